This is an optimization exercise on Yosys and OpenROAD, whose aim is small area, not a production implementation.
RTL that was checked went through simulation tests only; none was proved equivalent to the original.
The runs stand in the order in which they began. Some may have run side by side, so a run need not build on the results above it, and the first need not be the original design.
The series may have gaps, and a smaller design here may also do less where the tests do not look.
Only the layout flow was run in runs 3 and 15 to 18; the RTL was not checked for function there.
The clock cells of runs 12 to 21 come from the design's own scripts or RTL, not from TritonCTS.
The flow treats the clock pin as an ideal source. Dropping or thinning the clock tree relies on that and would not hold on a real chip.

## design/flow/config.mk

```make
export PLATFORM = sky130hd
export DESIGN_NAME = led_controller
export DESIGN_NICKNAME = led_controller
export VERILOG_FILES = /design/flow/design.v
export SDC_FILE = /design/flow/constraint.sdc
export NUM_CORES = 4
export LEC_CHECK = 0
export CAP_MARGIN = 20
export CORE_MARGIN = 2
export CORE_UTILIZATION = 40
export SLEW_MARGIN = 20
```

## design/flow/constraint.sdc

```tcl
create_clock -name core_clock -period 10.0 [get_ports {clk}]
set_input_delay 2.0000 -clock core_clock [delete_from_list [all_inputs] [get_ports {clk}]]
set_output_delay 2.0000 -clock core_clock [all_outputs]
set_load 0.01 [all_outputs]
```

## design/flow/design.v

```verilog
`timescale 1ns / 1ps
module transmitter #(
    parameter T0H = 30,
    parameter T1H = 60,
    parameter T0L = 90,
    parameter T1L = 60,
    parameter TRST = 8000,
    parameter pixel_width = 24
) (
    input wire clk,
    input wire aresetn,
    input wire reset,
    input wire ready_in,
    input wire [pixel_width -1 : 0] pixelData,
    output reg ready_out,
    output reg data_out
);
    localparam Ready = 0; 
    localparam WaitingForHandShake = 1;
    localparam PixelHigh = 2;
    localparam PixelLow = 3;
    localparam Reset = 4;
    reg[2:0] state;
    integer index;
    integer counter;
    integer threshold;
    reg [pixel_width -1 : 0] currentPixelData;
    always @ (posedge clk) begin
        if (aresetn == 1'b0) begin
            state <= Ready;
            index <= 0;
            counter <= 0;
            currentPixelData <= 0;
            ready_out <= 0;
        end else
        case (state)
            Ready: begin
                state <= WaitingForHandShake;
                ready_out <= 1;
            end
            WaitingForHandShake: begin
                if (ready_in == 1) begin
                    if (reset == 1) begin
                        state <= Reset;
                        ready_out <= 0;
                        index <= 0;
                        counter <= 0;
                        currentPixelData <= 0;
                    end else begin
                        state <= PixelHigh;
                        currentPixelData <= pixelData;
                        ready_out <= 0;
                        index <= 0;
                        counter <= 0;
                    end
                end else begin
                    state <= WaitingForHandShake;
                end
            end
            PixelHigh: begin 
                if (counter >= threshold) begin
                    state <= PixelLow;
                    counter <= 0;
                end else begin
                    state <= PixelHigh;
                    counter <= counter + 1;
                end
            end
            PixelLow: begin 
                if (counter >= threshold) begin
                    index <= index + 1;
                    if (index >= (pixel_width - 1)) begin
                        state <= Ready;
                        counter <= 0;
                    end else begin
                        state <= PixelHigh;
                        counter <= 0;
                        currentPixelData <= currentPixelData << 1;
                    end
                end else begin
                    state <= PixelLow;
                    counter <= counter + 1;
                end
            end
            Reset: begin 
                if (counter == threshold) begin
                    state <= Ready;
                    counter <= 0;
                end else begin
                    state <= Reset;
                    counter <= counter + 1;
                end
            end
        endcase
    end
    always @ (posedge clk) begin
        if (aresetn == 1'b0) begin
            threshold <= TRST;
            data_out <= 0;
        end else
        case (state)
            PixelHigh: begin
                threshold <= currentPixelData[(pixel_width - 1)] == 1'b0 ? T0H : T1H;
                data_out <= 1;
            end
            PixelLow: begin
                threshold <= currentPixelData[(pixel_width - 1)] == 1'b0 ? T0L : T1L;
                data_out <= 0;
            end
            Reset: begin
                threshold <= TRST;
                data_out <= 0;
            end
            default: begin
                threshold <= threshold;
                data_out <= data_out;
            end
        endcase
    end
endmodule
module led_controller # (
    parameter T0H = 30,
    parameter T1H = 60,
    parameter T0L = 90,
    parameter T1L = 60,
    parameter TRST = 8000,
    parameter ADDR_WIDTH = 32,
    parameter PIXEL_WIDTH = 24,
    parameter PIXEL_OFFSET = 4
)(
        input wire clk,
        input wire aresetn,
        input wire [ADDR_WIDTH - 1:0] dout,
        output reg [ADDR_WIDTH - 1:0] addr,
        output reg en,
        output wire led_data,
        output reg [3:0]web,
        output reg rst
    );
    localparam Idle = 0;
    localparam RequestPixelCount = 1;
    localparam WaitForPixelCount = 2;
    localparam SetPixelCount = 3;
    localparam IsValidToContinue = 4;
    localparam WaitForPixelValue = 5;
    localparam GetPixelValue = 6;
    localparam WaitForHandShake = 7;
    localparam ShakeHand = 8;
    localparam AdvanceState = 9;
    reg [3:0] state;
    reg [PIXEL_WIDTH -1 : 0] nextPixelData;
    reg [ADDR_WIDTH -1 : 0] pixelCount;
    reg [ADDR_WIDTH -1 : 0] pixelIndex;
    reg handshake;
    reg set_reset;
    wire handshake_in;
    transmitter #(.T0H(T0H), .T1H(T1H), .T0L(T0L), .T1L(T1L), .TRST(TRST), .pixel_width(PIXEL_WIDTH)) transmitter_int(
        .clk(clk),
        .aresetn(aresetn),
        .reset(set_reset),
        .ready_in(handshake),
        .pixelData(nextPixelData),
        .ready_out(handshake_in),
        .data_out(led_data)
    );
    always @ (posedge clk) begin
        rst <= 0;
        web <= 0;
    end
    always @ (posedge clk) begin
        if (aresetn == 1'b0) begin
            state <= Idle;
            addr <= 0;
            en <= 0;
            pixelCount <= 0;
            nextPixelData <= 0;
            set_reset <= 0;
            handshake <= 0;
            pixelIndex <= 0;
        end else begin
            case (state)
                Idle: begin
                    state <= RequestPixelCount;
                end
                RequestPixelCount: begin
                    addr <= 0;
                    en <= 1;
                    state <= WaitForPixelCount;
                end
                WaitForPixelCount: begin
                    en <= 0;
                    state <= SetPixelCount;
                end
                SetPixelCount: begin
                    pixelCount <= dout;
                    state <= IsValidToContinue;
                end
                IsValidToContinue: begin
                    if (pixelCount == 0) begin
                        state <= RequestPixelCount;
                    end else if (pixelIndex >= pixelCount) begin
                        state <= WaitForHandShake;
                        set_reset <= 1;
                    end else begin
                        addr <= addr + PIXEL_OFFSET;
                        en <= 1;
                        state <= WaitForPixelValue;
                    end
                end
                WaitForPixelValue: begin
                    state <= GetPixelValue;
                    en <= 0;
                end
                GetPixelValue: begin
                    state <= WaitForHandShake;
                    nextPixelData <= dout[PIXEL_WIDTH -1 : 0];
                end
                WaitForHandShake: begin
                    if (handshake_in == 1) begin
                        state <= ShakeHand;
                        handshake <= 1;
                    end else begin
                        state <= WaitForHandShake;
                        handshake <= 0;
                    end
                end
                ShakeHand: begin
                    if (handshake_in == 0) begin
                        state <= AdvanceState;
                        handshake <= 0;
                    end else begin
                        state <= ShakeHand;
                        handshake <= 1;
                    end
                end
                AdvanceState: begin
                    if (set_reset == 1) begin
                        state <= RequestPixelCount;
                        pixelIndex <= 0;
                        set_reset <= 0;
                    end else begin
                        state <= IsValidToContinue;
                        pixelIndex <= pixelIndex + 1;
                    end
                end
            endcase
        end
    end
endmodule
```

## design/flow/run.sh

```bash
#!/bin/bash
# synth_recipe.tcl (not shown) runs the flow's synth.tcl, then flattens the netlist and writes it again
# the make line also repeats each setting of config.mk as NAME=value (left out here)
make -C /OpenROAD-flow-scripts/flow DESIGN_CONFIG=/design/flow/config.mk WORK_HOME=/design/flow/orfs CLKGATE_MAP_FILE= SYNTH_SCRIPT=/design/flow/synth_recipe.tcl finish
```

==> results of run 1 <==
[cells in the mapped netlist, types with 12 or more instances]
master,n
o21ai_0,41
o21ai_1,27
nand3_1,65
inv_1,61
xnor2_1,27
ha_1,47
buf_2,12
clkbuf_1,60
xor2_1,45
and2_1,16
and3_1,52
nor2_1,113
a21oi_2,22
nand4_1,47
or3_1,14
nand2_1,218
a21oi_1,137
dfxtp_1,224
nor4_1,23
nor3_1,16
o31ai_1,29
[logic make-up (layout without fill, tap and decap cells)]
logic type	Yosys count	after routing	synth area share [%]
other	1	7	0.0331
multiplexers	3	3	0.265
XOR/XNOR	72	72	5.57
AND/OR/NAND/NOR	608	608	26.0
flip-flops	224	224	39.6
adder cells (fa/ha/maj)	47	47	5.20
AO/OA/AOI/OAI	325	325	17.9
buffers and inverters	147	175	5.44
[routing by layer]
layer,part of all wire [%],vias up
met5,0,-
met4,1.6,0
met3,3.5,32
met2,48,160
met1,47,4675
li1,-,5041
[layout make-up]
cell class	instances	area share, %
Sequential cell	224	34.5
Timing Repair Buffer	73	5.59
Tap cell	378	3.64
Multi-Input combinational cell	1062	48.3
Inverter	62	1.79
Clock inverter	4	0.568
Clock buffer	36	5.60
[worst max-delay path, stage by stage]
cell             delay, ps
clkdlybuf4s50_1        460
buf_4                  400
nand2_1                670
or4_1                  690
nand2_1                 80
[flip-flops by register name (all words and copies together), names as in the netlist, 3 cells and up]
register	flops
addr	30
nextPixelData	24
pixelCount	32
pixelIndex	32
state	4
transmitter_int.counter	32
transmitter_int.currentPixelData	24
transmitter_int.index	32
transmitter_int.state	3
transmitter_int.threshold	6
[worst max-delay path by stage]
stage / endpoint
after floorplan: transmitter_int.counter[29]
after global placement: transmitter_int.counter[29]
after detailed placement: transmitter_int.counter[29]
after CTS: transmitter_int.counter[29]
after global routing: transmitter_int.index[14]
final: transmitter_int.index[14]
[metrics by stage]
step / instances / worst slack [ps] / area, um^2
global route: 1839 / 5940 / 13000
finish: 1839 / 6140 / 13000
floorplan: 1433 / 7050 / 11300
global placement: 1797 / 5480 / 12100
detailed placement: 1797 / 5400 / 12100
CTS: 1837 / 5930 / 12900
[cells in the final DEF, fill, tap and decap left out, types with 15 or more instances in the layout]
cell type,count
a21oi_1,137
a21oi_2,22
and2_1,16
and3_1,51
clkbuf_16,25
clkdlybuf4s50_1,65
dfxtp_1,224
ha_1,47
inv_1,60
nand2_1,218
nand3_1,63
nand4_1,47
nor2_1,112
nor3_1,15
nor4_1,23
o21ai_0,41
o21ai_1,27
o31ai_1,28
xnor2_1,27
xor2_1,45
==> results_dict.tcl, run 1 <==
set metrics [dict create \
    status "timing/DRC/antenna clean" \
    period_share_pct 38.6 \
    rows 61 \
    ys_warn_count 2 \
    reg2reg_from "transmitter_int.counter[16]" \
    hp-class "flip-flop to flip-flop" \
    holdPathStages 2 \
    root_buffer "clkbuf_16" \
    area_growth_pct 14.8 \
    layout_min_cycle_time_ps 3860 \
    synth_area_leader_cell "dfxtp_1" \
    port_buffers 65 \
    grt_max_degree 78 \
    critical_path_required_ps 10470 \
    post_cts_resize_count 0 \
    route.detailed.drc 0 \
    fin_nets 1529 \
    pin_count 73 \
    rsz0062_at_grt "no" \
    tns_ps 0 \
    use_met3_pct 2.59 \
    grtUsageTotal_pct 19.0 \
    synth_edf_count 0 \
    rrSetupSlack_ps 6600 \
    timing.critical_path.from "aresetn" \
    r2r_cells 8 \
    ctsHoldBuffers 0 \
    yosysUniqueCellTypes 64 \
    avgViaCountPerCell 5.39 \
    grt_pass1_vias 9388 \
    start_util_pct 40.6 \
    drtIter0Drc 506 \
    syn_area_um2 11300 \
    hpwl_um 19300 \
    cts.clk_slew.worst_paths_ps 60 \
    wl_per_cell_um 15.0 \
    insertion_delay_ps 530 \
    first_pass_iters 5 \
    crit_fanout 41 \
    hold_viol 0 \
    synth_area_leaders "dfxtp_1 40%, nand2_1 7.2%, a21oi_1 6.1%" \
    holdPathEnd "nextPixelData[14]" \
    htreeDepth 1 \
    multiInputGateArea_um2 6270 \
    vias 9908 \
    endpoint_kind "flip-flop" \
    hp-start "nextPixelData[14]" \
    postCtsSetupRepairBufs 0 \
    grt-busiest-layer "met2" \
    postSynthAreaPerCell_um2 7.93 \
    grt.met1_usage_pct 25.8 \
    met2_usage_pct 31.8 \
    setup_viol 0 \
    antenna_cells 0 \
    grt_pass1_wl_um 46800 \
    cts_buffer_depth 3 \
    worst_clock_skew_ps 14.3 \
    ant_nets 0 \
    core_area_um2 27900 \
    syn_inst 1427 \
    yosysTopAreaCellShare_pct 39.6 \
    synth_top_flop_cell "dfxtp_1" \
    finalMaxSlewViolations 0 \
    path_class "primary input to flip-flop" \
    gp_congestion 0.785 \
    overflow 0 \
    die_x_um 172 \
    routed_wl_um 27600 \
    antenna_found_initial 0 \
    cts_tree "done" \
    ys_ff_latch 224 \
    drive_gt1_share_pct 5.95 \
    max_freq_mhz 259 \
    numCtsBuffers 25 \
    relSlewSlack_pct 31.6 \
    r2r-end "transmitter_int.currentPixelData[23]" \
    start_kind "primary input" \
    cts.sinks 224 \
    holdWs_ps 449 \
    num-fill-cells 2793 \
    ff_latch_area_um2 4480 \
    drv_cap 0 \
    dieArea_um2 29700 \
    seq_area_frac_synth_pct 39.6 \
    final_core_util_pct 46.6 \
    die_h_um 172 \
    critPathArrivalTime_ps 4330 \
    async_flop_share_pct 0 \
    worst-slew-pin-transition_ps 1030 \
]
Power of run 1 is not shown: the default activity estimate is doubtful for this run.
==> inputs of run 2 (changes only) <==
==> design/flow/design.v (replaced) <==
`timescale 1ns / 1ps
module led_controller # (
    parameter T0H = 30,
    parameter T1H = 60,
    parameter T0L = 90,
    parameter T1L = 60,
    parameter TRST = 8000,
    parameter ADDR_WIDTH = 32,
    parameter PIXEL_WIDTH = 24,
    parameter PIXEL_OFFSET = 4
)(
        input wire clk,
        input wire aresetn,
        input wire [ADDR_WIDTH - 1:0] dout,
        output wire [ADDR_WIDTH - 1:0] addr,
        output reg en,
        output reg led_data,
        output wire [3:0] web,
        output wire rst
    );
    localparam Advance = 3'd0;
    localparam RequestPixelCount = 3'd1;
    localparam WaitForPixelCount = 3'd2;
    localparam SetPixelCount = 3'd3;
    localparam IsValidToContinue = 3'd4;
    localparam WaitForPixelValue = 3'd5;
    localparam GetPixelValue = 3'd6;
    localparam Sending = 3'd7;
    localparam [6:0] TSTART = 7'd3;                  
    localparam [6:0] TBIT = 7'd128 - (T0H + T0L + 2);  
    localparam [12:0] LSTART = 13'd8191 - TRST;      
    reg [2:0] cst;
    reg [31:0] pixelCount;
    reg [31:0] pixelIndex;
    reg [23:0] pixel;
    reg latch;       
    reg last;        
    reg tx;
    reg [4:0] tb;
    reg [6:0] tt;
    assign addr = {pixelIndex[29:0], 2'b00};
    assign web = 4'b0000;
    assign rst = 1'b0;
    wire tpre = !latch && tt < TBIT;                
    wire twait = !latch && tt == TSTART + 7'd1;
    wire tgo = !latch && tt == TSTART + 7'd2;
    wire tbitend = !latch && tt == 7'd127;
    wire hold = twait && cst != Sending;
    wire eq = pixelIndex == pixelCount;
    wire pcheck = !latch && tb == 5'd8 && tt == TBIT + 7'd2;
    wire check = cst == IsValidToContinue || pcheck;
    always @(posedge clk) begin
        if (!aresetn) begin
            latch <= 1'b0;
            tb <= 5'd8;
            tt <= TSTART;
        end else if (hold) begin
        end else if (tgo && last) begin
            latch <= 1'b1;
            {tx, tb, tt} <= LSTART;
        end else if (tbitend) begin
            if (tb == 5'd31) begin
                tb <= 5'd8;
                tt <= TSTART;
            end else begin
                tb <= tb + 5'd1;
                tt <= TBIT;
            end
        end else if (latch && {tx, tb, tt} == 13'h1fff) begin
            latch <= 1'b0;
            tb <= 5'd8;
            tt <= TSTART;
        end else begin
            {tx, tb, tt} <= {tx, tb, tt} + 13'd1;
        end
    end
    always @(posedge clk) begin
        if (tpre)
            pixel <= dout[23:0];
        else if (tbitend)
            pixel <= {pixel[22:0], 1'b0};
    end
    always @(posedge clk) begin
        if (!aresetn)
            led_data <= 1'b0;
        else
            led_data <= !latch && !tpre
                && tt <= (pixel[23] ? TBIT + T1H : TBIT + T0H);
    end
    always @(posedge clk) begin
        if (!aresetn)
            cst <= Advance;
        else case (cst)
            IsValidToContinue: cst <= eq ? RequestPixelCount : WaitForPixelValue;
            Sending: if (latch && last) cst <= Advance;
            default: cst <= cst + 3'd1;
        endcase
    end
    always @(posedge clk) begin
        if (!aresetn)
            last <= 1'b0;
        else if (pcheck && eq)
            last <= 1'b1;
        else if (cst == Advance)
            last <= 1'b0;
    end
    always @(posedge clk) begin
        if (!aresetn)
            en <= 1'b0;
        else
            en <= cst == RequestPixelCount || (check && !eq);
    end
    always @(posedge clk) begin
        if (cst == RequestPixelCount)
            pixelIndex <= 32'd0;
        else if (check && !eq)
            pixelIndex <= pixelIndex + 32'd1;
    end
    always @(posedge clk) begin
        if (cst == SetPixelCount)
            pixelCount <= dout;
    end
endmodule
==> run 2 against run 1 <==
Still clean. Sequential cell count is 116 lower. Cell count is 59% lower. Global-route usage is 0.78 points lower. Synthesized area is 49% lower. Core utilization is 0.20 points higher. Clock skew is 5.9 ps lower. Setup slack better by 360 ps. Register-to-register slack better by 380 ps. Sequential share of layout area is 7.2 points higher. Critical path type is now flip-flop to output pin. Largest cell class is now registers.
==> results_dict.tcl, run 2 <==
set metrics [dict create \
    rrSetupSlack_ps 6980 \
    layout_min_cycle_time_ps 3500 \
    reg2reg_from "tt[4]" \
    wl_per_cell_um 17.4 \
    port_buffers 65 \
    crit_buf_inv 1 \
    timing.critical_path.from "pixelIndex[17]" \
    cts.sinks 108 \
    crit_fanout 8 \
    grtUsageTotal_pct 18.2 \
    grt_max_degree 31 \
    critical_path_required_ps 8000 \
    r2r_cells 3 \
    cts_buffer_depth 2 \
    antenna_found_initial 0 \
    die_x_um 124 \
    ctsHoldBuffers 0 \
    hp-class "flip-flop to flip-flop" \
    insertion_delay_ps 360 \
    grt_pass1_vias 3955 \
    antenna_cells 0 \
    synth_top_flop_cell "edfxtp_1" \
    drive_gt1_share_pct 13.3 \
    start_util_pct 41.1 \
    slowest_stage "clkdlybuf4s50_1" \
    setup_viol 0 \
    synth_area_leader_cell "edfxtp_1" \
    grt_pass1_wl_um 21200 \
    pin_count 73 \
    cts.clk_slew.worst_paths_ps 80 \
    route.detailed.drc 0 \
    period_share_pct 35.0 \
    layout_commonest_cell "clkdlybuf4s50_1" \
    post_cts_resize_count 0 \
    path_delay_family "buffers and inverters" \
    avgViaCountPerCell 5.37 \
    synthTopCellsByCount "57 x edfxtp_1, 51 x dfxtp_1, 43 x nor2_1, 41 x nand2_1, 38 x buf_4" \
    worstPathCellList "clkdlybuf4s50_1" \
    first_pass_iters 4 \
    seq_area_frac_synth_pct 47.5 \
    drv_cap 0 \
    critPathArrivalTime_ps 1500 \
    overflow 0 \
    drtIter0Drc 341 \
    synth_area_leaders "edfxtp_1 30%, dfxtp_1 18%, xor2_1 5.5%" \
    numCtsBuffers 9 \
    top_regs "pixelCount (32), pixelIndex (32), pixel (24)" \
    yosysUniqueCellTypes 69 \
    fin_nets 623 \
    start_kind "flip-flop" \
    rows 43 \
    postSynthAreaPerCell_um2 10.5 \
    cts_tree "done" \
    area_growth_pct 13.9 \
    synth_most_common_cell "edfxtp_1" \
    ant_nets 0 \
    gp_congestion 0.860 \
    endpoint "addr[19]" \
    syn_inst 547 \
    ys_warn_count 2 \
    postCtsSetupRepairBufs 0 \
    max_freq_mhz 286 \
    core_area_um2 14000 \
    htreeDepth 3 \
    final_cell_mix "65 x clkdlybuf4s50_1, 57 x edfxtp_1, 51 x dfxtp_1" \
    routed_wl_um 13200 \
    holdPathStages 2 \
    relSlewSlack_pct 33.5 \
    yosysTopAreaCellShare_pct 29.8 \
    synth_edf_count 57 \
    cp.depth 1 \
    syn_area_um2 5750 \
    max_stage_delay_ps 630 \
    status "timing/DRC/antenna clean" \
    path_class "flip-flop to output pin" \
    die_h_um 124 \
    rsz0062_at_grt "no" \
    worst_clock_skew_ps 8.42 \
    async_flop_share_pct 0 \
    root_buffer "clkbuf_16" \
    vias 4073 \
    ys_ff_latch 108 \
    endpoint_kind "output pin" \
    worst-slew-pin-transition_ps 996 \
    r2r-end "pixel[10]" \
    hpwl_um 9620 \
    finalMaxSlewViolations 0 \
    dieArea_um2 15400 \
    tns_ps 0 \
    hold_viol 0 \
]
-- run 2: cell types whose count changed after synthesis, sizes merged, moves of 23 or more --
cell,before,now
edfxtp,0,57
o21ai,68,18
clkbuf,60,8
and3,52,12
dfxtp,224,51
nand4,47,10
o31ai,30,3
a21oi,159,28
nand2,218,41
ha,47,16
mux2,0,23
nor2,113,43
nand3,65,17
inv,62,12
-- run 2: how the worst min path moves through the flow --
stage,start,end
floorplan,pixelIndex[16],pixelIndex[16]
global placement,tb[1],tb[1]
detailed placement,pixelIndex[16],pixelIndex[16]
CTS,pixelIndex[16],pixelIndex[16]
global route,tb[1],tb[1]
finish,pixelIndex[16],pixelIndex[16]
-- run 2: cell families after synthesis --
kind of cell	after synthesis	synth area share (%)
AND/OR/NAND/NOR	178	15.7
buffers and inverters	70	8.29
other	1	0.0652
flip-flops	108	47.5
adder cells (fa/ha/maj)	16	3.48
multiplexers	25	4.85
AO/OA/AOI/OAI	105	13.4
XOR/XNOR	44	6.70
-- run 2: metal layers --
| metal | GRT usage, % | vias to the layer above | part of all wire, % |
|---|---|---|---|
| li1 | - | 1998 | - |
| met1 | 25.1 | 1937 | 48 |
| met2 | 28.1 | 117 | 44 |
| met3 | 4.76 | 21 | 5.4 |
| met4 | 5.62 | 0 | 2.1 |
| met5 | 0 | - | 0 |
-- run 2: through the flow --
stage,cell area [um^2],setup slack (ps),hold WS (ps),std cells,utilization (%)
after detailed placement,6240,6400,527,742,44.6
after global routing,6550,6430,567,758,46.8
after floorplan,5780,7230,479,553,-
after global placement,6240,6430,514,742,44.6
final,6550,6500,543,758,46.8
after CTS,6550,6500,538,758,46.8
-- run 2: tightest hold or removal path: stages (launching register included) --
cell	delay [ps]
dfxtp_1	370
nand2_1	80
mux2i_1	60
-- run 2: layout make-up --
| cell class | instances | area [um^2] |
|---|---|---|
| fillers | 1299 | 7440 |
| flip-flops and latches | 108 | 2730 |
| multi-input cells | 375 | 2570 |
| repair buffers | 67 | 666 |
| clock buffers | 9 | 225 |
| well taps | 180 | 225 |
| clock inverters | 7 | 87.6 |
| inverters | 12 | 45.0 |
Power of run 2 is not shown: the default activity estimate is doubtful for this run.
==> inputs of run 3 (changes only) <==
--- a/design/flow/design.v
+++ b/design/flow/design.v
@@ -77,15 +77,13 @@
     always @(posedge clk) begin
         if (tpre)
             pixel <= dout[23:0];
-        else if (tbitend)
-            pixel <= {pixel[22:0], 1'b0};
     end
     always @(posedge clk) begin
         if (!aresetn)
             led_data <= 1'b0;
         else
             led_data <= !latch && !tpre
-                && tt <= (pixel[23] ? TBIT + T1H : TBIT + T0H);
+                && tt <= (pixel[~tb] ? TBIT + T1H : TBIT + T0H);
     end
     always @(posedge clk) begin
         if (!aresetn)
==> design/flow/flow/run.sh (new file) <==
#!/bin/bash
# Layout flow: the standard ORFS flow (standard.sh), with the input and
# output ports buffered by the smallest buffer and a clock tree of small
# clock buffers without dummy loads.
set -euo pipefail
export BUFFER_PORTS_ARGS="-buffer_cell sky130_fd_sc_hd__buf_1"
export CTS_ARGS="-sink_clustering_enable -repair_clock_nets -dont_use_dummy_load -buf_list sky130_fd_sc_hd__clkbuf_8 -sink_clustering_size 20 -sink_clustering_max_diameter 60"
bash standard.sh > flow_make.log 2>&1
==> design/flow/standard.sh (new file) <==
#!/bin/bash
# synth_recipe.tcl (not shown) runs the flow's synth.tcl, then flattens the netlist and writes it again
# the make line also repeats each setting of config.mk as NAME=value (left out here)
make -C /OpenROAD-flow-scripts/flow DESIGN_CONFIG=/design/flow/config.mk WORK_HOME=/design/flow/orfs CLKGATE_MAP_FILE= SYNTH_SCRIPT=/design/flow/synth_recipe.tcl "${@:-finish}"
removed: design/flow/run.sh
==> run 3 against run 2 <==
First-iteration DRC count fell by 34%. Global-route usage barely moved. Register-to-register slack got worse by 350 ps. Die area fell by 4.2%. Hold slack got worse by 52 ps. Critical path depth rose by 11. Critical path type is now flip-flop to flip-flop. Synthesized area fell by 4.4%. Clock-buffer cell count did not move. Synthesized cell count fell by 3.7%. Highest routed layer unchanged. Wire length fell by 1.2%.
==> results_dict.tcl, run 3 <==
set metrics [dict create \
    holdPathEnd "pixelIndex[31]" \
    ys_warn_count 2 \
    async_flop_share_pct 0 \
    start_kind "flip-flop" \
    period_share_pct 33.7 \
    layout_min_cycle_time_ps 3370 \
    cts.clk_slew.worst_paths_ps 90 \
    port_buffers 65 \
    root_buffer "clkbuf_8" \
    cts.sinks 108 \
    grt_pass1_vias 3885 \
    endpoint_kind "flip-flop" \
    core_area_um2 13300 \
    hp-class "flip-flop to flip-flop" \
    hold_viol 0 \
    synth_top_flop_cell "edfxtp_1" \
    grt_max_degree 33 \
    vias 4062 \
    wl_per_cell_um 17.9 \
    status "timing/DRC/antenna clean" \
    htreeDepth 3 \
    synthAdderAreaFrac_pct 3.64 \
    gp_congestion 0.846 \
    antenna_found_initial 0 \
    rrSetupSlack_ps 6630 \
    antenna_cells 0 \
    syn_inst 527 \
    worst-slew-pin-transition_ps 877 \
    post_cts_resize_count 0 \
    die_h_um 121 \
    cts_tree "done" \
    overflow 0 \
    drive_gt1_share_pct 5.65 \
    final_cell_mix "65 x buf_1, 57 x edfxtp_1, 51 x dfxtp_1" \
    path_delay_family "compound AO/OA/AOI/OAI gates" \
    final_core_util_pct 43.3 \
    rsz0062_at_grt "no" \
    synthMuxAreaShare_pct 3.03 \
    area_growth_pct 5.12 \
    ant_nets 0 \
    seq_area_frac_synth_pct 49.7 \
    r2r-end "led_data" \
    max_freq_mhz 297 \
    r2r_cells 12 \
    num-fill-cells 1334 \
    slowest_stage "dfxtp_1" \
    multiInputGateArea_um2 2400 \
    holdPathStages 2 \
    crit_fanout 11 \
    postSynthAreaPerCell_um2 10.4 \
    relSlewSlack_pct 40.7 \
    route.detailed.drc 0 \
    synth_top_family_by_area "simple AND/OR/NAND/NOR gates" \
    pin_count 73 \
    synthTopCellsByCount "57 x edfxtp_1, 51 x dfxtp_1, 37 x a21oi_1, 37 x buf_4, 37 x xor2_1" \
    max_stage_delay_ps 680 \
    worst_clock_skew_ps 28.2 \
    holdWs_ps 492 \
    hp-start "pixelIndex[31]" \
    yosysTopAreaCellShare_pct 31.1 \
    fin_nets 601 \
    drtIter0Drc 226 \
    hpwl_um 9600 \
    dp.cells 716 \
    tns_ps 0 \
    yosysUniqueCellTypes 60 \
    critical_path_required_ps 10270 \
    yosys.area_share.simple_pct 17.0 \
    rows 42 \
    ys_ff_latch 108 \
    ctsHoldBuffers 0 \
    worstPathCellList "mux4_2, mux2_2, a22o_1, a22oi_1, inv_1, ha_1, nor2b_1, o41ai_1, nand2b_1, a21oi_1, a41oi_1, nor4_1" \
    top_regs "pixelCount (32), pixelIndex (32), pixel (24)" \
    synth_edf_count 57 \
    path_class "flip-flop to flip-flop" \
    start_util_pct 41.2 \
    cts_buffer_depth 2 \
    dieArea_um2 14700 \
    first_pass_iters 5 \
    synth_area_leader_cell "edfxtp_1" \
    syn_area_um2 5500 \
    crit_buf_inv 1 \
    critPathArrivalTime_ps 3640 \
    insertion_delay_ps 370 \
    routed_wl_um 13000 \
    synth_most_common_cell "edfxtp_1" \
    avgViaCountPerCell 5.60 \
    setup_viol 0 \
    finalMaxSlewViolations 0 \
    layout_commonest_cell "buf_1" \
    ff_latch_area_um2 2730 \
    postCtsSetupRepairBufs 0 \
    grtUsageTotal_pct 18.2 \
    synthXorXnorAreaFrac_pct 7.01 \
    grt_pass1_wl_um 20600 \
    synth_compound_area_share_pct 12.0 \
    synth_area_leaders "edfxtp_1 31%, dfxtp_1 19%, xor2_1 5.9%" \
    instances_no_fill 725 \
    reg2reg_from "tb[0]" \
    drv_cap 0 \
    die_x_um 121 \
    numCtsBuffers 9 \
]
run 3: cell types whose count changed after synthesis, moves of 5 or more:
cell / delta
mux4_2: +6
or4_1: +9
or3_1: +6
nand4_1: +5
clkbuf_1: +13
o31ai_1: +7
nor3_1: -7
nand2_1: -7
mux2_2: -22
nor2_1: -7
a21oi_1: +9
a31o_2: -8
run 3: logic make-up after synthesis:
family          count (synthesis)
compound gates                102
xor+xnor                       44
fa+ha+maj                      16
buf+inv                        72
flops                         108
mux                             9
other cells                     1
simple gates                  175
run 3: metrics by stage:
step           instance area (um^2)  setup slack [ps]
6_report                       5780              6630
5_1_grt                        5780              6340
4_1_cts                        5770              6540
3_5_place_dp                   5650              6560
3_3_place_gp                   5640              6680
2_1_floorplan                  5520              6700
run 3: final cells by class:
type | instances | share of cell area (%)
inverters | 12 | 0.779
repair buffers | 67 | 4.54
flip-flops and latches | 108 | 47.3
well taps | 176 | 3.81
clock buffers | 9 | 2.14
multi-input cells | 353 | 41.5
run 3: worst max-delay path by stage:
stage               startpoint             end  depth (start not counted)
floorplan                tt[4]        pixel[0]                          3
global placement         tb[0]  pixelIndex[21]                          7
detailed placement       tb[0]  pixelIndex[13]                          7
CTS                      tb[0]  pixelIndex[13]                          7
global route             tb[0]        led_data                         12
finish                   tb[0]        led_data                         12
run 3: per-layer routing:
metal	vias to the layer above	track usage [%]	share of wire (%)
li1	1935	-	-
met1	1986	25.2	45
met2	132	29.5	48
met3	9	3.24	5.8
met4	0	4.81	1.4
met5	-	0	0
run 3: worst reg2reg max path, stage by stage (launching register included):
cell	delay, ps
dfxtp_1	680
mux4_2	560
mux2_2	280
a22o_1	180
a22oi_1	250
inv_1	140
ha_1	310
nor2b_1	140
o41ai_1	250
nand2b_1	100
a21oi_1	150
a41oi_1	60
nor4_1	180
Power of run 3 is not shown: the default activity estimate is doubtful for this run.
==> inputs of run 4 (changes only) <==
--- a/design/flow/design.v
+++ b/design/flow/design.v
@@ -49,6 +49,8 @@
     wire eq = pixelIndex == pixelCount;
     wire pcheck = !latch && tb == 5'd8 && tt == TBIT + 7'd2;
     wire check = cst == IsValidToContinue || pcheck;
+    wire [12:0] tnext = {tx, tb, tt} + 13'd1;
+    wire tpend = tb == 5'd31 && tt == 7'd127 && (tx || !latch);
     always @(posedge clk) begin
         if (!aresetn) begin
             latch <= 1'b0;
@@ -58,20 +60,12 @@
         end else if (tgo && last) begin
             latch <= 1'b1;
             {tx, tb, tt} <= LSTART;
-        end else if (tbitend) begin
-            if (tb == 5'd31) begin
-                tb <= 5'd8;
-                tt <= TSTART;
-            end else begin
-                tb <= tb + 5'd1;
-                tt <= TBIT;
-            end
-        end else if (latch && {tx, tb, tt} == 13'h1fff) begin
-            latch <= 1'b0;
-            tb <= 5'd8;
-            tt <= TSTART;
         end else begin
-            {tx, tb, tt} <= {tx, tb, tt} + 13'd1;
+            if (tpend)
+                latch <= 1'b0;
+            tx <= tnext[12];
+            tb <= tnext[11:7] | (tpend ? 5'd8 : 5'd0);
+            tt <= tnext[6:0] | (tpend ? TSTART : tbitend ? TBIT : 7'd0);
         end
     end
     always @(posedge clk) begin
==> design/flow/flow/run.sh (replaced) <==
#!/bin/bash
# Layout flow: the standard ORFS flow (standard.sh) with three changes:
# * synthesis maps the logic with an area-recovering ABC script (flow/area.abc)
#   instead of ORFS's delay script; everything else in synthesis, including
#   the registers, is the standard synthesis (synth_recipe.tcl);
# * the input and output ports are buffered with the smallest buffer;
# * the clock tree is built from clkbuf_8 cells, without dummy loads.
# Each tool's output goes to ORFS's logs (orfs/logs/...); make's output to
# flow_make.log here.
set -euo pipefail
W=$PWD
sed 's#^\( *\)log_cmd abc {\*}\$abc_args#\1set abc_args [lreplace $abc_args 1 1 '"$W"'/flow/area.abc]\n\1log_cmd abc {*}$abc_args#' \
    "$FLOW_HOME/scripts/synth.tcl" > my_synth.tcl
grep -q "flow/area.abc" my_synth.tcl
sed "s#source \$::env(SCRIPTS_DIR)/synth.tcl#source $W/my_synth.tcl#" synth_recipe.tcl > my_synth_recipe.tcl
grep -q "my_synth.tcl" my_synth_recipe.tcl
sed "s#SYNTH_SCRIPT=[^ ]*#SYNTH_SCRIPT=$W/my_synth_recipe.tcl#" standard.sh > my_standard.sh
grep -q "my_synth_recipe.tcl" my_standard.sh
export BUFFER_PORTS_ARGS="-buffer_cell sky130_fd_sc_hd__buf_1"
export CTS_ARGS="${CTS_ARGS_OVERRIDE:--sink_clustering_enable -repair_clock_nets -dont_use_dummy_load -buf_list {sky130_fd_sc_hd__clkbuf_2 sky130_fd_sc_hd__clkbuf_4 sky130_fd_sc_hd__clkbuf_8}}"
bash my_standard.sh > flow_make.log 2>&1
==> design/flow/flow/area.abc (new file) <==
&get -n
&st
&dch
&nf -R 1000
&st
&syn2
&if -g -K 6
&synch2
&nf -R 1000
&st
&syn2
&if -g -K 6
&synch2
&nf -R 1000
&put
topo
==> run 4 against run 3 <==
Die area down 8.2%. Fmax up 1.2%. First-iteration DRC count up 4.4%. Sequential share of layout area up 3.6 points. Core utilization up 0.87 points. Setup slack better by 41 ps. Highest routed layer unchanged. Global-route usage down 1.9 points.
==> results_dict.tcl, run 4 <==
set metrics [dict create \
    status "timing/DRC/antenna clean" \
    tns_ps 0 \
    drive_gt1_share_pct 4.06 \
    start_kind "flip-flop" \
    cts.sinks 108 \
    synthTopCellsByCount "57 x edfxtp_1, 51 x dfxtp_1, 51 x nor2_1, 49 x xnor2_1, 37 x buf_4" \
    crit_buf_inv 2 \
    rrSetupSlack_ps 6680 \
    synth_compound_area_share_pct 5.20 \
    cts_tree "done" \
    avgViaCountPerCell 4.97 \
    critPathArrivalTime_ps 3590 \
    drtIter0Drc 236 \
    synthXorXnorAreaFrac_pct 11.7 \
    synth_top_family_by_area "simple AND/OR/NAND/NOR gates" \
    ant_nets 0 \
    slowest_stage "dfxtp_1" \
    synth_area_leaders "edfxtp_1 34%, dfxtp_1 20%, xnor2_1 8.5%" \
    period_share_pct 33.2 \
    path_class "flip-flop to flip-flop" \
    grtUsageTotal_pct 16.3 \
    antenna_cells 0 \
    routed_wl_um 10200 \
    synth_most_common_cell "edfxtp_1" \
    fin_nets 542 \
    max_freq_mhz 301 \
    drv_cap 0 \
    start_util_pct 41.4 \
    worstPathCellList "mux4_2, mux4_2, nand2_1, o21a_1, clkinv_1, ha_1, clkinv_1, o21ai_0, o21ai_0, nand2b_1, a21oi_1, a41oi_1, nor4b_1" \
    worst-slew-pin-transition_ps 688 \
    yosysTopAreaCellShare_pct 34.0 \
    synthAdderAreaFrac_pct 3.23 \
    postCtsSetupRepairBufs 0 \
    max_stage_delay_ps 690 \
    route.detailed.drc 0 \
    worst_clock_skew_ps 15.9 \
    final_cell_mix "65 x buf_1, 57 x edfxtp_1, 51 x nor2_1, 51 x dfxtp_1, 49 x xnor2_1" \
    grt_pass1_vias 3177 \
    die_x_um 116 \
    vias 3282 \
    instances_no_fill 661 \
    root_buffer "clkbuf_8" \
    hp-class "flip-flop to flip-flop" \
    finalMaxSlewViolations 0 \
    layout_commonest_cell "buf_1" \
    synth_edf_count 57 \
    ys_warn_count 2 \
    post_cts_resize_count 0 \
    rows 40 \
    grt_max_degree 34 \
    dp.cells 652 \
    gp_congestion 0.825 \
    setup_viol 0 \
    seq_area_frac_synth_pct 54.3 \
    wl_per_cell_um 15.5 \
    syn_area_um2 5030 \
    numCtsBuffers 9 \
    synthMuxAreaShare_pct 3.75 \
    postSynthAreaPerCell_um2 11.2 \
    cts_buffer_depth 2 \
    grt_pass1_wl_um 16400 \
    syn_inst 448 \
    rsz0062_at_grt "no" \
    relSlewSlack_pct 54.1 \
    antenna_found_initial 0 \
    yosys.area_share.simple_pct 15.1 \
    synth_top_flop_cell "edfxtp_1" \
    die_h_um 116 \
    yosysUniqueCellTypes 40 \
    first_pass_iters 4 \
    core_area_um2 12200 \
    pin_count 73 \
    async_flop_share_pct 0 \
    ctsHoldBuffers 0 \
    ys_ff_latch 108 \
    crit_fanout 12 \
    htreeDepth 3 \
    hold_viol 0 \
    overflow 0 \
    port_buffers 65 \
    critical_path_required_ps 10270 \
    top_regs "pixelCount (32), pixelIndex (32), pixel (24)" \
    endpoint_kind "flip-flop" \
    dieArea_um2 13500 \
    area_growth_pct 6.79 \
    insertion_delay_ps 370 \
    cts.clk_slew.worst_paths_ps 90 \
    layout_min_cycle_time_ps 3320 \
    path_delay_family "multiplexers" \
    synth_area_leader_cell "edfxtp_1" \
    hpwl_um 7620 \
]
==> run 4: cell types whose count changed after synthesis, sizes merged, moves of 7 or more <==
cell	change
a21oi	-30
clkbuf	-20
clkinv	+15
inv	-12
nand3	-8
nor2	+15
nor4	-7
o31ai	-10
or4	-11
xnor2	+42
xor2	-19
==> run 4: logic make-up (layout without fill, tap and decap cells) <==
logic type,Yosys count,in the layout
other cells,1,7
fa+ha+maj,13,13
simple gates,156,156
buf+inv,52,91
flops,108,108
xor+xnor,67,67
mux,10,10
compound gates,41,41
==> run 4: per-stage QoR <==
| step | setup WS (ps) | utilization [%] | hold WS, ps | cell area (um^2) |
|---|---|---|---|---|
| 3_3_place_gp | 6820 | 43.2 | 517 | 5250 |
| 2_1_floorplan | 7020 | - | 491 | 5050 |
| 5_1_grt | 6320 | 44.2 | 565 | 5370 |
| 6_report | 6680 | 44.2 | 535 | 5370 |
| 4_1_cts | 6640 | 44.2 | 540 | 5370 |
| 3_5_place_dp | 6700 | 43.2 | 528 | 5250 |
==> run 4: path summary, 6_finish.rpt <==
kind	startpoint	endpoint	cells past startpoint
worst min register to register	pixelIndex[22]	pixelIndex[22]	2
worst min-delay path	pixelIndex[22]	pixelIndex[22]	2
worst max-delay path	tb[0]	led_data	13
worst max register to register	tb[0]	led_data	13
==> run 4: area by class of cell <==
type                            count  area (um^2)
Clock buffer                        9          124
Fill cell                        1176         6790
Inverter                           15         56.3
Multi-Input combinational cell    294         1990
Sequential cell                   108         2730
Tap cell                          168          210
Timing Repair Buffer               67          259
==> run 4: worst reg2reg max path: stages (launching register included) <==
cell and delay (ps):
dfxtp_1 690, mux4_2 580, mux4_2 460, nand2_1 80
o21a_1 160, clkinv_1 130, ha_1 310, clkinv_1 50
o21ai_0 80, o21ai_0 170, nand2b_1 70, a21oi_1 150
a41oi_1 60, nor4b_1 240
==> run 4: per-layer routing <==
layer  GRT usage, %  up-vias  share of wire (%)
met5              0        -                  0
met4           4.76        0                1.7
met1           22.3     1554                 47
met3           4.72       11                5.5
li1               -     1626                  -
met2           25.3       91                 46
Power of run 4 is not shown: the default activity estimate is doubtful for this run.
==> inputs of run 5 (changes only) <==
--- a/design/flow/flow/run.sh
+++ b/design/flow/flow/run.sh
@@ -17,5 +17,5 @@
 sed "s#SYNTH_SCRIPT=[^ ]*#SYNTH_SCRIPT=$W/my_synth_recipe.tcl#" standard.sh > my_standard.sh
 grep -q "my_synth_recipe.tcl" my_standard.sh
 export BUFFER_PORTS_ARGS="-buffer_cell sky130_fd_sc_hd__buf_1"
-export CTS_ARGS="${CTS_ARGS_OVERRIDE:--sink_clustering_enable -repair_clock_nets -dont_use_dummy_load -buf_list {sky130_fd_sc_hd__clkbuf_2 sky130_fd_sc_hd__clkbuf_4 sky130_fd_sc_hd__clkbuf_8}}"
+export CTS_ARGS="${CTS_ARGS_OVERRIDE:--sink_clustering_enable -repair_clock_nets -dont_use_dummy_load -buf_list sky130_fd_sc_hd__clkbuf_8}"
 bash my_standard.sh > flow_make.log 2>&1
==> run 5 against run 4 <==
Hold slack did not move. Synthesized area unchanged. Critical endpoint unchanged. Setup slack did not move. Non-clock buffer count is the same. Clock skew did not move. Design area did not move. Wire length stayed put. Critical path depth is the same. Clock-buffer cell count did not move.
==> results_dict.tcl, run 5 <==
set metrics [dict create \
    use_met3_pct 4.72 \
    vias 3282 \
    reg2reg_from "tb[0]" \
    grt-busiest-layer "met2" \
    relSlewSlack_pct 54.1 \
    rsz0062_at_grt "no" \
    cts.sinks 108 \
    layout_min_cycle_time_ps 3320 \
    start_kind "flip-flop" \
    antenna_found_initial 0 \
    synth_edf_count 57 \
    core_area_um2 12200 \
    drv_cap 0 \
    grt_max_degree 34 \
    holdWs_ps 535 \
    worstPathCellList "mux4_2, mux4_2, nand2_1, o21a_1, clkinv_1, ha_1, clkinv_1, o21ai_0, o21ai_0, nand2b_1, a21oi_1, a41oi_1, nor4b_1" \
    synth_top_flop_cell "edfxtp_1" \
    yosys.area_share.simple_pct 15.1 \
    die_x_um 116 \
    endpoint_kind "flip-flop" \
    placedInstanceArea_um2 5250 \
    port_buffers 65 \
    die_h_um 116 \
    numCtsBuffers 9 \
    grtUsageTotal_pct 16.3 \
    ant_nets 0 \
    async_flop_share_pct 0 \
    post-route-cell-area_um2 5370 \
    drtIter0Drc 236 \
    critPathArrivalTime_ps 3590 \
    insertion_delay_ps 370 \
    tns_ps 0 \
    grt_pass1_vias 3177 \
    period_share_pct 33.2 \
    cts.clk_slew.worst_paths_ps 90 \
    synth_top_family_by_area "simple AND/OR/NAND/NOR gates" \
    grt.met1_usage_pct 22.3 \
    root_buffer "clkbuf_8" \
    timing.critical_path.from "tb[0]" \
    postCtsSetupRepairBufs 0 \
    layout_commonest_cell "buf_1" \
    syn_inst 448 \
    final_cell_mix "65 x buf_1, 57 x edfxtp_1, 51 x nor2_1, 51 x dfxtp_1, 49 x xnor2_1" \
    crit_fanout 12 \
    setup_ws_ps 6680 \
    hp-start "pixelIndex[22]" \
    antenna_cells 0 \
    holdPathStages 2 \
    ctsHoldBuffers 0 \
    top_regs "pixelCount (32), pixelIndex (32), pixel (24)" \
    synth_area_leader_cell "edfxtp_1" \
    max_stage_delay_ps 690 \
    synth_compound_area_share_pct 5.20 \
    area_growth_pct 6.79 \
    pin_count 73 \
    setup_viol 0 \
    first_pass_iters 4 \
    hpwl_um 7620 \
    critical_path_required_ps 10270 \
    hold_viol 0 \
    pre_cts_ws_ps 6700 \
    avgViaCountPerCell 4.97 \
    rows 40 \
    synthAdderAreaFrac_pct 3.23 \
    dieArea_um2 13500 \
    wl_per_cell_um 15.5 \
    cts_buffer_depth 2 \
    status "timing/DRC/antenna clean" \
    path_class "flip-flop to flip-flop" \
    synthXorXnorAreaFrac_pct 11.7 \
    routed_wl_um 10200 \
    overflow 0 \
    post_cts_resize_count 0 \
    met2_usage_pct 25.3 \
    ys_ff_latch 108 \
    grt_pass1_wl_um 16400 \
    yosysUniqueCellTypes 40 \
    hp-class "flip-flop to flip-flop" \
    route.detailed.drc 0 \
    seq_area_frac_synth_pct 54.3 \
    finalMaxSlewViolations 0 \
    cts_tree "done" \
    start_util_pct 41.4 \
    htreeDepth 3 \
    slowest_stage "dfxtp_1" \
    r2r_cells 13 \
    synthMuxAreaShare_pct 3.75 \
    synth_area_leaders "edfxtp_1 34%, dfxtp_1 20%, xnor2_1 8.5%" \
    fin_nets 542 \
    ys_warn_count 2 \
    syn_area_um2 5030 \
    synth_most_common_cell "edfxtp_1" \
    worst_clock_skew_ps 15.9 \
    max_freq_mhz 301 \
    postSynthAreaPerCell_um2 11.2 \
    synthTopCellsByCount "57 x edfxtp_1, 51 x dfxtp_1, 51 x nor2_1, 49 x xnor2_1, 37 x buf_4" \
    worst-slew-pin-transition_ps 688 \
    yosysTopAreaCellShare_pct 34.0 \
    gp_congestion 0.825 \
    drive_gt1_share_pct 4.06 \
]
## run 5: cell counts in the layout (fill, tap and decap cells not counted)
No cell type changed its count.
## run 5: logic make-up (layout without fill, tap and decap cells)
kind of cell,after synthesis,after routing
adders and majority gates,13,13
xor gates and xnor gates,67,67
muxes,10,10
AOI/OAI and AO/OA,41,41
other,1,7
buffers and inverters,52,91
and+or+nand+nor,156,156
DFF,108,108
## run 5: final timing paths
check	endpoint	slack (ps)
worst max-delay path	led_data	6680
worst min register to register	pixelIndex[22]	540
worst max register to register	led_data	6680
worst min-delay path	pixelIndex[22]	540
## run 5: routing by layer
layer	part of all wire, %	vias to the layer above
met5	0	-
met4	1.7	0
met3	5.5	11
met2	46	91
met1	47	1554
li1	-	1626
## run 5: worst max-delay path: cells and delay by family (launching register included)
family	cells	cell delay (ps)
AO/OA/AOI/OAI	5	620
buffers and inverters	2	180
flip-flops	1	690
adder cells (fa/ha/maj)	1	310
AND/OR/NAND/NOR	3	390
multiplexers	2	1040
## run 5: cell type report
cell class | count | area, um^2
flip-flops and latches | 108 | 2730
fillers | 1176 | 6790
inverters | 15 | 56.3
multi-input cells | 294 | 1990
clock buffers | 9 | 124
well taps | 168 | 210
repair buffers | 67 | 259
## run 5: per-stage QoR
stage          std cells  utilization (%)
3_3_place_gp         652             43.2
3_5_place_dp         652             43.2
2_1_floorplan        454                -
6_report             661             44.2
5_1_grt              661             44.2
4_1_cts              661             44.2
Power of run 5 is not shown: the default activity estimate is doubtful for this run.
==> inputs of run 6 (changes only) <==
--- a/design/flow/flow/run.sh
+++ b/design/flow/flow/run.sh
@@ -17,5 +17,5 @@
 sed "s#SYNTH_SCRIPT=[^ ]*#SYNTH_SCRIPT=$W/my_synth_recipe.tcl#" standard.sh > my_standard.sh
 grep -q "my_synth_recipe.tcl" my_standard.sh
 export BUFFER_PORTS_ARGS="-buffer_cell sky130_fd_sc_hd__buf_1"
-export CTS_ARGS="${CTS_ARGS_OVERRIDE:--sink_clustering_enable -repair_clock_nets -dont_use_dummy_load -buf_list sky130_fd_sc_hd__clkbuf_8}"
+export CTS_ARGS="${CTS_ARGS_OVERRIDE:--sink_clustering_enable -repair_clock_nets -dont_use_dummy_load -buf_list sky130_fd_sc_hd__clkbuf_16 -sink_clustering_size 40 -sink_clustering_max_diameter 200}"
 bash my_standard.sh > flow_make.log 2>&1
==> run 6 against run 5 <==
Wire length increased by 0.41%. Synthesized area unchanged. Still clean. Critical endpoint unchanged. Design area increased by 1.9%. Die area unchanged. Global-route usage increased by 0.089 points. Critical path type unchanged.
==> results_dict.tcl, run 6 <==
set metrics [dict create \
    status "timing/DRC/antenna clean" \
    core_area_um2 12200 \
    route.met3.wl_um 559 \
    cts.clk_slew.worst_paths_ps 60 \
    finalMaxSlewViolations 0 \
    seq_area_frac_synth_pct 54.3 \
    layout_min_cycle_time_ps 3320 \
    gp_congestion 0.825 \
    overflow 0 \
    path_class "flip-flop to flip-flop" \
    root_buffer "clkbuf_16" \
    synth_edf_count 57 \
    die_h_um 116 \
    ant_nets 0 \
    drv_cap 0 \
    holdWs_ps 530 \
    yosysUniqueCellTypes 40 \
    worst-slew-pin-transition_ps 665 \
    numCtsBuffers 9 \
    relSlewSlack_pct 55.7 \
    crit_fanout 12 \
    yosysTopAreaCellShare_pct 34.0 \
    postCtsSetupRepairBufs 0 \
    hold_viol 0 \
    fin_nets 542 \
    rows 40 \
    syn_inst 448 \
    wl_per_cell_um 15.6 \
    num-fill-cells 1160 \
    ctsHoldBuffers 0 \
    dp.cells 652 \
    die_x_um 116 \
    top_regs "pixelCount (32), pixelIndex (32), pixel (24)" \
    ff_latch_area_um2 2730 \
    cts_buffer_depth 2 \
    synth_area_leaders "edfxtp_1 34%, dfxtp_1 20%, xnor2_1 8.5%" \
    insertion_delay_ps 350 \
    ys_ff_latch 108 \
    critPathArrivalTime_ps 3570 \
    synthTopCellsByCount "57 x edfxtp_1, 51 x dfxtp_1, 51 x nor2_1, 49 x xnor2_1, 37 x buf_4" \
    dieArea_um2 13500 \
    route.detailed.drc 0 \
    synth_area_leader_cell "edfxtp_1" \
    hpwl_um 7620 \
    vias 3283 \
    setup_viol 0 \
    postSynthAreaPerCell_um2 11.2 \
    endpoint_kind "flip-flop" \
    worst_clock_skew_ps 10.5 \
    max_freq_mhz 301 \
    grtUsageTotal_pct 16.3 \
    post_cts_resize_count 0 \
    synth_most_common_cell "edfxtp_1" \
    placedInstanceArea_um2 5250 \
    routed_wl_um 10300 \
    grt_max_degree 34 \
    instances_no_fill 661 \
    rsz0062_at_grt "no" \
    start_util_pct 41.4 \
    port_buffers 65 \
    ys_warn_count 2 \
    period_share_pct 33.2 \
    multiInputGateArea_um2 1990 \
    final_cell_mix "65 x buf_1, 57 x edfxtp_1, 51 x nor2_1, 51 x dfxtp_1, 49 x xnor2_1" \
    pin_count 73 \
    cts_tree "done" \
    highest_layer "met4" \
    post-route-cell-area_um2 5480 \
    wl_met1_um 4720 \
    htreeDepth 3 \
    hp-class "flip-flop to flip-flop" \
    met2_length_um 4870 \
    tns_ps 0 \
    antenna_found_initial 0 \
    cts.sinks 108 \
    antenna_cells 0 \
    critical_path_required_ps 10250 \
    grt_pass1_vias 3192 \
    syn_area_um2 5030 \
    grt_pass1_wl_um 16500 \
    drtIter0Drc 272 \
    area_growth_pct 8.80 \
    synth_top_flop_cell "edfxtp_1" \
    first_pass_iters 4 \
    drive_gt1_share_pct 4.06 \
    layout_commonest_cell "buf_1" \
    start_kind "flip-flop" \
    async_flop_share_pct 0 \
    avgViaCountPerCell 4.97 \
]
run 6: cell counts after synthesis:
Identical to the previous run, type by type.
run 6: cells by family after synthesis:
group | share of synthesized area, %
other cells | 0.0745
flops | 54.3
buf+inv | 6.64
mux | 3.75
simple gates | 15.1
fa+ha+maj | 3.23
xor+xnor | 11.7
compound gates | 5.20
run 6: final timing paths:
check	from	to	slack, ps	cells past startpoint
worst max register to register	tb[0]	led_data	6680	13
worst min-delay path	pixelIndex[22]	pixelIndex[22]	530	2
worst max-delay path	tb[0]	led_data	6680	13
worst min register to register	pixelIndex[22]	pixelIndex[22]	530	2
run 6: final cells by class:
class | count | share of cell area, %
sequential | 108 | 49.9
tap | 168 | 3.84
clock buffer | 9 | 4.11
timing repair buffer | 67 | 4.73
multi-input combinational | 294 | 36.4
inverter | 15 | 1.03
run 6: critical path: stages, from the launching register on:
cell	delay (ps)
dfxtp_1	690
mux4_2	580
mux4_2	460
nand2_1	80
o21a_1	160
clkinv_1	130
ha_1	310
clkinv_1	50
o21ai_0	80
o21ai_0	170
nand2b_1	70
a21oi_1	150
a41oi_1	60
nor4b_1	240
run 6: metal layers:
metal | track usage [%] | vias up
li1 | - | 1631
met1 | 22.5 | 1558
met2 | 25.4 | 88
met3 | 4.57 | 6
met4 | 4.92 | 0
met5 | 0 | -
run 6: through the flow:
step	setup slack [ps]	utilization, %
after floorplan	7020	-
after global placement	6820	43.2
after detailed placement	6700	43.2
after CTS	6650	45.0
after global routing	6330	45.0
final	6680	45.0
Power of run 6 is not shown: the default activity estimate is doubtful for this run.
==> inputs of run 7 (changes only) <==
--- a/design/flow/flow/run.sh
+++ b/design/flow/flow/run.sh
@@ -17,5 +17,5 @@
 sed "s#SYNTH_SCRIPT=[^ ]*#SYNTH_SCRIPT=$W/my_synth_recipe.tcl#" standard.sh > my_standard.sh
 grep -q "my_synth_recipe.tcl" my_standard.sh
 export BUFFER_PORTS_ARGS="-buffer_cell sky130_fd_sc_hd__buf_1"
-export CTS_ARGS="${CTS_ARGS_OVERRIDE:--sink_clustering_enable -repair_clock_nets -dont_use_dummy_load -buf_list sky130_fd_sc_hd__clkbuf_16 -sink_clustering_size 40 -sink_clustering_max_diameter 200}"
+export CTS_ARGS="${CTS_ARGS_OVERRIDE:--sink_clustering_enable -repair_clock_nets -dont_use_dummy_load -buf_list sky130_fd_sc_hd__clkbuf_8 -sink_buffer_max_cap_derate 1.0 -sink_clustering_size 40 -sink_clustering_max_diameter 200}"
 bash my_standard.sh > flow_make.log 2>&1
==> run 7 against run 6 <==
Critical path depth did not move. Core utilization fell by 0.83 points. Sequential cell count did not move. Non-clock buffer count did not move. Global-route usage fell by 0.089 points. Hold slack improved by 4.9 ps. Highest routed layer unchanged. Design area fell by 1.9%. Die area did not move. Wire length fell by 0.41%. Synthesized cell count did not move. Clock skew rose by 5.4 ps. Sequential share of layout area rose by 0.94 points.
==> results_dict.tcl, run 7 <==
set metrics [dict create \
    status "timing/DRC/antenna clean" \
    critical_path_required_ps 10270 \
    dieArea_um2 13500 \
    pin_count 73 \
    vias 3282 \
    async_flop_share_pct 0 \
    hold_viol 0 \
    core_area_um2 12200 \
    hp-class "flip-flop to flip-flop" \
    synth_most_common_cell "edfxtp_1" \
    antenna_found_initial 0 \
    finalMaxSlewViolations 0 \
    area_growth_pct 6.79 \
    endpoint "led_data" \
    ys_warn_count 2 \
    fin_nets 542 \
    multiInputGateArea_um2 1990 \
    worstPathCellList "mux4_2, mux4_2, nand2_1, o21a_1, clkinv_1, ha_1, clkinv_1, o21ai_0, o21ai_0, nand2b_1, a21oi_1, a41oi_1, nor4b_1" \
    relSlewSlack_pct 54.1 \
    synth_area_leaders "edfxtp_1 34%, dfxtp_1 20%, xnor2_1 8.5%" \
    max_stage_delay_ps 690 \
    port_buffers 65 \
    postSynthAreaPerCell_um2 11.2 \
    numCtsBuffers 9 \
    path_class "flip-flop to flip-flop" \
    cts.clk_slew.worst_paths_ps 90 \
    period_share_pct 33.2 \
    start_kind "flip-flop" \
    syn_inst 448 \
    critPathArrivalTime_ps 3590 \
    worst_clock_skew_ps 15.9 \
    ctsHoldBuffers 0 \
    antenna_cells 0 \
    rows 40 \
    ys_ff_latch 108 \
    rsz0062_at_grt "no" \
    synth_top_flop_cell "edfxtp_1" \
    r2r_cells 13 \
    routed_wl_um 10200 \
    syn_area_um2 5030 \
    overflow 0 \
    yosysTopAreaCellShare_pct 34.0 \
    cts_tree "done" \
    layout_commonest_cell "buf_1" \
    drive_gt1_share_pct 4.06 \
    die_h_um 116 \
    ff_latch_area_um2 2730 \
    root_buffer "clkbuf_8" \
    seq_area_frac_synth_pct 54.3 \
    route.detailed.drc 0 \
    cts.sinks 108 \
    timing.critical_path.from "tb[0]" \
    die_x_um 116 \
    slowest_stage "dfxtp_1" \
    post_cts_resize_count 0 \
    start_util_pct 41.4 \
    drv_cap 0 \
    ant_nets 0 \
    drtIter0Drc 236 \
    avgViaCountPerCell 4.97 \
    setup_viol 0 \
    wl_per_cell_um 15.5 \
    grtUsageTotal_pct 16.3 \
    cts_buffer_depth 2 \
    num-fill-cells 1176 \
    first_pass_iters 4 \
    synthTopCellsByCount "57 x edfxtp_1, 51 x dfxtp_1, 51 x nor2_1, 49 x xnor2_1, 37 x buf_4" \
    r2r-end "led_data" \
    top_regs "pixelCount (32), pixelIndex (32), pixel (24)" \
    final_cell_mix "65 x buf_1, 57 x edfxtp_1, 51 x nor2_1, 51 x dfxtp_1, 49 x xnor2_1" \
    yosysUniqueCellTypes 40 \
    grt_pass1_wl_um 16400 \
    max_freq_mhz 301 \
    rrSetupSlack_ps 6680 \
    gp_congestion 0.825 \
    grt_pass1_vias 3177 \
    crit_fanout 12 \
    worst-slew-pin-transition_ps 688 \
    grt_max_degree 34 \
    layout_min_cycle_time_ps 3320 \
    hpwl_um 7620 \
    htreeDepth 3 \
    insertion_delay_ps 370 \
    postCtsSetupRepairBufs 0 \
    synth_area_leader_cell "edfxtp_1" \
    endpoint_kind "flip-flop" \
    tns_ps 0 \
    reg2reg_from "tb[0]" \
    synth_edf_count 57 \
]
-- run 7: metal layers --
metal	routed length [um]	vias to the layer above	global-route usage (%)	part of all wire, %
li1	-	1626	-	-
met3	567	11	4.72	5.5
met4	169	0	4.76	1.7
met2	4700	91	25.3	46
met1	4800	1554	22.3	47
met5	0	-	0	0
-- run 7: worst max-delay path: cells and delay by family, from the launching register on --
family | cells | cell delay [ps]
AO/OA/AOI/OAI | 5 | 620
adder cells (fa/ha/maj) | 1 | 310
buffers and inverters | 2 | 180
flip-flops | 1 | 690
multiplexers | 2 | 1040
AND/OR/NAND/NOR | 3 | 390
-- run 7: worst min-delay path by stage --
stage | startpoint | to | slack, ps | cells after the start
final | pixelIndex[22] | pixelIndex[22] | 540 | 2
after global routing | pixelIndex[22] | pixelIndex[22] | 560 | 2
after CTS | pixelIndex[22] | pixelIndex[22] | 540 | 2
after detailed placement | pixelIndex[22] | pixelIndex[22] | 530 | 2
after global placement | pixelIndex[22] | pixelIndex[22] | 520 | 2
after floorplan | latch | led_data | 490 | 1
-- run 7: kinds of logic after synthesis --
logic type	Yosys count	synth area share (%)
other cells	1	0.0745
xor+xnor	67	11.7
compound gates	41	5.20
fa+ha+maj	13	3.23
flops	108	54.3
mux	10	3.75
buf+inv	52	6.64
simple gates	156	15.1
-- run 7: final cells by class --
cell class	instances	area share [%]
Clock buffer	9	2.31
Inverter	15	1.05
Multi-Input combinational cell	294	37.1
Sequential cell	108	50.8
Tap cell	168	3.91
Timing Repair Buffer	67	4.82
-- run 7: through the flow --
stage	setup WS [ps]	instances	hold WS, ps	util (%)	cell area, um^2
2_1_floorplan	7020	454	491	-	5050
3_3_place_gp	6820	652	517	43.2	5250
3_5_place_dp	6700	652	528	43.2	5250
4_1_cts	6640	661	540	44.2	5370
5_1_grt	6320	661	565	44.2	5370
6_report	6680	661	535	44.2	5370
Power of run 7 is not shown: the default activity estimate is doubtful for this run.
==> inputs of run 8 (changes only) <==
--- a/design/flow/design.v
+++ b/design/flow/design.v
@@ -13,8 +13,8 @@
         input wire aresetn,
         input wire [ADDR_WIDTH - 1:0] dout,
         output wire [ADDR_WIDTH - 1:0] addr,
-        output reg en,
-        output reg led_data,
+        output wire en,
+        output wire led_data,
         output wire [3:0] web,
         output wire rst
     );
@@ -72,13 +72,8 @@
         if (tpre)
             pixel <= dout[23:0];
     end
-    always @(posedge clk) begin
-        if (!aresetn)
-            led_data <= 1'b0;
-        else
-            led_data <= !latch && !tpre
-                && tt <= (pixel[~tb] ? TBIT + T1H : TBIT + T0H);
-    end
+    assign led_data = !latch && tt > TBIT
+        && tt <= (pixel[~tb] ? TBIT + T1H + 7'd1 : TBIT + T0H + 7'd1);
     always @(posedge clk) begin
         if (!aresetn)
             cst <= Advance;
@@ -96,12 +91,8 @@
         else if (cst == Advance)
             last <= 1'b0;
     end
-    always @(posedge clk) begin
-        if (!aresetn)
-            en <= 1'b0;
-        else
-            en <= cst == RequestPixelCount || (check && !eq);
-    end
+    assign en = cst == WaitForPixelCount || cst == WaitForPixelValue
+        || (!latch && tb == 5'd8 && tt == TBIT + 7'd3 && !last);
     always @(posedge clk) begin
         if (cst == RequestPixelCount)
             pixelIndex <= 32'd0;
--- a/design/flow/flow/run.sh
+++ b/design/flow/flow/run.sh
@@ -17,5 +17,5 @@
 sed "s#SYNTH_SCRIPT=[^ ]*#SYNTH_SCRIPT=$W/my_synth_recipe.tcl#" standard.sh > my_standard.sh
 grep -q "my_synth_recipe.tcl" my_standard.sh
 export BUFFER_PORTS_ARGS="-buffer_cell sky130_fd_sc_hd__buf_1"
-export CTS_ARGS="${CTS_ARGS_OVERRIDE:--sink_clustering_enable -repair_clock_nets -dont_use_dummy_load -buf_list sky130_fd_sc_hd__clkbuf_8 -sink_buffer_max_cap_derate 1.0 -sink_clustering_size 40 -sink_clustering_max_diameter 200}"
+export CTS_ARGS="${CTS_ARGS_OVERRIDE:--sink_clustering_enable -repair_clock_nets -dont_use_dummy_load -buf_list sky130_fd_sc_hd__clkbuf_8}"
 bash my_standard.sh > flow_make.log 2>&1
==> design/flow/flow/area.abc (replaced) <==
&get -n
&st
&deepsyn -T 30
&dch -f
&nf -R 1000 -p
&put
topo
==> run 8 against run 7 <==
Critical path depth is 2 higher. Clock-buffer cell count unchanged. Global-route usage up 0.89 points. Largest cell class unchanged.
==> results_dict.tcl, run 8 <==
set metrics [dict create \
    final_core_util_pct 43.3 \
    seq_area_frac_synth_pct 56.0 \
    route.detailed.drc 0 \
    yosysTopAreaCellShare_pct 35.6 \
    avgViaCountPerCell 5.46 \
    antenna_found_initial 0 \
    postCtsSetupRepairBufs 0 \
    grt_pass1_wl_um 17000 \
    setup_ws_ps 4420 \
    synth_edf_count 57 \
    r2r_cells 24 \
    critPathArrivalTime_ps 3580 \
    htreeDepth 3 \
    relSlewSlack_pct 61.0 \
    cts.clk_slew.worst_paths_ps 70 \
    status "timing/DRC/antenna clean" \
    ys_warn_count 2 \
    synthTopCellsByCount "57 x edfxtp_1, 49 x dfxtp_1, 38 x a21oi_1, 37 x buf_4, 33 x nor3_1" \
    die_x_um 114 \
    worst-slew-pin-transition_ps 580 \
    die_h_um 114 \
    endpoint_kind "output pin" \
    holdPathStages 2 \
    setup_viol 0 \
    ctsHoldBuffers 0 \
    pin_count 73 \
    grt_max_degree 33 \
    area_growth_pct 6.68 \
    worst_clock_skew_ps 29.1 \
    first_pass_iters 6 \
    post_cts_resize_count 0 \
    root_buffer "clkbuf_8" \
    async_flop_share_pct 0 \
    ant_nets 0 \
    numCtsBuffers 9 \
    ff_latch_area_um2 2690 \
    drv_cap 0 \
    cts.sinks 106 \
    start_kind "flip-flop" \
    final_cell_mix "65 x buf_1, 57 x edfxtp_1, 49 x dfxtp_1" \
    met2_usage_pct 25.3 \
    rows 40 \
    synth_area_leaders "edfxtp_1 36%, dfxtp_1 20%, buf_4 5.8%" \
    yosysUniqueCellTypes 43 \
    max_freq_mhz 179 \
    crit_fanout 10 \
    syn_area_um2 4810 \
    num-fill-cells 1137 \
    synth_top_flop_cell "edfxtp_1" \
    drtIter0Drc 326 \
    layout_commonest_cell "buf_1" \
    grt.met1_usage_pct 25.0 \
    layout_min_cycle_time_ps 5580 \
    multiInputGateArea_um2 1760 \
    synth_most_common_cell "edfxtp_1" \
    cts_buffer_depth 2 \
    insertion_delay_ps 380 \
    top_regs "pixelCount (32), pixelIndex (32), pixel (24)" \
    critical_path_required_ps 8000 \
    ys_ff_latch 106 \
    antenna_cells 0 \
    dieArea_um2 12900 \
    cts_tree "done" \
    routed_wl_um 10800 \
    finalMaxSlewViolations 0 \
    grt_pass1_vias 3227 \
    slowest_stage "dfxtp_1" \
    period_share_pct 55.8 \
    grt-busiest-layer "met2" \
    hp-class "flip-flop to flip-flop" \
    syn_inst 446 \
    synth_area_leader_cell "edfxtp_1" \
    core_area_um2 11900 \
    cpMostUsedCell "nor2_1" \
    use_met3_pct 3.72 \
    fin_nets 543 \
    hpwl_um 8120 \
    worstPathCellList "nand2_1, o22ai_1, nor2_1, o211ai_1, o21ai_0, mux2_1, a32oi_1, clkinv_1, ha_1, a211o_1, a21o_1, a21oi_1, nor2_1, nor3_1, buf_1" \
    pre_cts_ws_ps 4680 \
    tns_ps 0 \
    vias 3488 \
    path_class "flip-flop to output pin" \
    port_buffers 65 \
    max_stage_delay_ps 490 \
    overflow 0 \
    hold_viol 0 \
    grtUsageTotal_pct 17.1 \
    postSynthAreaPerCell_um2 10.8 \
    wl_per_cell_um 16.9 \
    drive_gt1_share_pct 2.64 \
    start_util_pct 40.6 \
    gp_congestion 0.877 \
    rsz0062_at_grt "no" \
]
[run 8: cell count changes in the layout (fill, tap and decap cells not counted), moves of 10 or more]
cell / before / now
nand2_1: 31 / 12
clkinv_1: 15 / 29
nand4_1: 15 / 5
a21oi_1: 7 / 38
o22ai_1: 0 / 12
xnor2_1: 49 / 5
and3_1: 8 / 27
nor3_1: 8 / 33
nor2_1: 51 / 26
[run 8: final timing paths]
check | from | end | slack (ps)
max | tb[0] | led_data | 4420
min | cst[1] | cst[1] | 510
max reg2reg | pixelIndex[11] | pixelIndex[31] | 4610
min reg2reg | cst[1] | cst[1] | 510
[run 8: worst max-delay path, delay by kind of cell (launching register included)]
| family | cells | cell delay (ps) |
|---|---|---|
| mux | 1 | 300 |
| buf+inv | 2 | 340 |
| fa+ha+maj | 1 | 320 |
| compound gates | 7 | 1260 |
| simple gates | 4 | 530 |
| flops | 1 | 490 |
[run 8: cell families (layout without fill, tap and decap cells)]
family | Yosys count | after routing | share of synthesized area, %
xor gates and xnor gates | 20 | 20 | 3.64
adders and majority gates | 15 | 15 | 3.90
muxes | 3 | 3 | 0.650
other | 1 | 7 | 0.0779
DFF | 106 | 106 | 56.0
and+or+nand+nor | 141 | 141 | 15.4
AOI/OAI and AO/OA | 94 | 94 | 12.3
buffers and inverters | 66 | 106 | 8.03
[run 8: through the flow]
| stage | cells | hold WS (ps) | area, um^2 |
|---|---|---|---|
| 3_5_place_dp | 630 | 498 | 5010 |
| 4_1_cts | 639 | 508 | 5130 |
| 3_3_place_gp | 630 | 486 | 5010 |
| 5_1_grt | 639 | 526 | 5130 |
| 2_1_floorplan | 452 | 470 | 4830 |
| 6_report | 639 | 507 | 5130 |
[run 8: cell type report]
| cell class | instances | area share, % |
|---|---|---|
| timing repair buffer | 68 | 5.19 |
| multi-input combinational | 280 | 34.2 |
| tap | 147 | 3.58 |
| inverter | 29 | 2.12 |
| sequential | 106 | 52.4 |
| clock buffer | 9 | 2.41 |
[run 8: per-layer routing]
| layer | share of wire (%) | wire, um | vias up |
|---|---|---|---|
| li1 | - | - | 1693 |
| met1 | 49 | 5260 | 1658 |
| met2 | 44 | 4720 | 125 |
| met3 | 6.3 | 685 | 12 |
| met4 | 1.4 | 156 | 0 |
| met5 | 0 | 0 | - |
Power of run 8 is not shown: the default activity estimate is doubtful for this run.
==> inputs of run 9 (changes only) <==
--- a/design/flow/flow/run.sh
+++ b/design/flow/flow/run.sh
@@ -4,7 +4,8 @@
 #   instead of ORFS's delay script; everything else in synthesis, including
 #   the registers, is the standard synthesis (synth_recipe.tcl);
 # * the input and output ports are buffered with the smallest buffer;
-# * the clock tree is built from clkbuf_8 cells, without dummy loads.
+# * the clock tree is built from clkbuf_8 cells, without dummy loads;
+# * the constant outputs share one tie cell.
 # Each tool's output goes to ORFS's logs (orfs/logs/...); make's output to
 # flow_make.log here.
 set -euo pipefail
@@ -17,5 +18,6 @@
 sed "s#SYNTH_SCRIPT=[^ ]*#SYNTH_SCRIPT=$W/my_synth_recipe.tcl#" standard.sh > my_standard.sh
 grep -q "my_synth_recipe.tcl" my_standard.sh
 export BUFFER_PORTS_ARGS="-buffer_cell sky130_fd_sc_hd__buf_1"
+export SKIP_REPAIR_TIE_FANOUT=1
 export CTS_ARGS="${CTS_ARGS_OVERRIDE:--sink_clustering_enable -repair_clock_nets -dont_use_dummy_load -buf_list sky130_fd_sc_hd__clkbuf_8}"
 bash my_standard.sh > flow_make.log 2>&1
--- a/design/flow/config.mk
+++ b/design/flow/config.mk
@@ -5,7 +5,8 @@
 export SDC_FILE = /design/flow/constraint.sdc
 export NUM_CORES = 4
 export LEC_CHECK = 0
-export CAP_MARGIN = 20
+export CAP_MARGIN = 5
 export CORE_MARGIN = 2
 export CORE_UTILIZATION = 40
-export SLEW_MARGIN = 20
+export GPL_TIMING_DRIVEN = 0
+export SLEW_MARGIN = 5
==> run 9 against run 8 <==
Largest cell class unchanged. Critical endpoint unchanged. Clock skew fell by 13 ps. Setup slack worse by 110 ps. Via count increased by 3.5%. Still clean. Wire length fell by 1.0%.
==> results_dict.tcl, run 9 <==
set metrics [dict create \
    layout_min_cycle_time_ps 5690 \
    drtIter0Drc 231 \
    seq_area_frac_synth_pct 56.0 \
    hold_viol 0 \
    die_h_um 114 \
    rsz0062_at_grt "no" \
    tns_ps 0 \
    slowest_stage "dfxtp_1" \
    num-fill-cells 1134 \
    grtUsageTotal_pct 16.8 \
    hp-start "cst[1]" \
    start_util_pct 40.6 \
    worst-slew-pin-transition_ps 806 \
    rows 40 \
    ant_nets 0 \
    synth_edf_count 57 \
    cts_buffer_depth 2 \
    reg2reg_from "pixelIndex[11]" \
    root_buffer "clkbuf_8" \
    ctsHoldBuffers 0 \
    status "timing/DRC/antenna clean" \
    antenna_found_initial 0 \
    r2r-end "pixelIndex[31]" \
    pin_count 73 \
    path_delay_family "compound AO/OA/AOI/OAI gates" \
    postCtsSetupRepairBufs 0 \
    core_area_um2 11900 \
    antenna_cells 0 \
    synth_area_leader_cell "edfxtp_1" \
    layout_commonest_cell "buf_1" \
    synth_area_leaders "edfxtp_1 36%, dfxtp_1 20%, buf_4 5.8%" \
    drive_gt1_share_pct 9.58 \
    dieArea_um2 12900 \
    yosysUniqueCellTypes 43 \
    holdPathStages 2 \
    yosysTopAreaCellShare_pct 35.6 \
    wl_per_cell_um 16.0 \
    max_stage_delay_ps 500 \
    grt_pass1_wl_um 17000 \
    syn_inst 446 \
    first_pass_iters 4 \
    syn_area_um2 4810 \
    top_regs "pixelCount (32), pixelIndex (32), pixel (24)" \
    overflow 0 \
    ys_warn_count 2 \
    vias 3610 \
    cts.clk_slew.worst_paths_ps 80 \
    worstPathCellList "nand2_1, o22ai_1, nor2_1, o211ai_1, o21ai_0, mux2_1, a32oi_1, clkinv_1, ha_1, a211o_1, a21o_1, a21oi_1, nor2_1, nor3_1, buf_1" \
    crit_buf_inv 2 \
    die_x_um 114 \
    setup_viol 0 \
    synthTopCellsByCount "57 x edfxtp_1, 49 x dfxtp_1, 38 x a21oi_1, 37 x buf_4, 33 x nor3_1" \
    hpwl_um 8250 \
    route.detailed.drc 0 \
    insertion_delay_ps 370 \
    placedInstanceArea_um2 5290 \
    crit_fanout 10 \
    htreeDepth 3 \
    async_flop_share_pct 0 \
    holdPathEnd "cst[1]" \
    grt_max_degree 33 \
    start_kind "flip-flop" \
    post_cts_resize_count 0 \
    period_share_pct 56.9 \
    fin_nets 573 \
    synth_most_common_cell "edfxtp_1" \
    cts.sinks 106 \
    rrSetupSlack_ps 4440 \
    critical_path_required_ps 8000 \
    routed_wl_um 10700 \
    cts_tree "done" \
    finalMaxSlewViolations 0 \
    synth_top_flop_cell "edfxtp_1" \
    cpMostUsedCell "nor2_1" \
    grt_pass1_vias 3349 \
    endpoint_kind "output pin" \
    ys_ff_latch 106 \
    post-route-cell-area_um2 5410 \
    gp_congestion 0.881 \
    drv_cap 0 \
    final_cell_mix "65 x buf_1, 57 x edfxtp_1, 49 x dfxtp_1" \
    critPathArrivalTime_ps 3690 \
    path_class "flip-flop to output pin" \
    max_freq_mhz 176 \
    r2r_cells 24 \
    worst_clock_skew_ps 16.5 \
    relSlewSlack_pct 46.2 \
    area_growth_pct 12.5 \
    hp-class "flip-flop to flip-flop" \
    port_buffers 65 \
    numCtsBuffers 9 \
    avgViaCountPerCell 5.40 \
    postSynthAreaPerCell_um2 10.8 \
]
## run 9: cell count changes in the layout (fill, tap and decap cells not counted)
cell,change
and2_1,+1
and2_0,-1
buf_16,+1
ha_1,-1
buf_4,+34
conb_1,-6
buf_8,+1
ha_2,+1
## run 9: logic make-up (layout without fill, tap and decap cells)
kind of cell | count (synthesis) | count (layout) | synth area share (%)
other | 1 | 1 | 0.0779
muxes | 3 | 3 | 0.650
buffers and inverters | 66 | 142 | 8.03
AOI/OAI and AO/OA | 94 | 94 | 12.3
xor gates and xnor gates | 20 | 20 | 3.64
DFF | 106 | 106 | 56.0
adders and majority gates | 15 | 15 | 3.90
and+or+nand+nor | 141 | 141 | 15.4
## run 9: routing by layer
layer / vias to the layer above / track usage [%] / share of wire [%]
li1: 1769 / - / -
met1: 1721 / 23.5 / 48
met2: 101 / 26.5 / 45
met3: 19 / 2.39 / 5.0
met4: 0 / 6.91 / 2.0
met5: - / 0 / 0
## run 9: how the worst max path moves through the flow
| stage | startpoint | slack (ps) | cells after the start | to |
|---|---|---|---|---|
| after detailed placement | pixelIndex[11] | 4500 | 24 | pixelIndex[31] |
| after global routing | tb[0] | 4020 | 15 | led_data |
| final | tb[0] | 4310 | 15 | led_data |
| after global placement | pixelIndex[11] | 4540 | 24 | pixelIndex[31] |
| after CTS | tb[0] | 4310 | 15 | led_data |
| after floorplan | pixelIndex[11] | 5140 | 24 | pixelIndex[31] |
## run 9: layout make-up
type	instances	area [um^2]	area share, %
timing repair buffer	67	287	5.29
tap	147	184	3.40
clock buffer	9	124	2.29
multi-input combinational	274	1740	32.1
buffer	37	278	5.13
inverter	29	109	2.01
sequential	106	2690	49.8
## run 9: worst reg2reg max path: stages, from the launching register on
cell,delay (ps)
dfxtp_1,430
clkinv_1,140
a22o_1,220
nor4_1,340
nand4_1,120
or4_1,490
a21boi_0,260
and2_0,290
nand3_1,100
nor2_1,60
and3_1,200
and3_1,200
and3_1,200
and3_1,210
and3_1,210
and3_1,210
and3_1,210
and3_1,210
and3_1,210
and3_1,210
and3_1,210
and3_1,210
and3_1,210
and3_1,180
nor3_1,150
## run 9: through the flow
step / utilization, % / worst slack [ps] / hold slack [ps] / instances
CTS: 45.6 / 4310 / 511 / 669
detailed placement: 44.6 / 4500 / 500 / 660
global route: 45.6 / 4020 / 530 / 669
global placement: 44.2 / 4540 / 488 / 658
finish: 45.6 / 4310 / 505 / 669
floorplan: - / 5140 / 470 / 446
Power of run 9 is not shown: the default activity estimate is doubtful for this run.
==> inputs of run 10 (changes only) <==
==> design/flow/config.mk (replaced) <==
export PLATFORM = sky130hd
export DESIGN_NAME = led_controller
export DESIGN_NICKNAME = led_controller
export VERILOG_FILES = /design/flow/design.v
export SDC_FILE = /design/flow/constraint.sdc
export NUM_CORES = 4
export LEC_CHECK = 0
export CAP_MARGIN = 10
export CORE_MARGIN = 2
export CORE_UTILIZATION = 40
export SLEW_MARGIN = 10
==> run 10 against run 9 <==
Critical path type unchanged. Critical path depth did not move. Still clean. Die area did not move. Fmax rose by 3.0%.
==> results_dict.tcl, run 10 <==
set metrics [dict create \
    status "timing/DRC/antenna clean" \
    highest_layer "met4" \
    synth_edf_count 57 \
    setup_viol 0 \
    critical_path_required_ps 8000 \
    holdWs_ps 517 \
    layout_commonest_cell "buf_1" \
    cts.sinks 106 \
    cts.clk_slew.worst_paths_ps 90 \
    grtUsageTotal_pct 17.2 \
    synthTopCellsByCount "57 x edfxtp_1, 49 x dfxtp_1, 38 x a21oi_1, 37 x buf_4, 33 x nor3_1" \
    hpwl_um 8200 \
    max_freq_mhz 181 \
    tns_ps 0 \
    num-fill-cells 1133 \
    fin_nets 537 \
    wl_met1_um 5210 \
    ff_latch_area_um2 2690 \
    antenna_found_initial 0 \
    endpoint_kind "output pin" \
    crit_fanout 10 \
    vias 3476 \
    htreeDepth 3 \
    hp-class "flip-flop to flip-flop" \
    dieArea_um2 12900 \
    cpMostUsedCell "nor2_1" \
    grt_max_degree 33 \
    first_pass_iters 5 \
    start_util_pct 40.6 \
    syn_area_um2 4810 \
    routed_wl_um 10800 \
    cts_tree "done" \
    grt_pass1_vias 3324 \
    ctsHoldBuffers 0 \
    worstPathCellList "nand2_1, o22ai_1, nor2_1, o211ai_1, o21ai_0, mux2_1, a32oi_1, clkinv_1, ha_1, a211o_1, a21o_1, a21oi_1, nor2_1, nor3_1, buf_1" \
    multiInputGateArea_um2 1740 \
    ys_ff_latch 106 \
    route.met3.wl_um 561 \
    yosysUniqueCellTypes 43 \
    synth_area_leaders "edfxtp_1 36%, dfxtp_1 20%, buf_4 5.8%" \
    gp_congestion 0.864 \
    synth_top_flop_cell "edfxtp_1" \
    antenna_cells 0 \
    seq_area_frac_synth_pct 56.0 \
    slowest_stage "dfxtp_1" \
    start_kind "flip-flop" \
    period_share_pct 55.2 \
    synth_most_common_cell "edfxtp_1" \
    path_class "flip-flop to output pin" \
    drive_gt1_share_pct 2.67 \
    yosysTopAreaCellShare_pct 35.6 \
    postCtsSetupRepairBufs 0 \
    synth_area_leader_cell "edfxtp_1" \
    max_stage_delay_ps 490 \
    ys_warn_count 2 \
    worst_clock_skew_ps 36.9 \
    rsz0062_at_grt "no" \
    rows 40 \
    hold_viol 0 \
    syn_inst 446 \
    ant_nets 0 \
    insertion_delay_ps 380 \
    dp.cells 624 \
    overflow 0 \
    drv_cap 0 \
    port_buffers 65 \
    postSynthAreaPerCell_um2 10.8 \
    drtIter0Drc 195 \
    wl_per_cell_um 17.1 \
    relSlewSlack_pct 46.2 \
    core_area_um2 11900 \
    grt_pass1_wl_um 17100 \
    post_cts_resize_count 0 \
    die_x_um 114 \
    instances_no_fill 633 \
    die_h_um 114 \
    numCtsBuffers 9 \
    area_growth_pct 6.21 \
    avgViaCountPerCell 5.49 \
    async_flop_share_pct 0 \
    pre_cts_ws_ps 4690 \
    root_buffer "clkbuf_8" \
    met2_length_um 4890 \
    final_cell_mix "65 x buf_1, 57 x edfxtp_1, 49 x dfxtp_1" \
    top_regs "pixelCount (32), pixelIndex (32), pixel (24)" \
    critPathArrivalTime_ps 3520 \
    setup_ws_ps 4480 \
    worst-slew-pin-transition_ps 807 \
    layout_min_cycle_time_ps 5520 \
    route.detailed.drc 0 \
    pin_count 73 \
    cts_buffer_depth 2 \
    finalMaxSlewViolations 0 \
]
run 10: cell counts after synthesis:
Identical to the previous run, type by type.
run 10: cell families (layout without fill, tap and decap cells):
family / count (synthesis) / in the layout / share of synthesized area [%]
buf+inv: 66 / 106 / 8.03
flops: 106 / 106 / 56.0
compound gates: 94 / 94 / 12.3
xor+xnor: 20 / 20 / 3.64
simple gates: 141 / 141 / 15.4
mux: 3 / 3 / 0.650
other cells: 1 / 1 / 0.0779
fa+ha+maj: 15 / 15 / 3.90
run 10: metal layers:
layer	global-route usage (%)	vias to the layer above
li1	-	1692
met1	24.0	1669
met2	26.5	101
met3	3.67	14
met4	6.26	0
met5	0	-
run 10: path summary, 6_finish.rpt:
kind	start	end	slack, ps	cells after the start
worst max-delay path	tb[0]	led_data	4480	15
worst min-delay path	cst[1]	cst[1]	520	2
worst max register to register	pixelIndex[11]	pixelIndex[31]	4620	24
worst min register to register	cst[1]	cst[1]	520	2
run 10: critical path: cells and delay by family, from the launching register on:
kind | cells | cell delay, ps
multiplexers | 1 | 300
flip-flops | 1 | 490
adder cells (fa/ha/maj) | 1 | 310
AND/OR/NAND/NOR | 4 | 490
buffers and inverters | 2 | 330
AO/OA/AOI/OAI | 7 | 1240
run 10: per-stage QoR:
| step | util, % | cell area (um^2) |
|---|---|---|
| floorplan | - | 4810 |
| global placement | 42.0 | 4990 |
| detailed placement | 42.0 | 4990 |
| CTS | 43.1 | 5110 |
| global route | 43.1 | 5110 |
| finish | 43.1 | 5110 |
run 10: layout make-up:
class / count / area share [%]
flip-flops and latches: 106 / 52.7
multi-input cells: 274 / 34.0
well taps: 147 / 3.60
repair buffers: 68 / 5.21
inverters: 29 / 2.13
clock buffers: 9 / 2.42
Power of run 10 is not shown: the default activity estimate is doubtful for this run.
==> inputs of run 11 (changes only) <==
--- a/design/flow/config.mk
+++ b/design/flow/config.mk
@@ -5,7 +5,7 @@
 export SDC_FILE = /design/flow/constraint.sdc
 export NUM_CORES = 4
 export LEC_CHECK = 0
-export CAP_MARGIN = 10
+export CAP_MARGIN = 20
 export CORE_MARGIN = 2
 export CORE_UTILIZATION = 40
-export SLEW_MARGIN = 10
+export SLEW_MARGIN = 20
==> run 11 against run 10 <==
Still clean on timing, DRC and antenna. First-iteration DRC count is the same. Global-route usage unchanged. Clock skew stayed put. Register-to-register slack hardly changed. Core utilization unchanged. Critical path depth unchanged. Non-clock buffer count unchanged. Synthesized area unchanged. Sequential cell count did not move. Hold slack did not move. Cell count unchanged. Critical endpoint unchanged.
==> results_dict.tcl, run 11 <==
set metrics [dict create \
    layout_commonest_cell "buf_1" \
    wl_per_cell_um 17.1 \
    drive_gt1_share_pct 2.67 \
    synth_most_common_cell "edfxtp_1" \
    antenna_cells 0 \
    area_growth_pct 6.21 \
    grt_pass1_vias 3324 \
    final_cell_mix "65 x buf_1, 57 x edfxtp_1, 49 x dfxtp_1" \
    gp_congestion 0.864 \
    grtUsageTotal_pct 17.2 \
    period_share_pct 55.2 \
    die_h_um 114 \
    synth_top_flop_cell "edfxtp_1" \
    route.detailed.drc 0 \
    multiInputGateArea_um2 1740 \
    core_area_um2 11900 \
    setup_viol 0 \
    ctsHoldBuffers 0 \
    postSynthAreaPerCell_um2 10.8 \
    cts.clk_slew.worst_paths_ps 90 \
    path_class "flip-flop to output pin" \
    syn_inst 446 \
    die_x_um 114 \
    pin_count 73 \
    async_flop_share_pct 0 \
    hold_viol 0 \
    root_buffer "clkbuf_8" \
    hpwl_um 8200 \
    ys_ff_latch 106 \
    critical_path_required_ps 8000 \
    dieArea_um2 12900 \
    ant_nets 0 \
    yosysTopAreaCellShare_pct 35.6 \
    grt_max_degree 33 \
    status "timing/DRC/antenna clean" \
    seq_area_frac_synth_pct 56.0 \
    port_buffers 65 \
    fin_nets 537 \
    syn_area_um2 4810 \
    cts_buffer_depth 2 \
    max_freq_mhz 181 \
    layout_min_cycle_time_ps 5520 \
    hp-class "flip-flop to flip-flop" \
    synthTopCellsByCount "57 x edfxtp_1, 49 x dfxtp_1, 38 x a21oi_1, 37 x buf_4, 33 x nor3_1" \
    top_regs "pixelCount (32), pixelIndex (32), pixel (24)" \
    drtIter0Drc 195 \
    start_kind "flip-flop" \
    post_cts_resize_count 0 \
    synth_area_leaders "edfxtp_1 36%, dfxtp_1 20%, buf_4 5.8%" \
    critPathArrivalTime_ps 3520 \
    insertion_delay_ps 380 \
    routed_wl_um 10800 \
    synth_area_leader_cell "edfxtp_1" \
    rrSetupSlack_ps 4620 \
    rsz0062_at_grt "no" \
    tns_ps 0 \
    first_pass_iters 5 \
    relSlewSlack_pct 46.2 \
    drv_cap 0 \
    crit_fanout 10 \
    htreeDepth 3 \
    worst_clock_skew_ps 36.9 \
    overflow 0 \
    worst-slew-pin-transition_ps 807 \
    finalMaxSlewViolations 0 \
    numCtsBuffers 9 \
    ys_warn_count 2 \
    cts_tree "done" \
    endpoint_kind "output pin" \
    antenna_found_initial 0 \
    rows 40 \
    cts.sinks 106 \
    avgViaCountPerCell 5.49 \
    synth_edf_count 57 \
    ff_latch_area_um2 2690 \
    num-fill-cells 1133 \
    grt_pass1_wl_um 17100 \
    start_util_pct 40.6 \
    vias 3476 \
    yosysUniqueCellTypes 43 \
    postCtsSetupRepairBufs 0 \
]
==> run 11: cell counts after synthesis <==
No cell type changed its count.
==> run 11: stage by stage <==
stage / instances / area (um^2) / setup WS (ps) / util (%) / hold slack [ps]
after global routing: 633 / 5110 / 4120 / 43.1 / 556
after global placement: 624 / 4990 / 4770 / 42.0 / 492
after detailed placement: 624 / 4990 / 4690 / 42.0 / 497
final: 633 / 5110 / 4480 / 43.1 / 517
after floorplan: 446 / 4810 / 5140 / - / 470
after CTS: 633 / 5110 / 4450 / 43.1 / 511
==> run 11: layer usage <==
metal  track usage [%]  wire (um)
met5                 0          0
met4              6.26        182
met3              3.67        561
met2              26.5       4890
met1              24.0       5210
==> run 11: worst paths after layout <==
path / from / to / cells after the start
hold / removal: cst[1] / cst[1] / 2
setup / recovery: tb[0] / led_data / 15
setup reg to reg: pixelIndex[11] / pixelIndex[31] / 24
hold reg to reg: cst[1] / cst[1] / 2
==> run 11: cell families (layout without fill, tap and decap cells) <==
| family | Yosys count | in the layout | share of synthesized area [%] |
|---|---|---|---|
| muxes | 3 | 3 | 0.650 |
| and+or+nand+nor | 141 | 141 | 15.4 |
| other | 1 | 1 | 0.0779 |
| AOI/OAI and AO/OA | 94 | 94 | 12.3 |
| buffers and inverters | 66 | 106 | 8.03 |
| xor gates and xnor gates | 20 | 20 | 3.64 |
| adders and majority gates | 15 | 15 | 3.90 |
| DFF | 106 | 106 | 56.0 |
==> run 11: layout make-up <==
class	count	area share [%]
timing repair buffer	68	5.21
clock buffer	9	2.42
multi-input combinational	274	34.0
tap	147	3.60
sequential	106	52.7
inverter	29	2.13
==> run 11: worst max-delay path, cell delays in order, from the launching register on <==
cell      delay, ps
dfxtp_1         490
nand2_1         210
o22ai_1         190
nor2_1           60
o211ai_1         90
o21ai_0         100
mux2_1          300
a32oi_1         300
clkinv_1        160
ha_1            310
a211o_1         260
a21o_1          170
a21oi_1         130
nor2_1           60
nor3_1          160
buf_1           170
Power of run 11 is not shown: the default activity estimate is doubtful for this run.
==> inputs of run 12 (changes only) <==
==> design/flow/flow/run.sh (replaced) <==
#!/bin/bash
# Layout flow: the standard ORFS flow (standard.sh) with these changes:
# * synthesis maps the logic with an area-recovering ABC script (flow/area.abc)
#   instead of ORFS's delay script; everything else in synthesis, including
#   the registers, is the standard synthesis (synth_recipe.tcl);
# * the input and output ports are buffered with the smallest buffer;
# * the constant outputs share one tie cell;
# * after ORFS's clock tree synthesis, flow/clocktree.tcl rebuilds the clock
#   tree as one level of four buffers fed by the clock port, each driving the
#   flip-flops of one quarter of the layout; routing and the rest then run as
#   usual (with their timing repair).
# make's output goes to flow_make.log, the clock tree step's to clocktree.log;
# each ORFS step's own log is under orfs/logs/.
set -euo pipefail
W=$PWD
sed 's#^\( *\)log_cmd abc {\*}\$abc_args#\1set abc_args [lreplace $abc_args 1 1 '"$W"'/flow/area.abc]\n\1log_cmd abc {*}$abc_args#' \
    "$FLOW_HOME/scripts/synth.tcl" > my_synth.tcl
grep -q "flow/area.abc" my_synth.tcl
sed "s#source \$::env(SCRIPTS_DIR)/synth.tcl#source $W/my_synth.tcl#" synth_recipe.tcl > my_synth_recipe.tcl
grep -q "my_synth.tcl" my_synth_recipe.tcl
sed "s#SYNTH_SCRIPT=[^ ]*#SYNTH_SCRIPT=$W/my_synth_recipe.tcl#" standard.sh > my_standard.sh
grep -q "my_synth_recipe.tcl" my_standard.sh
export BUFFER_PORTS_ARGS="-buffer_cell sky130_fd_sc_hd__buf_1"
export SKIP_REPAIR_TIE_FANOUT=1
export CTS_ARGS="-sink_clustering_enable -repair_clock_nets -dont_use_dummy_load -buf_list sky130_fd_sc_hd__clkbuf_8"
bash my_standard.sh synth floorplan place cts > flow_make.log 2>&1
R=orfs/results/$FLOW_PLATFORM/led_controller/base
LIB_FILE=$FLOW_HOME/platforms/$FLOW_PLATFORM/lib/sky130_fd_sc_hd__tt_025C_1v80.lib \
PLATFORM_DIR=$FLOW_HOME/platforms/$FLOW_PLATFORM \
IN_ODB=$R/4_cts.odb IN_SDC=$R/4_cts.sdc OUT_ODB=$R/4_cts.odb \
NLEAF=4 LEAF_BUF=sky130_fd_sc_hd__buf_12 CLK_PORT=clk \
    openroad -no_init -exit flow/clocktree.tcl > clocktree.log 2>&1
bash my_standard.sh finish >> flow_make.log 2>&1
==> design/flow/flow/clocktree.tcl (new file) <==
read_liberty $::env(LIB_FILE)
read_db $::env(IN_ODB)
read_sdc $::env(IN_SDC)
set block [ord::get_db_block]
set nleaf $::env(NLEAF)
set bufname $::env(LEAF_BUF)
set clknet [$block findNet $::env(CLK_PORT)]
set sinks {}
set bufs {}
set nets {}
proc walk {net} {
  global sinks bufs nets
  foreach it [$net getITerms] {
    if {[$it isOutputSignal]} { continue }
    set inst [$it getInst]
    set m [[$inst getMaster] getName]
    if {[string match "*clkbuf*" $m] || [string match "*clkinv*" $m] || [string match "*_buf_*" $m]} {
      lappend bufs $inst
      foreach o [$inst getITerms] {
        if {[$o isOutputSignal] && [$o getNet] ne "NULL"} { set n [$o getNet]; lappend nets $n; walk $n }
      }
    } else {
      lappend sinks $it
    }
  }
}
walk $clknet
puts "clocktree: [llength $bufs] buffers, [llength $sinks] sinks"
foreach inst $bufs { odb::dbInst_destroy $inst }
foreach n $nets { odb::dbNet_destroy $n }
# sink positions
set pts {}
foreach it $sinks {
  set b [[$it getInst] getBBox]
  lappend pts [list [expr {([$b xMin]+[$b xMax])/2}] [expr {([$b yMin]+[$b yMax])/2}] $it]
}
proc split_groups {pts n axis} {
  if {$n <= 1} { return [list $pts] }
  set s [lsort -integer -index $axis $pts]
  set h [expr {[llength $s] * ($n/2) / $n}]
  set a [lrange $s 0 [expr {$h-1}]]
  set b [lrange $s $h end]
  set na [expr {$n/2}]
  return [concat [split_groups $a $na [expr {1-$axis}]] [split_groups $b [expr {$n-$na}] [expr {1-$axis}]]]
}
set groups [split_groups $pts $nleaf 0]
set master [[ord::get_db] findMaster $bufname]
set k 0
foreach g $groups {
  set sx 0; set sy 0
  foreach p $g { incr sx [lindex $p 0]; incr sy [lindex $p 1] }
  set cx [expr {$sx / [llength $g]}]; set cy [expr {$sy / [llength $g]}]
  set inst [odb::dbInst_create $block $master "clkbuf_leaf_${k}_clk"]
  $inst setLocation [expr {$cx - [$master getWidth]/2}] [expr {$cy - [$master getHeight]/2}]
  $inst setPlacementStatus PLACED
  set net [odb::dbNet_create $block "clknet_leaf_${k}_clk"]
  $net setSigType CLOCK
  [$inst findITerm A] connect $clknet
  [$inst findITerm X] connect $net
  foreach p $g { [lindex $p 2] connect $net }
  puts "clocktree: leaf $k drives [llength $g] sinks"
  incr k
}
detailed_placement
check_placement -verbose
write_db $::env(OUT_ODB)
==> run 12 against run 11 <==
Critical endpoint is now pixelIndex[31]. Global-route usage fell by 0.49 points. Synthesized cell count did not move. Sequential cell count did not move. Clock skew fell by 29 ps. Register-to-register slack barely moved. Highest routed layer unchanged. Hold slack got worse by 2.3 ps. Synthesized area did not move. Via count fell by 1.8%. Die area did not move. Critical path type is now flip-flop to flip-flop. Fmax rose by 2.5%. Core utilization fell by 0.37 points. Wire length fell by 1.9%.
==> results_dict.tcl, run 12 <==
set metrics [dict create \
    worstPathCellList "clkinv_1, a22o_1, nor4_1, nand4_1, or4_1, a21boi_0, and2_0, nand3_1, nor2_1, and3_1, and3_1, and3_1, and3_1, and3_1, and3_1, and3_1, and3_1, and3_1, and3_1, and3_1, and3_1, and3_1, and3_1, nor3_1" \
    rrSetupSlack_ps 4610 \
    hp-class "flip-flop to flip-flop" \
    route.detailed.drc 0 \
    overflow 0 \
    synth_area_leaders "edfxtp_1 36%, dfxtp_1 20%, buf_4 5.8%" \
    endpoint_kind "flip-flop" \
    wl_met1_um 5060 \
    start_util_pct 40.6 \
    antenna_found_initial 0 \
    num-fill-cells 1138 \
    route.met3.wl_um 560 \
    ys_ff_latch 106 \
    crit_fanout 6 \
    worst-slew-pin-transition_ps 808 \
    worst_clock_skew_ps 7.83 \
    antenna_cells 0 \
    vias 3413 \
    grt_pass1_wl_um 17000 \
    die_h_um 114 \
    grt_max_degree 33 \
    tns_ps 0 \
    ctsHoldBuffers 0 \
    cts.clk_slew.worst_paths_ps 100 \
    hp-start "cst[1]" \
    die_x_um 114 \
    pin_count 73 \
    rows 40 \
    highest_layer "met4" \
    met2_length_um 4900 \
    holdPathEnd "cst[1]" \
    r2r_cells 24 \
    final_cell_mix "65 x buf_1, 57 x edfxtp_1, 49 x dfxtp_1" \
    setup_viol 0 \
    insertion_delay_ps 140 \
    synth_edf_count 57 \
    yosysTopAreaCellShare_pct 35.6 \
    hold_viol 0 \
    rsz0062_at_grt "no" \
    routed_wl_um 10600 \
    layout_min_cycle_time_ps 5390 \
    async_flop_share_pct 0 \
    reg2reg_from "pixelIndex[11]" \
    max_stage_delay_ps 470 \
    max_freq_mhz 186 \
    drtIter0Drc 226 \
    relSlewSlack_pct 46.1 \
    seq_area_frac_synth_pct 56.0 \
    slowest_stage "or4_1" \
    postCtsSetupRepairBufs 0 \
    yosysUniqueCellTypes 43 \
    synthTopCellsByCount "57 x edfxtp_1, 49 x dfxtp_1, 38 x a21oi_1, 37 x buf_4, 33 x nor3_1" \
    critical_path_required_ps 10060 \
    cpMostUsedCell "and3_1" \
    ant_nets 0 \
    syn_inst 446 \
    fin_nets 532 \
    grt_pass1_vias 3281 \
    postSynthAreaPerCell_um2 10.8 \
    ys_warn_count 2 \
    dieArea_um2 12900 \
    hpwl_um 8200 \
    first_pass_iters 4 \
    critPathArrivalTime_ps 5450 \
    synth_top_flop_cell "edfxtp_1" \
    gp_congestion 0.864 \
    start_kind "flip-flop" \
    status "timing/DRC/antenna clean" \
    r2r-end "pixelIndex[31]" \
    layout_commonest_cell "buf_1" \
    syn_area_um2 4810 \
    core_area_um2 11900 \
    wl_per_cell_um 16.9 \
    avgViaCountPerCell 5.43 \
    drv_cap 0 \
    drive_gt1_share_pct 1.66 \
    port_buffers 65 \
    cts.sinks 106 \
    area_growth_pct 5.30 \
    path_class "flip-flop to flip-flop" \
    finalMaxSlewViolations 0 \
    synth_most_common_cell "edfxtp_1" \
    synth_area_leader_cell "edfxtp_1" \
    post_cts_resize_count 0 \
    top_regs "pixelCount (32), pixelIndex (32), pixel (24)" \
    grtUsageTotal_pct 16.7 \
    period_share_pct 53.9 \
    holdPathStages 2 \
]
## run 12: cell types whose count changed in the layout (fill, tap and decap cells not counted), sizes merged
cell / before / now
clkbuf: 9 / 0
buf: 68 / 72
## run 12: kinds of logic after synthesis
logic type               after synthesis  share of synthesized area, %
AO/OA/AOI/OAI                         94                          12.3
flip-flops                           106                          56.0
multiplexers                           3                         0.650
adder cells (fa/ha/maj)               15                          3.90
AND/OR/NAND/NOR                      141                          15.4
other                                  1                        0.0779
buffers and inverters                 66                          8.03
XOR/XNOR                              20                          3.64
## run 12: metrics by stage
| step | hold WS [ps] | utilization (%) | instance area (um^2) | std cells | setup slack, ps |
|---|---|---|---|---|---|
| detailed placement | 497 | 42.0 | 4990 | 624 | 4690 |
| floorplan | 470 | - | 4810 | 446 | 5140 |
| global route | 557 | 42.7 | 5070 | 628 | 4220 |
| global placement | 492 | 42.0 | 4990 | 624 | 4770 |
| finish | 514 | 42.7 | 5070 | 628 | 4610 |
| CTS | 511 | 43.1 | 5110 | 633 | 4450 |
## run 12: worst max-delay path by stage
stage              startpoint              to  depth (start not counted)
3_5_place_dp   pixelIndex[11]  pixelIndex[31]                         24
5_1_grt        pixelIndex[11]  pixelIndex[31]                         24
4_1_cts                 tb[0]        led_data                         15
3_3_place_gp   pixelIndex[11]  pixelIndex[31]                         24
2_1_floorplan  pixelIndex[11]  pixelIndex[31]                         24
6_report       pixelIndex[11]  pixelIndex[31]                         24
## run 12: layout make-up
| cell class | instances | area (um^2) | share of cell area [%] |
|---|---|---|---|
| flip-flops and latches | 106 | 2690 | 53.1 |
| multi-input cells | 274 | 1740 | 34.2 |
| repair buffers | 68 | 267 | 5.26 |
| well taps | 147 | 184 | 3.63 |
| inverters | 29 | 109 | 2.15 |
| plain buffers | 4 | 80.1 | 1.58 |
## run 12: metal layers
layer  track usage, %  vias up
met5                0        -
met4             4.07        0
met3             2.76        8
met2             26.7       91
met1             23.9     1629
li1                 -     1685
## run 12: critical path, delay by kind of cell (launching register included)
family / cells / cell delay (ps)
simple gates: 21 / 4290
compound gates: 2 / 450
flops: 1 / 430
buf+inv: 1 / 120
Power of run 12 is not shown: the default activity estimate is doubtful for this run.
==> inputs of run 13 (changes only) <==
--- a/design/flow/flow/run.sh
+++ b/design/flow/flow/run.sh
@@ -2,7 +2,8 @@
 # Layout flow: the standard ORFS flow (standard.sh) with these changes:
 # * synthesis maps the logic with an area-recovering ABC script (flow/area.abc)
 #   instead of ORFS's delay script; everything else in synthesis, including
-#   the registers, is the standard synthesis (synth_recipe.tcl);
+#   the registers, is the standard synthesis (synth_recipe.tcl), except
+#   that adders are left to ABC rather than premapped to half-adder cells;
 # * the input and output ports are buffered with the smallest buffer;
 # * the constant outputs share one tie cell;
 # * after ORFS's clock tree synthesis, flow/clocktree.tcl rebuilds the clock
@@ -22,6 +23,7 @@
 grep -q "my_synth_recipe.tcl" my_standard.sh
 export BUFFER_PORTS_ARGS="-buffer_cell sky130_fd_sc_hd__buf_1"
 export SKIP_REPAIR_TIE_FANOUT=1
+export ADDER_MAP_FILE=
 export CTS_ARGS="-sink_clustering_enable -repair_clock_nets -dont_use_dummy_load -buf_list sky130_fd_sc_hd__clkbuf_8"
 bash my_standard.sh synth floorplan place cts > flow_make.log 2>&1
 R=orfs/results/$FLOW_PLATFORM/led_controller/base
==> design/flow/flow/area.abc (replaced) <==
&get -n
&st
&deepsyn -T 20
&dch -f
&nf -R 1000 -p
&st
&deepsyn -T 20
&dch -f
&nf -R 1000 -p
&put
topo
==> run 13 against run 12 <==
Still clean on timing, DRC and antenna. Critical endpoint unchanged. Register-to-register slack lost 1000 ps. Core utilization grew 0.48 points. First-iteration DRC count shrank 23%. Fmax shrank 16%. Sequential share of layout area grew 4.4 points. Cell count shrank 9.1%.
==> results_dict.tcl, run 13 <==
set metrics [dict create \
    cts.clk_slew.worst_paths_ps 110 \
    port_buffers 65 \
    endpoint_kind "flip-flop" \
    crit_fanout 6 \
    cpMostUsedCell "and3_1" \
    synthTopCellsByCount "57 x edfxtp_1, 49 x dfxtp_1, 37 x buf_4, 31 x o21ai_0, 28 x a21oi_1" \
    max_freq_mhz 155 \
    synthXorXnorAreaFrac_pct 4.93 \
    post_cts_resize_count 0 \
    antenna_cells 0 \
    path_class "flip-flop to flip-flop" \
    grt_pass1_wl_um 14700 \
    synth_compound_area_share_pct 12.8 \
    yosys.area_share.simple_pct 14.0 \
    cts.sinks 106 \
    grt_max_degree 35 \
    ctsHoldBuffers 0 \
    async_flop_share_pct 0 \
    route.detailed.drc 0 \
    worst-slew-pin-transition_ps 683 \
    instances_no_fill 571 \
    worst_clock_skew_ps 14.0 \
    hp-class "flip-flop to flip-flop" \
    num-fill-cells 1065 \
    top_regs "pixelCount (32), pixelIndex (32), pixel (24)" \
    start_util_pct 41.0 \
    ys_warn_count 2 \
    layout_commonest_cell "buf_1" \
    syn_inst 397 \
    critPathArrivalTime_ps 6490 \
    drive_gt1_share_pct 1.62 \
    final_cell_mix "65 x buf_1, 57 x edfxtp_1, 49 x dfxtp_1" \
    drtIter0Drc 173 \
    final_core_util_pct 43.2 \
    synthMuxAreaShare_pct 0 \
    avgViaCountPerCell 5.28 \
    grt_pass1_vias 2742 \
    gp_congestion 0.873 \
    rsz0062_at_grt "no" \
    placedInstanceArea_um2 4600 \
    synthAdderAreaFrac_pct 0 \
    period_share_pct 64.3 \
    overflow 0 \
    dieArea_um2 12000 \
    insertion_delay_ps 140 \
    dp.cells 567 \
    setup_viol 0 \
    layout_min_cycle_time_ps 6430 \
    post-route-cell-area_um2 4680 \
    status "timing/DRC/antenna clean" \
    hpwl_um 7250 \
    ys_ff_latch 106 \
    fin_nets 467 \
    synth_top_family_by_area "simple AND/OR/NAND/NOR gates" \
    finalMaxSlewViolations 0 \
    seq_area_frac_synth_pct 60.6 \
    critical_path_required_ps 10060 \
    antenna_found_initial 0 \
    core_area_um2 10800 \
    synth_area_leader_cell "edfxtp_1" \
    ant_nets 0 \
    synth_area_leaders "edfxtp_1 39%, dfxtp_1 22%, buf_4 6.3%" \
    postSynthAreaPerCell_um2 11.2 \
    tns_ps 0 \
    yosysUniqueCellTypes 40 \
    pin_count 73 \
    grtUsageTotal_pct 16.4 \
    vias 3015 \
    wl_per_cell_um 17.0 \
    max_stage_delay_ps 440 \
    die_h_um 109 \
    routed_wl_um 9710 \
    syn_area_um2 4440 \
    synth_edf_count 57 \
    rrSetupSlack_ps 3570 \
    synth_most_common_cell "edfxtp_1" \
    start_kind "flip-flop" \
    relSlewSlack_pct 54.4 \
    postCtsSetupRepairBufs 0 \
    synth_top_flop_cell "edfxtp_1" \
    first_pass_iters 4 \
    die_x_um 109 \
    drv_cap 0 \
    area_growth_pct 5.47 \
    slowest_stage "or3_1" \
    yosysTopAreaCellShare_pct 38.5 \
    rows 38 \
    hold_viol 0 \
]
-- run 13: cell count changes after synthesis, moves of 5 or more --
cell	before	now
ha_1	15	0
and2_0	5	15
o2bb2ai_1	6	1
o21ai_0	9	31
nor2_1	26	21
clkinv_1	29	15
a21oi_1	38	28
xnor2_1	5	10
nor3_1	33	26
o22ai_1	12	6
and3_1	27	14
-- run 13: metal layers --
layer | GRT usage [%] | share of wire [%] | vias up
met4 | 3.71 | 1.3 | 0
met3 | 3.26 | 4.8 | 10
li1 | - | - | 1496
met1 | 22.7 | 46 | 1439
met5 | 0 | 0 | -
met2 | 26.7 | 48 | 70
-- run 13: worst max-delay path: cells and delay by family, from the launching register on --
kind,cells,cell delay (ps)
flops,1,380
simple gates,26,5720
xor+xnor,1,250
-- run 13: cell families after synthesis --
logic type                count (synthesis)
xor gates and xnor gates                 25
AOI/OAI and AO/OA                        94
buffers and inverters                    52
and+or+nand+nor                         119
other                                     1
DFF                                     106
-- run 13: final timing paths --
check | startpoint | to | cells past startpoint
setup / recovery | pixelIndex[25] | pixelIndex[31] | 27
hold / removal | pixelIndex[30] | pixelIndex[30] | 1
setup reg to reg | pixelIndex[25] | pixelIndex[31] | 27
hold reg to reg | pixelIndex[30] | pixelIndex[30] | 1
-- run 13: area by class of cell --
type	instances	area [um^2]	share of cell area, %
plain buffers	4	80.1	1.71
repair buffers	67	259	5.53
flip-flops and latches	106	2690	57.5
inverters	15	56.3	1.20
well taps	140	175	3.74
multi-input cells	239	1420	30.3
-- run 13: through the flow --
| step | setup slack, ps | hold WS [ps] |
|---|---|---|
| 2_1_floorplan | 4290 | 462 |
| 3_3_place_gp | 3860 | 492 |
| 3_5_place_dp | 3670 | 498 |
| 4_1_cts | 3600 | 516 |
| 5_1_grt | 3060 | 554 |
| 6_report | 3570 | 524 |
Power of run 13 is not shown: the default activity estimate is doubtful for this run.
==> inputs of run 14 (changes only) <==
--- a/design/flow/config.mk
+++ b/design/flow/config.mk
@@ -7,5 +7,5 @@
 export LEC_CHECK = 0
 export CAP_MARGIN = 20
 export CORE_MARGIN = 2
-export CORE_UTILIZATION = 40
+export CORE_UTILIZATION = 70
 export SLEW_MARGIN = 20
==> run 14 against run 13 <==
Register-to-register slack worse by 20 ps. Critical path depth is the same. Die area fell by 41%. Clock skew barely moved. Via count grew 1.6%. Fmax shrank 0.30%. Synthesized area unchanged. Critical endpoint unchanged.
==> results_dict.tcl, run 14 <==
set metrics [dict create \
    final_cell_mix "65 x buf_1, 57 x edfxtp_1, 49 x dfxtp_1" \
    routed_wl_um 8930 \
    antenna_cells 0 \
    yosysUniqueCellTypes 40 \
    grtUsageTotal_pct 26.8 \
    rows 29 \
    status "timing/DRC/antenna clean" \
    cts.clk_slew.worst_paths_ps 100 \
    path_class "flip-flop to flip-flop" \
    critical_path_required_ps 10050 \
    first_pass_iters 5 \
    worst_clock_skew_ps 14.0 \
    synthTopCellsByCount "57 x edfxtp_1, 49 x dfxtp_1, 37 x buf_4, 31 x o21ai_0, 28 x a21oi_1" \
    max_freq_mhz 155 \
    seq_area_frac_synth_pct 60.6 \
    crit_fanout 6 \
    grt_pass1_vias 2985 \
    ant_nets 0 \
    avgViaCountPerCell 6.03 \
    synth_edf_count 57 \
    die_x_um 83.6 \
    top_regs "pixelCount (32), pixelIndex (32), pixel (24)" \
    hold_viol 0 \
    layout_commonest_cell "buf_1" \
    gp_congestion 0.892 \
    grt_max_degree 35 \
    core_area_um2 6240 \
    critPathArrivalTime_ps 6510 \
    rsz0062_at_grt "no" \
    synth_most_common_cell "edfxtp_1" \
    start_util_pct 71.2 \
    holdWs_ps 528 \
    postSynthAreaPerCell_um2 11.2 \
    relSlewSlack_pct 45.2 \
    endpoint_kind "flip-flop" \
    cts.sinks 106 \
    drtIter0Drc 204 \
    setup_viol 0 \
    syn_inst 397 \
    ys_warn_count 2 \
    async_flop_share_pct 0 \
    r2r-end "pixelIndex[31]" \
    yosysTopAreaCellShare_pct 38.5 \
    wl_per_cell_um 17.6 \
    syn_area_um2 4440 \
    ys_ff_latch 106 \
    route.met3.wl_um 461 \
    drive_gt1_share_pct 1.62 \
    wl_met1_um 3910 \
    worst-slew-pin-transition_ps 821 \
    met2_length_um 4360 \
    hp-class "flip-flop to flip-flop" \
    port_buffers 65 \
    post_cts_resize_count 0 \
    reg2reg_from "pixelIndex[22]" \
    highest_layer "met4" \
    pin_count 73 \
    finalMaxSlewViolations 0 \
    synth_area_leaders "edfxtp_1 39%, dfxtp_1 22%, buf_4 6.3%" \
    ctsHoldBuffers 0 \
    layout_min_cycle_time_ps 6450 \
    overflow 0 \
    rrSetupSlack_ps 3550 \
    vias 3064 \
    insertion_delay_ps 140 \
    hp-start "pixelIndex[30]" \
    drv_cap 0 \
    postCtsSetupRepairBufs 0 \
    synth_area_leader_cell "edfxtp_1" \
    start_kind "flip-flop" \
    die_h_um 83.6 \
    holdPathEnd "pixelIndex[30]" \
    route.detailed.drc 0 \
    grt_pass1_wl_um 14600 \
    synth_top_flop_cell "edfxtp_1" \
    area_growth_pct 3.69 \
    tns_ps 0 \
    fin_nets 467 \
    holdPathStages 1 \
    r2r_cells 27 \
    antenna_found_initial 0 \
    period_share_pct 64.5 \
    dieArea_um2 7000 \
    hpwl_um 6620 \
]
run 14: cell counts in the layout (fill, tap and decap cells not counted):
Identical to the previous run, type by type.
run 14: how the worst max path moves through the flow:
stage	start	endpoint	slack, ps	cells after the start
after floorplan	pixelCount[14]	pixelIndex[31]	4290	27
after global placement	pixelCount[14]	pixelIndex[31]	3890	27
after detailed placement	pixelCount[27]	pixelIndex[31]	3630	27
after CTS	pixelCount[27]	pixelIndex[31]	3580	27
after global routing	tt[5]	pixelIndex[31]	2980	26
final	pixelIndex[22]	pixelIndex[31]	3550	27
run 14: layer usage:
layer,vias up,global-route usage (%)
li1,1496,-
met1,1442,37.1
met2,106,43.4
met3,20,3.66
met4,0,10.3
met5,-,0
run 14: per-stage QoR:
step / std cells / utilization, % / instance area, um^2 / worst slack [ps]
CTS: 513 / 74.5 / 4650 / 3580
floorplan: 397 / - / 4440 / 4290
global route: 508 / 73.8 / 4600 / 2980
global placement: 504 / 72.5 / 4520 / 3890
detailed placement: 504 / 72.5 / 4520 / 3630
finish: 508 / 73.8 / 4600 / 3550
run 14: worst max-delay path: stages, from the launching register on:
cell      delay [ps]
dfxtp_1          460
clkinv_1         140
a22o_1           220
a211oi_1         180
nand4_1          110
or3_1            440
and3_1           240
and3_1           200
and2_0           220
and3_1           230
and2_0           220
and3_1           230
and2_0           220
and3_1           230
and2_0           220
and3_1           230
and2_0           220
and3_1           230
and2_0           210
and3_1           230
and2_0           210
and3_1           220
and2_0           210
and3_1           220
and2_0           220
and3_1           260
and3_1           190
nor3_1           140
run 14: layout make-up:
type	count	area, um^2
fillers	463	1640
well taps	77	96.3
flip-flops and latches	106	2690
inverters	15	56.3
repair buffers	67	259
multi-input cells	239	1420
plain buffers	4	80.1
run 14: logic make-up after synthesis:
group,synth area share [%]
xor+xnor,4.93
compound gates,12.8
flops,60.6
buf+inv,7.52
other cells,0.0844
simple gates,14.0
Power of run 14 is not shown: the default activity estimate is doubtful for this run.
==> inputs of run 15 (changes only) <==
--- a/design/flow/design.v
+++ b/design/flow/design.v
@@ -49,14 +49,13 @@
     wire eq = pixelIndex == pixelCount;
     wire pcheck = !latch && tb == 5'd8 && tt == TBIT + 7'd2;
     wire check = cst == IsValidToContinue || pcheck;
-    wire [12:0] tnext = {tx, tb, tt} + 13'd1;
+    wire [12:0] tnext = {tx, tb, tt} + {12'd0, !hold};
     wire tpend = tb == 5'd31 && tt == 7'd127 && (tx || !latch);
     always @(posedge clk) begin
         if (!aresetn) begin
             latch <= 1'b0;
             tb <= 5'd8;
             tt <= TSTART;
-        end else if (hold) begin
         end else if (tgo && last) begin
             latch <= 1'b1;
             {tx, tb, tt} <= LSTART;
==> design/flow/config.mk (replaced) <==
export PLATFORM = sky130hd
export DESIGN_NAME = led_controller
export DESIGN_NICKNAME = led_controller
export VERILOG_FILES = /design/flow/design.v
export SDC_FILE = /design/flow/constraint.sdc
export NUM_CORES = 4
export LEC_CHECK = 0
export CAP_MARGIN = 0
export CORE_MARGIN = 2
export CORE_UTILIZATION = 40
export SLEW_MARGIN = 0
==> run 15 against run 14 <==
Clock skew down 2.2 ps. Sequential cell count unchanged. Die area up 71%. Via count down 4.2%. Setup slack better by 50 ps. Wire length up 3.4%. Critical path depth unchanged. Register-to-register slack better by 50 ps. Core utilization down 30 points. Critical endpoint unchanged.
==> results_dict.tcl, run 15 <==
set metrics [dict create \
    start_util_pct 41.0 \
    postSynthAreaPerCell_um2 11.2 \
    first_pass_iters 4 \
    hp-class "flip-flop to flip-flop" \
    overflow 0 \
    final_cell_mix "65 x buf_1, 57 x edfxtp_1, 49 x dfxtp_1" \
    max_freq_mhz 156 \
    worst_clock_skew_ps 11.8 \
    dieArea_um2 12000 \
    layout_commonest_cell "buf_1" \
    ctsHoldBuffers 0 \
    synth_top_flop_cell "edfxtp_1" \
    async_flop_share_pct 0 \
    ys_warn_count 2 \
    hold_viol 0 \
    cts.clk_slew.worst_paths_ps 110 \
    hpwl_um 6930 \
    syn_area_um2 4440 \
    rsz0062_at_grt "no" \
    die_x_um 109 \
    ys_ff_latch 106 \
    critPathArrivalTime_ps 6470 \
    syn_inst 396 \
    layout_min_cycle_time_ps 6400 \
    critical_path_required_ps 10070 \
    crit_fanout 4 \
    drtIter0Drc 120 \
    synth_area_leader_cell "edfxtp_1" \
    core_area_um2 10800 \
    cts.sinks 106 \
    timing.critical_path.from "pixelCount[22]" \
    grtUsageTotal_pct 15.9 \
    antenna_cells 0 \
    port_buffers 65 \
    top_regs "pixelCount (32), pixelIndex (32), pixel (24)" \
    yosysTopAreaCellShare_pct 38.5 \
    drive_gt1_share_pct 2.32 \
    status "timing/DRC/antenna clean" \
    period_share_pct 64.0 \
    pin_count 73 \
    endpoint "pixelIndex[31]" \
    die_h_um 109 \
    path_class "flip-flop to flip-flop" \
    grt_pass1_wl_um 14300 \
    drv_cap 0 \
    insertion_delay_ps 140 \
    fin_nets 467 \
    rrSetupSlack_ps 3600 \
    route.detailed.drc 0 \
    yosysUniqueCellTypes 35 \
    synth_area_leaders "edfxtp_1 39%, dfxtp_1 22%, buf_4 6.3%" \
    wl_per_cell_um 16.2 \
    routed_wl_um 9240 \
    grt_max_degree 33 \
    r2r-end "pixelIndex[31]" \
    endpoint_kind "flip-flop" \
    tns_ps 0 \
    start_kind "flip-flop" \
    antenna_found_initial 0 \
    ant_nets 0 \
    final_core_util_pct 43.3 \
    setup_viol 0 \
    reg2reg_from "pixelCount[22]" \
    rows 38 \
    vias 2935 \
    grt_pass1_vias 2645 \
    synth_edf_count 57 \
    relSlewSlack_pct 62.7 \
    finalMaxSlewViolations 0 \
    post_cts_resize_count 0 \
    synth_most_common_cell "edfxtp_1" \
    worst-slew-pin-transition_ps 552 \
    seq_area_frac_synth_pct 60.6 \
    r2r_cells 27 \
    synthTopCellsByCount "57 x edfxtp_1, 49 x dfxtp_1, 37 x buf_4, 37 x nor3_1, 32 x nor2_1" \
    num-fill-cells 1062 \
    postCtsSetupRepairBufs 0 \
    avgViaCountPerCell 5.14 \
    gp_congestion 0.865 \
    area_growth_pct 5.72 \
]
## run 15: changes by cell type after synthesis, moves of 3 or more
cell and change:
a21oi_1 -3, o221ai_1 -3, o21ai_0 -25, o22ai_1 +4, xnor2_1 +7, xor2_1 +4
a21boi_0 -4, nor2_1 +11, and2_0 -4, nor3_1 +11
## run 15: per-layer routing
metal	global-route usage (%)	vias to the layer above	routed length [um]
li1	-	1462	-
met1	23.2	1401	4600
met2	25.0	62	4170
met3	1.78	10	333
met4	4.79	0	139
met5	0	-	0
## run 15: worst min-delay path by stage
| stage | from | to | slack (ps) | depth (start not counted) |
|---|---|---|---|---|
| after floorplan | tx | latch | 480 | 1 |
| after global placement | tx | latch | 500 | 1 |
| after detailed placement | tx | latch | 520 | 1 |
| after CTS | tx | latch | 530 | 1 |
| after global routing | tx | latch | 550 | 1 |
| final | tx | latch | 530 | 1 |
## run 15: through the flow
stage	cells	setup slack [ps]	instance area [um^2]	hold WS [ps]
2_1_floorplan	396	4260	4440	476
3_3_place_gp	567	3800	4610	503
3_5_place_dp	567	3630	4610	516
4_1_cts	576	3570	4740	530
5_1_grt	571	2980	4690	551
6_report	571	3600	4690	534
## run 15: cell type report
type | instances | area [um^2] | share of cell area (%)
tap | 140 | 175 | 3.73
multi-input combinational | 239 | 1430 | 30.4
timing repair buffer | 68 | 267 | 5.68
sequential | 106 | 2690 | 57.4
buffer | 4 | 80.1 | 1.71
inverter | 14 | 52.6 | 1.12
## run 15: worst max-delay path: stages, from the launching register on
cell and delay (ps):
edfxtp_1 420, xor2_1 180, nor4_1 370, nand4_1 140, or3_1 450, and3_1 250
nand2_1 90, nor2_1 60, and2_0 210, and3_1 250, and3_1 220, and2_0 220
and3_1 230, and2_0 220, and3_1 240, and2_0 220, and3_1 230, and2_0 210
and3_1 230, and2_0 210, and3_1 230, and2_0 210, and3_1 230, and2_0 210
and3_1 230, and2_0 210, and3_1 200, nor3_1 160
## run 15: cell families (layout without fill, tap and decap cells)
family,after synthesis,after routing,share of synthesized area [%]
simple gates,144,144,16.7
other cells,1,1,0.0844
buf+inv,51,86,7.44
xor+xnor,36,36,7.10
compound gates,58,58,8.06
flops,106,106,60.6
Power of run 15 is not shown: the default activity estimate is doubtful for this run.
==> inputs of run 16 (changes only) <==
--- a/design/flow/config.mk
+++ b/design/flow/config.mk
@@ -5,7 +5,7 @@
 export SDC_FILE = /design/flow/constraint.sdc
 export NUM_CORES = 4
 export LEC_CHECK = 0
-export CAP_MARGIN = 0
+export CAP_MARGIN = 20
 export CORE_MARGIN = 2
 export CORE_UTILIZATION = 40
-export SLEW_MARGIN = 0
+export SLEW_MARGIN = 20
==> run 16 against run 15 <==
Setup slack stayed put. Synthesized cell count stayed put. Die area stayed put. Critical path depth stayed put. Design area stayed put. Core utilization stayed put. Hold slack stayed put. Sequential cell count stayed put. Via count stayed put. Fmax stayed put.
==> results_dict.tcl, run 16 <==
set metrics [dict create \
    synth_top_flop_cell "edfxtp_1" \
    hpwl_um 6930 \
    crit_fanout 4 \
    hold_viol 0 \
    dieArea_um2 12000 \
    antenna_cells 0 \
    synth_area_leader_cell "edfxtp_1" \
    postSynthAreaPerCell_um2 11.2 \
    cts.clk_slew.worst_paths_ps 110 \
    core_area_um2 10800 \
    first_pass_iters 4 \
    seq_area_frac_synth_pct 60.6 \
    rsz0062_at_grt "no" \
    layout_min_cycle_time_ps 6400 \
    post_cts_resize_count 0 \
    critPathArrivalTime_ps 6470 \
    setup_ws_ps 3600 \
    critical_path_required_ps 10070 \
    period_share_pct 64.0 \
    layout_commonest_cell "buf_1" \
    synth_area_leaders "edfxtp_1 39%, dfxtp_1 22%, buf_4 6.3%" \
    gp_congestion 0.865 \
    hp-class "flip-flop to flip-flop" \
    port_buffers 65 \
    drtIter0Drc 120 \
    drive_gt1_share_pct 2.32 \
    die_h_um 109 \
    vias 2935 \
    avgViaCountPerCell 5.14 \
    ys_ff_latch 106 \
    worst_clock_skew_ps 11.8 \
    synth_most_common_cell "edfxtp_1" \
    worst-slew-pin-transition_ps 552 \
    start_kind "flip-flop" \
    routed_wl_um 9240 \
    async_flop_share_pct 0 \
    yosysUniqueCellTypes 35 \
    rows 38 \
    fin_nets 467 \
    start_util_pct 41.0 \
    tns_ps 0 \
    status "timing/DRC/antenna clean" \
    finalMaxSlewViolations 0 \
    syn_inst 396 \
    path_class "flip-flop to flip-flop" \
    overflow 0 \
    cts.sinks 106 \
    max_freq_mhz 156 \
    ys_warn_count 2 \
    drv_cap 0 \
    final_cell_mix "65 x buf_1, 57 x edfxtp_1, 49 x dfxtp_1" \
    antenna_found_initial 0 \
    grtUsageTotal_pct 15.9 \
    postCtsSetupRepairBufs 0 \
    grt_pass1_wl_um 14300 \
    wl_per_cell_um 16.2 \
    ctsHoldBuffers 0 \
    relSlewSlack_pct 62.7 \
    route.detailed.drc 0 \
    endpoint_kind "flip-flop" \
    setup_viol 0 \
    final_core_util_pct 43.3 \
    area_growth_pct 5.72 \
    top_regs "pixelCount (32), pixelIndex (32), pixel (24)" \
    die_x_um 109 \
    ant_nets 0 \
    insertion_delay_ps 140 \
    pin_count 73 \
    grt_max_degree 33 \
    synth_edf_count 57 \
    yosysTopAreaCellShare_pct 38.5 \
    syn_area_um2 4440 \
    pre_cts_ws_ps 3630 \
    grt_pass1_vias 2645 \
    synthTopCellsByCount "57 x edfxtp_1, 49 x dfxtp_1, 37 x buf_4, 37 x nor3_1, 32 x nor2_1" \
]
## run 16: final timing paths
kind	to	slack (ps)	cells past startpoint	from
worst min-delay path	latch	530	1	tx
worst max register to register	pixelIndex[31]	3600	27	pixelCount[22]
worst min register to register	latch	530	1	tx
worst max-delay path	pixelIndex[31]	3600	27	pixelCount[22]
## run 16: layout make-up
class | instances | area [um^2]
plain buffers | 4 | 80.1
fillers | 1062 | 6150
inverters | 14 | 52.6
multi-input cells | 239 | 1430
flip-flops and latches | 106 | 2690
well taps | 140 | 175
repair buffers | 68 | 267
## run 16: routing by layer
metal	vias up	part of all wire [%]	GRT usage (%)
li1	1462	-	-
met1	1401	50	23.2
met2	62	45	25.0
met3	10	3.6	1.78
met4	0	1.5	4.79
met5	-	0	0
## run 16: cells by family (layout without fill, tap and decap cells)
family	Yosys count	after routing	share of synthesized area, %
other	1	1	0.0844
flip-flops	106	106	60.6
AND/OR/NAND/NOR	144	144	16.7
buffers and inverters	51	86	7.44
AO/OA/AOI/OAI	58	58	8.06
XOR/XNOR	36	36	7.10
## run 16: through the flow
stage	std cells	hold WS, ps	instance area, um^2
after floorplan	396	476	4440
after global placement	567	503	4610
after detailed placement	567	516	4610
after CTS	576	530	4740
after global routing	571	551	4690
final	571	534	4690
## run 16: critical path, cell delays in order (launching register included)
cell and delay, ps:
edfxtp_1 420, xor2_1 180, nor4_1 370, nand4_1 140, or3_1 450, and3_1 250
nand2_1 90, nor2_1 60, and2_0 210, and3_1 250, and3_1 220, and2_0 220
and3_1 230, and2_0 220, and3_1 240, and2_0 220, and3_1 230, and2_0 210
and3_1 230, and2_0 210, and3_1 230, and2_0 210, and3_1 230, and2_0 210
and3_1 230, and2_0 210, and3_1 200, nor3_1 160
Power of run 16 is not shown: the default activity estimate is doubtful for this run.
==> inputs of run 17 (changes only) <==
--- a/design/flow/design.v
+++ b/design/flow/design.v
@@ -95,8 +95,8 @@
     always @(posedge clk) begin
         if (cst == RequestPixelCount)
             pixelIndex <= 32'd0;
-        else if (check && !eq)
-            pixelIndex <= pixelIndex + 32'd1;
+        else
+            pixelIndex <= pixelIndex + {31'd0, check && !eq};
     end
     always @(posedge clk) begin
         if (cst == SetPixelCount)
==> design/flow/flow/area.abc (replaced) <==
&get -n
&st
&deepsyn -J 100 -T 120
&dch -f
&nf -R 1000 -p
&put
topo
==> run 17 against run 16 <==
Fmax fell by 2.8%. Hold slack got worse by 46 ps. Critical path type unchanged. Clock skew fell by 2.0 ps. Via count rose by 6.1%. Critical endpoint is now pixelIndex[31]. Cell count rose by 2.6%. Highest routed layer unchanged. Die area rose by 1.2%. Synthesized cell count rose by 3.8%. Sequential share of layout area fell by 0.66 points.
==> results_dict.tcl, run 17 <==
set metrics [dict create \
    synth_top_flop_cell "edfxtp_1" \
    final_cell_mix "65 x buf_1, 57 x edfxtp_1, 49 x dfxtp_1" \
    drive_gt1_share_pct 2.24 \
    setup_ws_ps 3420 \
    setup_viol 0 \
    ctsHoldBuffers 0 \
    synth_top_family_by_area "simple AND/OR/NAND/NOR gates" \
    cts.sinks 106 \
    synth_most_common_cell "edfxtp_1" \
    worst-slew-pin-transition_ps 520 \
    routed_wl_um 9530 \
    antenna_cells 0 \
    start_kind "flip-flop" \
    timing.critical_path.from "tb[0]" \
    fin_nets 482 \
    grt_pass1_vias 2832 \
    gp_congestion 0.867 \
    synth_area_leader_cell "edfxtp_1" \
    reg2reg_from "tb[0]" \
    core_area_um2 10900 \
    seq_area_frac_synth_pct 59.9 \
    critPathArrivalTime_ps 6660 \
    endpoint_kind "flip-flop" \
    holdWs_ps 488 \
    rows 38 \
    tns_ps 0 \
    hold_viol 0 \
    pre_cts_ws_ps 3460 \
    yosys.area_share.simple_pct 16.9 \
    crit_fanout 12 \
    dp.cells 582 \
    async_flop_share_pct 0 \
    grt_max_degree 34 \
    start_util_pct 41.3 \
    syn_inst 411 \
    drv_cap 0 \
    path_class "flip-flop to flip-flop" \
    max_freq_mhz 152 \
    route.detailed.drc 0 \
    postSynthAreaPerCell_um2 10.9 \
    insertion_delay_ps 140 \
    synthMuxAreaShare_pct 0 \
    synth_compound_area_share_pct 10.0 \
    ys_warn_count 2 \
    grt_pass1_wl_um 14700 \
    synthXorXnorAreaFrac_pct 5.07 \
    syn_area_um2 4500 \
    status "timing/DRC/antenna clean" \
    drtIter0Drc 211 \
    postCtsSetupRepairBufs 0 \
    yosysTopAreaCellShare_pct 38.1 \
    cts.clk_slew.worst_paths_ps 100 \
    grtUsageTotal_pct 16.1 \
    hp-class "flip-flop to flip-flop" \
    die_x_um 110 \
    yosysUniqueCellTypes 38 \
    critical_path_required_ps 10080 \
    synth_edf_count 57 \
    port_buffers 65 \
    synthTopCellsByCount "57 x edfxtp_1, 49 x dfxtp_1, 37 x buf_4, 36 x nor2_1, 29 x nor3_1" \
    post_cts_resize_count 0 \
    area_growth_pct 5.65 \
    layout_commonest_cell "buf_1" \
    ant_nets 0 \
    pin_count 73 \
    ys_ff_latch 106 \
    die_h_um 110 \
    dieArea_um2 12100 \
    top_regs "pixelCount (32), pixelIndex (32), pixel (24)" \
    relSlewSlack_pct 65.4 \
    hpwl_um 7250 \
    instances_no_fill 586 \
    antenna_found_initial 0 \
    hp-start "pixelIndex[31]" \
    layout_min_cycle_time_ps 6580 \
    wl_per_cell_um 16.3 \
    synth_area_leaders "edfxtp_1 38%, dfxtp_1 22%, buf_4 6.2%" \
    first_pass_iters 5 \
    vias 3115 \
    overflow 0 \
    avgViaCountPerCell 5.32 \
    worst_clock_skew_ps 9.80 \
    period_share_pct 65.8 \
    rsz0062_at_grt "no" \
    synthAdderAreaFrac_pct 0 \
    finalMaxSlewViolations 0 \
    num-fill-cells 1043 \
]
run 17: cell count changes after synthesis, moves of 4 or more:
cell / before / now
nor3_1: 37 / 29
a21boi_0: 0 / 4
a221oi_1: 4 / 8
xor2_1: 19 / 13
clkinv_1: 14 / 22
nand2_1: 12 / 21
xnor2_1: 17 / 13
nor2_1: 32 / 36
run 17: kinds of logic after synthesis:
| logic type | count (synthesis) |
|---|---|
| xor gates and xnor gates | 26 |
| other | 1 |
| buffers and inverters | 59 |
| AOI/OAI and AO/OA | 68 |
| and+or+nand+nor | 151 |
| DFF | 106 |
run 17: area by class of cell:
type / count / area [um^2] / area share (%)
well taps: 140 / 175 / 3.69
inverters: 22 / 82.6 / 1.74
flip-flops and latches: 106 / 2690 / 56.7
plain buffers: 4 / 80.1 / 1.69
repair buffers: 68 / 267 / 5.61
multi-input cells: 246 / 1450 / 30.6
run 17: through the flow:
step	utilization, %	instance area (um^2)
5_1_grt	43.6	4750
3_3_place_gp	42.9	4670
6_report	43.6	4750
4_1_cts	44.0	4790
3_5_place_dp	42.9	4670
2_1_floorplan	-	4500
run 17: final timing paths:
kind	to	slack, ps	depth (start not counted)
min reg2reg	pixelIndex[31]	490	1
max reg2reg	pixelIndex[31]	3420	27
min	pixelIndex[31]	490	1
max	pixelIndex[31]	3420	27
run 17: critical path: stages (launching register included):
cell and delay [ps]:
dfxtp_1 430, nor2_1 420, nand4_1 140, or2_0 240, or3_1 330, nand2_1 90
and3_1 230, and3_1 210, and2_0 230, and3_1 250, and3_1 210, and2_0 240
and3_1 220, and2_0 300, and3_1 250, and2_0 240, and3_1 220, and2_0 240
and3_1 220, and2_0 230, and3_1 220, and2_0 250, and3_1 220, and2_0 230
and3_1 230, and3_1 210, o21bai_1 70, a21oi_1 110
run 17: metal layers:
metal	part of all wire, %	vias up	wire [um]	global-route usage, %
met3	5.1	10	491	2.94
met4	1.5	0	146	4.79
li1	-	1513	-	-
met5	0	-	0	0
met2	44	87	4230	24.8
met1	49	1505	4670	23.2
Power of run 17 is not shown: the default activity estimate is doubtful for this run.
==> inputs of run 18 (changes only) <==
==> design/flow/flow/area.abc (replaced) <==
&get -n
&st
&deepsyn -I 4 -J 100 -T 300
&dch -f
&nf -R 1000 -p -C 32 -F 10 -A 10
&put
topo
==> run 18 against run 17 <==
Still clean on timing, DRC and antenna. Via count fell by 2.7%. Global-route usage rose by 0.43 points. Cell count fell by 1.9%. Design area fell by 1.1%. Synthesized area fell by 0.78%. Setup slack got worse by 71 ps. Die area fell by 0.75%. Hold slack improved by 41 ps. Critical path depth did not move. Clock skew rose by 3.9 ps. Wire length fell by 0.87%. Fmax fell by 1.1%. Critical path type unchanged.
==> results_dict.tcl, run 18 <==
set metrics [dict create \
    drv_cap 0 \
    r2r_cells 27 \
    yosysTopAreaCellShare_pct 38.4 \
    ys_warn_count 2 \
    postCtsSetupRepairBufs 0 \
    post_cts_resize_count 0 \
    num-fill-cells 1058 \
    seq_area_frac_synth_pct 60.4 \
    start_util_pct 41.1 \
    rsz0062_at_grt "no" \
    port_buffers 65 \
    pre_cts_ws_ps 3400 \
    overflow 0 \
    grt_max_degree 35 \
    avgViaCountPerCell 5.27 \
    postSynthAreaPerCell_um2 11.1 \
    relSlewSlack_pct 49.0 \
    grt_pass1_vias 2775 \
    syn_area_um2 4460 \
    die_x_um 110 \
    vias 3030 \
    tns_ps 0 \
    fin_nets 471 \
    reg2reg_from "pixelIndex[25]" \
    dieArea_um2 12000 \
    drive_gt1_share_pct 2.07 \
    period_share_pct 66.5 \
    rrSetupSlack_ps 3350 \
    ctsHoldBuffers 0 \
    holdPathStages 2 \
    path_class "flip-flop to flip-flop" \
    synth_area_leader_cell "edfxtp_1" \
    grtUsageTotal_pct 16.5 \
    finalMaxSlewViolations 0 \
    ant_nets 0 \
    hp-class "flip-flop to flip-flop" \
    wl_per_cell_um 16.4 \
    cts.clk_slew.worst_paths_ps 100 \
    die_h_um 110 \
    multiInputGateArea_um2 1410 \
    core_area_um2 10800 \
    drtIter0Drc 151 \
    gp_congestion 0.897 \
    hpwl_um 7240 \
    syn_inst 401 \
    layout_min_cycle_time_ps 6650 \
    antenna_found_initial 0 \
    synth_most_common_cell "edfxtp_1" \
    max_freq_mhz 150 \
    async_flop_share_pct 0 \
    synthTopCellsByCount "57 x edfxtp_1, 49 x dfxtp_1, 37 x buf_4, 28 x a21oi_1" \
    endpoint_kind "flip-flop" \
    setup_ws_ps 3350 \
    start_kind "flip-flop" \
    grt_pass1_wl_um 14900 \
    r2r-end "pixelIndex[31]" \
    setup_viol 0 \
    worst_clock_skew_ps 13.7 \
    worst-slew-pin-transition_ps 765 \
    antenna_cells 0 \
    layout_commonest_cell "buf_1" \
    synth_area_leaders "edfxtp_1 38%, dfxtp_1 22%, buf_4 6.2%" \
    critical_path_required_ps 10060 \
    rows 38 \
    ff_latch_area_um2 2690 \
    pin_count 73 \
    routed_wl_um 9450 \
    synth_edf_count 57 \
    first_pass_iters 4 \
    critPathArrivalTime_ps 6710 \
    status "timing/DRC/antenna clean" \
    ys_ff_latch 106 \
    crit_fanout 6 \
    insertion_delay_ps 140 \
    hold_viol 0 \
    hp-start "last" \
    holdPathEnd "last" \
    area_growth_pct 5.36 \
    yosysUniqueCellTypes 39 \
    route.detailed.drc 0 \
    synth_top_flop_cell "edfxtp_1" \
    cts.sinks 106 \
    top_regs "pixelCount (32), pixelIndex (32), pixel (24)" \
    final_cell_mix "65 x buf_1, 57 x edfxtp_1, 49 x dfxtp_1" \
]
run 18: kinds of logic (layout without fill, tap and decap cells):
group                  count (synthesis)  in the layout  synth area share, %
other                                  1              1               0.0841
AO/OA/AOI/OAI                         98             98                 13.5
multiplexers                           2              2                 1.01
AND/OR/NAND/NOR                      117            117                 13.5
buffers and inverters                 60             94                 8.16
XOR/XNOR                              17             17                 3.34
flip-flops                           106            106                 60.4
run 18: how the worst max path moves through the flow:
stage / cells after the start / slack (ps) / endpoint / from
finish: 27 / 3350 / pixelIndex[31] / pixelIndex[25]
global route: 27 / 2690 / pixelIndex[31] / pixelIndex[25]
CTS: 27 / 3380 / pixelIndex[31] / pixelIndex[25]
detailed placement: 27 / 3400 / pixelIndex[31] / pixelIndex[25]
global placement: 27 / 3700 / pixelIndex[31] / pixelIndex[25]
floorplan: 28 / 4200 / pixelIndex[31] / pixelIndex[13]
run 18: routing by layer:
layer,wire (um),vias to the layer above,track usage (%)
met3,493,8,3.14
met1,4470,1432,23.7
met5,0,-,0
met4,133,0,4.25
met2,4350,90,25.8
li1,-,1500,-
run 18: cell type report:
class / instances / share of cell area, %
sequential: 106 / 57.3
multi-input combinational: 235 / 29.9
timing repair buffer: 67 / 5.51
tap: 140 / 3.73
inverter: 23 / 1.84
buffer: 4 / 1.70
run 18: worst max-delay path: stages (launching register included):
cell	delay, ps
dfxtp_1	440
clkinv_1	130
a221oi_1	250
nor3b_1	230
nand4_1	110
nor4_1	680
nor3_1	180
and3_1	250
and2_0	210
and3_1	230
and2_0	210
and3_1	220
and2_0	210
and3_1	220
and2_0	220
and3_1	230
and2_0	230
and3_1	230
and2_0	210
and3_1	220
and2_0	210
and3_1	230
and2_0	210
and3_1	220
and2_0	210
and3_1	250
and3_1	190
nor3_1	140
run 18: through the flow:
stage                     cell area [um^2]  util [%]  hold slack, ps  cells
after floorplan                       4460         -             463    401
after global placement                4620      42.6             495    571
after detailed placement              4620      42.6             499    571
after CTS                             4740      43.8             522    580
after global routing                  4700      43.4             550    575
final                                 4700      43.4             530    575
Power of run 18 is not shown: the default activity estimate is doubtful for this run.
==> inputs of run 19 (changes only) <==
--- a/design/flow/design.v
+++ b/design/flow/design.v
@@ -28,14 +28,13 @@
     localparam Sending = 3'd7;
     localparam [6:0] TSTART = 7'd3;                  
     localparam [6:0] TBIT = 7'd128 - (T0H + T0L + 2);  
-    localparam [12:0] LSTART = 13'd8191 - TRST;      
+    localparam [12:0] LSTART = 13'd8192 - TRST;      
     reg [2:0] cst;
     reg [31:0] pixelCount;
     reg [31:0] pixelIndex;
     reg [23:0] pixel;
     reg latch;       
-    reg last;        
-    reg tx;
+    reg tx;          
     reg [4:0] tb;
     reg [6:0] tt;
     assign addr = {pixelIndex[29:0], 2'b00};
@@ -43,26 +42,27 @@
     assign rst = 1'b0;
     wire tpre = !latch && tt < TBIT;                
     wire twait = !latch && tt == TSTART + 7'd1;
-    wire tgo = !latch && tt == TSTART + 7'd2;
     wire tbitend = !latch && tt == 7'd127;
     wire hold = twait && cst != Sending;
     wire eq = pixelIndex == pixelCount;
     wire pcheck = !latch && tb == 5'd8 && tt == TBIT + 7'd2;
+    wire tlatch = !latch && tb == 5'd8 && tt == TBIT && tx;
     wire check = cst == IsValidToContinue || pcheck;
     wire [12:0] tnext = {tx, tb, tt} + {12'd0, !hold};
     wire tpend = tb == 5'd31 && tt == 7'd127 && (tx || !latch);
     always @(posedge clk) begin
         if (!aresetn) begin
             latch <= 1'b0;
+            tx <= 1'b0;
             tb <= 5'd8;
             tt <= TSTART;
-        end else if (tgo && last) begin
+        end else if (tlatch) begin
             latch <= 1'b1;
             {tx, tb, tt} <= LSTART;
         end else begin
             if (tpend)
                 latch <= 1'b0;
-            tx <= tnext[12];
+            tx <= latch ? tnext[12] : tx || (pcheck && eq);
             tb <= tnext[11:7] | (tpend ? 5'd8 : 5'd0);
             tt <= tnext[6:0] | (tpend ? TSTART : tbitend ? TBIT : 7'd0);
         end
@@ -78,20 +78,12 @@
             cst <= Advance;
         else case (cst)
             IsValidToContinue: cst <= eq ? RequestPixelCount : WaitForPixelValue;
-            Sending: if (latch && last) cst <= Advance;
+            Sending: if (tlatch) cst <= Advance;
             default: cst <= cst + 3'd1;
         endcase
     end
-    always @(posedge clk) begin
-        if (!aresetn)
-            last <= 1'b0;
-        else if (pcheck && eq)
-            last <= 1'b1;
-        else if (cst == Advance)
-            last <= 1'b0;
-    end
     assign en = cst == WaitForPixelCount || cst == WaitForPixelValue
-        || (!latch && tb == 5'd8 && tt == TBIT + 7'd3 && !last);
+        || (!latch && tb == 5'd8 && tt == TBIT + 7'd3 && !tx);
     always @(posedge clk) begin
         if (cst == RequestPixelCount)
             pixelIndex <= 32'd0;
--- a/design/flow/flow/run.sh
+++ b/design/flow/flow/run.sh
@@ -24,6 +24,7 @@
 export BUFFER_PORTS_ARGS="-buffer_cell sky130_fd_sc_hd__buf_1"
 export SKIP_REPAIR_TIE_FANOUT=1
 export ADDER_MAP_FILE=
+export SYNTH_INSBUF=0
 export CTS_ARGS="-sink_clustering_enable -repair_clock_nets -dont_use_dummy_load -buf_list sky130_fd_sc_hd__clkbuf_8"
 bash my_standard.sh synth floorplan place cts > flow_make.log 2>&1
 R=orfs/results/$FLOW_PLATFORM/led_controller/base
--- a/design/flow/config.mk
+++ b/design/flow/config.mk
@@ -8,4 +8,5 @@
 export CAP_MARGIN = 20
 export CORE_MARGIN = 2
 export CORE_UTILIZATION = 40
+export GPL_TIMING_DRIVEN = 0
 export SLEW_MARGIN = 20
==> run 19 against run 18 <==
First-iteration DRC count grew 29%. Sequential cell count fell by 1. Largest cell class unchanged. Die area is 6.6% lower. Critical endpoint unchanged. Critical path depth grew 2. Wire length fell by 2.5%. Global-route usage about the same. Cell count shrank 0.52%. Design area fell by 0.13%. Clock skew is 1.4 ps higher. Hold slack lost 48 ps.
==> results_dict.tcl, run 19 <==
set metrics [dict create \
    grt_max_degree 33 \
    start_kind "flip-flop" \
    grtUsageTotal_pct 16.6 \
    layout_commonest_cell "buf_1" \
    pin_count 73 \
    synthTopCellsByCount "56 x edfxtp_1, 49 x dfxtp_1, 43 x nor2_1, 32 x nor3_1, 24 x a21oi_1" \
    slowest_stage "dfxtp_1" \
    critPathArrivalTime_ps 7470 \
    route.met3.wl_um 435 \
    synth_area_leader_cell "edfxtp_1" \
    grt_pass1_vias 2798 \
    rows 37 \
    antenna_cells 0 \
    path_class "flip-flop to flip-flop" \
    seq_area_frac_synth_pct 64.1 \
    ctsHoldBuffers 0 \
    die_h_um 106 \
    endpoint_kind "flip-flop" \
    async_flop_share_pct 0 \
    finalMaxSlewViolations 0 \
    hold_viol 0 \
    final_cell_mix "65 x buf_1, 56 x edfxtp_1, 49 x dfxtp_1" \
    worst-slew-pin-transition_ps 752 \
    die_x_um 106 \
    antenna_found_initial 0 \
    drv_cap 0 \
    fin_nets 472 \
    ys_ff_latch 105 \
    route.detailed.drc 0 \
    max_freq_mhz 135 \
    cts.clk_slew.worst_paths_ps 110 \
    top_regs "pixelCount (32), pixelIndex (32), pixel (24)" \
    layout_min_cycle_time_ps 7390 \
    period_share_pct 73.9 \
    crit_buf_inv 0 \
    ys_warn_count 3 \
    synth_area_leaders "edfxtp_1 40%, dfxtp_1 24%, nor2_1 3.9%" \
    insertion_delay_ps 140 \
    ant_nets 0 \
    avgViaCountPerCell 5.19 \
    dieArea_um2 11200 \
    drive_gt1_share_pct 1.83 \
    status "timing/DRC/antenna clean" \
    relSlewSlack_pct 49.8 \
    drtIter0Drc 195 \
    port_buffers 65 \
    hpwl_um 6810 \
    highest_layer "met4" \
    synth_top_flop_cell "edfxtp_1" \
    yosysTopAreaCellShare_pct 40.5 \
    wl_met1_um 4350 \
    routed_wl_um 9220 \
    worst_clock_skew_ps 15.1 \
    met2_length_um 4330 \
    crit_fanout 14 \
    core_area_um2 10200 \
    cts.sinks 105 \
    hp-class "flip-flop to flip-flop" \
    ff_latch_area_um2 2660 \
    num-fill-cells 985 \
    syn_area_um2 4160 \
    overflow 0 \
    postCtsSetupRepairBufs 0 \
    tns_ps 0 \
    area_growth_pct 12.9 \
    first_pass_iters 4 \
    rsz0062_at_grt "no" \
    post_cts_resize_count 0 \
    wl_per_cell_um 16.1 \
    gp_congestion 0.807 \
    max_stage_delay_ps 470 \
    synth_edf_count 56 \
    path_delay_family "simple AND/OR/NAND/NOR gates" \
    yosysUniqueCellTypes 35 \
    grt_pass1_wl_um 14400 \
    multiInputGateArea_um2 1440 \
    critical_path_required_ps 10080 \
    synth_most_common_cell "edfxtp_1" \
    vias 2969 \
    start_util_pct 40.8 \
    postSynthAreaPerCell_um2 11.4 \
    syn_inst 366 \
    setup_viol 0 \
]
==> run 19: changes by cell type in the layout (fill, tap and decap cells not counted), moves of 3 or more <==
cell,before,now
and2_0,14,11
xnor2_1,7,18
o2bb2ai_1,5,2
a22oi_1,2,5
a21oi_1,28,24
nand3b_1,0,3
o21a_1,4,1
nand2_1,15,11
nor2_1,27,41
o21ai_0,27,5
nor3_1,19,32
==> run 19: layer usage <==
metal  vias to the layer above  track usage [%]
li1                       1485                -
met1                      1422             22.5
met2                        56             27.6
met3                         6             3.56
met4                         0             3.20
met5                         -                0
==> run 19: worst paths after layout <==
check                         to  slack (ps)  cells after the start            from
hold reg to reg   pixelIndex[31]         480                      1  pixelIndex[31]
setup reg to reg  pixelIndex[31]        2610                     29           tb[0]
setup / recovery  pixelIndex[31]        2610                     29           tb[0]
hold / removal    pixelIndex[31]         480                      1  pixelIndex[31]
==> run 19: cell type report <==
| cell class | instances | area share [%] |
|---|---|---|
| flip-flops and latches | 105 | 56.7 |
| multi-input cells | 240 | 30.6 |
| repair buffers | 66 | 5.63 |
| well taps | 136 | 3.63 |
| plain buffers | 4 | 1.71 |
| inverters | 21 | 1.68 |
==> run 19: metrics by stage <==
stage / hold WS, ps / cells / cell area (um^2) / utilization (%) / setup WS (ps)
final: 481 / 572 / 4690 / 46.1 / 2610
after global routing: 525 / 572 / 4690 / 46.1 / 1800
after CTS: 478 / 577 / 4740 / 46.5 / 2540
after detailed placement: 464 / 568 / 4610 / 45.3 / 2610
after global placement: 456 / 567 / 4570 / 44.9 / 2780
after floorplan: 445 / 366 / 4160 / - / 4010
==> run 19: kinds of logic after synthesis <==
group / count (synthesis) / synth area share (%)
AND/OR/NAND/NOR: 140 / 16.9
flip-flops: 105 / 64.1
AO/OA/AOI/OAI: 69 / 10.7
XOR/XNOR: 30 / 6.32
buffers and inverters: 21 / 1.90
other: 1 / 0.0902
==> run 19: worst reg2reg max path, delay by kind of cell, from the launching register on <==
| family | cells | cell delay, ps |
|---|---|---|
| compound gates | 3 | 330 |
| flops | 1 | 470 |
| simple gates | 26 | 6550 |
Power of run 19 is not shown: the default activity estimate is doubtful for this run.
==> inputs of run 20 (changes only) <==
--- a/design/flow/flow/run.sh
+++ b/design/flow/flow/run.sh
@@ -24,7 +24,6 @@
 export BUFFER_PORTS_ARGS="-buffer_cell sky130_fd_sc_hd__buf_1"
 export SKIP_REPAIR_TIE_FANOUT=1
 export ADDER_MAP_FILE=
-export SYNTH_INSBUF=0
 export CTS_ARGS="-sink_clustering_enable -repair_clock_nets -dont_use_dummy_load -buf_list sky130_fd_sc_hd__clkbuf_8"
 bash my_standard.sh synth floorplan place cts > flow_make.log 2>&1
 R=orfs/results/$FLOW_PLATFORM/led_controller/base
--- a/design/flow/config.mk
+++ b/design/flow/config.mk
@@ -8,5 +8,4 @@
 export CAP_MARGIN = 20
 export CORE_MARGIN = 2
 export CORE_UTILIZATION = 40
-export GPL_TIMING_DRIVEN = 0
 export SLEW_MARGIN = 20
==> run 20 against run 19 <==
Core utilization decreased by 2.9 points. Critical path depth unchanged. Synthesized cell count grew 10%. Cell count is 1.0% higher. Setup slack improved by 450 ps. Critical endpoint unchanged. Largest cell class unchanged. Highest routed layer unchanged.
==> results_dict.tcl, run 20 <==
set metrics [dict create \
    hpwl_um 6930 \
    pin_count 73 \
    layout_min_cycle_time_ps 6940 \
    synth_most_common_cell "edfxtp_1" \
    max_freq_mhz 144 \
    core_area_um2 10800 \
    worst_clock_skew_ps 11.3 \
    antenna_found_initial 0 \
    slowest_stage "dfxtp_1" \
    synth_top_flop_cell "edfxtp_1" \
    ys_warn_count 3 \
    crit_buf_inv 0 \
    grt_pass1_wl_um 14400 \
    ant_nets 0 \
    path_class "flip-flop to flip-flop" \
    avgViaCountPerCell 5.11 \
    critPathArrivalTime_ps 7010 \
    routed_wl_um 9230 \
    post-route-cell-area_um2 4690 \
    route.detailed.drc 0 \
    yosysTopAreaCellShare_pct 37.9 \
    cts.clk_slew.worst_paths_ps 100 \
    antenna_cells 0 \
    dieArea_um2 11900 \
    drive_gt1_share_pct 2.28 \
    synthTopCellsByCount "56 x edfxtp_1, 49 x dfxtp_1, 43 x nor2_1, 37 x buf_4, 32 x nor3_1" \
    status "timing/DRC/antenna clean" \
    layout_commonest_cell "buf_1" \
    endpoint_kind "flip-flop" \
    gp_congestion 0.878 \
    top_regs "pixelCount (32), pixelIndex (32), pixel (24)" \
    start_util_pct 40.9 \
    wl_per_cell_um 16.0 \
    grtUsageTotal_pct 15.9 \
    grt_pass1_vias 2760 \
    die_h_um 109 \
    cts.sinks 105 \
    postCtsSetupRepairBufs 0 \
    synth_edf_count 56 \
    overflow 0 \
    syn_area_um2 4430 \
    fin_nets 474 \
    crit_fanout 14 \
    die_x_um 109 \
    path_delay_family "simple AND/OR/NAND/NOR gates" \
    final_cell_mix "65 x buf_1, 56 x edfxtp_1, 49 x dfxtp_1" \
    relSlewSlack_pct 56.9 \
    rsz0062_at_grt "no" \
    period_share_pct 69.4 \
    dp.cells 574 \
    insertion_delay_ps 140 \
    port_buffers 65 \
    critical_path_required_ps 10070 \
    num-fill-cells 1039 \
    setup_viol 0 \
    start_kind "flip-flop" \
    yosysUniqueCellTypes 36 \
    synth_area_leaders "edfxtp_1 38%, dfxtp_1 22%, buf_4 6.3%" \
    instances_no_fill 578 \
    finalMaxSlewViolations 0 \
    hp-class "flip-flop to flip-flop" \
    seq_area_frac_synth_pct 60.0 \
    drv_cap 0 \
    max_stage_delay_ps 450 \
    postSynthAreaPerCell_um2 11.0 \
    drtIter0Drc 127 \
    syn_inst 403 \
    synth_area_leader_cell "edfxtp_1" \
    ctsHoldBuffers 0 \
    grt_max_degree 33 \
    worst-slew-pin-transition_ps 645 \
    tns_ps 0 \
    post_cts_resize_count 0 \
    first_pass_iters 5 \
    ys_ff_latch 105 \
    async_flop_share_pct 0 \
    hold_viol 0 \
    holdWs_ps 482 \
    rows 38 \
    vias 2953 \
    placedInstanceArea_um2 4610 \
    area_growth_pct 5.67 \
]
-- run 20: layout make-up --
type | count | area [um^2] | area share, %
Tap cell | 140 | 175 | 3.74
Sequential cell | 105 | 2660 | 56.8
Timing Repair Buffer | 68 | 267 | 5.69
Inverter | 21 | 78.8 | 1.68
Buffer | 4 | 80.1 | 1.71
Multi-Input combinational cell | 240 | 1420 | 30.4
-- run 20: metal layers --
layer	up-vias	routed length (um)	track usage, %
li1	1484	-	-
met1	1386	4300	22.3
met2	77	4280	26.1
met3	6	572	3.02
met4	0	79	2.98
met5	-	0	0
-- run 20: path summary, 6_finish.rpt --
kind / slack [ps] / endpoint / cells after the start / startpoint
worst max-delay path: 3060 / pixelIndex[31] / 29 / tb[0]
worst min register to register: 480 / pixelIndex[31] / 1 / pixelIndex[31]
worst max register to register: 3060 / pixelIndex[31] / 29 / tb[0]
worst min-delay path: 480 / pixelIndex[31] / 1 / pixelIndex[31]
-- run 20: stage by stage --
stage	worst slack, ps	utilization [%]
floorplan	4010	-
global placement	3400	42.5
detailed placement	3140	42.5
CTS	3120	43.6
global route	2340	43.2
finish	3060	43.2
-- run 20: logic make-up after synthesis --
| logic type | synth area share (%) |
|---|---|
| xor+xnor | 5.93 |
| compound gates | 10.1 |
| other cells | 0.0846 |
| simple gates | 15.8 |
| flops | 60.0 |
| buf+inv | 8.04 |
Power of run 20 is not shown: the default activity estimate is doubtful for this run.
==> inputs of run 21 (changes only) <==
--- a/design/flow/flow/run.sh
+++ b/design/flow/flow/run.sh
@@ -24,6 +24,7 @@
 export BUFFER_PORTS_ARGS="-buffer_cell sky130_fd_sc_hd__buf_1"
 export SKIP_REPAIR_TIE_FANOUT=1
 export ADDER_MAP_FILE=
+export GPL_KEEP_OVERFLOW=0
 export CTS_ARGS="-sink_clustering_enable -repair_clock_nets -dont_use_dummy_load -buf_list sky130_fd_sc_hd__clkbuf_8"
 bash my_standard.sh synth floorplan place cts > flow_make.log 2>&1
 R=orfs/results/$FLOW_PLATFORM/led_controller/base
==> run 21 against run 20 <==
Core utilization increased by 0.12 points. Sequential share of layout area is 0.15 points lower. Via count grew 0.14%. Die area stayed put. Still clean. Wire length grew 1.1%. Setup slack gained 36 ps. Highest routed layer unchanged. Synthesized cell count unchanged. Cell count fell by 0.35%. First-iteration DRC count rose by 12%.
==> results_dict.tcl, run 21 <==
set metrics [dict create \
    area_growth_pct 5.95 \
    ys_ff_latch 105 \
    max_stage_delay_ps 450 \
    antenna_cells 0 \
    synth_area_leader_cell "edfxtp_1" \
    grt_pass1_wl_um 14400 \
    yosysUniqueCellTypes 36 \
    hpwl_um 7040 \
    grt_pass1_vias 2766 \
    fin_nets 472 \
    cts.sinks 105 \
    path_delay_family "simple AND/OR/NAND/NOR gates" \
    ctsHoldBuffers 0 \
    worst-slew-pin-transition_ps 733 \
    dieArea_um2 11900 \
    num-fill-cells 1055 \
    core_area_um2 10800 \
    seq_area_frac_synth_pct 60.0 \
    max_freq_mhz 145 \
    setup_viol 0 \
    hold_viol 0 \
    antenna_found_initial 0 \
    status "timing/DRC/antenna clean" \
    critical_path_required_ps 10080 \
    start_kind "flip-flop" \
    endpoint_kind "flip-flop" \
    layout_min_cycle_time_ps 6900 \
    drive_gt1_share_pct 1.83 \
    pin_count 73 \
    async_flop_share_pct 0 \
    synth_area_leaders "edfxtp_1 38%, dfxtp_1 22%, buf_4 6.3%" \
    slowest_stage "dfxtp_1" \
    synth_edf_count 56 \
    yosysTopAreaCellShare_pct 37.9 \
    path_class "flip-flop to flip-flop" \
    port_buffers 65 \
    die_h_um 109 \
    cts.clk_slew.worst_paths_ps 100 \
    route.detailed.drc 0 \
    gp_congestion 0.865 \
    period_share_pct 69.0 \
    wl_per_cell_um 16.2 \
    tns_ps 0 \
    first_pass_iters 4 \
    synth_most_common_cell "edfxtp_1" \
    final_cell_mix "65 x buf_1, 56 x edfxtp_1, 49 x dfxtp_1" \
    vias 2957 \
    worst_clock_skew_ps 9.96 \
    relSlewSlack_pct 51.0 \
    rows 38 \
    drv_cap 0 \
    postCtsSetupRepairBufs 0 \
    critPathArrivalTime_ps 6980 \
    syn_inst 403 \
    die_x_um 109 \
    synth_top_flop_cell "edfxtp_1" \
    grt_max_degree 33 \
    synthTopCellsByCount "56 x edfxtp_1, 49 x dfxtp_1, 43 x nor2_1, 37 x buf_4, 32 x nor3_1" \
    layout_commonest_cell "buf_1" \
    insertion_delay_ps 140 \
    avgViaCountPerCell 5.13 \
    hp-class "flip-flop to flip-flop" \
    ys_warn_count 3 \
    ant_nets 0 \
    crit_fanout 14 \
    finalMaxSlewViolations 0 \
    overflow 0 \
    post_cts_resize_count 0 \
    grtUsageTotal_pct 16.2 \
    syn_area_um2 4430 \
    drtIter0Drc 142 \
    routed_wl_um 9330 \
    rsz0062_at_grt "no" \
    crit_buf_inv 0 \
    start_util_pct 40.9 \
    postSynthAreaPerCell_um2 11.0 \
    top_regs "pixelCount (32), pixelIndex (32), pixel (24)" \
]
==> run 21: layout make-up <==
cell class	instances	area, um^2	area share, %
multi-input combinational	240	1440	30.6
inverter	21	78.8	1.68
tap	140	175	3.73
sequential	105	2660	56.7
buffer	4	80.1	1.70
timing repair buffer	66	264	5.62
==> run 21: stage by stage <==
step                hold WS, ps  cell area (um^2)  cells  setup WS, ps  util, %
global route                502              4700    576          2220     43.3
finish                      484              4700    576          3100     43.3
global placement            466              4580    571          3390     42.2
detailed placement          471              4620    572          3170     42.6
CTS                         489              4740    581          3150     43.7
floorplan                   445              4430    403          4010        -
==> run 21: worst paths after layout <==
check | from | endpoint | slack, ps | cells after the start
worst max-delay path | tb[0] | pixelIndex[31] | 3100 | 29
worst min-delay path | pixelIndex[31] | pixelIndex[31] | 480 | 1
worst min register to register | pixelIndex[31] | pixelIndex[31] | 480 | 1
worst max register to register | tb[0] | pixelIndex[31] | 3100 | 29
==> run 21: cells by family (layout without fill, tap and decap cells) <==
kind of cell / Yosys count / in the layout / synth area share (%)
and+or+nand+nor: 140 / 140 / 15.8
AOI/OAI and AO/OA: 69 / 69 / 10.1
xor gates and xnor gates: 30 / 30 / 5.93
buffers and inverters: 58 / 91 / 8.04
other: 1 / 1 / 0.0846
DFF: 105 / 105 / 60.0
==> run 21: per-layer routing <==
| metal | up-vias | track usage (%) | wire [um] |
|---|---|---|---|
| met1 | 1393 | 22.3 | 4420 |
| met5 | - | 0 | 0 |
| met4 | 0 | 3.71 | 133 |
| met3 | 10 | 2.96 | 479 |
| li1 | 1483 | - | - |
| met2 | 71 | 26.6 | 4300 |
Power of run 21 is not shown: the default activity estimate is doubtful for this run.

## separate check: timing with driven ports
The flow's constraints put no driver on any port. The routed layouts listed below were extracted and timed again, unchanged, in two steps. Step 1, drivers: a clkbuf_16 drives clk and a buf_2 each remaining input, both assumed. Step 2 times the ports against the registers' clock, not the clock port: input delays grow and output delays shrink by t, the midpoint of the rising clock arrivals with the driver on. Three values: ideal, step 1, step 2; two values: the first two.
run | t, ns | slack for setup (ns) | clock arrival spread, ns
run 1 | 0.568 | 6.138 / 6.159 / 5.591 | 0.014 / 0.014
run 2 | 0.392 | 6.500 / 6.459 / 6.385 | 0.008 / 0.008
run 3 | 0.391 | 6.634 / 6.634 / 6.634 | 0.028 / 0.028
run 4 | 0.392 | 6.675 / 6.675 / 6.675 | 0.016 / 0.016
run 5 | 0.392 | 6.675 / 6.675 / 6.675 | 0.016 / 0.016
run 6 | 0.379 | 6.680 / 6.680 / 6.680 | 0.011 / 0.011
run 7 | 0.392 | 6.675 / 6.675 / 6.675 | 0.016 / 0.016
run 8 | 0.392 | 4.422 / 4.391 / 4.614 | 0.038 / 0.038
run 9 | 0.396 | 4.312 / 4.280 / 4.444 | 0.017 / 0.017
run 10 | 0.395 | 4.476 / 4.444 / 4.624 | 0.037 / 0.037
run 11 | 0.395 | 4.476 / 4.444 / 4.624 | 0.037 / 0.037
run 12 | 0.221 | 4.612 / 4.596 / 4.612 | 0.008 / 0.008
run 13 | 0.224 | 3.568 / 3.568 / 3.568 | 0.014 / 0.014
run 14 | 0.216 | 3.549 / 3.549 / 3.549 | 0.014 / 0.014
run 15 | 0.221 | 3.599 / 3.598 / 3.598 | 0.012 / 0.012
run 16 | 0.221 | 3.599 / 3.598 / 3.598 | 0.012 / 0.012
run 17 | 0.222 | 3.417 / 3.417 / 3.417 | 0.010 / 0.010
run 18 | 0.218 | 3.346 / 3.346 / 3.346 | 0.014 / 0.014
run 19 | 0.224 | 2.607 / 2.607 / 2.607 | 0.015 / 0.015
run 20 | 0.217 | 3.062 / 3.062 / 3.062 | 0.012 / 0.011
run 21 | 0.219 | 3.098 / 3.098 / 3.098 | 0.010 / 0.010
After both steps setup and hold are still met in every run listed. The setup slack of run 1, which loses most, moves by +0.021 ns with the drivers and by -0.547 ns with both steps.
